This is an optimization exercise on Yosys and OpenROAD, whose aim is small area, a short achievable clock period and few clock cycles per item, not a production implementation.
The RTL was checked by simulation tests, not by an equivalence proof against the original design.
The runs stand in the order in which they began. Some may have run side by side, so a run need not build on the results above it, and the first need not be the original design.
Not every run is shown, and edits may drop behaviour that the tests do not exercise.

$ cat flow/design.v
module bram 
#(parameter BRAM_ADDR_WIDTH = 10,
  parameter BRAM_DATA_WIDTH = 8) 
 (input  logic clock,
  input  logic [BRAM_ADDR_WIDTH-1:0] rd_addr,
  input  logic [BRAM_ADDR_WIDTH-1:0] wr_addr,
  input  logic wr_en,
  input  logic [BRAM_DATA_WIDTH-1:0] din, 
  output logic [BRAM_DATA_WIDTH-1:0] dout);
  logic [BRAM_DATA_WIDTH-1:0] mem [0:2**BRAM_ADDR_WIDTH-1];
  logic [BRAM_ADDR_WIDTH-1:0] read_addr;
  assign dout = mem[read_addr];
  always_ff @(posedge clock) begin
    read_addr <= rd_addr;
    if (wr_en) mem[wr_addr] <= din; 
  end
endmodule
module matmul
#(
    parameter DATA_WIDTH = 32,
    parameter ADDR_WIDTH = 6,
    parameter VECTOR_SIZE = 8,
    parameter IDX_SIZE = 3
)
(
    input   logic                   clock,
    input   logic                   reset,
    input   logic                   start,
    output  logic                   done,
    input   logic [DATA_WIDTH-1:0]  x_dout,
    output  logic [ADDR_WIDTH-1:0]  x_addr,
    input   logic [DATA_WIDTH-1:0]  y_dout,
    output  logic [ADDR_WIDTH-1:0]  y_addr,
    output  logic [DATA_WIDTH-1:0]  z_din,
    output  logic [ADDR_WIDTH-1:0]  z_addr,
    output  logic                   z_wr_en
);
typedef enum logic [1:0] { s0, s1, s2, s3 } state_t;
state_t state, state_c;
logic [IDX_SIZE:0] j, k, j_c, k_c;
logic [IDX_SIZE:0] i, i_c;
logic done_c;
logic [DATA_WIDTH-1:0] sum, sum_c;
always_ff @(posedge clock or posedge reset) begin
    if (reset) begin
        state <= s0;
        i <= '0;
        j <= '0;
        k <= '0;
        done <= 1'b0;
        sum <= '0;
    end else begin
        state <= state_c;
        i <= i_c;
        j <= j_c;
        k <= k_c;
        done <= done_c;
        sum <= sum_c;
    end
end
always_comb begin
    x_addr = 'b0;
    y_addr = 'b0;
    z_addr = 'b0;
    z_din = 'b0;
    z_wr_en = 'b0;
    done_c = done;
    i_c = i;
    j_c = j;
    k_c = k;
    state_c = state;
    sum_c = sum;
    case (state)
        s0: begin
            i_c = '0;
            j_c = '0;
            k_c = '0;
            sum_c = '0;
            if (start == 1'b1) begin
                state_c = s1;
                done_c = 1'b0;
            end
        end
        s1: begin
            x_addr = ($unsigned(i_c) * $unsigned(VECTOR_SIZE)) + $unsigned(k_c);
            y_addr = ($unsigned(k_c) * $unsigned(VECTOR_SIZE)) + $unsigned(j_c);
            state_c = s2; 
        end
        s2: begin
            sum_c = (sum + ($unsigned(x_dout) * $unsigned(y_dout)));
            k_c = k + 1;
            if ($unsigned(k) == $unsigned(VECTOR_SIZE) - 1) begin
                k_c = '0;
                state_c = s3;
            end else begin
                state_c = s2;
            end
            x_addr = ($unsigned(i_c) * $unsigned(VECTOR_SIZE)) + $unsigned(k_c);
            y_addr = ($unsigned(k_c) * $unsigned(VECTOR_SIZE)) + $unsigned(j_c);
        end
        s3: begin
            z_din = sum;
            z_addr = ($unsigned(i) * $unsigned(VECTOR_SIZE)) + $unsigned(j);
            z_wr_en = 1'b1;
            sum_c = '0;
            state_c = s1;
            if ($unsigned(j) == $unsigned(VECTOR_SIZE) - 1 && $unsigned(i) == $unsigned(VECTOR_SIZE) - 1) begin
                done_c = 1'b1;
                state_c = s0;
            end else if ($unsigned(j) == $unsigned(VECTOR_SIZE) - 1) begin
                j_c = '0;
                i_c = i + 1;
            end else begin
                j_c = j + 1;
                i_c = i;
            end   
        end
        default: begin
            x_addr = 'x;
            y_addr = 'x;
            z_addr = 'x;
            z_din = 'x;
            z_wr_en = 'x;
            done_c = 'x;
            i_c = 'x;
            j_c = 'x;
            k_c = 'x;
            state_c = s0;
            sum_c = 'x;
        end
    endcase
end
endmodule
module matmul_top
#(
    parameter DATA_WIDTH = 32,
    parameter ADDR_WIDTH = 6,
    parameter VECTOR_SIZE = 8
)
(
    input logic                     clock,
    input logic                     reset,
    input logic                     start,
    output logic                    done,
    input logic [DATA_WIDTH-1:0]    x_din,
    input logic [ADDR_WIDTH-1:0]    x_wr_addr,
    input logic                     x_wr_en,
    input logic [DATA_WIDTH-1:0]    y_din,
    input logic [ADDR_WIDTH-1:0]    y_wr_addr,
    input logic                     y_wr_en,
    output logic [DATA_WIDTH-1:0]   z_dout,
    input logic [ADDR_WIDTH-1:0]    z_addr
);
logic [DATA_WIDTH-1:0]  x_dout;
logic [ADDR_WIDTH-1:0]  x_addr;
logic [DATA_WIDTH-1:0]  y_dout;
logic [ADDR_WIDTH-1:0]  y_addr;
logic [DATA_WIDTH-1:0]  z_din;
logic [ADDR_WIDTH-1:0]  z_wr_addr;
logic                   z_wr_en;
matmul #(
    .DATA_WIDTH(DATA_WIDTH),
    .ADDR_WIDTH(ADDR_WIDTH),
    .VECTOR_SIZE(VECTOR_SIZE)
) matmul_inst (
    .clock(clock),
    .reset(reset),
    .start(start),
    .done(done),
    .x_dout(x_dout),
    .x_addr(x_addr),
    .y_dout(y_dout),
    .y_addr(y_addr),
    .z_din(z_din),
    .z_addr(z_wr_addr),
    .z_wr_en(z_wr_en)
);
bram #(
    .BRAM_DATA_WIDTH(DATA_WIDTH),
    .BRAM_ADDR_WIDTH(ADDR_WIDTH)
) x_inst (
    .clock(clock),
    .rd_addr(x_addr),
    .wr_addr(x_wr_addr),
    .wr_en(x_wr_en),
    .dout(x_dout),
    .din(x_din)
);
bram #(
    .BRAM_DATA_WIDTH(DATA_WIDTH),
    .BRAM_ADDR_WIDTH(ADDR_WIDTH)
) y_inst (
    .clock(clock),
    .rd_addr(y_addr),
    .wr_addr(y_wr_addr),
    .wr_en(y_wr_en),
    .dout(y_dout),
    .din(y_din)
);
bram #(
    .BRAM_DATA_WIDTH(DATA_WIDTH),
    .BRAM_ADDR_WIDTH(ADDR_WIDTH)
) z_inst (
    .clock(clock),
    .rd_addr(z_addr),
    .wr_addr(z_wr_addr),
    .wr_en(z_wr_en),
    .dout(z_dout),
    .din(z_din)
);
endmodule
$ cat flow/run.sh
#!/bin/bash
# synth_recipe.tcl (not shown) runs the flow's synth.tcl, then flattens the netlist and writes it again
# the make line also repeats each setting of config.mk as NAME=value (left out here)
make -C /OpenROAD-flow-scripts/flow DESIGN_CONFIG=/design/flow/config.mk WORK_HOME=/design/flow/orfs CLKGATE_MAP_FILE= SYNTH_SCRIPT=/design/flow/synth_recipe.tcl finish
$ cat flow/config.mk
export PLATFORM = sky130hd
export DESIGN_NAME = matmul_top
export DESIGN_NICKNAME = matmul_top
export VERILOG_FILES = /design/flow/design.v
export SDC_FILE = /design/flow/constraint.sdc
export NUM_CORES = 4
export LEC_CHECK = 0
export CAP_MARGIN = 20
export CORE_MARGIN = 2
export CORE_UTILIZATION = 45
export SLEW_MARGIN = 20
$ cat flow/constraint.sdc
create_clock -name core_clock -period 10.5 [get_ports {clock}]
set_input_delay 2.1000 -clock core_clock [delete_from_list [all_inputs] [get_ports {clock}]]
set_output_delay 2.1000 -clock core_clock [all_outputs]
set_load 0.01 [all_outputs]
==> summary.txt, run 1 <==
First-pass GRT wire length = 991100 um
Tmin final = 10.18 ns
Final Skew = 0.08655 ns
Final Wtd Congestion = 0.8538
Final Hold Violating Endpoints = 0
Req. time, crit path = 11.42 ns
Htree depth = 6
Crit path buffers/inverters = 12
Final worst-path cycle share = 0.9695
Post-Route WL = 706400 um
Critical path's top delay family = adder cells
Number of synthesized flops with an enable pin = 6144
Layout cells sized above 1 = 0.2801
Netlist cell types = 86
Synthesized cell area = 0.2538 mm2
Fmax = 98.24 MHz
Worst skew pair latency = 1.09 ns
Number of filler cells placed in the layout = 43.38k
Placeable Area = 0.5612 mm2
Row Count = 275
Fin worst setup slack = 0.3205 ns
Max-slew violation count = 0
Vias in the first global route = 129.4k
Ys flop type = edfxtp_1
Actual slew at the worst max-slew pin = 1.210 ns
Number of I/O port buffers = 119
I/O pin count = 120
Slowest CP cell = mux4_2
Nets = 13.30k
Post-place setup slack = 0.2302 ns
Worst Hold Class = reg -> reg
Max transition margin = 0.1932
Synth Area per Inst = 21.45 um2
Total congestion overflow = 0
Antenna viol nets, final = 0
Die height = 755.0 um
DR pass1 iterations = 6
Drt initial violations = 18.12k
CTS root buffer = clkbuf_16
Routed vias/inst = 6.131
Cells after Synth = 11.83k
Largest cells by area after synthesis = edfxtp_1, mux4_2, fa_1, mux2i_1, inv_1
Vias = 126.6k
Final setup vio count = 0
Clock Tree Buf Depth = 4
Yosys top cell area share = 0.7270
Slowest stage delay, CP = 0.55 ns
WL/cell = 34.21 um
Startpoint type of the worst setup path = flop
Number of synthesized register bits = 6209
Clock-pin slew of the registers on the worst-case setup and hold paths = 0.06 ns
TNS Setup = 0 ns
Layout area overhead = 14.05%
Status = finished clean
Worst endpoint data arrival time = 11.10 ns
Pin count of the biggest net entering global routing = 141
CP Capture Type = flop
CTS Buf Count = 638
Max-Cap Viols = 0
Crit path top cell by count = fa_1
Global Route Usage Sum = 0.2451
Initial antenna violation count = 43
Ys async rst share = 0.007570
Initial Utilization = 0.4522
Synthesis Warnings = 2
Crit path max fanout = 24
Critical path class = reg -> reg
DRC = 0
Post-Syn Nets = 12.49k
# clock sinks = 6209
Die W = 755.0 um
Sequential-to-total area share from yosys stat = 0.7331
Cts hold-fix bufs = 0
Die area = 0.5700 mm2
Hold path startpoint = matmul_inst.done
Dominant cell type by area after synthesis = edfxtp_1
Post-DP HPWL = 408000 um
TritonCTS clock tree = done
==> cell usage after synthesis, drive strengths merged (15+ instances only) <==
library cell,instances
buf,331
a221oi,53
edfxtp,6144
dfrtp,47
fa,438
nand4,25
o211ai,15
nor2,520
nor2b,106
a22o,53
nand2,238
clkbuf,270
mux2i,236
dfxtp,18
inv,540
a211oi,31
a21oi,77
nand2b,91
o21ai,80
a22oi,111
mux4,1693
ha,138
mux2,46
o22ai,63
nor3,24
nand3,70
xnor2,63
or2,58
and2,61
xor2,15
==> sequential cells by signal, indices dropped and copies added, names as in the netlist, 2 cells and up, named ones only <==
name               cells
x_inst.mem          2048
y_inst.mem          2048
z_inst.mem          2048
matmul_inst.sum       32
matmul_inst.i          4
matmul_inst.j          4
matmul_inst.k          4
matmul_inst.state      2
==> worst paths after layout <==
| check | end | slack (ns) | depth (start not counted) |
|---|---|---|---|
| worst max-delay path | matmul_inst.sum[28] | 0.32 | 37 |
| worst min-delay path | matmul_inst.done | 0.52 | 1 |
| worst max register to register | matmul_inst.sum[28] | 0.32 | 37 |
| worst min register to register | matmul_inst.done | 0.52 | 1 |
| max in group asynchronous | matmul_inst.sum[6] | 8.03 | 2 |
| min in group asynchronous | matmul_inst.i[3] | 1.89 | 2 |
==> kinds of logic after synthesis <==
family | count (synthesis) | share of synthesized area
DFF | 6209 | 0.7331
muxes | 1975 | 0.1617
and+or+nand+nor | 1265 | 0.02364
buffers and inverters | 1142 | 0.02061
AOI/OAI and AO/OA | 579 | 0.01645
adders and majority gates | 576 | 0.04136
xor gates and xnor gates | 84 | 0.003224
==> metal layers <==
| metal | wire length, um | global-route usage | share of wire |
|---|---|---|---|
| met1 | 285000 | 0.3518 | 0.40 |
| met2 | 337800 | 0.3917 | 0.48 |
| met3 | 64190 | 0.04622 | 0.091 |
| met4 | 19280 | 0.06111 | 0.027 |
| met5 | 149 | 0 | 0.00021 |
==> timing repair <==
item                       in CTS  in global routing
setup endpoints to repair       0                  5
resized for setup               0                 10
setup buffers                   0                 21
==> layout by cell type, fill, tap and decap left out, types with 136 or more instances in the layout <==
master and n:
clkinv_1 150, nor2_1 326, ha_1 136, nand2_1 238, fa_1 438, clkbuf_16 645, edfxtp_1 6144, inv_1 535
buf_4 579, mux4_2 1688, mux2i_1 234, nor2_4 192, clkbuf_1 139
==> through the flow <==
stage | std cells | util | cell area (um2) | hold WS (ns)
final | 20650 | 0.5157 | 289400 | 0.5153
after global routing | 20640 | 0.5157 | 289400 | 0.5470
after CTS | 20610 | 0.5148 | 288900 | 0.5144
after detailed placement | 19450 | 0.4781 | 268300 | 0.5133
after global placement | 19450 | 0.4781 | 268300 | 0.5034
after floorplan | 11830 | - | 253800 | 0.4598
==> area by class of cell <==
cell class | count | area, um2 | share of cell area
sequential | 6209 | 186100 | 0.6430
multi-input combinational | 4479 | 64300 | 0.2222
clock buffer | 788 | 16710 | 0.05772
tap | 7479 | 9358 | 0.03233
timing repair buffer | 766 | 7028 | 0.02428
clock inverter | 378 | 3889 | 0.01344
inverter | 541 | 2032 | 0.007021
antenna | 10 | 25.02 | 0.00008646
Testbench counts, summed over its fixed seeds: cycles 23,064, jobs 32.
Power of run 1 is not shown: the default activity estimate is doubtful for this run.
==> inputs of run 2 (changes only) <==
==> flow/design.v (replaced) <==
module bram
#(parameter BRAM_ADDR_WIDTH = 6,
  parameter BRAM_DATA_WIDTH = 32)
 (input  logic clock,
  input  logic [BRAM_ADDR_WIDTH-1:0] wr_addr,
  input  logic wr_en,
  input  logic [BRAM_DATA_WIDTH-1:0] din,
  output logic [2**BRAM_ADDR_WIDTH-1:0][BRAM_DATA_WIDTH-1:0] q);
  for (genvar w = 0; w < 2**BRAM_ADDR_WIDTH; w++) begin : g_word
    always_ff @(posedge clock)
      if (wr_en && wr_addr == w) q[w] <= din;
  end
endmodule
module mul_csa (
  input  logic [15:0] one,
  input  logic [15:0] two,
  input  logic [15:0] neg,
  input  logic [31:0] b,
  output logic [31:0] s,
  output logic [31:0] c
);
  logic pp1;
  logic pp2;
  logic pp3;
  logic pp4;
  logic pp5;
  logic pp6;
  logic pp7;
  logic pp8;
  logic pp9;
  logic pp10;
  logic pp11;
  logic pp12;
  logic pp13;
  logic pp14;
  logic pp15;
  logic pp16;
  logic pp17;
  logic pp18;
  logic pp19;
  logic pp20;
  logic pp21;
  logic pp22;
  logic pp23;
  logic pp24;
  logic pp25;
  logic pp26;
  logic pp27;
  logic pp28;
  logic pp29;
  logic pp30;
  logic pp31;
  logic pp32;
  logic pp33;
  logic pp34;
  logic pp35;
  logic pp36;
  logic pp37;
  logic pp38;
  logic pp39;
  logic pp40;
  logic pp41;
  logic pp42;
  logic pp43;
  logic pp44;
  logic pp45;
  logic pp46;
  logic pp47;
  logic pp48;
  logic pp49;
  logic pp50;
  logic pp51;
  logic pp52;
  logic pp53;
  logic pp54;
  logic pp55;
  logic pp56;
  logic pp57;
  logic pp58;
  logic pp59;
  logic pp60;
  logic pp61;
  logic pp62;
  logic pp63;
  logic pp64;
  logic pp65;
  logic pp66;
  logic pp67;
  logic pp68;
  logic pp69;
  logic pp70;
  logic pp71;
  logic pp72;
  logic pp73;
  logic pp74;
  logic pp75;
  logic pp76;
  logic pp77;
  logic pp78;
  logic pp79;
  logic pp80;
  logic pp81;
  logic pp82;
  logic pp83;
  logic pp84;
  logic pp85;
  logic pp86;
  logic pp87;
  logic pp88;
  logic pp89;
  logic pp90;
  logic pp91;
  logic pp92;
  logic pp93;
  logic pp94;
  logic pp95;
  logic pp96;
  logic pp97;
  logic pp98;
  logic pp99;
  logic pp100;
  logic pp101;
  logic pp102;
  logic pp103;
  logic pp104;
  logic pp105;
  logic pp106;
  logic pp107;
  logic pp108;
  logic pp109;
  logic pp110;
  logic pp111;
  logic pp112;
  logic pp113;
  logic pp114;
  logic pp115;
  logic pp116;
  logic pp117;
  logic pp118;
  logic pp119;
  logic pp120;
  logic pp121;
  logic pp122;
  logic pp123;
  logic pp124;
  logic pp125;
  logic pp126;
  logic pp127;
  logic pp128;
  logic pp129;
  logic pp130;
  logic pp131;
  logic pp132;
  logic pp133;
  logic pp134;
  logic pp135;
  logic pp136;
  logic pp137;
  logic pp138;
  logic pp139;
  logic pp140;
  logic pp141;
  logic pp142;
  logic pp143;
  logic pp144;
  logic pp145;
  logic pp146;
  logic pp147;
  logic pp148;
  logic pp149;
  logic pp150;
  logic pp151;
  logic pp152;
  logic pp153;
  logic pp154;
  logic pp155;
  logic pp156;
  logic pp157;
  logic pp158;
  logic pp159;
  logic pp160;
  logic pp161;
  logic pp162;
  logic pp163;
  logic pp164;
  logic pp165;
  logic pp166;
  logic pp167;
  logic pp168;
  logic pp169;
  logic pp170;
  logic pp171;
  logic pp172;
  logic pp173;
  logic pp174;
  logic pp175;
  logic pp176;
  logic pp177;
  logic pp178;
  logic pp179;
  logic pp180;
  logic pp181;
  logic pp182;
  logic pp183;
  logic pp184;
  logic pp185;
  logic pp186;
  logic pp187;
  logic pp188;
  logic pp189;
  logic pp190;
  logic pp191;
  logic pp192;
  logic pp193;
  logic pp194;
  logic pp195;
  logic pp196;
  logic pp197;
  logic pp198;
  logic pp199;
  logic pp200;
  logic pp201;
  logic pp202;
  logic pp203;
  logic pp204;
  logic pp205;
  logic pp206;
  logic pp207;
  logic pp208;
  logic pp209;
  logic pp210;
  logic pp211;
  logic pp212;
  logic pp213;
  logic pp214;
  logic pp215;
  logic pp216;
  logic pp217;
  logic pp218;
  logic pp219;
  logic pp220;
  logic pp221;
  logic pp222;
  logic pp223;
  logic pp224;
  logic pp225;
  logic pp226;
  logic pp227;
  logic pp228;
  logic pp229;
  logic pp230;
  logic pp231;
  logic pp232;
  logic pp233;
  logic pp234;
  logic pp235;
  logic pp236;
  logic pp237;
  logic pp238;
  logic pp239;
  logic pp240;
  logic pp241;
  logic pp242;
  logic pp243;
  logic pp244;
  logic pp245;
  logic pp246;
  logic pp247;
  logic pp248;
  logic pp249;
  logic pp250;
  logic pp251;
  logic pp252;
  logic pp253;
  logic pp254;
  logic pp255;
  logic pp256;
  logic pp257;
  logic pp258;
  logic pp259;
  logic pp260;
  logic pp261;
  logic pp262;
  logic pp263;
  logic pp264;
  logic pp265;
  logic pp266;
  logic pp267;
  logic pp268;
  logic pp269;
  logic pp270;
  logic pp271;
  logic pp272;
  logic hs273;
  logic hc274;
  logic hs275;
  logic hc276;
  logic fs277;
  logic fc278;
  logic hs279;
  logic hc280;
  logic fs281;
  logic fc282;
  logic hs283;
  logic hc284;
  logic fs285;
  logic fc286;
  logic fs287;
  logic fc288;
  logic hs289;
  logic hc290;
  logic fs291;
  logic fc292;
  logic fs293;
  logic fc294;
  logic hs295;
  logic hc296;
  logic fs297;
  logic fc298;
  logic fs299;
  logic fc300;
  logic fs301;
  logic fc302;
  logic hs303;
  logic hc304;
  logic fs305;
  logic fc306;
  logic fs307;
  logic fc308;
  logic fs309;
  logic fc310;
  logic hs311;
  logic hc312;
  logic hs313;
  logic hc314;
  logic hs315;
  logic hc316;
  logic fs317;
  logic fc318;
  logic hs319;
  logic hc320;
  logic fs321;
  logic fc322;
  logic hs323;
  logic hc324;
  logic fs325;
  logic fc326;
  logic fs327;
  logic fc328;
  logic hs329;
  logic hc330;
  logic fs331;
  logic fc332;
  logic fs333;
  logic fc334;
  logic hs335;
  logic hc336;
  logic fs337;
  logic fc338;
  logic fs339;
  logic fc340;
  logic fs341;
  logic fc342;
  logic hs343;
  logic hc344;
  logic fs345;
  logic fc346;
  logic fs347;
  logic fc348;
  logic fs349;
  logic fc350;
  logic hs351;
  logic hc352;
  logic fs353;
  logic fc354;
  logic fs355;
  logic fc356;
  logic fs357;
  logic fc358;
  logic fs359;
  logic fc360;
  logic fs361;
  logic fc362;
  logic fs363;
  logic fc364;
  logic fs365;
  logic fc366;
  logic fs367;
  logic fc368;
  logic fs369;
  logic fc370;
  logic fs371;
  logic fc372;
  logic fs373;
  logic fc374;
  logic fs375;
  logic fc376;
  logic fs377;
  logic fc378;
  logic fs379;
  logic fc380;
  logic fs381;
  logic fc382;
  logic fs383;
  logic fc384;
  logic fs385;
  logic fc386;
  logic fs387;
  logic fc388;
  logic fs389;
  logic fc390;
  logic fs391;
  logic fc392;
  logic fs393;
  logic fc394;
  logic fs395;
  logic fc396;
  logic fs397;
  logic fc398;
  logic fs399;
  logic fc400;
  logic fs401;
  logic fc402;
  logic fs403;
  logic fc404;
  logic fs405;
  logic fc406;
  logic fs407;
  logic fc408;
  logic fs409;
  logic fc410;
  logic fs411;
  logic fc412;
  logic fs413;
  logic fc414;
  logic fs415;
  logic fc416;
  logic hs417;
  logic hc418;
  logic hs419;
  logic hc420;
  logic fs421;
  logic fc422;
  logic hs423;
  logic hc424;
  logic fs425;
  logic fc426;
  logic hs427;
  logic hc428;
  logic fs429;
  logic fc430;
  logic fs431;
  logic fc432;
  logic hs433;
  logic hc434;
  logic fs435;
  logic fc436;
  logic fs437;
  logic fc438;
  logic hs439;
  logic hc440;
  logic fs441;
  logic fc442;
  logic fs443;
  logic fc444;
  logic fs445;
  logic fc446;
  logic fs447;
  logic fc448;
  logic fs449;
  logic fc450;
  logic fs451;
  logic fc452;
  logic fs453;
  logic fc454;
  logic fs455;
  logic fc456;
  logic fs457;
  logic fc458;
  logic fs459;
  logic fc460;
  logic fs461;
  logic fc462;
  logic fs463;
  logic fc464;
  logic fs465;
  logic fc466;
  logic fs467;
  logic fc468;
  logic fs469;
  logic fc470;
  logic fs471;
  logic fc472;
  logic fs473;
  logic fc474;
  logic fs475;
  logic fc476;
  logic fs477;
  logic fc478;
  logic fs479;
  logic fc480;
  logic fs481;
  logic fc482;
  logic fs483;
  logic fc484;
  logic fs485;
  logic fc486;
  logic fs487;
  logic fc488;
  logic fs489;
  logic fc490;
  logic fs491;
  logic fc492;
  logic fs493;
  logic fc494;
  logic fs495;
  logic fc496;
  logic fs497;
  logic fc498;
  logic fs499;
  logic fc500;
  logic fs501;
  logic fc502;
  logic fs503;
  logic fc504;
  logic fs505;
  logic fc506;
  logic fs507;
  logic fc508;
  logic fs509;
  logic fc510;
  logic fs511;
  logic fc512;
  logic fs513;
  logic fc514;
  logic fs515;
  logic fc516;
  logic fs517;
  logic fc518;
  logic fs519;
  logic fc520;
  logic fs521;
  logic fc522;
  logic fs523;
  logic fc524;
  logic fs525;
  logic fc526;
  logic fs527;
  logic fc528;
  logic fs529;
  logic fc530;
  logic fs531;
  logic fc532;
  logic fs533;
  logic fc534;
  logic fs535;
  logic fc536;
  logic hs537;
  logic hc538;
  logic hs539;
  logic hc540;
  logic fs541;
  logic fc542;
  logic hs543;
  logic hc544;
  logic fs545;
  logic fc546;
  logic hs547;
  logic hc548;
  logic fs549;
  logic fc550;
  logic fs551;
  logic fc552;
  logic fs553;
  logic fc554;
  logic fs555;
  logic fc556;
  logic fs557;
  logic fc558;
  logic fs559;
  logic fc560;
  logic fs561;
  logic fc562;
  logic fs563;
  logic fc564;
  logic fs565;
  logic fc566;
  logic fs567;
  logic fc568;
  logic fs569;
  logic fc570;
  logic fs571;
  logic fc572;
  logic fs573;
  logic fc574;
  logic fs575;
  logic fc576;
  logic fs577;
  logic fc578;
  logic fs579;
  logic fc580;
  logic fs581;
  logic fc582;
  logic fs583;
  logic fc584;
  logic fs585;
  logic fc586;
  logic fs587;
  logic fc588;
  logic fs589;
  logic fc590;
  logic fs591;
  logic fc592;
  logic fs593;
  logic fc594;
  logic fs595;
  logic fc596;
  logic fs597;
  logic fc598;
  logic fs599;
  logic fc600;
  logic fs601;
  logic fc602;
  logic fs603;
  logic fc604;
  logic fs605;
  logic fc606;
  logic fs607;
  logic fc608;
  logic fs609;
  logic fc610;
  logic fs611;
  logic fc612;
  logic fs613;
  logic fc614;
  logic fs615;
  logic fc616;
  logic fs617;
  logic fc618;
  logic fs619;
  logic fc620;
  logic fs621;
  logic fc622;
  logic fs623;
  logic fc624;
  logic fs625;
  logic fc626;
  logic fs627;
  logic fc628;
  logic fs629;
  logic fc630;
  logic fs631;
  logic fc632;
  logic fs633;
  logic fc634;
  logic fs635;
  logic fc636;
  logic hs637;
  logic hc638;
  logic hs639;
  logic hc640;
  logic fs641;
  logic fc642;
  logic fs643;
  logic fc644;
  logic fs645;
  logic fc646;
  logic fs647;
  logic fc648;
  logic fs649;
  logic fc650;
  logic fs651;
  logic fc652;
  logic fs653;
  logic fc654;
  logic fs655;
  logic fc656;
  logic fs657;
  logic fc658;
  logic fs659;
  logic fc660;
  logic fs661;
  logic fc662;
  logic fs663;
  logic fc664;
  logic fs665;
  logic fc666;
  logic fs667;
  logic fc668;
  logic fs669;
  logic fc670;
  logic fs671;
  logic fc672;
  logic fs673;
  logic fc674;
  logic fs675;
  logic fc676;
  logic fs677;
  logic fc678;
  logic fs679;
  logic fc680;
  logic fs681;
  logic fc682;
  logic fs683;
  logic fc684;
  logic fs685;
  logic fc686;
  logic fs687;
  logic fc688;
  logic fs689;
  logic fc690;
  logic fs691;
  logic fc692;
  logic hs693;
  logic hc694;
  logic hs695;
  logic hc696;
  logic fs697;
  logic fc698;
  logic fs699;
  logic fc700;
  logic fs701;
  logic fc702;
  logic fs703;
  logic fc704;
  logic fs705;
  logic fc706;
  logic fs707;
  logic fc708;
  logic fs709;
  logic fc710;
  logic fs711;
  logic fc712;
  logic fs713;
  logic fc714;
  logic fs715;
  logic fc716;
  logic fs717;
  logic fc718;
  logic fs719;
  logic fc720;
  logic fs721;
  logic fc722;
  logic fs723;
  logic fc724;
  logic fs725;
  logic fc726;
  logic fs727;
  logic fc728;
  logic fs729;
  logic fc730;
  logic fs731;
  logic fc732;
  logic fs733;
  logic fc734;
  logic fs735;
  logic fc736;
  logic fs737;
  logic fc738;
  logic fs739;
  logic fc740;
  logic fs741;
  logic fc742;
  logic fs743;
  logic fc744;
  logic fs745;
  logic fc746;
  logic fs747;
  logic fc748;
  logic fs749;
  logic fc750;
  logic fs751;
  logic fc752;
  assign pp1 = (one[0] & b[0]) ^ neg[0];
  assign pp2 = ((one[0] & b[1]) | (two[0] & b[0])) ^ neg[0];
  assign pp3 = ((one[0] & b[2]) | (two[0] & b[1])) ^ neg[0];
  assign pp4 = ((one[0] & b[3]) | (two[0] & b[2])) ^ neg[0];
  assign pp5 = ((one[0] & b[4]) | (two[0] & b[3])) ^ neg[0];
  assign pp6 = ((one[0] & b[5]) | (two[0] & b[4])) ^ neg[0];
  assign pp7 = ((one[0] & b[6]) | (two[0] & b[5])) ^ neg[0];
  assign pp8 = ((one[0] & b[7]) | (two[0] & b[6])) ^ neg[0];
  assign pp9 = ((one[0] & b[8]) | (two[0] & b[7])) ^ neg[0];
  assign pp10 = ((one[0] & b[9]) | (two[0] & b[8])) ^ neg[0];
  assign pp11 = ((one[0] & b[10]) | (two[0] & b[9])) ^ neg[0];
  assign pp12 = ((one[0] & b[11]) | (two[0] & b[10])) ^ neg[0];
  assign pp13 = ((one[0] & b[12]) | (two[0] & b[11])) ^ neg[0];
  assign pp14 = ((one[0] & b[13]) | (two[0] & b[12])) ^ neg[0];
  assign pp15 = ((one[0] & b[14]) | (two[0] & b[13])) ^ neg[0];
  assign pp16 = ((one[0] & b[15]) | (two[0] & b[14])) ^ neg[0];
  assign pp17 = ((one[0] & b[16]) | (two[0] & b[15])) ^ neg[0];
  assign pp18 = ((one[0] & b[17]) | (two[0] & b[16])) ^ neg[0];
  assign pp19 = ((one[0] & b[18]) | (two[0] & b[17])) ^ neg[0];
  assign pp20 = ((one[0] & b[19]) | (two[0] & b[18])) ^ neg[0];
  assign pp21 = ((one[0] & b[20]) | (two[0] & b[19])) ^ neg[0];
  assign pp22 = ((one[0] & b[21]) | (two[0] & b[20])) ^ neg[0];
  assign pp23 = ((one[0] & b[22]) | (two[0] & b[21])) ^ neg[0];
  assign pp24 = ((one[0] & b[23]) | (two[0] & b[22])) ^ neg[0];
  assign pp25 = ((one[0] & b[24]) | (two[0] & b[23])) ^ neg[0];
  assign pp26 = ((one[0] & b[25]) | (two[0] & b[24])) ^ neg[0];
  assign pp27 = ((one[0] & b[26]) | (two[0] & b[25])) ^ neg[0];
  assign pp28 = ((one[0] & b[27]) | (two[0] & b[26])) ^ neg[0];
  assign pp29 = ((one[0] & b[28]) | (two[0] & b[27])) ^ neg[0];
  assign pp30 = ((one[0] & b[29]) | (two[0] & b[28])) ^ neg[0];
  assign pp31 = ((one[0] & b[30]) | (two[0] & b[29])) ^ neg[0];
  assign pp32 = ((one[0] & b[31]) | (two[0] & b[30])) ^ neg[0];
  assign pp33 = (one[1] & b[0]) ^ neg[1];
  assign pp34 = ((one[1] & b[1]) | (two[1] & b[0])) ^ neg[1];
  assign pp35 = ((one[1] & b[2]) | (two[1] & b[1])) ^ neg[1];
  assign pp36 = ((one[1] & b[3]) | (two[1] & b[2])) ^ neg[1];
  assign pp37 = ((one[1] & b[4]) | (two[1] & b[3])) ^ neg[1];
  assign pp38 = ((one[1] & b[5]) | (two[1] & b[4])) ^ neg[1];
  assign pp39 = ((one[1] & b[6]) | (two[1] & b[5])) ^ neg[1];
  assign pp40 = ((one[1] & b[7]) | (two[1] & b[6])) ^ neg[1];
  assign pp41 = ((one[1] & b[8]) | (two[1] & b[7])) ^ neg[1];
  assign pp42 = ((one[1] & b[9]) | (two[1] & b[8])) ^ neg[1];
  assign pp43 = ((one[1] & b[10]) | (two[1] & b[9])) ^ neg[1];
  assign pp44 = ((one[1] & b[11]) | (two[1] & b[10])) ^ neg[1];
  assign pp45 = ((one[1] & b[12]) | (two[1] & b[11])) ^ neg[1];
  assign pp46 = ((one[1] & b[13]) | (two[1] & b[12])) ^ neg[1];
  assign pp47 = ((one[1] & b[14]) | (two[1] & b[13])) ^ neg[1];
  assign pp48 = ((one[1] & b[15]) | (two[1] & b[14])) ^ neg[1];
  assign pp49 = ((one[1] & b[16]) | (two[1] & b[15])) ^ neg[1];
  assign pp50 = ((one[1] & b[17]) | (two[1] & b[16])) ^ neg[1];
  assign pp51 = ((one[1] & b[18]) | (two[1] & b[17])) ^ neg[1];
  assign pp52 = ((one[1] & b[19]) | (two[1] & b[18])) ^ neg[1];
  assign pp53 = ((one[1] & b[20]) | (two[1] & b[19])) ^ neg[1];
  assign pp54 = ((one[1] & b[21]) | (two[1] & b[20])) ^ neg[1];
  assign pp55 = ((one[1] & b[22]) | (two[1] & b[21])) ^ neg[1];
  assign pp56 = ((one[1] & b[23]) | (two[1] & b[22])) ^ neg[1];
  assign pp57 = ((one[1] & b[24]) | (two[1] & b[23])) ^ neg[1];
  assign pp58 = ((one[1] & b[25]) | (two[1] & b[24])) ^ neg[1];
  assign pp59 = ((one[1] & b[26]) | (two[1] & b[25])) ^ neg[1];
  assign pp60 = ((one[1] & b[27]) | (two[1] & b[26])) ^ neg[1];
  assign pp61 = ((one[1] & b[28]) | (two[1] & b[27])) ^ neg[1];
  assign pp62 = ((one[1] & b[29]) | (two[1] & b[28])) ^ neg[1];
  assign pp63 = (one[2] & b[0]) ^ neg[2];
  assign pp64 = ((one[2] & b[1]) | (two[2] & b[0])) ^ neg[2];
  assign pp65 = ((one[2] & b[2]) | (two[2] & b[1])) ^ neg[2];
  assign pp66 = ((one[2] & b[3]) | (two[2] & b[2])) ^ neg[2];
  assign pp67 = ((one[2] & b[4]) | (two[2] & b[3])) ^ neg[2];
  assign pp68 = ((one[2] & b[5]) | (two[2] & b[4])) ^ neg[2];
  assign pp69 = ((one[2] & b[6]) | (two[2] & b[5])) ^ neg[2];
  assign pp70 = ((one[2] & b[7]) | (two[2] & b[6])) ^ neg[2];
  assign pp71 = ((one[2] & b[8]) | (two[2] & b[7])) ^ neg[2];
  assign pp72 = ((one[2] & b[9]) | (two[2] & b[8])) ^ neg[2];
  assign pp73 = ((one[2] & b[10]) | (two[2] & b[9])) ^ neg[2];
  assign pp74 = ((one[2] & b[11]) | (two[2] & b[10])) ^ neg[2];
  assign pp75 = ((one[2] & b[12]) | (two[2] & b[11])) ^ neg[2];
  assign pp76 = ((one[2] & b[13]) | (two[2] & b[12])) ^ neg[2];
  assign pp77 = ((one[2] & b[14]) | (two[2] & b[13])) ^ neg[2];
  assign pp78 = ((one[2] & b[15]) | (two[2] & b[14])) ^ neg[2];
  assign pp79 = ((one[2] & b[16]) | (two[2] & b[15])) ^ neg[2];
  assign pp80 = ((one[2] & b[17]) | (two[2] & b[16])) ^ neg[2];
  assign pp81 = ((one[2] & b[18]) | (two[2] & b[17])) ^ neg[2];
  assign pp82 = ((one[2] & b[19]) | (two[2] & b[18])) ^ neg[2];
  assign pp83 = ((one[2] & b[20]) | (two[2] & b[19])) ^ neg[2];
  assign pp84 = ((one[2] & b[21]) | (two[2] & b[20])) ^ neg[2];
  assign pp85 = ((one[2] & b[22]) | (two[2] & b[21])) ^ neg[2];
  assign pp86 = ((one[2] & b[23]) | (two[2] & b[22])) ^ neg[2];
  assign pp87 = ((one[2] & b[24]) | (two[2] & b[23])) ^ neg[2];
  assign pp88 = ((one[2] & b[25]) | (two[2] & b[24])) ^ neg[2];
  assign pp89 = ((one[2] & b[26]) | (two[2] & b[25])) ^ neg[2];
  assign pp90 = ((one[2] & b[27]) | (two[2] & b[26])) ^ neg[2];
  assign pp91 = (one[3] & b[0]) ^ neg[3];
  assign pp92 = ((one[3] & b[1]) | (two[3] & b[0])) ^ neg[3];
  assign pp93 = ((one[3] & b[2]) | (two[3] & b[1])) ^ neg[3];
  assign pp94 = ((one[3] & b[3]) | (two[3] & b[2])) ^ neg[3];
  assign pp95 = ((one[3] & b[4]) | (two[3] & b[3])) ^ neg[3];
  assign pp96 = ((one[3] & b[5]) | (two[3] & b[4])) ^ neg[3];
  assign pp97 = ((one[3] & b[6]) | (two[3] & b[5])) ^ neg[3];
  assign pp98 = ((one[3] & b[7]) | (two[3] & b[6])) ^ neg[3];
  assign pp99 = ((one[3] & b[8]) | (two[3] & b[7])) ^ neg[3];
  assign pp100 = ((one[3] & b[9]) | (two[3] & b[8])) ^ neg[3];
  assign pp101 = ((one[3] & b[10]) | (two[3] & b[9])) ^ neg[3];
  assign pp102 = ((one[3] & b[11]) | (two[3] & b[10])) ^ neg[3];
  assign pp103 = ((one[3] & b[12]) | (two[3] & b[11])) ^ neg[3];
  assign pp104 = ((one[3] & b[13]) | (two[3] & b[12])) ^ neg[3];
  assign pp105 = ((one[3] & b[14]) | (two[3] & b[13])) ^ neg[3];
  assign pp106 = ((one[3] & b[15]) | (two[3] & b[14])) ^ neg[3];
  assign pp107 = ((one[3] & b[16]) | (two[3] & b[15])) ^ neg[3];
  assign pp108 = ((one[3] & b[17]) | (two[3] & b[16])) ^ neg[3];
  assign pp109 = ((one[3] & b[18]) | (two[3] & b[17])) ^ neg[3];
  assign pp110 = ((one[3] & b[19]) | (two[3] & b[18])) ^ neg[3];
  assign pp111 = ((one[3] & b[20]) | (two[3] & b[19])) ^ neg[3];
  assign pp112 = ((one[3] & b[21]) | (two[3] & b[20])) ^ neg[3];
  assign pp113 = ((one[3] & b[22]) | (two[3] & b[21])) ^ neg[3];
  assign pp114 = ((one[3] & b[23]) | (two[3] & b[22])) ^ neg[3];
  assign pp115 = ((one[3] & b[24]) | (two[3] & b[23])) ^ neg[3];
  assign pp116 = ((one[3] & b[25]) | (two[3] & b[24])) ^ neg[3];
  assign pp117 = (one[4] & b[0]) ^ neg[4];
  assign pp118 = ((one[4] & b[1]) | (two[4] & b[0])) ^ neg[4];
  assign pp119 = ((one[4] & b[2]) | (two[4] & b[1])) ^ neg[4];
  assign pp120 = ((one[4] & b[3]) | (two[4] & b[2])) ^ neg[4];
  assign pp121 = ((one[4] & b[4]) | (two[4] & b[3])) ^ neg[4];
  assign pp122 = ((one[4] & b[5]) | (two[4] & b[4])) ^ neg[4];
  assign pp123 = ((one[4] & b[6]) | (two[4] & b[5])) ^ neg[4];
  assign pp124 = ((one[4] & b[7]) | (two[4] & b[6])) ^ neg[4];
  assign pp125 = ((one[4] & b[8]) | (two[4] & b[7])) ^ neg[4];
  assign pp126 = ((one[4] & b[9]) | (two[4] & b[8])) ^ neg[4];
  assign pp127 = ((one[4] & b[10]) | (two[4] & b[9])) ^ neg[4];
  assign pp128 = ((one[4] & b[11]) | (two[4] & b[10])) ^ neg[4];
  assign pp129 = ((one[4] & b[12]) | (two[4] & b[11])) ^ neg[4];
  assign pp130 = ((one[4] & b[13]) | (two[4] & b[12])) ^ neg[4];
  assign pp131 = ((one[4] & b[14]) | (two[4] & b[13])) ^ neg[4];
  assign pp132 = ((one[4] & b[15]) | (two[4] & b[14])) ^ neg[4];
  assign pp133 = ((one[4] & b[16]) | (two[4] & b[15])) ^ neg[4];
  assign pp134 = ((one[4] & b[17]) | (two[4] & b[16])) ^ neg[4];
  assign pp135 = ((one[4] & b[18]) | (two[4] & b[17])) ^ neg[4];
  assign pp136 = ((one[4] & b[19]) | (two[4] & b[18])) ^ neg[4];
  assign pp137 = ((one[4] & b[20]) | (two[4] & b[19])) ^ neg[4];
  assign pp138 = ((one[4] & b[21]) | (two[4] & b[20])) ^ neg[4];
  assign pp139 = ((one[4] & b[22]) | (two[4] & b[21])) ^ neg[4];
  assign pp140 = ((one[4] & b[23]) | (two[4] & b[22])) ^ neg[4];
  assign pp141 = (one[5] & b[0]) ^ neg[5];
  assign pp142 = ((one[5] & b[1]) | (two[5] & b[0])) ^ neg[5];
  assign pp143 = ((one[5] & b[2]) | (two[5] & b[1])) ^ neg[5];
  assign pp144 = ((one[5] & b[3]) | (two[5] & b[2])) ^ neg[5];
  assign pp145 = ((one[5] & b[4]) | (two[5] & b[3])) ^ neg[5];
  assign pp146 = ((one[5] & b[5]) | (two[5] & b[4])) ^ neg[5];
  assign pp147 = ((one[5] & b[6]) | (two[5] & b[5])) ^ neg[5];
  assign pp148 = ((one[5] & b[7]) | (two[5] & b[6])) ^ neg[5];
  assign pp149 = ((one[5] & b[8]) | (two[5] & b[7])) ^ neg[5];
  assign pp150 = ((one[5] & b[9]) | (two[5] & b[8])) ^ neg[5];
  assign pp151 = ((one[5] & b[10]) | (two[5] & b[9])) ^ neg[5];
  assign pp152 = ((one[5] & b[11]) | (two[5] & b[10])) ^ neg[5];
  assign pp153 = ((one[5] & b[12]) | (two[5] & b[11])) ^ neg[5];
  assign pp154 = ((one[5] & b[13]) | (two[5] & b[12])) ^ neg[5];
  assign pp155 = ((one[5] & b[14]) | (two[5] & b[13])) ^ neg[5];
  assign pp156 = ((one[5] & b[15]) | (two[5] & b[14])) ^ neg[5];
  assign pp157 = ((one[5] & b[16]) | (two[5] & b[15])) ^ neg[5];
  assign pp158 = ((one[5] & b[17]) | (two[5] & b[16])) ^ neg[5];
  assign pp159 = ((one[5] & b[18]) | (two[5] & b[17])) ^ neg[5];
  assign pp160 = ((one[5] & b[19]) | (two[5] & b[18])) ^ neg[5];
  assign pp161 = ((one[5] & b[20]) | (two[5] & b[19])) ^ neg[5];
  assign pp162 = ((one[5] & b[21]) | (two[5] & b[20])) ^ neg[5];
  assign pp163 = (one[6] & b[0]) ^ neg[6];
  assign pp164 = ((one[6] & b[1]) | (two[6] & b[0])) ^ neg[6];
  assign pp165 = ((one[6] & b[2]) | (two[6] & b[1])) ^ neg[6];
  assign pp166 = ((one[6] & b[3]) | (two[6] & b[2])) ^ neg[6];
  assign pp167 = ((one[6] & b[4]) | (two[6] & b[3])) ^ neg[6];
  assign pp168 = ((one[6] & b[5]) | (two[6] & b[4])) ^ neg[6];
  assign pp169 = ((one[6] & b[6]) | (two[6] & b[5])) ^ neg[6];
  assign pp170 = ((one[6] & b[7]) | (two[6] & b[6])) ^ neg[6];
  assign pp171 = ((one[6] & b[8]) | (two[6] & b[7])) ^ neg[6];
  assign pp172 = ((one[6] & b[9]) | (two[6] & b[8])) ^ neg[6];
  assign pp173 = ((one[6] & b[10]) | (two[6] & b[9])) ^ neg[6];
  assign pp174 = ((one[6] & b[11]) | (two[6] & b[10])) ^ neg[6];
  assign pp175 = ((one[6] & b[12]) | (two[6] & b[11])) ^ neg[6];
  assign pp176 = ((one[6] & b[13]) | (two[6] & b[12])) ^ neg[6];
  assign pp177 = ((one[6] & b[14]) | (two[6] & b[13])) ^ neg[6];
  assign pp178 = ((one[6] & b[15]) | (two[6] & b[14])) ^ neg[6];
  assign pp179 = ((one[6] & b[16]) | (two[6] & b[15])) ^ neg[6];
  assign pp180 = ((one[6] & b[17]) | (two[6] & b[16])) ^ neg[6];
  assign pp181 = ((one[6] & b[18]) | (two[6] & b[17])) ^ neg[6];
  assign pp182 = ((one[6] & b[19]) | (two[6] & b[18])) ^ neg[6];
  assign pp183 = (one[7] & b[0]) ^ neg[7];
  assign pp184 = ((one[7] & b[1]) | (two[7] & b[0])) ^ neg[7];
  assign pp185 = ((one[7] & b[2]) | (two[7] & b[1])) ^ neg[7];
  assign pp186 = ((one[7] & b[3]) | (two[7] & b[2])) ^ neg[7];
  assign pp187 = ((one[7] & b[4]) | (two[7] & b[3])) ^ neg[7];
  assign pp188 = ((one[7] & b[5]) | (two[7] & b[4])) ^ neg[7];
  assign pp189 = ((one[7] & b[6]) | (two[7] & b[5])) ^ neg[7];
  assign pp190 = ((one[7] & b[7]) | (two[7] & b[6])) ^ neg[7];
  assign pp191 = ((one[7] & b[8]) | (two[7] & b[7])) ^ neg[7];
  assign pp192 = ((one[7] & b[9]) | (two[7] & b[8])) ^ neg[7];
  assign pp193 = ((one[7] & b[10]) | (two[7] & b[9])) ^ neg[7];
  assign pp194 = ((one[7] & b[11]) | (two[7] & b[10])) ^ neg[7];
  assign pp195 = ((one[7] & b[12]) | (two[7] & b[11])) ^ neg[7];
  assign pp196 = ((one[7] & b[13]) | (two[7] & b[12])) ^ neg[7];
  assign pp197 = ((one[7] & b[14]) | (two[7] & b[13])) ^ neg[7];
  assign pp198 = ((one[7] & b[15]) | (two[7] & b[14])) ^ neg[7];
  assign pp199 = ((one[7] & b[16]) | (two[7] & b[15])) ^ neg[7];
  assign pp200 = ((one[7] & b[17]) | (two[7] & b[16])) ^ neg[7];
  assign pp201 = (one[8] & b[0]) ^ neg[8];
  assign pp202 = ((one[8] & b[1]) | (two[8] & b[0])) ^ neg[8];
  assign pp203 = ((one[8] & b[2]) | (two[8] & b[1])) ^ neg[8];
  assign pp204 = ((one[8] & b[3]) | (two[8] & b[2])) ^ neg[8];
  assign pp205 = ((one[8] & b[4]) | (two[8] & b[3])) ^ neg[8];
  assign pp206 = ((one[8] & b[5]) | (two[8] & b[4])) ^ neg[8];
  assign pp207 = ((one[8] & b[6]) | (two[8] & b[5])) ^ neg[8];
  assign pp208 = ((one[8] & b[7]) | (two[8] & b[6])) ^ neg[8];
  assign pp209 = ((one[8] & b[8]) | (two[8] & b[7])) ^ neg[8];
  assign pp210 = ((one[8] & b[9]) | (two[8] & b[8])) ^ neg[8];
  assign pp211 = ((one[8] & b[10]) | (two[8] & b[9])) ^ neg[8];
  assign pp212 = ((one[8] & b[11]) | (two[8] & b[10])) ^ neg[8];
  assign pp213 = ((one[8] & b[12]) | (two[8] & b[11])) ^ neg[8];
  assign pp214 = ((one[8] & b[13]) | (two[8] & b[12])) ^ neg[8];
  assign pp215 = ((one[8] & b[14]) | (two[8] & b[13])) ^ neg[8];
  assign pp216 = ((one[8] & b[15]) | (two[8] & b[14])) ^ neg[8];
  assign pp217 = (one[9] & b[0]) ^ neg[9];
  assign pp218 = ((one[9] & b[1]) | (two[9] & b[0])) ^ neg[9];
  assign pp219 = ((one[9] & b[2]) | (two[9] & b[1])) ^ neg[9];
  assign pp220 = ((one[9] & b[3]) | (two[9] & b[2])) ^ neg[9];
  assign pp221 = ((one[9] & b[4]) | (two[9] & b[3])) ^ neg[9];
  assign pp222 = ((one[9] & b[5]) | (two[9] & b[4])) ^ neg[9];
  assign pp223 = ((one[9] & b[6]) | (two[9] & b[5])) ^ neg[9];
  assign pp224 = ((one[9] & b[7]) | (two[9] & b[6])) ^ neg[9];
  assign pp225 = ((one[9] & b[8]) | (two[9] & b[7])) ^ neg[9];
  assign pp226 = ((one[9] & b[9]) | (two[9] & b[8])) ^ neg[9];
  assign pp227 = ((one[9] & b[10]) | (two[9] & b[9])) ^ neg[9];
  assign pp228 = ((one[9] & b[11]) | (two[9] & b[10])) ^ neg[9];
  assign pp229 = ((one[9] & b[12]) | (two[9] & b[11])) ^ neg[9];
  assign pp230 = ((one[9] & b[13]) | (two[9] & b[12])) ^ neg[9];
  assign pp231 = (one[10] & b[0]) ^ neg[10];
  assign pp232 = ((one[10] & b[1]) | (two[10] & b[0])) ^ neg[10];
  assign pp233 = ((one[10] & b[2]) | (two[10] & b[1])) ^ neg[10];
  assign pp234 = ((one[10] & b[3]) | (two[10] & b[2])) ^ neg[10];
  assign pp235 = ((one[10] & b[4]) | (two[10] & b[3])) ^ neg[10];
  assign pp236 = ((one[10] & b[5]) | (two[10] & b[4])) ^ neg[10];
  assign pp237 = ((one[10] & b[6]) | (two[10] & b[5])) ^ neg[10];
  assign pp238 = ((one[10] & b[7]) | (two[10] & b[6])) ^ neg[10];
  assign pp239 = ((one[10] & b[8]) | (two[10] & b[7])) ^ neg[10];
  assign pp240 = ((one[10] & b[9]) | (two[10] & b[8])) ^ neg[10];
  assign pp241 = ((one[10] & b[10]) | (two[10] & b[9])) ^ neg[10];
  assign pp242 = ((one[10] & b[11]) | (two[10] & b[10])) ^ neg[10];
  assign pp243 = (one[11] & b[0]) ^ neg[11];
  assign pp244 = ((one[11] & b[1]) | (two[11] & b[0])) ^ neg[11];
  assign pp245 = ((one[11] & b[2]) | (two[11] & b[1])) ^ neg[11];
  assign pp246 = ((one[11] & b[3]) | (two[11] & b[2])) ^ neg[11];
  assign pp247 = ((one[11] & b[4]) | (two[11] & b[3])) ^ neg[11];
  assign pp248 = ((one[11] & b[5]) | (two[11] & b[4])) ^ neg[11];
  assign pp249 = ((one[11] & b[6]) | (two[11] & b[5])) ^ neg[11];
  assign pp250 = ((one[11] & b[7]) | (two[11] & b[6])) ^ neg[11];
  assign pp251 = ((one[11] & b[8]) | (two[11] & b[7])) ^ neg[11];
  assign pp252 = ((one[11] & b[9]) | (two[11] & b[8])) ^ neg[11];
  assign pp253 = (one[12] & b[0]) ^ neg[12];
  assign pp254 = ((one[12] & b[1]) | (two[12] & b[0])) ^ neg[12];
  assign pp255 = ((one[12] & b[2]) | (two[12] & b[1])) ^ neg[12];
  assign pp256 = ((one[12] & b[3]) | (two[12] & b[2])) ^ neg[12];
  assign pp257 = ((one[12] & b[4]) | (two[12] & b[3])) ^ neg[12];
  assign pp258 = ((one[12] & b[5]) | (two[12] & b[4])) ^ neg[12];
  assign pp259 = ((one[12] & b[6]) | (two[12] & b[5])) ^ neg[12];
  assign pp260 = ((one[12] & b[7]) | (two[12] & b[6])) ^ neg[12];
  assign pp261 = (one[13] & b[0]) ^ neg[13];
  assign pp262 = ((one[13] & b[1]) | (two[13] & b[0])) ^ neg[13];
  assign pp263 = ((one[13] & b[2]) | (two[13] & b[1])) ^ neg[13];
  assign pp264 = ((one[13] & b[3]) | (two[13] & b[2])) ^ neg[13];
  assign pp265 = ((one[13] & b[4]) | (two[13] & b[3])) ^ neg[13];
  assign pp266 = ((one[13] & b[5]) | (two[13] & b[4])) ^ neg[13];
  assign pp267 = (one[14] & b[0]) ^ neg[14];
  assign pp268 = ((one[14] & b[1]) | (two[14] & b[0])) ^ neg[14];
  assign pp269 = ((one[14] & b[2]) | (two[14] & b[1])) ^ neg[14];
  assign pp270 = ((one[14] & b[3]) | (two[14] & b[2])) ^ neg[14];
  assign pp271 = (one[15] & b[0]) ^ neg[15];
  assign pp272 = ((one[15] & b[1]) | (two[15] & b[0])) ^ neg[15];
  assign hs273 = pp25 ^ pp55;
  assign hc274 = pp25 & pp55;
  assign hs275 = pp26 ^ pp56;
  assign hc276 = pp26 & pp56;
  assign fs277 = pp27 ^ pp57 ^ pp85;
  assign fc278 = (pp27 & pp57) | (pp27 & pp85) | (pp57 & pp85);
  assign hs279 = pp111 ^ pp135;
  assign hc280 = pp111 & pp135;
  assign fs281 = pp28 ^ pp58 ^ pp86;
  assign fc282 = (pp28 & pp58) | (pp28 & pp86) | (pp58 & pp86);
  assign hs283 = pp112 ^ pp136;
  assign hc284 = pp112 & pp136;
  assign fs285 = pp29 ^ pp59 ^ pp87;
  assign fc286 = (pp29 & pp59) | (pp29 & pp87) | (pp59 & pp87);
  assign fs287 = pp113 ^ pp137 ^ pp159;
  assign fc288 = (pp113 & pp137) | (pp113 & pp159) | (pp137 & pp159);
  assign hs289 = pp179 ^ pp197;
  assign hc290 = pp179 & pp197;
  assign fs291 = pp30 ^ pp60 ^ pp88;
  assign fc292 = (pp30 & pp60) | (pp30 & pp88) | (pp60 & pp88);
  assign fs293 = pp114 ^ pp138 ^ pp160;
  assign fc294 = (pp114 & pp138) | (pp114 & pp160) | (pp138 & pp160);
  assign hs295 = pp180 ^ pp198;
  assign hc296 = pp180 & pp198;
  assign fs297 = pp31 ^ pp61 ^ pp89;
  assign fc298 = (pp31 & pp61) | (pp31 & pp89) | (pp61 & pp89);
  assign fs299 = pp115 ^ pp139 ^ pp161;
  assign fc300 = (pp115 & pp139) | (pp115 & pp161) | (pp139 & pp161);
  assign fs301 = pp181 ^ pp199 ^ pp215;
  assign fc302 = (pp181 & pp199) | (pp181 & pp215) | (pp199 & pp215);
  assign hs303 = pp229 ^ pp241;
  assign hc304 = pp229 & pp241;
  assign fs305 = pp32 ^ pp62 ^ pp90;
  assign fc306 = (pp32 & pp62) | (pp32 & pp90) | (pp62 & pp90);
  assign fs307 = pp116 ^ pp140 ^ pp162;
  assign fc308 = (pp116 & pp140) | (pp116 & pp162) | (pp140 & pp162);
  assign fs309 = pp182 ^ pp200 ^ pp216;
  assign fc310 = (pp182 & pp200) | (pp182 & pp216) | (pp200 & pp216);
  assign hs311 = pp230 ^ pp242;
  assign hc312 = pp230 & pp242;
  assign hs313 = pp17 ^ pp47;
  assign hc314 = pp17 & pp47;
  assign hs315 = pp18 ^ pp48;
  assign hc316 = pp18 & pp48;
  assign fs317 = pp19 ^ pp49 ^ pp77;
  assign fc318 = (pp19 & pp49) | (pp19 & pp77) | (pp49 & pp77);
  assign hs319 = pp103 ^ pp127;
  assign hc320 = pp103 & pp127;
  assign fs321 = pp20 ^ pp50 ^ pp78;
  assign fc322 = (pp20 & pp50) | (pp20 & pp78) | (pp50 & pp78);
  assign hs323 = pp104 ^ pp128;
  assign hc324 = pp104 & pp128;
  assign fs325 = pp21 ^ pp51 ^ pp79;
  assign fc326 = (pp21 & pp51) | (pp21 & pp79) | (pp51 & pp79);
  assign fs327 = pp105 ^ pp129 ^ pp151;
  assign fc328 = (pp105 & pp129) | (pp105 & pp151) | (pp129 & pp151);
  assign hs329 = pp171 ^ pp189;
  assign hc330 = pp171 & pp189;
  assign fs331 = pp22 ^ pp52 ^ pp80;
  assign fc332 = (pp22 & pp52) | (pp22 & pp80) | (pp52 & pp80);
  assign fs333 = pp106 ^ pp130 ^ pp152;
  assign fc334 = (pp106 & pp130) | (pp106 & pp152) | (pp130 & pp152);
  assign hs335 = pp172 ^ pp190;
  assign hc336 = pp172 & pp190;
  assign fs337 = pp23 ^ pp53 ^ pp81;
  assign fc338 = (pp23 & pp53) | (pp23 & pp81) | (pp53 & pp81);
  assign fs339 = pp107 ^ pp131 ^ pp153;
  assign fc340 = (pp107 & pp131) | (pp107 & pp153) | (pp131 & pp153);
  assign fs341 = pp173 ^ pp191 ^ pp207;
  assign fc342 = (pp173 & pp191) | (pp173 & pp207) | (pp191 & pp207);
  assign hs343 = pp221 ^ pp233;
  assign hc344 = pp221 & pp233;
  assign fs345 = pp24 ^ pp54 ^ pp82;
  assign fc346 = (pp24 & pp54) | (pp24 & pp82) | (pp54 & pp82);
  assign fs347 = pp108 ^ pp132 ^ pp154;
  assign fc348 = (pp108 & pp132) | (pp108 & pp154) | (pp132 & pp154);
  assign fs349 = pp174 ^ pp192 ^ pp208;
  assign fc350 = (pp174 & pp192) | (pp174 & pp208) | (pp192 & pp208);
  assign hs351 = pp222 ^ pp234;
  assign hc352 = pp222 & pp234;
  assign fs353 = hs273 ^ pp83 ^ pp109;
  assign fc354 = (hs273 & pp83) | (hs273 & pp109) | (pp83 & pp109);
  assign fs355 = pp133 ^ pp155 ^ pp175;
  assign fc356 = (pp133 & pp155) | (pp133 & pp175) | (pp155 & pp175);
  assign fs357 = pp193 ^ pp209 ^ pp223;
  assign fc358 = (pp193 & pp209) | (pp193 & pp223) | (pp209 & pp223);
  assign fs359 = pp235 ^ pp245 ^ pp253;
  assign fc360 = (pp235 & pp245) | (pp235 & pp253) | (pp245 & pp253);
  assign fs361 = hc274 ^ hs275 ^ pp84;
  assign fc362 = (hc274 & hs275) | (hc274 & pp84) | (hs275 & pp84);
  assign fs363 = pp110 ^ pp134 ^ pp156;
  assign fc364 = (pp110 & pp134) | (pp110 & pp156) | (pp134 & pp156);
  assign fs365 = pp176 ^ pp194 ^ pp210;
  assign fc366 = (pp176 & pp194) | (pp176 & pp210) | (pp194 & pp210);
  assign fs367 = pp224 ^ pp236 ^ pp246;
  assign fc368 = (pp224 & pp236) | (pp224 & pp246) | (pp236 & pp246);
  assign fs369 = hc276 ^ fs277 ^ hs279;
  assign fc370 = (hc276 & fs277) | (hc276 & hs279) | (fs277 & hs279);
  assign fs371 = pp157 ^ pp177 ^ pp195;
  assign fc372 = (pp157 & pp177) | (pp157 & pp195) | (pp177 & pp195);
  assign fs373 = pp211 ^ pp225 ^ pp237;
  assign fc374 = (pp211 & pp225) | (pp211 & pp237) | (pp225 & pp237);
  assign fs375 = pp247 ^ pp255 ^ pp261;
  assign fc376 = (pp247 & pp255) | (pp247 & pp261) | (pp255 & pp261);
  assign fs377 = fc278 ^ hc280 ^ fs281;
  assign fc378 = (fc278 & hc280) | (fc278 & fs281) | (hc280 & fs281);
  assign fs379 = hs283 ^ pp158 ^ pp178;
  assign fc380 = (hs283 & pp158) | (hs283 & pp178) | (pp158 & pp178);
  assign fs381 = pp196 ^ pp212 ^ pp226;
  assign fc382 = (pp196 & pp212) | (pp196 & pp226) | (pp212 & pp226);
  assign fs383 = pp238 ^ pp248 ^ pp256;
  assign fc384 = (pp238 & pp248) | (pp238 & pp256) | (pp248 & pp256);
  assign fs385 = fc282 ^ hc284 ^ fs285;
  assign fc386 = (fc282 & hc284) | (fc282 & fs285) | (hc284 & fs285);
  assign fs387 = fs287 ^ hs289 ^ pp213;
  assign fc388 = (fs287 & hs289) | (fs287 & pp213) | (hs289 & pp213);
  assign fs389 = pp227 ^ pp239 ^ pp249;
  assign fc390 = (pp227 & pp239) | (pp227 & pp249) | (pp239 & pp249);
  assign fs391 = pp257 ^ pp263 ^ pp267;
  assign fc392 = (pp257 & pp263) | (pp257 & pp267) | (pp263 & pp267);
  assign fs393 = fc286 ^ fc288 ^ hc290;
  assign fc394 = (fc286 & fc288) | (fc286 & hc290) | (fc288 & hc290);
  assign fs395 = fs291 ^ fs293 ^ hs295;
  assign fc396 = (fs291 & fs293) | (fs291 & hs295) | (fs293 & hs295);
  assign fs397 = pp214 ^ pp228 ^ pp240;
  assign fc398 = (pp214 & pp228) | (pp214 & pp240) | (pp228 & pp240);
  assign fs399 = pp250 ^ pp258 ^ pp264;
  assign fc400 = (pp250 & pp258) | (pp250 & pp264) | (pp258 & pp264);
  assign fs401 = fc292 ^ fc294 ^ hc296;
  assign fc402 = (fc292 & fc294) | (fc292 & hc296) | (fc294 & hc296);
  assign fs403 = fs297 ^ fs299 ^ fs301;
  assign fc404 = (fs297 & fs299) | (fs297 & fs301) | (fs299 & fs301);
  assign fs405 = hs303 ^ pp251 ^ pp259;
  assign fc406 = (hs303 & pp251) | (hs303 & pp259) | (pp251 & pp259);
  assign fs407 = pp265 ^ pp269 ^ pp271;
  assign fc408 = (pp265 & pp269) | (pp265 & pp271) | (pp269 & pp271);
  assign fs409 = fc298 ^ fc300 ^ fc302;
  assign fc410 = (fc298 & fc300) | (fc298 & fc302) | (fc300 & fc302);
  assign fs411 = hc304 ^ fs305 ^ fs307;
  assign fc412 = (hc304 & fs305) | (hc304 & fs307) | (fs305 & fs307);
  assign fs413 = fs309 ^ hs311 ^ pp252;
  assign fc414 = (fs309 & hs311) | (fs309 & pp252) | (hs311 & pp252);
  assign fs415 = pp260 ^ pp266 ^ pp270;
  assign fc416 = (pp260 & pp266) | (pp260 & pp270) | (pp266 & pp270);
  assign hs417 = pp11 ^ pp41;
  assign hc418 = pp11 & pp41;
  assign hs419 = pp12 ^ pp42;
  assign hc420 = pp12 & pp42;
  assign fs421 = pp13 ^ pp43 ^ pp71;
  assign fc422 = (pp13 & pp43) | (pp13 & pp71) | (pp43 & pp71);
  assign hs423 = pp97 ^ pp121;
  assign hc424 = pp97 & pp121;
  assign fs425 = pp14 ^ pp44 ^ pp72;
  assign fc426 = (pp14 & pp44) | (pp14 & pp72) | (pp44 & pp72);
  assign hs427 = pp98 ^ pp122;
  assign hc428 = pp98 & pp122;
  assign fs429 = pp15 ^ pp45 ^ pp73;
  assign fc430 = (pp15 & pp45) | (pp15 & pp73) | (pp45 & pp73);
  assign fs431 = pp99 ^ pp123 ^ pp145;
  assign fc432 = (pp99 & pp123) | (pp99 & pp145) | (pp123 & pp145);
  assign hs433 = pp165 ^ pp183;
  assign hc434 = pp165 & pp183;
  assign fs435 = pp16 ^ pp46 ^ pp74;
  assign fc436 = (pp16 & pp46) | (pp16 & pp74) | (pp46 & pp74);
  assign fs437 = pp100 ^ pp124 ^ pp146;
  assign fc438 = (pp100 & pp124) | (pp100 & pp146) | (pp124 & pp146);
  assign hs439 = pp166 ^ pp184;
  assign hc440 = pp166 & pp184;
  assign fs441 = hs313 ^ pp75 ^ pp101;
  assign fc442 = (hs313 & pp75) | (hs313 & pp101) | (pp75 & pp101);
  assign fs443 = pp125 ^ pp147 ^ pp167;
  assign fc444 = (pp125 & pp147) | (pp125 & pp167) | (pp147 & pp167);
  assign fs445 = pp185 ^ pp201 ^ neg[8];
  assign fc446 = (pp185 & pp201) | (pp185 & neg[8]) | (pp201 & neg[8]);
  assign fs447 = hc314 ^ hs315 ^ pp76;
  assign fc448 = (hc314 & hs315) | (hc314 & pp76) | (hs315 & pp76);
  assign fs449 = pp102 ^ pp126 ^ pp148;
  assign fc450 = (pp102 & pp126) | (pp102 & pp148) | (pp126 & pp148);
  assign fs451 = pp168 ^ pp186 ^ pp202;
  assign fc452 = (pp168 & pp186) | (pp168 & pp202) | (pp186 & pp202);
  assign fs453 = hc316 ^ fs317 ^ hs319;
  assign fc454 = (hc316 & fs317) | (hc316 & hs319) | (fs317 & hs319);
  assign fs455 = pp149 ^ pp169 ^ pp187;
  assign fc456 = (pp149 & pp169) | (pp149 & pp187) | (pp169 & pp187);
  assign fs457 = pp203 ^ pp217 ^ neg[9];
  assign fc458 = (pp203 & pp217) | (pp203 & neg[9]) | (pp217 & neg[9]);
  assign fs459 = fc318 ^ hc320 ^ fs321;
  assign fc460 = (fc318 & hc320) | (fc318 & fs321) | (hc320 & fs321);
  assign fs461 = hs323 ^ pp150 ^ pp170;
  assign fc462 = (hs323 & pp150) | (hs323 & pp170) | (pp150 & pp170);
  assign fs463 = pp188 ^ pp204 ^ pp218;
  assign fc464 = (pp188 & pp204) | (pp188 & pp218) | (pp204 & pp218);
  assign fs465 = fc322 ^ hc324 ^ fs325;
  assign fc466 = (fc322 & hc324) | (fc322 & fs325) | (hc324 & fs325);
  assign fs467 = fs327 ^ hs329 ^ pp205;
  assign fc468 = (fs327 & hs329) | (fs327 & pp205) | (hs329 & pp205);
  assign fs469 = pp219 ^ pp231 ^ neg[10];
  assign fc470 = (pp219 & pp231) | (pp219 & neg[10]) | (pp231 & neg[10]);
  assign fs471 = fc326 ^ fc328 ^ hc330;
  assign fc472 = (fc326 & fc328) | (fc326 & hc330) | (fc328 & hc330);
  assign fs473 = fs331 ^ fs333 ^ hs335;
  assign fc474 = (fs331 & fs333) | (fs331 & hs335) | (fs333 & hs335);
  assign fs475 = pp206 ^ pp220 ^ pp232;
  assign fc476 = (pp206 & pp220) | (pp206 & pp232) | (pp220 & pp232);
  assign fs477 = fc332 ^ fc334 ^ hc336;
  assign fc478 = (fc332 & fc334) | (fc332 & hc336) | (fc334 & hc336);
  assign fs479 = fs337 ^ fs339 ^ fs341;
  assign fc480 = (fs337 & fs339) | (fs337 & fs341) | (fs339 & fs341);
  assign fs481 = hs343 ^ pp243 ^ neg[11];
  assign fc482 = (hs343 & pp243) | (hs343 & neg[11]) | (pp243 & neg[11]);
  assign fs483 = fc338 ^ fc340 ^ fc342;
  assign fc484 = (fc338 & fc340) | (fc338 & fc342) | (fc340 & fc342);
  assign fs485 = hc344 ^ fs345 ^ fs347;
  assign fc486 = (hc344 & fs345) | (hc344 & fs347) | (fs345 & fs347);
  assign fs487 = fs349 ^ hs351 ^ pp244;
  assign fc488 = (fs349 & hs351) | (fs349 & pp244) | (hs351 & pp244);
  assign fs489 = fc346 ^ fc348 ^ fc350;
  assign fc490 = (fc346 & fc348) | (fc346 & fc350) | (fc348 & fc350);
  assign fs491 = hc352 ^ fs353 ^ fs355;
  assign fc492 = (hc352 & fs353) | (hc352 & fs355) | (fs353 & fs355);
  assign fs493 = fs357 ^ fs359 ^ neg[12];
  assign fc494 = (fs357 & fs359) | (fs357 & neg[12]) | (fs359 & neg[12]);
  assign fs495 = fc354 ^ fc356 ^ fc358;
  assign fc496 = (fc354 & fc356) | (fc354 & fc358) | (fc356 & fc358);
  assign fs497 = fc360 ^ fs361 ^ fs363;
  assign fc498 = (fc360 & fs361) | (fc360 & fs363) | (fs361 & fs363);
  assign fs499 = fs365 ^ fs367 ^ pp254;
  assign fc500 = (fs365 & fs367) | (fs365 & pp254) | (fs367 & pp254);
  assign fs501 = fc362 ^ fc364 ^ fc366;
  assign fc502 = (fc362 & fc364) | (fc362 & fc366) | (fc364 & fc366);
  assign fs503 = fc368 ^ fs369 ^ fs371;
  assign fc504 = (fc368 & fs369) | (fc368 & fs371) | (fs369 & fs371);
  assign fs505 = fs373 ^ fs375 ^ neg[13];
  assign fc506 = (fs373 & fs375) | (fs373 & neg[13]) | (fs375 & neg[13]);
  assign fs507 = fc370 ^ fc372 ^ fc374;
  assign fc508 = (fc370 & fc372) | (fc370 & fc374) | (fc372 & fc374);
  assign fs509 = fc376 ^ fs377 ^ fs379;
  assign fc510 = (fc376 & fs377) | (fc376 & fs379) | (fs377 & fs379);
  assign fs511 = fs381 ^ fs383 ^ pp262;
  assign fc512 = (fs381 & fs383) | (fs381 & pp262) | (fs383 & pp262);
  assign fs513 = fc378 ^ fc380 ^ fc382;
  assign fc514 = (fc378 & fc380) | (fc378 & fc382) | (fc380 & fc382);
  assign fs515 = fc384 ^ fs385 ^ fs387;
  assign fc516 = (fc384 & fs385) | (fc384 & fs387) | (fs385 & fs387);
  assign fs517 = fs389 ^ fs391 ^ neg[14];
  assign fc518 = (fs389 & fs391) | (fs389 & neg[14]) | (fs391 & neg[14]);
  assign fs519 = fc386 ^ fc388 ^ fc390;
  assign fc520 = (fc386 & fc388) | (fc386 & fc390) | (fc388 & fc390);
  assign fs521 = fc392 ^ fs393 ^ fs395;
  assign fc522 = (fc392 & fs393) | (fc392 & fs395) | (fs393 & fs395);
  assign fs523 = fs397 ^ fs399 ^ pp268;
  assign fc524 = (fs397 & fs399) | (fs397 & pp268) | (fs399 & pp268);
  assign fs525 = fc394 ^ fc396 ^ fc398;
  assign fc526 = (fc394 & fc396) | (fc394 & fc398) | (fc396 & fc398);
  assign fs527 = fc400 ^ fs401 ^ fs403;
  assign fc528 = (fc400 & fs401) | (fc400 & fs403) | (fs401 & fs403);
  assign fs529 = fs405 ^ fs407 ^ neg[15];
  assign fc530 = (fs405 & fs407) | (fs405 & neg[15]) | (fs407 & neg[15]);
  assign fs531 = fc402 ^ fc404 ^ fc406;
  assign fc532 = (fc402 & fc404) | (fc402 & fc406) | (fc404 & fc406);
  assign fs533 = fc408 ^ fs409 ^ fs411;
  assign fc534 = (fc408 & fs409) | (fc408 & fs411) | (fs409 & fs411);
  assign fs535 = fs413 ^ fs415 ^ pp272;
  assign fc536 = (fs413 & fs415) | (fs413 & pp272) | (fs415 & pp272);
  assign hs537 = pp7 ^ pp37;
  assign hc538 = pp7 & pp37;
  assign hs539 = pp8 ^ pp38;
  assign hc540 = pp8 & pp38;
  assign fs541 = pp9 ^ pp39 ^ pp67;
  assign fc542 = (pp9 & pp39) | (pp9 & pp67) | (pp39 & pp67);
  assign hs543 = pp93 ^ pp117;
  assign hc544 = pp93 & pp117;
  assign fs545 = pp10 ^ pp40 ^ pp68;
  assign fc546 = (pp10 & pp40) | (pp10 & pp68) | (pp40 & pp68);
  assign hs547 = pp94 ^ pp118;
  assign hc548 = pp94 & pp118;
  assign fs549 = hs417 ^ pp69 ^ pp95;
  assign fc550 = (hs417 & pp69) | (hs417 & pp95) | (pp69 & pp95);
  assign fs551 = pp119 ^ pp141 ^ neg[5];
  assign fc552 = (pp119 & pp141) | (pp119 & neg[5]) | (pp141 & neg[5]);
  assign fs553 = hc418 ^ hs419 ^ pp70;
  assign fc554 = (hc418 & hs419) | (hc418 & pp70) | (hs419 & pp70);
  assign fs555 = pp96 ^ pp120 ^ pp142;
  assign fc556 = (pp96 & pp120) | (pp96 & pp142) | (pp120 & pp142);
  assign fs557 = hc420 ^ fs421 ^ hs423;
  assign fc558 = (hc420 & fs421) | (hc420 & hs423) | (fs421 & hs423);
  assign fs559 = pp143 ^ pp163 ^ neg[6];
  assign fc560 = (pp143 & pp163) | (pp143 & neg[6]) | (pp163 & neg[6]);
  assign fs561 = fc422 ^ hc424 ^ fs425;
  assign fc562 = (fc422 & hc424) | (fc422 & fs425) | (hc424 & fs425);
  assign fs563 = hs427 ^ pp144 ^ pp164;
  assign fc564 = (hs427 & pp144) | (hs427 & pp164) | (pp144 & pp164);
  assign fs565 = fc426 ^ hc428 ^ fs429;
  assign fc566 = (fc426 & hc428) | (fc426 & fs429) | (hc428 & fs429);
  assign fs567 = fs431 ^ hs433 ^ neg[7];
  assign fc568 = (fs431 & hs433) | (fs431 & neg[7]) | (hs433 & neg[7]);
  assign fs569 = fc430 ^ fc432 ^ hc434;
  assign fc570 = (fc430 & fc432) | (fc430 & hc434) | (fc432 & hc434);
  assign fs571 = fs435 ^ fs437 ^ hs439;
  assign fc572 = (fs435 & fs437) | (fs435 & hs439) | (fs437 & hs439);
  assign fs573 = fc436 ^ fc438 ^ hc440;
  assign fc574 = (fc436 & fc438) | (fc436 & hc440) | (fc438 & hc440);
  assign fs575 = fs441 ^ fs443 ^ fs445;
  assign fc576 = (fs441 & fs443) | (fs441 & fs445) | (fs443 & fs445);
  assign fs577 = fc442 ^ fc444 ^ fc446;
  assign fc578 = (fc442 & fc444) | (fc442 & fc446) | (fc444 & fc446);
  assign fs579 = fs447 ^ fs449 ^ fs451;
  assign fc580 = (fs447 & fs449) | (fs447 & fs451) | (fs449 & fs451);
  assign fs581 = fc448 ^ fc450 ^ fc452;
  assign fc582 = (fc448 & fc450) | (fc448 & fc452) | (fc450 & fc452);
  assign fs583 = fs453 ^ fs455 ^ fs457;
  assign fc584 = (fs453 & fs455) | (fs453 & fs457) | (fs455 & fs457);
  assign fs585 = fc454 ^ fc456 ^ fc458;
  assign fc586 = (fc454 & fc456) | (fc454 & fc458) | (fc456 & fc458);
  assign fs587 = fs459 ^ fs461 ^ fs463;
  assign fc588 = (fs459 & fs461) | (fs459 & fs463) | (fs461 & fs463);
  assign fs589 = fc460 ^ fc462 ^ fc464;
  assign fc590 = (fc460 & fc462) | (fc460 & fc464) | (fc462 & fc464);
  assign fs591 = fs465 ^ fs467 ^ fs469;
  assign fc592 = (fs465 & fs467) | (fs465 & fs469) | (fs467 & fs469);
  assign fs593 = fc466 ^ fc468 ^ fc470;
  assign fc594 = (fc466 & fc468) | (fc466 & fc470) | (fc468 & fc470);
  assign fs595 = fs471 ^ fs473 ^ fs475;
  assign fc596 = (fs471 & fs473) | (fs471 & fs475) | (fs473 & fs475);
  assign fs597 = fc472 ^ fc474 ^ fc476;
  assign fc598 = (fc472 & fc474) | (fc472 & fc476) | (fc474 & fc476);
  assign fs599 = fs477 ^ fs479 ^ fs481;
  assign fc600 = (fs477 & fs479) | (fs477 & fs481) | (fs479 & fs481);
  assign fs601 = fc478 ^ fc480 ^ fc482;
  assign fc602 = (fc478 & fc480) | (fc478 & fc482) | (fc480 & fc482);
  assign fs603 = fs483 ^ fs485 ^ fs487;
  assign fc604 = (fs483 & fs485) | (fs483 & fs487) | (fs485 & fs487);
  assign fs605 = fc484 ^ fc486 ^ fc488;
  assign fc606 = (fc484 & fc486) | (fc484 & fc488) | (fc486 & fc488);
  assign fs607 = fs489 ^ fs491 ^ fs493;
  assign fc608 = (fs489 & fs491) | (fs489 & fs493) | (fs491 & fs493);
  assign fs609 = fc490 ^ fc492 ^ fc494;
  assign fc610 = (fc490 & fc492) | (fc490 & fc494) | (fc492 & fc494);
  assign fs611 = fs495 ^ fs497 ^ fs499;
  assign fc612 = (fs495 & fs497) | (fs495 & fs499) | (fs497 & fs499);
  assign fs613 = fc496 ^ fc498 ^ fc500;
  assign fc614 = (fc496 & fc498) | (fc496 & fc500) | (fc498 & fc500);
  assign fs615 = fs501 ^ fs503 ^ fs505;
  assign fc616 = (fs501 & fs503) | (fs501 & fs505) | (fs503 & fs505);
  assign fs617 = fc502 ^ fc504 ^ fc506;
  assign fc618 = (fc502 & fc504) | (fc502 & fc506) | (fc504 & fc506);
  assign fs619 = fs507 ^ fs509 ^ fs511;
  assign fc620 = (fs507 & fs509) | (fs507 & fs511) | (fs509 & fs511);
  assign fs621 = fc508 ^ fc510 ^ fc512;
  assign fc622 = (fc508 & fc510) | (fc508 & fc512) | (fc510 & fc512);
  assign fs623 = fs513 ^ fs515 ^ fs517;
  assign fc624 = (fs513 & fs515) | (fs513 & fs517) | (fs515 & fs517);
  assign fs625 = fc514 ^ fc516 ^ fc518;
  assign fc626 = (fc514 & fc516) | (fc514 & fc518) | (fc516 & fc518);
  assign fs627 = fs519 ^ fs521 ^ fs523;
  assign fc628 = (fs519 & fs521) | (fs519 & fs523) | (fs521 & fs523);
  assign fs629 = fc520 ^ fc522 ^ fc524;
  assign fc630 = (fc520 & fc522) | (fc520 & fc524) | (fc522 & fc524);
  assign fs631 = fs525 ^ fs527 ^ fs529;
  assign fc632 = (fs525 & fs527) | (fs525 & fs529) | (fs527 & fs529);
  assign fs633 = fc526 ^ fc528 ^ fc530;
  assign fc634 = (fc526 & fc528) | (fc526 & fc530) | (fc528 & fc530);
  assign fs635 = fs531 ^ fs533 ^ fs535;
  assign fc636 = (fs531 & fs533) | (fs531 & fs535) | (fs533 & fs535);
  assign hs637 = pp5 ^ pp35;
  assign hc638 = pp5 & pp35;
  assign hs639 = pp6 ^ pp36;
  assign hc640 = pp6 & pp36;
  assign fs641 = hs537 ^ pp65 ^ pp91;
  assign fc642 = (hs537 & pp65) | (hs537 & pp91) | (pp65 & pp91);
  assign fs643 = hc538 ^ hs539 ^ pp66;
  assign fc644 = (hc538 & hs539) | (hc538 & pp66) | (hs539 & pp66);
  assign fs645 = hc540 ^ fs541 ^ hs543;
  assign fc646 = (hc540 & fs541) | (hc540 & hs543) | (fs541 & hs543);
  assign fs647 = fc542 ^ hc544 ^ fs545;
  assign fc648 = (fc542 & hc544) | (fc542 & fs545) | (hc544 & fs545);
  assign fs649 = fc546 ^ hc548 ^ fs549;
  assign fc650 = (fc546 & hc548) | (fc546 & fs549) | (hc548 & fs549);
  assign fs651 = fc550 ^ fc552 ^ fs553;
  assign fc652 = (fc550 & fc552) | (fc550 & fs553) | (fc552 & fs553);
  assign fs653 = fc554 ^ fc556 ^ fs557;
  assign fc654 = (fc554 & fc556) | (fc554 & fs557) | (fc556 & fs557);
  assign fs655 = fc558 ^ fc560 ^ fs561;
  assign fc656 = (fc558 & fc560) | (fc558 & fs561) | (fc560 & fs561);
  assign fs657 = fc562 ^ fc564 ^ fs565;
  assign fc658 = (fc562 & fc564) | (fc562 & fs565) | (fc564 & fs565);
  assign fs659 = fc566 ^ fc568 ^ fs569;
  assign fc660 = (fc566 & fc568) | (fc566 & fs569) | (fc568 & fs569);
  assign fs661 = fc570 ^ fc572 ^ fs573;
  assign fc662 = (fc570 & fc572) | (fc570 & fs573) | (fc572 & fs573);
  assign fs663 = fc574 ^ fc576 ^ fs577;
  assign fc664 = (fc574 & fc576) | (fc574 & fs577) | (fc576 & fs577);
  assign fs665 = fc578 ^ fc580 ^ fs581;
  assign fc666 = (fc578 & fc580) | (fc578 & fs581) | (fc580 & fs581);
  assign fs667 = fc582 ^ fc584 ^ fs585;
  assign fc668 = (fc582 & fc584) | (fc582 & fs585) | (fc584 & fs585);
  assign fs669 = fc586 ^ fc588 ^ fs589;
  assign fc670 = (fc586 & fc588) | (fc586 & fs589) | (fc588 & fs589);
  assign fs671 = fc590 ^ fc592 ^ fs593;
  assign fc672 = (fc590 & fc592) | (fc590 & fs593) | (fc592 & fs593);
  assign fs673 = fc594 ^ fc596 ^ fs597;
  assign fc674 = (fc594 & fc596) | (fc594 & fs597) | (fc596 & fs597);
  assign fs675 = fc598 ^ fc600 ^ fs601;
  assign fc676 = (fc598 & fc600) | (fc598 & fs601) | (fc600 & fs601);
  assign fs677 = fc602 ^ fc604 ^ fs605;
  assign fc678 = (fc602 & fc604) | (fc602 & fs605) | (fc604 & fs605);
  assign fs679 = fc606 ^ fc608 ^ fs609;
  assign fc680 = (fc606 & fc608) | (fc606 & fs609) | (fc608 & fs609);
  assign fs681 = fc610 ^ fc612 ^ fs613;
  assign fc682 = (fc610 & fc612) | (fc610 & fs613) | (fc612 & fs613);
  assign fs683 = fc614 ^ fc616 ^ fs617;
  assign fc684 = (fc614 & fc616) | (fc614 & fs617) | (fc616 & fs617);
  assign fs685 = fc618 ^ fc620 ^ fs621;
  assign fc686 = (fc618 & fc620) | (fc618 & fs621) | (fc620 & fs621);
  assign fs687 = fc622 ^ fc624 ^ fs625;
  assign fc688 = (fc622 & fc624) | (fc622 & fs625) | (fc624 & fs625);
  assign fs689 = fc626 ^ fc628 ^ fs629;
  assign fc690 = (fc626 & fc628) | (fc626 & fs629) | (fc628 & fs629);
  assign fs691 = fc630 ^ fc632 ^ fs633;
  assign fc692 = (fc630 & fc632) | (fc630 & fs633) | (fc632 & fs633);
  assign hs693 = pp3 ^ pp33;
  assign hc694 = pp3 & pp33;
  assign hs695 = pp4 ^ pp34;
  assign hc696 = pp4 & pp34;
  assign fs697 = hs637 ^ pp63 ^ neg[2];
  assign fc698 = (hs637 & pp63) | (hs637 & neg[2]) | (pp63 & neg[2]);
  assign fs699 = hc638 ^ hs639 ^ pp64;
  assign fc700 = (hc638 & hs639) | (hc638 & pp64) | (hs639 & pp64);
  assign fs701 = hc640 ^ fs641 ^ neg[3];
  assign fc702 = (hc640 & fs641) | (hc640 & neg[3]) | (fs641 & neg[3]);
  assign fs703 = fc642 ^ fs643 ^ pp92;
  assign fc704 = (fc642 & fs643) | (fc642 & pp92) | (fs643 & pp92);
  assign fs705 = fc644 ^ fs645 ^ neg[4];
  assign fc706 = (fc644 & fs645) | (fc644 & neg[4]) | (fs645 & neg[4]);
  assign fs707 = fc646 ^ fs647 ^ hs547;
  assign fc708 = (fc646 & fs647) | (fc646 & hs547) | (fs647 & hs547);
  assign fs709 = fc648 ^ fs649 ^ fs551;
  assign fc710 = (fc648 & fs649) | (fc648 & fs551) | (fs649 & fs551);
  assign fs711 = fc650 ^ fs651 ^ fs555;
  assign fc712 = (fc650 & fs651) | (fc650 & fs555) | (fs651 & fs555);
  assign fs713 = fc652 ^ fs653 ^ fs559;
  assign fc714 = (fc652 & fs653) | (fc652 & fs559) | (fs653 & fs559);
  assign fs715 = fc654 ^ fs655 ^ fs563;
  assign fc716 = (fc654 & fs655) | (fc654 & fs563) | (fs655 & fs563);
  assign fs717 = fc656 ^ fs657 ^ fs567;
  assign fc718 = (fc656 & fs657) | (fc656 & fs567) | (fs657 & fs567);
  assign fs719 = fc658 ^ fs659 ^ fs571;
  assign fc720 = (fc658 & fs659) | (fc658 & fs571) | (fs659 & fs571);
  assign fs721 = fc660 ^ fs661 ^ fs575;
  assign fc722 = (fc660 & fs661) | (fc660 & fs575) | (fs661 & fs575);
  assign fs723 = fc662 ^ fs663 ^ fs579;
  assign fc724 = (fc662 & fs663) | (fc662 & fs579) | (fs663 & fs579);
  assign fs725 = fc664 ^ fs665 ^ fs583;
  assign fc726 = (fc664 & fs665) | (fc664 & fs583) | (fs665 & fs583);
  assign fs727 = fc666 ^ fs667 ^ fs587;
  assign fc728 = (fc666 & fs667) | (fc666 & fs587) | (fs667 & fs587);
  assign fs729 = fc668 ^ fs669 ^ fs591;
  assign fc730 = (fc668 & fs669) | (fc668 & fs591) | (fs669 & fs591);
  assign fs731 = fc670 ^ fs671 ^ fs595;
  assign fc732 = (fc670 & fs671) | (fc670 & fs595) | (fs671 & fs595);
  assign fs733 = fc672 ^ fs673 ^ fs599;
  assign fc734 = (fc672 & fs673) | (fc672 & fs599) | (fs673 & fs599);
  assign fs735 = fc674 ^ fs675 ^ fs603;
  assign fc736 = (fc674 & fs675) | (fc674 & fs603) | (fs675 & fs603);
  assign fs737 = fc676 ^ fs677 ^ fs607;
  assign fc738 = (fc676 & fs677) | (fc676 & fs607) | (fs677 & fs607);
  assign fs739 = fc678 ^ fs679 ^ fs611;
  assign fc740 = (fc678 & fs679) | (fc678 & fs611) | (fs679 & fs611);
  assign fs741 = fc680 ^ fs681 ^ fs615;
  assign fc742 = (fc680 & fs681) | (fc680 & fs615) | (fs681 & fs615);
  assign fs743 = fc682 ^ fs683 ^ fs619;
  assign fc744 = (fc682 & fs683) | (fc682 & fs619) | (fs683 & fs619);
  assign fs745 = fc684 ^ fs685 ^ fs623;
  assign fc746 = (fc684 & fs685) | (fc684 & fs623) | (fs685 & fs623);
  assign fs747 = fc686 ^ fs687 ^ fs627;
  assign fc748 = (fc686 & fs687) | (fc686 & fs627) | (fs687 & fs627);
  assign fs749 = fc688 ^ fs689 ^ fs631;
  assign fc750 = (fc688 & fs689) | (fc688 & fs631) | (fs689 & fs631);
  assign fs751 = fc690 ^ fs691 ^ fs635;
  assign fc752 = (fc690 & fs691) | (fc690 & fs635) | (fs691 & fs635);
  assign s[0] = pp1;
  assign c[0] = neg[0];
  assign s[1] = pp2;
  assign c[1] = 1'b0;
  assign s[2] = hs693;
  assign c[2] = neg[1];
  assign s[3] = hc694;
  assign c[3] = hs695;
  assign s[4] = hc696;
  assign c[4] = fs697;
  assign s[5] = fc698;
  assign c[5] = fs699;
  assign s[6] = fc700;
  assign c[6] = fs701;
  assign s[7] = fc702;
  assign c[7] = fs703;
  assign s[8] = fc704;
  assign c[8] = fs705;
  assign s[9] = fc706;
  assign c[9] = fs707;
  assign s[10] = fc708;
  assign c[10] = fs709;
  assign s[11] = fc710;
  assign c[11] = fs711;
  assign s[12] = fc712;
  assign c[12] = fs713;
  assign s[13] = fc714;
  assign c[13] = fs715;
  assign s[14] = fc716;
  assign c[14] = fs717;
  assign s[15] = fc718;
  assign c[15] = fs719;
  assign s[16] = fc720;
  assign c[16] = fs721;
  assign s[17] = fc722;
  assign c[17] = fs723;
  assign s[18] = fc724;
  assign c[18] = fs725;
  assign s[19] = fc726;
  assign c[19] = fs727;
  assign s[20] = fc728;
  assign c[20] = fs729;
  assign s[21] = fc730;
  assign c[21] = fs731;
  assign s[22] = fc732;
  assign c[22] = fs733;
  assign s[23] = fc734;
  assign c[23] = fs735;
  assign s[24] = fc736;
  assign c[24] = fs737;
  assign s[25] = fc738;
  assign c[25] = fs739;
  assign s[26] = fc740;
  assign c[26] = fs741;
  assign s[27] = fc742;
  assign c[27] = fs743;
  assign s[28] = fc744;
  assign c[28] = fs745;
  assign s[29] = fc746;
  assign c[29] = fs747;
  assign s[30] = fc748;
  assign c[30] = fs749;
  assign s[31] = fc750;
  assign c[31] = fs751;
endmodule
module matmul_top
#(
    parameter DATA_WIDTH = 32,
    parameter ADDR_WIDTH = 6,
    parameter VECTOR_SIZE = 8
)
(
    input logic                     clock,
    input logic                     reset,
    input logic                     start,
    output logic                    done,
    input logic [DATA_WIDTH-1:0]    x_din,
    input logic [ADDR_WIDTH-1:0]    x_wr_addr,
    input logic                     x_wr_en,
    input logic [DATA_WIDTH-1:0]    y_din,
    input logic [ADDR_WIDTH-1:0]    y_wr_addr,
    input logic                     y_wr_en,
    output logic [DATA_WIDTH-1:0]   z_dout,
    input logic [ADDR_WIDTH-1:0]    z_addr
);
logic        xw_en, yw_en, start_r;
logic [5:0]  xw_addr, yw_addr, z_rd;
logic [31:0] xw_din, yw_din;
always_ff @(posedge clock or posedge reset) begin
    if (reset) begin
        xw_en   <= 1'b0;
        yw_en   <= 1'b0;
        start_r <= 1'b0;
    end else begin
        xw_en   <= x_wr_en;
        yw_en   <= y_wr_en;
        start_r <= start;
    end
end
always_ff @(posedge clock) begin
    xw_addr <= x_wr_addr;
    xw_din  <= x_din;
    yw_addr <= y_wr_addr;
    yw_din  <= y_din;
    z_rd    <= z_addr;
end
logic [63:0][31:0] xq, yq;
bram #(.BRAM_ADDR_WIDTH(6), .BRAM_DATA_WIDTH(32)) x_inst (
    .clock(clock), .wr_addr(xw_addr), .wr_en(xw_en), .din(xw_din), .q(xq));
bram #(.BRAM_ADDR_WIDTH(6), .BRAM_DATA_WIDTH(32)) y_inst (
    .clock(clock), .wr_addr(yw_addr), .wr_en(yw_en), .din(yw_din), .q(yq));
typedef enum logic [1:0] { IDLE, FLUSH, BUSY } state_t;
state_t state;
logic [63:0] issued;     
logic [63:0] wx, wy;     
logic        spec_ok;    
logic [7:0]  rowv;       
logic        v1, v2, v3;
logic [5:0]  p1;
logic [2:0]  i2, i3;
logic [7:0]  yfull, icol;
logic [63:0] elig;
logic        go, pipe_empty, finish;
always_comb begin
    for (int k = 0; k < 8; k++) begin
        yfull[k] = &wy[k*8 +: 8];
        icol[k]  = 1'b0;
        for (int i = 0; i < 8; i++) icol[k] = icol[k] | issued[i*8+k];
    end
    go = (state == BUSY);
    for (int p = 0; p < 64; p++)
        elig[p] = ~issued[p] & (go | (spec_ok & wx[p] & yfull[p % 8]));
end
logic [7:0]  gany;
logic [2:0]  gsel [0:7];
logic [2:0]  gfirst;
logic        sel_v;
logic [5:0]  sel_p;
always_comb begin
    for (int g = 0; g < 8; g++) begin
        gany[g] = |elig[g*8 +: 8];
        gsel[g] = 3'd0;
        for (int b = 7; b >= 0; b--) if (elig[g*8+b]) gsel[g] = b[2:0];
    end
    gfirst = 3'd0;
    for (int g = 7; g >= 0; g--) if (gany[g]) gfirst = g[2:0];
    sel_v = |gany;
    sel_p = {gfirst, gsel[gfirst]};
end
assign pipe_empty = ~v1 & ~v2 & ~v3;
assign finish = (state == BUSY) & (&issued) & pipe_empty;
always_ff @(posedge clock or posedge reset) begin
    if (reset) begin
        state   <= IDLE;
        issued  <= '0;
        wx      <= '0;
        wy      <= '0;
        spec_ok <= 1'b1;
        rowv    <= '0;
        v1      <= 1'b0;
        v2      <= 1'b0;
        v3      <= 1'b0;
        done    <= 1'b0;
    end else begin
        v1 <= sel_v;
        v2 <= v1;
        v3 <= v2;
        if (sel_v) issued[sel_p] <= 1'b1;
        if (xw_en) begin
            wx[xw_addr] <= 1'b1;
            if (issued[xw_addr]) spec_ok <= 1'b0;
        end
        if (yw_en) begin
            wy[yw_addr] <= 1'b1;
            if (icol[yw_addr[5:3]]) spec_ok <= 1'b0;
        end
        if (v3) rowv[i3] <= 1'b1;
        if (start) done <= 1'b0;
        case (state)
            IDLE: if (start_r) state <= spec_ok ? BUSY : FLUSH;
            FLUSH: if (pipe_empty) begin
                issued <= '0;
                rowv   <= '0;
                state  <= BUSY;
            end
            BUSY: if (finish) begin
                done    <= 1'b1;
                issued  <= '0;
                wx      <= '0;
                wy      <= '0;
                rowv    <= '0;
                spec_ok <= 1'b1;
                state   <= IDLE;
            end
            default: state <= IDLE;
        endcase
    end
end
logic [31:0] xop;
logic [32:0] xext;
logic [15:0] one2, two2, neg2, one_c, two_c, neg_c;
logic [7:0][31:0] yop2;
always_ff @(posedge clock) p1 <= sel_p;
always_comb begin
    xop  = xq[p1];
    xext = {xop, 1'b0};
    for (int m = 0; m < 16; m++) begin
        one_c[m] = xext[2*m+1] ^ xext[2*m];
        two_c[m] = (xext[2*m+2] & ~xext[2*m+1] & ~xext[2*m]) |
                   (~xext[2*m+2] & xext[2*m+1] & xext[2*m]);
        neg_c[m] = xext[2*m+2];
    end
end
always_ff @(posedge clock) begin
    one2 <= one_c;
    two2 <= two_c;
    neg2 <= neg_c;
    i2   <= p1[5:3];
    for (int j = 0; j < 8; j++) yop2[j] <= yq[{p1[2:0], j[2:0]}];
end
logic [7:0][31:0] ps, pc, ps3, pc3;
for (genvar j = 0; j < 8; j++) begin : g_lane
    mul_csa u_mul (.one(one2), .two(two2), .neg(neg2), .b(yop2[j]),
                   .s(ps[j]), .c(pc[j]));
end
always_ff @(posedge clock) begin
    ps3 <= ps;
    pc3 <= pc;
    i3  <= i2;
end
logic [7:0][7:0][31:0] za, zo;
logic [7:0][31:0] zsum;
always_comb
    for (int j = 0; j < 8; j++)
        zsum[j] = (rowv[i3] ? za[i3][j] : 32'd0) + ps3[j] + pc3[j];
for (genvar i = 0; i < 8; i++) begin : g_zrow
    always_ff @(posedge clock)
        if (v3 && i3 == i) za[i] <= zsum;
end
always_ff @(posedge clock)
    if (finish) zo <= za;
assign z_dout = zo[z_rd[5:3]][z_rd[2:0]];
endmodule
==> summary.txt, run 2 <==
Status = finished clean
WL/cell = 35.50 um
Critical-path cell list = buf_12, buf_4, mux4_2, nand2_1, a21oi_1, fa_1, ha_1, nand2_1, a2111oi_0, buf_4, o31ai_1, o21ai_0, o41ai_1, o21ai_0, o41ai_1, o21ai_0, buf_4, or3b_2, a31oi_1, xnor2_1
Setup Buffers After CTS = 0
Number of synthesized flops with an enable pin = 8192
Pin count of the biggest net entering global routing = 177
Critical path's top delay family = compound AO/OA/AOI/OAI gates
Most frequent cells in the layout = edfxtp_1, mux4_2, a22oi_1
TritonCTS clock tree = done
Number of I/O port buffers = 119
Die height = 986.7 um
Actual slew at the worst max-slew pin = 1.317 ns
Vias in the first global route = 247.7k
Global Route Usage Sum = 0.2802
Ys flop type = edfxtp_1
First-pass GRT wire length = 1944000 um
Crit path max fanout = 69
Top-count cell post-synth = edfxtp_1
TNS Setup = 0 ns
DRC = 0
Worst skew pair latency = 1.17 ns
CTS Buf Count = 951
Layout cells sized above 1 = 0.2005
Final Skew = 0.1502 ns
RSZ-0062 raised after global routing = false
Post-Route WL = 1389000 um
Cts hold-fix bufs = 0
M2 GR Usage = 0.4295
Post-Layout Inst Area = 0.4850 mm2
Vias = 244.1k
I/O pin count = 120
Dominant cell type by area after synthesis = edfxtp_1
Synthesis Warnings = 3
Final worst-path cycle share = 0.8929
Netlist cell types = 96
Req. time, crit path = 11.26 ns
Startpoint type of the worst setup path = flop
Crit path buffers/inverters = 4
Initial antenna violation count = 110
Max-slew violation count = 0
Post-Syn Nets = 27.80k
Number of synthesized register bits = 9290
# clock sinks = 9290
Final Wtd Congestion = 0.9211
Slowest stage delay, CP = 0.82 ns
Layout area overhead = 11.61%
GRT Max-Usage Layer = met2
RR Startpoint = i3[0]
Routed vias/inst = 6.238
Leading cell type in the layout, fill and taps excluded = edfxtp_1
Sequential-to-total area share from yosys stat = 0.6190
CP Capture Type = flop
Post-DP HPWL = 877600 um
Total congestion overflow = 0
Fmax = 106.7 MHz
Synthesized cell area = 0.4346 mm2
Post-place setup slack = 1.237 ns
Die area = 0.9736 mm2
GRT met1 Usage = 0.3980
Worst reg2reg setup slack = 1.13 ns
Htree depth = 6
Synth Area per Inst = 17.08 um2
Drt initial violations = 33.84k
Largest cells by area after synthesis = edfxtp_1, mux4_2, fa_1, dfxtp_1, a22oi_1
Hold path startpoint = za[925]
Crit path launch = i3[0]
Worst Hold Class = reg -> reg
Final Hold Violating Endpoints = 0
Die W = 986.7 um
Placed Area = 0.4529 mm2
Row Count = 361
Resize count post-CTS = 0
DR pass1 iterations = 7
Clock-pin slew of the registers on the worst-case setup and hold paths = 0.06 ns
Initial Utilization = 0.4507
Final setup vio count = 0
Yosys top cell area share = 0.5660
Placeable Area = 0.9643 mm2
Clock Tree Buf Depth = 5
Tmin final = 9.375 ns
Post-synth top cells = edfxtp_1, mux4_2, a22oi_1
Antenna viol nets, final = 0
Met3 Use GR = 0.06044
Fin worst setup slack = 1.125 ns
Worst endpoint data arrival time = 10.13 ns
Critical path class = reg -> reg
CTS root buffer = clkbuf_16
Max transition margin = 0.1220
Nets = 27.72k
Ys async rst share = 0.02260
Max-Cap Viols = 0
Slowest CP cell = a21oi_1
Cells after Synth = 25.45k
## run 2: kinds of logic (layout without fill, tap and decap cells)
kind of cell             Yosys count  count (layout)  share of synthesized area
AND/OR/NAND/NOR                 1736            1736                    0.01758
multiplexers                    2720            2720                     0.1321
other                              0              58                          0
AO/OA/AOI/OAI                   3204            3204                    0.05231
adder cells (fa/ha/maj)         2264            2264                    0.09558
XOR/XNOR                        2556            2556                    0.05151
buffers and inverters           3680            4413                    0.03188
flip-flops                      9290            9290                     0.6190
## run 2: worst register-to-register path: stages, from the launching register on
cell and delay (ns):
dfxtp_4 0.65, buf_12 0.51, buf_4 0.67, mux4_2 0.32, nand2_1 0.05, a21oi_1 0.82, fa_1 0.57, ha_1 0.39
nand2_1 0.12, a2111oi_0 0.13, buf_4 0.21, o31ai_1 0.81, o21ai_0 0.39, o41ai_1 0.73, o21ai_0 0.42, o41ai_1 0.68
o21ai_0 0.24, buf_4 0.21, or3b_2 0.51, a31oi_1 0.24, xnor2_1 0.36
## run 2: metrics by stage
stage / util / hold slack [ns] / std cells
6_report: 0.5030 / 0.3455 / 39130
5_1_grt: 0.5029 / 0.3846 / 39100
4_1_cts: 0.5027 / 0.3546 / 39070
3_5_place_dp: 0.4696 / 0.3700 / 37300
3_3_place_gp: 0.4695 / 0.3534 / 37300
2_1_floorplan: - / 0.3096 / 25450
## run 2: final cells by class
type | instances | area (um2)
diodes | 58 | 145.1
clock buffers | 1201 | 25630
clock inverters | 568 | 6248
fillers | 78150 | 479300
inverters | 1836 | 6914
multi-input cells | 12480 | 153000
flip-flops and latches | 9290 | 269400
well taps | 12890 | 16120
repair buffers | 808 | 7515
## run 2: per-layer routing
layer  vias to the layer above  share of wire
li1                      96350              -
met1                    130700           0.40
met2                     14330           0.45
met3                      2678           0.10
met4                        52          0.044
met5                         -        0.00027
## run 2: worst paths after layout
| kind | endpoint | depth (start not counted) |
|---|---|---|
| max | za[510] | 20 |
| min | zo[925] | 0 |
| max reg2reg | za[510] | 20 |
| min reg2reg | zo[925] | 0 |
| max in group asynchronous | wx[17] | 3 |
| min in group asynchronous | issued[16] | 2 |
Testbench counts for the RTL of run 2, summed over its fixed seeds: cycles 3,352, jobs 32.
Power of run 2 is not shown: default switching activity piles up to over one toggle a cycle in this logic, so the estimate is an artifact.
==> inputs of run 3 (changes only) <==
--- a/flow/design.v
+++ b/flow/design.v
@@ -12,11 +12,13 @@
   end
 endmodule
-module mul_csa (
+module mul_pp4 (
   input  logic [15:0] one,
   input  logic [15:0] two,
   input  logic [15:0] neg,
   input  logic [31:0] b,
-  output logic [31:0] s,
-  output logic [31:0] c
+  output logic [31:0] r0,
+  output logic [31:0] r1,
+  output logic [31:0] r2,
+  output logic [31:0] r3
 );
   logic pp1;
@@ -656,120 +658,4 @@
   logic fs635;
   logic fc636;
-  logic hs637;
-  logic hc638;
-  logic hs639;
-  logic hc640;
-  logic fs641;
-  logic fc642;
-  logic fs643;
-  logic fc644;
-  logic fs645;
-  logic fc646;
-  logic fs647;
-  logic fc648;
-  logic fs649;
-  logic fc650;
-  logic fs651;
-  logic fc652;
-  logic fs653;
-  logic fc654;
-  logic fs655;
-  logic fc656;
-  logic fs657;
-  logic fc658;
-  logic fs659;
-  logic fc660;
-  logic fs661;
-  logic fc662;
-  logic fs663;
-  logic fc664;
-  logic fs665;
-  logic fc666;
-  logic fs667;
-  logic fc668;
-  logic fs669;
-  logic fc670;
-  logic fs671;
-  logic fc672;
-  logic fs673;
-  logic fc674;
-  logic fs675;
-  logic fc676;
-  logic fs677;
-  logic fc678;
-  logic fs679;
-  logic fc680;
-  logic fs681;
-  logic fc682;
-  logic fs683;
-  logic fc684;
-  logic fs685;
-  logic fc686;
-  logic fs687;
-  logic fc688;
-  logic fs689;
-  logic fc690;
-  logic fs691;
-  logic fc692;
-  logic hs693;
-  logic hc694;
-  logic hs695;
-  logic hc696;
-  logic fs697;
-  logic fc698;
-  logic fs699;
-  logic fc700;
-  logic fs701;
-  logic fc702;
-  logic fs703;
-  logic fc704;
-  logic fs705;
-  logic fc706;
-  logic fs707;
-  logic fc708;
-  logic fs709;
-  logic fc710;
-  logic fs711;
-  logic fc712;
-  logic fs713;
-  logic fc714;
-  logic fs715;
-  logic fc716;
-  logic fs717;
-  logic fc718;
-  logic fs719;
-  logic fc720;
-  logic fs721;
-  logic fc722;
-  logic fs723;
-  logic fc724;
-  logic fs725;
-  logic fc726;
-  logic fs727;
-  logic fc728;
-  logic fs729;
-  logic fc730;
-  logic fs731;
-  logic fc732;
-  logic fs733;
-  logic fc734;
-  logic fs735;
-  logic fc736;
-  logic fs737;
-  logic fc738;
-  logic fs739;
-  logic fc740;
-  logic fs741;
-  logic fc742;
-  logic fs743;
-  logic fc744;
-  logic fs745;
-  logic fc746;
-  logic fs747;
-  logic fc748;
-  logic fs749;
-  logic fc750;
-  logic fs751;
-  logic fc752;
   assign pp1 = (one[0] & b[0]) ^ neg[0];
   assign pp2 = ((one[0] & b[1]) | (two[0] & b[0])) ^ neg[0];
@@ -1408,184 +1294,461 @@
   assign fs635 = fs531 ^ fs533 ^ fs535;
   assign fc636 = (fs531 & fs533) | (fs531 & fs535) | (fs533 & fs535);
-  assign hs637 = pp5 ^ pp35;
-  assign hc638 = pp5 & pp35;
-  assign hs639 = pp6 ^ pp36;
-  assign hc640 = pp6 & pp36;
-  assign fs641 = hs537 ^ pp65 ^ pp91;
-  assign fc642 = (hs537 & pp65) | (hs537 & pp91) | (pp65 & pp91);
-  assign fs643 = hc538 ^ hs539 ^ pp66;
-  assign fc644 = (hc538 & hs539) | (hc538 & pp66) | (hs539 & pp66);
-  assign fs645 = hc540 ^ fs541 ^ hs543;
-  assign fc646 = (hc540 & fs541) | (hc540 & hs543) | (fs541 & hs543);
-  assign fs647 = fc542 ^ hc544 ^ fs545;
-  assign fc648 = (fc542 & hc544) | (fc542 & fs545) | (hc544 & fs545);
-  assign fs649 = fc546 ^ hc548 ^ fs549;
-  assign fc650 = (fc546 & hc548) | (fc546 & fs549) | (hc548 & fs549);
-  assign fs651 = fc550 ^ fc552 ^ fs553;
-  assign fc652 = (fc550 & fc552) | (fc550 & fs553) | (fc552 & fs553);
-  assign fs653 = fc554 ^ fc556 ^ fs557;
-  assign fc654 = (fc554 & fc556) | (fc554 & fs557) | (fc556 & fs557);
-  assign fs655 = fc558 ^ fc560 ^ fs561;
-  assign fc656 = (fc558 & fc560) | (fc558 & fs561) | (fc560 & fs561);
-  assign fs657 = fc562 ^ fc564 ^ fs565;
-  assign fc658 = (fc562 & fc564) | (fc562 & fs565) | (fc564 & fs565);
-  assign fs659 = fc566 ^ fc568 ^ fs569;
-  assign fc660 = (fc566 & fc568) | (fc566 & fs569) | (fc568 & fs569);
-  assign fs661 = fc570 ^ fc572 ^ fs573;
-  assign fc662 = (fc570 & fc572) | (fc570 & fs573) | (fc572 & fs573);
-  assign fs663 = fc574 ^ fc576 ^ fs577;
-  assign fc664 = (fc574 & fc576) | (fc574 & fs577) | (fc576 & fs577);
-  assign fs665 = fc578 ^ fc580 ^ fs581;
-  assign fc666 = (fc578 & fc580) | (fc578 & fs581) | (fc580 & fs581);
-  assign fs667 = fc582 ^ fc584 ^ fs585;
-  assign fc668 = (fc582 & fc584) | (fc582 & fs585) | (fc584 & fs585);
-  assign fs669 = fc586 ^ fc588 ^ fs589;
-  assign fc670 = (fc586 & fc588) | (fc586 & fs589) | (fc588 & fs589);
-  assign fs671 = fc590 ^ fc592 ^ fs593;
-  assign fc672 = (fc590 & fc592) | (fc590 & fs593) | (fc592 & fs593);
-  assign fs673 = fc594 ^ fc596 ^ fs597;
-  assign fc674 = (fc594 & fc596) | (fc594 & fs597) | (fc596 & fs597);
-  assign fs675 = fc598 ^ fc600 ^ fs601;
-  assign fc676 = (fc598 & fc600) | (fc598 & fs601) | (fc600 & fs601);
-  assign fs677 = fc602 ^ fc604 ^ fs605;
-  assign fc678 = (fc602 & fc604) | (fc602 & fs605) | (fc604 & fs605);
-  assign fs679 = fc606 ^ fc608 ^ fs609;
-  assign fc680 = (fc606 & fc608) | (fc606 & fs609) | (fc608 & fs609);
-  assign fs681 = fc610 ^ fc612 ^ fs613;
-  assign fc682 = (fc610 & fc612) | (fc610 & fs613) | (fc612 & fs613);
-  assign fs683 = fc614 ^ fc616 ^ fs617;
-  assign fc684 = (fc614 & fc616) | (fc614 & fs617) | (fc616 & fs617);
-  assign fs685 = fc618 ^ fc620 ^ fs621;
-  assign fc686 = (fc618 & fc620) | (fc618 & fs621) | (fc620 & fs621);
-  assign fs687 = fc622 ^ fc624 ^ fs625;
-  assign fc688 = (fc622 & fc624) | (fc622 & fs625) | (fc624 & fs625);
-  assign fs689 = fc626 ^ fc628 ^ fs629;
-  assign fc690 = (fc626 & fc628) | (fc626 & fs629) | (fc628 & fs629);
-  assign fs691 = fc630 ^ fc632 ^ fs633;
-  assign fc692 = (fc630 & fc632) | (fc630 & fs633) | (fc632 & fs633);
-  assign hs693 = pp3 ^ pp33;
-  assign hc694 = pp3 & pp33;
-  assign hs695 = pp4 ^ pp34;
-  assign hc696 = pp4 & pp34;
-  assign fs697 = hs637 ^ pp63 ^ neg[2];
-  assign fc698 = (hs637 & pp63) | (hs637 & neg[2]) | (pp63 & neg[2]);
-  assign fs699 = hc638 ^ hs639 ^ pp64;
-  assign fc700 = (hc638 & hs639) | (hc638 & pp64) | (hs639 & pp64);
-  assign fs701 = hc640 ^ fs641 ^ neg[3];
-  assign fc702 = (hc640 & fs641) | (hc640 & neg[3]) | (fs641 & neg[3]);
-  assign fs703 = fc642 ^ fs643 ^ pp92;
-  assign fc704 = (fc642 & fs643) | (fc642 & pp92) | (fs643 & pp92);
-  assign fs705 = fc644 ^ fs645 ^ neg[4];
-  assign fc706 = (fc644 & fs645) | (fc644 & neg[4]) | (fs645 & neg[4]);
-  assign fs707 = fc646 ^ fs647 ^ hs547;
-  assign fc708 = (fc646 & fs647) | (fc646 & hs547) | (fs647 & hs547);
-  assign fs709 = fc648 ^ fs649 ^ fs551;
-  assign fc710 = (fc648 & fs649) | (fc648 & fs551) | (fs649 & fs551);
-  assign fs711 = fc650 ^ fs651 ^ fs555;
-  assign fc712 = (fc650 & fs651) | (fc650 & fs555) | (fs651 & fs555);
-  assign fs713 = fc652 ^ fs653 ^ fs559;
-  assign fc714 = (fc652 & fs653) | (fc652 & fs559) | (fs653 & fs559);
-  assign fs715 = fc654 ^ fs655 ^ fs563;
-  assign fc716 = (fc654 & fs655) | (fc654 & fs563) | (fs655 & fs563);
-  assign fs717 = fc656 ^ fs657 ^ fs567;
-  assign fc718 = (fc656 & fs657) | (fc656 & fs567) | (fs657 & fs567);
-  assign fs719 = fc658 ^ fs659 ^ fs571;
-  assign fc720 = (fc658 & fs659) | (fc658 & fs571) | (fs659 & fs571);
-  assign fs721 = fc660 ^ fs661 ^ fs575;
-  assign fc722 = (fc660 & fs661) | (fc660 & fs575) | (fs661 & fs575);
-  assign fs723 = fc662 ^ fs663 ^ fs579;
-  assign fc724 = (fc662 & fs663) | (fc662 & fs579) | (fs663 & fs579);
-  assign fs725 = fc664 ^ fs665 ^ fs583;
-  assign fc726 = (fc664 & fs665) | (fc664 & fs583) | (fs665 & fs583);
-  assign fs727 = fc666 ^ fs667 ^ fs587;
-  assign fc728 = (fc666 & fs667) | (fc666 & fs587) | (fs667 & fs587);
-  assign fs729 = fc668 ^ fs669 ^ fs591;
-  assign fc730 = (fc668 & fs669) | (fc668 & fs591) | (fs669 & fs591);
-  assign fs731 = fc670 ^ fs671 ^ fs595;
-  assign fc732 = (fc670 & fs671) | (fc670 & fs595) | (fs671 & fs595);
-  assign fs733 = fc672 ^ fs673 ^ fs599;
-  assign fc734 = (fc672 & fs673) | (fc672 & fs599) | (fs673 & fs599);
-  assign fs735 = fc674 ^ fs675 ^ fs603;
-  assign fc736 = (fc674 & fs675) | (fc674 & fs603) | (fs675 & fs603);
-  assign fs737 = fc676 ^ fs677 ^ fs607;
-  assign fc738 = (fc676 & fs677) | (fc676 & fs607) | (fs677 & fs607);
-  assign fs739 = fc678 ^ fs679 ^ fs611;
-  assign fc740 = (fc678 & fs679) | (fc678 & fs611) | (fs679 & fs611);
-  assign fs741 = fc680 ^ fs681 ^ fs615;
-  assign fc742 = (fc680 & fs681) | (fc680 & fs615) | (fs681 & fs615);
-  assign fs743 = fc682 ^ fs683 ^ fs619;
-  assign fc744 = (fc682 & fs683) | (fc682 & fs619) | (fs683 & fs619);
-  assign fs745 = fc684 ^ fs685 ^ fs623;
-  assign fc746 = (fc684 & fs685) | (fc684 & fs623) | (fs685 & fs623);
-  assign fs747 = fc686 ^ fs687 ^ fs627;
-  assign fc748 = (fc686 & fs687) | (fc686 & fs627) | (fs687 & fs627);
-  assign fs749 = fc688 ^ fs689 ^ fs631;
-  assign fc750 = (fc688 & fs689) | (fc688 & fs631) | (fs689 & fs631);
-  assign fs751 = fc690 ^ fs691 ^ fs635;
-  assign fc752 = (fc690 & fs691) | (fc690 & fs635) | (fs691 & fs635);
-  assign s[0] = pp1;
-  assign c[0] = neg[0];
-  assign s[1] = pp2;
-  assign c[1] = 1'b0;
-  assign s[2] = hs693;
-  assign c[2] = neg[1];
-  assign s[3] = hc694;
-  assign c[3] = hs695;
-  assign s[4] = hc696;
-  assign c[4] = fs697;
-  assign s[5] = fc698;
-  assign c[5] = fs699;
-  assign s[6] = fc700;
-  assign c[6] = fs701;
-  assign s[7] = fc702;
-  assign c[7] = fs703;
-  assign s[8] = fc704;
-  assign c[8] = fs705;
-  assign s[9] = fc706;
-  assign c[9] = fs707;
-  assign s[10] = fc708;
-  assign c[10] = fs709;
-  assign s[11] = fc710;
-  assign c[11] = fs711;
-  assign s[12] = fc712;
-  assign c[12] = fs713;
-  assign s[13] = fc714;
-  assign c[13] = fs715;
-  assign s[14] = fc716;
-  assign c[14] = fs717;
-  assign s[15] = fc718;
-  assign c[15] = fs719;
-  assign s[16] = fc720;
-  assign c[16] = fs721;
-  assign s[17] = fc722;
-  assign c[17] = fs723;
-  assign s[18] = fc724;
-  assign c[18] = fs725;
-  assign s[19] = fc726;
-  assign c[19] = fs727;
-  assign s[20] = fc728;
-  assign c[20] = fs729;
-  assign s[21] = fc730;
-  assign c[21] = fs731;
-  assign s[22] = fc732;
-  assign c[22] = fs733;
-  assign s[23] = fc734;
-  assign c[23] = fs735;
-  assign s[24] = fc736;
-  assign c[24] = fs737;
-  assign s[25] = fc738;
-  assign c[25] = fs739;
-  assign s[26] = fc740;
-  assign c[26] = fs741;
-  assign s[27] = fc742;
-  assign c[27] = fs743;
-  assign s[28] = fc744;
-  assign c[28] = fs745;
-  assign s[29] = fc746;
-  assign c[29] = fs747;
-  assign s[30] = fc748;
-  assign c[30] = fs749;
-  assign s[31] = fc750;
-  assign c[31] = fs751;
+  assign r0[0] = pp1;
+  assign r1[0] = neg[0];
+  assign r2[0] = 1'b0;
+  assign r3[0] = 1'b0;
+  assign r0[1] = pp2;
+  assign r1[1] = 1'b0;
+  assign r2[1] = 1'b0;
+  assign r3[1] = 1'b0;
+  assign r0[2] = pp3;
+  assign r1[2] = pp33;
+  assign r2[2] = neg[1];
+  assign r3[2] = 1'b0;
+  assign r0[3] = pp4;
+  assign r1[3] = pp34;
+  assign r2[3] = 1'b0;
+  assign r3[3] = 1'b0;
+  assign r0[4] = pp5;
+  assign r1[4] = pp35;
+  assign r2[4] = pp63;
+  assign r3[4] = neg[2];
+  assign r0[5] = pp6;
+  assign r1[5] = pp36;
+  assign r2[5] = pp64;
+  assign r3[5] = 1'b0;
+  assign r0[6] = hs537;
+  assign r1[6] = pp65;
+  assign r2[6] = pp91;
+  assign r3[6] = neg[3];
+  assign r0[7] = hc538;
+  assign r1[7] = hs539;
+  assign r2[7] = pp66;
+  assign r3[7] = pp92;
+  assign r0[8] = hc540;
+  assign r1[8] = fs541;
+  assign r2[8] = hs543;
+  assign r3[8] = neg[4];
+  assign r0[9] = fc542;
+  assign r1[9] = hc544;
+  assign r2[9] = fs545;
+  assign r3[9] = hs547;
+  assign r0[10] = fc546;
+  assign r1[10] = hc548;
+  assign r2[10] = fs549;
+  assign r3[10] = fs551;
+  assign r0[11] = fc550;
+  assign r1[11] = fc552;
+  assign r2[11] = fs553;
+  assign r3[11] = fs555;
+  assign r0[12] = fc554;
+  assign r1[12] = fc556;
+  assign r2[12] = fs557;
+  assign r3[12] = fs559;
+  assign r0[13] = fc558;
+  assign r1[13] = fc560;
+  assign r2[13] = fs561;
+  assign r3[13] = fs563;
+  assign r0[14] = fc562;
+  assign r1[14] = fc564;
+  assign r2[14] = fs565;
+  assign r3[14] = fs567;
+  assign r0[15] = fc566;
+  assign r1[15] = fc568;
+  assign r2[15] = fs569;
+  assign r3[15] = fs571;
+  assign r0[16] = fc570;
+  assign r1[16] = fc572;
+  assign r2[16] = fs573;
+  assign r3[16] = fs575;
+  assign r0[17] = fc574;
+  assign r1[17] = fc576;
+  assign r2[17] = fs577;
+  assign r3[17] = fs579;
+  assign r0[18] = fc578;
+  assign r1[18] = fc580;
+  assign r2[18] = fs581;
+  assign r3[18] = fs583;
+  assign r0[19] = fc582;
+  assign r1[19] = fc584;
+  assign r2[19] = fs585;
+  assign r3[19] = fs587;
+  assign r0[20] = fc586;
+  assign r1[20] = fc588;
+  assign r2[20] = fs589;
+  assign r3[20] = fs591;
+  assign r0[21] = fc590;
+  assign r1[21] = fc592;
+  assign r2[21] = fs593;
+  assign r3[21] = fs595;
+  assign r0[22] = fc594;
+  assign r1[22] = fc596;
+  assign r2[22] = fs597;
+  assign r3[22] = fs599;
+  assign r0[23] = fc598;
+  assign r1[23] = fc600;
+  assign r2[23] = fs601;
+  assign r3[23] = fs603;
+  assign r0[24] = fc602;
+  assign r1[24] = fc604;
+  assign r2[24] = fs605;
+  assign r3[24] = fs607;
+  assign r0[25] = fc606;
+  assign r1[25] = fc608;
+  assign r2[25] = fs609;
+  assign r3[25] = fs611;
+  assign r0[26] = fc610;
+  assign r1[26] = fc612;
+  assign r2[26] = fs613;
+  assign r3[26] = fs615;
+  assign r0[27] = fc614;
+  assign r1[27] = fc616;
+  assign r2[27] = fs617;
+  assign r3[27] = fs619;
+  assign r0[28] = fc618;
+  assign r1[28] = fc620;
+  assign r2[28] = fs621;
+  assign r3[28] = fs623;
+  assign r0[29] = fc622;
+  assign r1[29] = fc624;
+  assign r2[29] = fs625;
+  assign r3[29] = fs627;
+  assign r0[30] = fc626;
+  assign r1[30] = fc628;
+  assign r2[30] = fs629;
+  assign r3[30] = fs631;
+  assign r0[31] = fc630;
+  assign r1[31] = fc632;
+  assign r2[31] = fs633;
+  assign r3[31] = fs635;
+endmodule
+module csa4to2 (
+  input  logic [31:0] r0,
+  input  logic [31:0] r1,
+  input  logic [31:0] r2,
+  input  logic [31:0] r3,
+  output logic [31:0] s,
+  output logic [31:0] c
+);
+  logic hs1;
+  logic hc2;
+  logic fs3;
+  logic fc4;
+  logic fs5;
+  logic fc6;
+  logic fs7;
+  logic fc8;
+  logic fs9;
+  logic fc10;
+  logic fs11;
+  logic fc12;
+  logic fs13;
+  logic fc14;
+  logic fs15;
+  logic fc16;
+  logic fs17;
+  logic fc18;
+  logic fs19;
+  logic fc20;
+  logic fs21;
+  logic fc22;
+  logic fs23;
+  logic fc24;
+  logic fs25;
+  logic fc26;
+  logic fs27;
+  logic fc28;
+  logic fs29;
+  logic fc30;
+  logic fs31;
+  logic fc32;
+  logic fs33;
+  logic fc34;
+  logic fs35;
+  logic fc36;
+  logic fs37;
+  logic fc38;
+  logic fs39;
+  logic fc40;
+  logic fs41;
+  logic fc42;
+  logic fs43;
+  logic fc44;
+  logic fs45;
+  logic fc46;
+  logic fs47;
+  logic fc48;
+  logic fs49;
+  logic fc50;
+  logic fs51;
+  logic fc52;
+  logic fs53;
+  logic fc54;
+  logic fs55;
+  logic fc56;
+  logic fs57;
+  logic fc58;
+  logic fs59;
+  logic fc60;
+  logic fs61;
+  logic fc62;
+  logic fs63;
+  logic fc64;
+  logic hs65;
+  logic hc66;
+  logic fs67;
+  logic fc68;
+  logic fs69;
+  logic fc70;
+  logic fs71;
+  logic fc72;
+  logic fs73;
+  logic fc74;
+  logic fs75;
+  logic fc76;
+  logic fs77;
+  logic fc78;
+  logic fs79;
+  logic fc80;
+  logic fs81;
+  logic fc82;
+  logic fs83;
+  logic fc84;
+  logic fs85;
+  logic fc86;
+  logic fs87;
+  logic fc88;
+  logic fs89;
+  logic fc90;
+  logic fs91;
+  logic fc92;
+  logic fs93;
+  logic fc94;
+  logic fs95;
+  logic fc96;
+  logic fs97;
+  logic fc98;
+  logic fs99;
+  logic fc100;
+  logic fs101;
+  logic fc102;
+  logic fs103;
+  logic fc104;
+  logic fs105;
+  logic fc106;
+  logic fs107;
+  logic fc108;
+  logic fs109;
+  logic fc110;
+  logic fs111;
+  logic fc112;
+  logic fs113;
+  logic fc114;
+  logic fs115;
+  logic fc116;
+  logic fs117;
+  logic fc118;
+  logic fs119;
+  logic fc120;
+  logic fs121;
+  logic fc122;
+  logic fs123;
+  logic fc124;
+  logic fs125;
+  logic fc126;
+  logic fs127;
+  logic fc128;
+  assign hs1 = r0[0] ^ r1[0];
+  assign hc2 = r0[0] & r1[0];
+  assign fs3 = r0[1] ^ r1[1] ^ r2[1];
+  assign fc4 = (r0[1] & r1[1]) | (r0[1] & r2[1]) | (r1[1] & r2[1]);
+  assign fs5 = r0[2] ^ r1[2] ^ r2[2];
+  assign fc6 = (r0[2] & r1[2]) | (r0[2] & r2[2]) | (r1[2] & r2[2]);
+  assign fs7 = r0[3] ^ r1[3] ^ r2[3];
+  assign fc8 = (r0[3] & r1[3]) | (r0[3] & r2[3]) | (r1[3] & r2[3]);
+  assign fs9 = r0[4] ^ r1[4] ^ r2[4];
+  assign fc10 = (r0[4] & r1[4]) | (r0[4] & r2[4]) | (r1[4] & r2[4]);
+  assign fs11 = r0[5] ^ r1[5] ^ r2[5];
+  assign fc12 = (r0[5] & r1[5]) | (r0[5] & r2[5]) | (r1[5] & r2[5]);
+  assign fs13 = r0[6] ^ r1[6] ^ r2[6];
+  assign fc14 = (r0[6] & r1[6]) | (r0[6] & r2[6]) | (r1[6] & r2[6]);
+  assign fs15 = r0[7] ^ r1[7] ^ r2[7];
+  assign fc16 = (r0[7] & r1[7]) | (r0[7] & r2[7]) | (r1[7] & r2[7]);
+  assign fs17 = r0[8] ^ r1[8] ^ r2[8];
+  assign fc18 = (r0[8] & r1[8]) | (r0[8] & r2[8]) | (r1[8] & r2[8]);
+  assign fs19 = r0[9] ^ r1[9] ^ r2[9];
+  assign fc20 = (r0[9] & r1[9]) | (r0[9] & r2[9]) | (r1[9] & r2[9]);
+  assign fs21 = r0[10] ^ r1[10] ^ r2[10];
+  assign fc22 = (r0[10] & r1[10]) | (r0[10] & r2[10]) | (r1[10] & r2[10]);
+  assign fs23 = r0[11] ^ r1[11] ^ r2[11];
+  assign fc24 = (r0[11] & r1[11]) | (r0[11] & r2[11]) | (r1[11] & r2[11]);
+  assign fs25 = r0[12] ^ r1[12] ^ r2[12];
+  assign fc26 = (r0[12] & r1[12]) | (r0[12] & r2[12]) | (r1[12] & r2[12]);
+  assign fs27 = r0[13] ^ r1[13] ^ r2[13];
+  assign fc28 = (r0[13] & r1[13]) | (r0[13] & r2[13]) | (r1[13] & r2[13]);
+  assign fs29 = r0[14] ^ r1[14] ^ r2[14];
+  assign fc30 = (r0[14] & r1[14]) | (r0[14] & r2[14]) | (r1[14] & r2[14]);
+  assign fs31 = r0[15] ^ r1[15] ^ r2[15];
+  assign fc32 = (r0[15] & r1[15]) | (r0[15] & r2[15]) | (r1[15] & r2[15]);
+  assign fs33 = r0[16] ^ r1[16] ^ r2[16];
+  assign fc34 = (r0[16] & r1[16]) | (r0[16] & r2[16]) | (r1[16] & r2[16]);
+  assign fs35 = r0[17] ^ r1[17] ^ r2[17];
+  assign fc36 = (r0[17] & r1[17]) | (r0[17] & r2[17]) | (r1[17] & r2[17]);
+  assign fs37 = r0[18] ^ r1[18] ^ r2[18];
+  assign fc38 = (r0[18] & r1[18]) | (r0[18] & r2[18]) | (r1[18] & r2[18]);
+  assign fs39 = r0[19] ^ r1[19] ^ r2[19];
+  assign fc40 = (r0[19] & r1[19]) | (r0[19] & r2[19]) | (r1[19] & r2[19]);
+  assign fs41 = r0[20] ^ r1[20] ^ r2[20];
+  assign fc42 = (r0[20] & r1[20]) | (r0[20] & r2[20]) | (r1[20] & r2[20]);
+  assign fs43 = r0[21] ^ r1[21] ^ r2[21];
+  assign fc44 = (r0[21] & r1[21]) | (r0[21] & r2[21]) | (r1[21] & r2[21]);
+  assign fs45 = r0[22] ^ r1[22] ^ r2[22];
+  assign fc46 = (r0[22] & r1[22]) | (r0[22] & r2[22]) | (r1[22] & r2[22]);
+  assign fs47 = r0[23] ^ r1[23] ^ r2[23];
+  assign fc48 = (r0[23] & r1[23]) | (r0[23] & r2[23]) | (r1[23] & r2[23]);
+  assign fs49 = r0[24] ^ r1[24] ^ r2[24];
+  assign fc50 = (r0[24] & r1[24]) | (r0[24] & r2[24]) | (r1[24] & r2[24]);
+  assign fs51 = r0[25] ^ r1[25] ^ r2[25];
+  assign fc52 = (r0[25] & r1[25]) | (r0[25] & r2[25]) | (r1[25] & r2[25]);
+  assign fs53 = r0[26] ^ r1[26] ^ r2[26];
+  assign fc54 = (r0[26] & r1[26]) | (r0[26] & r2[26]) | (r1[26] & r2[26]);
+  assign fs55 = r0[27] ^ r1[27] ^ r2[27];
+  assign fc56 = (r0[27] & r1[27]) | (r0[27] & r2[27]) | (r1[27] & r2[27]);
+  assign fs57 = r0[28] ^ r1[28] ^ r2[28];
+  assign fc58 = (r0[28] & r1[28]) | (r0[28] & r2[28]) | (r1[28] & r2[28]);
+  assign fs59 = r0[29] ^ r1[29] ^ r2[29];
+  assign fc60 = (r0[29] & r1[29]) | (r0[29] & r2[29]) | (r1[29] & r2[29]);
+  assign fs61 = r0[30] ^ r1[30] ^ r2[30];
+  assign fc62 = (r0[30] & r1[30]) | (r0[30] & r2[30]) | (r1[30] & r2[30]);
+  assign fs63 = r0[31] ^ r1[31] ^ r2[31];
+  assign fc64 = (r0[31] & r1[31]) | (r0[31] & r2[31]) | (r1[31] & r2[31]);
+  assign hs65 = hs1 ^ r2[0];
+  assign hc66 = hs1 & r2[0];
+  assign fs67 = hc2 ^ fs3 ^ r3[1];
+  assign fc68 = (hc2 & fs3) | (hc2 & r3[1]) | (fs3 & r3[1]);
+  assign fs69 = fc4 ^ fs5 ^ r3[2];
+  assign fc70 = (fc4 & fs5) | (fc4 & r3[2]) | (fs5 & r3[2]);
+  assign fs71 = fc6 ^ fs7 ^ r3[3];
+  assign fc72 = (fc6 & fs7) | (fc6 & r3[3]) | (fs7 & r3[3]);
+  assign fs73 = fc8 ^ fs9 ^ r3[4];
+  assign fc74 = (fc8 & fs9) | (fc8 & r3[4]) | (fs9 & r3[4]);
+  assign fs75 = fc10 ^ fs11 ^ r3[5];
+  assign fc76 = (fc10 & fs11) | (fc10 & r3[5]) | (fs11 & r3[5]);
+  assign fs77 = fc12 ^ fs13 ^ r3[6];
+  assign fc78 = (fc12 & fs13) | (fc12 & r3[6]) | (fs13 & r3[6]);
+  assign fs79 = fc14 ^ fs15 ^ r3[7];
+  assign fc80 = (fc14 & fs15) | (fc14 & r3[7]) | (fs15 & r3[7]);
+  assign fs81 = fc16 ^ fs17 ^ r3[8];
+  assign fc82 = (fc16 & fs17) | (fc16 & r3[8]) | (fs17 & r3[8]);
+  assign fs83 = fc18 ^ fs19 ^ r3[9];
+  assign fc84 = (fc18 & fs19) | (fc18 & r3[9]) | (fs19 & r3[9]);
+  assign fs85 = fc20 ^ fs21 ^ r3[10];
+  assign fc86 = (fc20 & fs21) | (fc20 & r3[10]) | (fs21 & r3[10]);
+  assign fs87 = fc22 ^ fs23 ^ r3[11];
+  assign fc88 = (fc22 & fs23) | (fc22 & r3[11]) | (fs23 & r3[11]);
+  assign fs89 = fc24 ^ fs25 ^ r3[12];
+  assign fc90 = (fc24 & fs25) | (fc24 & r3[12]) | (fs25 & r3[12]);
+  assign fs91 = fc26 ^ fs27 ^ r3[13];
+  assign fc92 = (fc26 & fs27) | (fc26 & r3[13]) | (fs27 & r3[13]);
+  assign fs93 = fc28 ^ fs29 ^ r3[14];
+  assign fc94 = (fc28 & fs29) | (fc28 & r3[14]) | (fs29 & r3[14]);
+  assign fs95 = fc30 ^ fs31 ^ r3[15];
+  assign fc96 = (fc30 & fs31) | (fc30 & r3[15]) | (fs31 & r3[15]);
+  assign fs97 = fc32 ^ fs33 ^ r3[16];
+  assign fc98 = (fc32 & fs33) | (fc32 & r3[16]) | (fs33 & r3[16]);
+  assign fs99 = fc34 ^ fs35 ^ r3[17];
+  assign fc100 = (fc34 & fs35) | (fc34 & r3[17]) | (fs35 & r3[17]);
+  assign fs101 = fc36 ^ fs37 ^ r3[18];
+  assign fc102 = (fc36 & fs37) | (fc36 & r3[18]) | (fs37 & r3[18]);
+  assign fs103 = fc38 ^ fs39 ^ r3[19];
+  assign fc104 = (fc38 & fs39) | (fc38 & r3[19]) | (fs39 & r3[19]);
+  assign fs105 = fc40 ^ fs41 ^ r3[20];
+  assign fc106 = (fc40 & fs41) | (fc40 & r3[20]) | (fs41 & r3[20]);
+  assign fs107 = fc42 ^ fs43 ^ r3[21];
+  assign fc108 = (fc42 & fs43) | (fc42 & r3[21]) | (fs43 & r3[21]);
+  assign fs109 = fc44 ^ fs45 ^ r3[22];
+  assign fc110 = (fc44 & fs45) | (fc44 & r3[22]) | (fs45 & r3[22]);
+  assign fs111 = fc46 ^ fs47 ^ r3[23];
+  assign fc112 = (fc46 & fs47) | (fc46 & r3[23]) | (fs47 & r3[23]);
+  assign fs113 = fc48 ^ fs49 ^ r3[24];
+  assign fc114 = (fc48 & fs49) | (fc48 & r3[24]) | (fs49 & r3[24]);
+  assign fs115 = fc50 ^ fs51 ^ r3[25];
+  assign fc116 = (fc50 & fs51) | (fc50 & r3[25]) | (fs51 & r3[25]);
+  assign fs117 = fc52 ^ fs53 ^ r3[26];
+  assign fc118 = (fc52 & fs53) | (fc52 & r3[26]) | (fs53 & r3[26]);
+  assign fs119 = fc54 ^ fs55 ^ r3[27];
+  assign fc120 = (fc54 & fs55) | (fc54 & r3[27]) | (fs55 & r3[27]);
+  assign fs121 = fc56 ^ fs57 ^ r3[28];
+  assign fc122 = (fc56 & fs57) | (fc56 & r3[28]) | (fs57 & r3[28]);
+  assign fs123 = fc58 ^ fs59 ^ r3[29];
+  assign fc124 = (fc58 & fs59) | (fc58 & r3[29]) | (fs59 & r3[29]);
+  assign fs125 = fc60 ^ fs61 ^ r3[30];
+  assign fc126 = (fc60 & fs61) | (fc60 & r3[30]) | (fs61 & r3[30]);
+  assign fs127 = fc62 ^ fs63 ^ r3[31];
+  assign fc128 = (fc62 & fs63) | (fc62 & r3[31]) | (fs63 & r3[31]);
+  assign s[0] = hs65;
+  assign c[0] = r3[0];
+  assign s[1] = hc66;
+  assign c[1] = fs67;
+  assign s[2] = fc68;
+  assign c[2] = fs69;
+  assign s[3] = fc70;
+  assign c[3] = fs71;
+  assign s[4] = fc72;
+  assign c[4] = fs73;
+  assign s[5] = fc74;
+  assign c[5] = fs75;
+  assign s[6] = fc76;
+  assign c[6] = fs77;
+  assign s[7] = fc78;
+  assign c[7] = fs79;
+  assign s[8] = fc80;
+  assign c[8] = fs81;
+  assign s[9] = fc82;
+  assign c[9] = fs83;
+  assign s[10] = fc84;
+  assign c[10] = fs85;
+  assign s[11] = fc86;
+  assign c[11] = fs87;
+  assign s[12] = fc88;
+  assign c[12] = fs89;
+  assign s[13] = fc90;
+  assign c[13] = fs91;
+  assign s[14] = fc92;
+  assign c[14] = fs93;
+  assign s[15] = fc94;
+  assign c[15] = fs95;
+  assign s[16] = fc96;
+  assign c[16] = fs97;
+  assign s[17] = fc98;
+  assign c[17] = fs99;
+  assign s[18] = fc100;
+  assign c[18] = fs101;
+  assign s[19] = fc102;
+  assign c[19] = fs103;
+  assign s[20] = fc104;
+  assign c[20] = fs105;
+  assign s[21] = fc106;
+  assign c[21] = fs107;
+  assign s[22] = fc108;
+  assign c[22] = fs109;
+  assign s[23] = fc110;
+  assign c[23] = fs111;
+  assign s[24] = fc112;
+  assign c[24] = fs113;
+  assign s[25] = fc114;
+  assign c[25] = fs115;
+  assign s[26] = fc116;
+  assign c[26] = fs117;
+  assign s[27] = fc118;
+  assign c[27] = fs119;
+  assign s[28] = fc120;
+  assign c[28] = fs121;
+  assign s[29] = fc122;
+  assign c[29] = fs123;
+  assign s[30] = fc124;
+  assign c[30] = fs125;
+  assign s[31] = fc126;
+  assign c[31] = fs127;
 endmodule
 module matmul_top
@@ -1609,30 +1772,9 @@
     input logic [ADDR_WIDTH-1:0]    z_addr
 );
-logic        xw_en, yw_en, start_r;
-logic [5:0]  xw_addr, yw_addr, z_rd;
-logic [31:0] xw_din, yw_din;
-always_ff @(posedge clock or posedge reset) begin
-    if (reset) begin
-        xw_en   <= 1'b0;
-        yw_en   <= 1'b0;
-        start_r <= 1'b0;
-    end else begin
-        xw_en   <= x_wr_en;
-        yw_en   <= y_wr_en;
-        start_r <= start;
-    end
-end
-always_ff @(posedge clock) begin
-    xw_addr <= x_wr_addr;
-    xw_din  <= x_din;
-    yw_addr <= y_wr_addr;
-    yw_din  <= y_din;
-    z_rd    <= z_addr;
-end
 logic [63:0][31:0] xq, yq;
 bram #(.BRAM_ADDR_WIDTH(6), .BRAM_DATA_WIDTH(32)) x_inst (
-    .clock(clock), .wr_addr(xw_addr), .wr_en(xw_en), .din(xw_din), .q(xq));
+    .clock(clock), .wr_addr(x_wr_addr), .wr_en(x_wr_en), .din(x_din), .q(xq));
 bram #(.BRAM_ADDR_WIDTH(6), .BRAM_DATA_WIDTH(32)) y_inst (
-    .clock(clock), .wr_addr(yw_addr), .wr_en(yw_en), .din(yw_din), .q(yq));
+    .clock(clock), .wr_addr(y_wr_addr), .wr_en(y_wr_en), .din(y_din), .q(yq));
 typedef enum logic [1:0] { IDLE, FLUSH, BUSY } state_t;
 state_t state;
@@ -1641,10 +1783,14 @@
 logic        spec_ok;    
 logic [7:0]  rowv;       
-logic        v1, v2, v3;
-logic [5:0]  p1;
-logic [2:0]  i2, i3;
+logic        v1, v2, v3, v4, v5;
+logic        finish;     
+logic        zdone;      
+logic [63:0] p1;         
+logic [7:0]  k1;         
+logic [7:0]  i1, i2, i3, i4, i5;   
+logic [7:0]  rd3, rd4, rd5;   
 logic [7:0]  yfull, icol;
 logic [63:0] elig;
-logic        go, pipe_empty, finish;
+logic        go, pipe_empty;
 always_comb begin
     for (int k = 0; k < 8; k++) begin
@@ -1657,22 +1803,30 @@
         elig[p] = ~issued[p] & (go | (spec_ok & wx[p] & yfull[p % 8]));
 end
-logic [7:0]  gany;
-logic [2:0]  gsel [0:7];
-logic [2:0]  gfirst;
+logic [7:0]  gany, gfirst;
+logic [7:0]  lfirst [0:7];
+logic [63:0] sel_oh;
+logic [7:0]  sel_k;
 logic        sel_v;
-logic [5:0]  sel_p;
 always_comb begin
     for (int g = 0; g < 8; g++) begin
         gany[g] = |elig[g*8 +: 8];
-        gsel[g] = 3'd0;
-        for (int b = 7; b >= 0; b--) if (elig[g*8+b]) gsel[g] = b[2:0];
+        for (int b = 0; b < 8; b++) begin
+            lfirst[g][b] = elig[g*8+b];
+            for (int c = 0; c < b; c++) lfirst[g][b] = lfirst[g][b] & ~elig[g*8+c];
+        end
+    end
+    for (int g = 0; g < 8; g++) begin
+        gfirst[g] = gany[g];
+        for (int h = 0; h < g; h++) gfirst[g] = gfirst[g] & ~gany[h];
     end
-    gfirst = 3'd0;
-    for (int g = 7; g >= 0; g--) if (gany[g]) gfirst = g[2:0];
     sel_v = |gany;
-    sel_p = {gfirst, gsel[gfirst]};
+    sel_k = '0;
+    for (int g = 0; g < 8; g++)
+        for (int b = 0; b < 8; b++) begin
+            sel_oh[g*8+b] = gfirst[g] & lfirst[g][b];
+            sel_k[b] = sel_k[b] | sel_oh[g*8+b];
+        end
 end
-assign pipe_empty = ~v1 & ~v2 & ~v3;
-assign finish = (state == BUSY) & (&issued) & pipe_empty;
+assign pipe_empty = ~v1 & ~v2 & ~v3 & ~v4 & ~v5;
 always_ff @(posedge clock or posedge reset) begin
     if (reset) begin
@@ -1686,4 +1840,8 @@
         v2      <= 1'b0;
         v3      <= 1'b0;
+        v4      <= 1'b0;
+        v5      <= 1'b0;
+        finish  <= 1'b0;
+        zdone   <= 1'b0;
         done    <= 1'b0;
     end else begin
@@ -1691,17 +1849,22 @@
         v2 <= v1;
         v3 <= v2;
-        if (sel_v) issued[sel_p] <= 1'b1;
-        if (xw_en) begin
-            wx[xw_addr] <= 1'b1;
-            if (issued[xw_addr]) spec_ok <= 1'b0;
+        v4 <= v3;
+        v5 <= v4;
+        issued <= issued | sel_oh;
+        if (x_wr_en) begin
+            wx[x_wr_addr] <= 1'b1;
+            if (issued[x_wr_addr]) spec_ok <= 1'b0;
         end
-        if (yw_en) begin
-            wy[yw_addr] <= 1'b1;
-            if (icol[yw_addr[5:3]]) spec_ok <= 1'b0;
+        if (y_wr_en) begin
+            wy[y_wr_addr] <= 1'b1;
+            if (icol[y_wr_addr[5:3]]) spec_ok <= 1'b0;
         end
-        if (v3) rowv[i3] <= 1'b1;
+        if (v3) rowv <= rowv | i3;
+        finish <= (state == BUSY) & (&issued) & ~v1 & ~v2 & ~v3 & ~v4 & ~finish;
+        zdone <= finish;
         if (start) done <= 1'b0;
+        else if (zdone) done <= 1'b1;
         case (state)
-            IDLE: if (start_r) state <= spec_ok ? BUSY : FLUSH;
+            IDLE: if (start) state <= spec_ok ? BUSY : FLUSH;
             FLUSH: if (pipe_empty) begin
                 issued <= '0;
@@ -1710,5 +1873,4 @@
             end
             BUSY: if (finish) begin
-                done    <= 1'b1;
                 issued  <= '0;
                 wx      <= '0;
@@ -1725,8 +1887,17 @@
 logic [32:0] xext;
 logic [15:0] one2, two2, neg2, one_c, two_c, neg_c;
-logic [7:0][31:0] yop2;
-always_ff @(posedge clock) p1 <= sel_p;
+logic [7:0][31:0] yop2, yrow;
+always_ff @(posedge clock) begin
+    p1 <= sel_oh;
+    k1 <= sel_k;
+    i1 <= gfirst;
+end
 always_comb begin
-    xop  = xq[p1];
+    xop = '0;
+    for (int p = 0; p < 64; p++) xop = xop | ({32{p1[p]}} & xq[p]);
+    for (int j = 0; j < 8; j++) begin
+        yrow[j] = '0;
+        for (int k = 0; k < 8; k++) yrow[j] = yrow[j] | ({32{k1[k]}} & yq[k*8+j]);
+    end
     xext = {xop, 1'b0};
     for (int m = 0; m < 16; m++) begin
@@ -1741,28 +1912,97 @@
     two2 <= two_c;
     neg2 <= neg_c;
-    i2   <= p1[5:3];
-    for (int j = 0; j < 8; j++) yop2[j] <= yq[{p1[2:0], j[2:0]}];
+    i2   <= i1;
+    yop2 <= yrow;
 end
-logic [7:0][31:0] ps, pc, ps3, pc3;
+logic [7:0][31:0] r0, r1, r2, r3, q0, q1, q2, q3;
 for (genvar j = 0; j < 8; j++) begin : g_lane
-    mul_csa u_mul (.one(one2), .two(two2), .neg(neg2), .b(yop2[j]),
-                   .s(ps[j]), .c(pc[j]));
+    mul_pp4 u_mul (.one(one2), .two(two2), .neg(neg2), .b(yop2[j]),
+                   .r0(r0[j]), .r1(r1[j]), .r2(r2[j]), .r3(r3[j]));
 end
 always_ff @(posedge clock) begin
-    ps3 <= ps;
-    pc3 <= pc;
+    q0  <= r0;
+    q1  <= r1;
+    q2  <= r2;
+    q3  <= r3;
     i3  <= i2;
+    rd3 <= i2 & (rowv | ({8{v3}} & i3));
 end
 logic [7:0][7:0][31:0] za, zo;
-logic [7:0][31:0] zsum;
-always_comb
-    for (int j = 0; j < 8; j++)
-        zsum[j] = (rowv[i3] ? za[i3][j] : 32'd0) + ps3[j] + pc3[j];
+logic [7:0][31:0] ts, tc;
+logic [7:0][10:0] zold_a, fs_a, fc_a, zsum_a;
+logic [7:0][10:0] zold_b, fs_b, fc_b, zsum_b, ts4b, tc4b;
+logic [7:0][9:0]  zold_c, fs_c, fc_c, zsum_c, ts4c, tc4c, ts5c, tc5c;
+logic [7:0]       ca_a, cb_a, ca_a4, cb_a4, ca_b, cb_b, ca_b5, cb_b5;
+for (genvar j = 0; j < 8; j++) begin : g_acc
+    csa4to2 u_csa (.r0(q0[j]), .r1(q1[j]), .r2(q2[j]), .r3(q3[j]),
+                   .s(ts[j]), .c(tc[j]));
+    always_comb begin
+        zold_a[j] = '0;
+        zold_b[j] = '0;
+        zold_c[j] = '0;
+        for (int i = 0; i < 8; i++) begin
+            zold_a[j] = zold_a[j] | ({11{rd3[i]}} & za[i][j][10:0]);
+            zold_b[j] = zold_b[j] | ({11{rd4[i]}} & za[i][j][21:11]);
+            zold_c[j] = zold_c[j] | ({10{rd5[i]}} & za[i][j][31:22]);
+        end
+    end
+    assign fs_a[j] = zold_a[j] ^ ts[j][10:0] ^ tc[j][10:0];
+    assign fc_a[j] = {(zold_a[j][9:0] & ts[j][9:0]) | (zold_a[j][9:0] & tc[j][9:0]) |
+                      (ts[j][9:0] & tc[j][9:0]), 1'b0};
+    assign ca_a[j] = (zold_a[j][10] & ts[j][10]) | (zold_a[j][10] & tc[j][10]) |
+                     (ts[j][10] & tc[j][10]);
+    assign {cb_a[j], zsum_a[j]} = {1'b0, fs_a[j]} + {1'b0, fc_a[j]};
+    assign fs_b[j] = zold_b[j] ^ ts4b[j] ^ tc4b[j];
+    assign fc_b[j] = {(zold_b[j][9:0] & ts4b[j][9:0]) | (zold_b[j][9:0] & tc4b[j][9:0]) |
+                      (ts4b[j][9:0] & tc4b[j][9:0]), ca_a4[j]};
+    assign ca_b[j] = (zold_b[j][10] & ts4b[j][10]) | (zold_b[j][10] & tc4b[j][10]) |
+                     (ts4b[j][10] & tc4b[j][10]);
+    logic [12:0] bsum;
+    assign bsum = {1'b0, fs_b[j], cb_a4[j]} + {1'b0, fc_b[j], cb_a4[j]};
+    assign zsum_b[j] = bsum[11:1];
+    assign cb_b[j]   = bsum[12];
+    assign fs_c[j] = zold_c[j] ^ ts5c[j] ^ tc5c[j];
+    assign fc_c[j] = {(zold_c[j][8:0] & ts5c[j][8:0]) | (zold_c[j][8:0] & tc5c[j][8:0]) |
+                      (ts5c[j][8:0] & tc5c[j][8:0]), ca_b5[j]};
+    logic [10:0] csum;
+    assign csum = {fs_c[j], cb_b5[j]} + {fc_c[j], cb_b5[j]};
+    assign zsum_c[j] = csum[10:1];
+end
+always_ff @(posedge clock) begin
+    for (int j = 0; j < 8; j++) begin
+        ts4b[j] <= ts[j][21:11];
+        tc4b[j] <= tc[j][21:11];
+        ts4c[j] <= ts[j][31:22];
+        tc4c[j] <= tc[j][31:22];
+    end
+    ts5c  <= ts4c;
+    tc5c  <= tc4c;
+    ca_a4 <= ca_a;
+    cb_a4 <= cb_a;
+    ca_b5 <= ca_b;
+    cb_b5 <= cb_b;
+    i4    <= i3;
+    i5    <= i4;
+    rd4   <= rd3;
+    rd5   <= rd4;
+end
 for (genvar i = 0; i < 8; i++) begin : g_zrow
-    always_ff @(posedge clock)
-        if (v3 && i3 == i) za[i] <= zsum;
+    always_ff @(posedge clock) begin
+        if (v3 && i3[i])
+            for (int j = 0; j < 8; j++) za[i][j][10:0] <= zsum_a[j];
+        if (v4 && i4[i])
+            for (int j = 0; j < 8; j++) za[i][j][21:11] <= zsum_b[j];
+        if (v5 && i5[i])
+            for (int j = 0; j < 8; j++) za[i][j][31:22] <= zsum_c[j];
+    end
 end
 always_ff @(posedge clock)
     if (finish) zo <= za;
-assign z_dout = zo[z_rd[5:3]][z_rd[2:0]];
+logic [31:0] zrd;
+always_comb begin
+    zrd = '0;
+    for (int a = 0; a < 64; a++) zrd = zrd | ({32{z_addr == a}} & zo[a / 8][a % 8]);
+end
+always_ff @(posedge clock)
+    z_dout <= zrd;
 endmodule
==> flow/flow/run.sh (new file) <==
#!/bin/bash
# The standard layout, with timing repair aiming for a setup slack of
# SETUP_SLACK_MARGIN ns at the design's clock period, and buf_4 cells as
# the port buffers.
set -o pipefail
bash standard.sh "BUFFER_PORTS_ARGS=-buffer_cell sky130_fd_sc_hd__buf_4" \
    SETUP_SLACK_MARGIN=6.5 finish > orfs_make.log 2>&1
==> flow/standard.sh (new file) <==
#!/bin/bash
# synth_recipe.tcl (not shown) runs the flow's synth.tcl, then flattens the netlist and writes it again
# the make line also repeats each setting of config.mk as NAME=value (left out here)
make -C /OpenROAD-flow-scripts/flow DESIGN_CONFIG=/design/flow/config.mk WORK_HOME=/design/flow/orfs CLKGATE_MAP_FILE= SYNTH_SCRIPT=/design/flow/synth_recipe.tcl "${@:-finish}"
--- a/flow/config.mk
+++ b/flow/config.mk
@@ -8,4 +8,4 @@
 export CAP_MARGIN = 20
 export CORE_MARGIN = 2
-export CORE_UTILIZATION = 45
+export CORE_UTILIZATION = 55
 export SLEW_MARGIN = 20
removed: flow/run.sh
==> summary.txt, run 3 <==
Status = finished clean
CTS Buf Count = 1136
Slowest stage delay, CP = 0.79 ns
Most frequent cells in the layout = edfxtp_1, a22oi_1, fa_1
Ys async rst share = 0.02045
Vias = 286.6k
I/O pin count = 120
Final Core Density = 0.6272
Total congestion overflow = 0
Synth Area per Inst = 15.53 um2
Htree depth = 7
RSZ-0062 raised after global routing = true
Layout area overhead = 13.85%
Placed Area = 0.4485 mm2
Synthesis Warnings = 3
Placeable Area = 0.7864 mm2
Yosys top cell area share = 0.5678
Largest cells by area after synthesis = edfxtp_1, dfxtp_1, fa_1, a22oi_1, xnor2_1
Cells after Synth = 27.90k
Routed vias/inst = 7.218
Final Hold Violating Endpoints = 0
Max-slew violation count = 0
Top-count cell post-synth = edfxtp_1
Post-DP HPWL = 1030000 um
Dominant cell type by area after synthesis = edfxtp_1
Die area = 0.7948 mm2
Ys flop type = edfxtp_1
Tmin final = 4.459 ns
Worst Hold Class = reg -> reg
Critical path's top delay family = compound AO/OA/AOI/OAI gates
Synthesized cell area = 0.4332 mm2
Row Count = 326
Die W = 891.5 um
Post-Syn Nets = 30.29k
Leading cell type in the layout, fill and taps excluded = edfxtp_1
Final Wtd Congestion = 0.9639
Initial antenna violation count = 184
Clock-pin slew of the registers on the worst-case setup and hold paths = 0.06 ns
Final worst-path cycle share = 0.4247
Worst endpoint data arrival time = 5.45 ns
Dpl cells = 37.25k
Final Skew = 0.1091 ns
CP Capture Type = flop
Slowest CP cell = fa_1
Global Route Usage Sum = 0.4262
DR pass1 iterations = 10
Max-Cap Viols = 0
Number of synthesized flops with an enable pin = 8192
Critical-path cell list = buf_16, buf_12, buf_6, a22oi_2, nand4_1, fa_1, buf_6, ha_4, a21o_1, a21oi_4, o21bai_1, a21oi_2, o21ai_2, a21o_1, a21oi_4, xnor2_4
Nets = 30.68k
Actual slew at the worst max-slew pin = 1.319 ns
Startpoint type of the worst setup path = flop
Vias in the first global route = 271.3k
Worst skew pair latency = 1.32 ns
Post-Layout Inst Area = 0.4932 mm2
# clock sinks = 10.32k
Cts hold-fix bufs = 0
Final setup vio count = 0
WL/cell = 43.80 um
Number of synthesized register bits = 10.32k
DRC = 0
Initial Utilization = 0.5509
Fmax = 224.3 MHz
CTS root buffer = clkbuf_16
Netlist cell types = 70
Crit path buffers/inverters = 4
Antenna viol nets, final = 0
Die height = 891.5 um
Drt initial violations = 55.30k
Post-Route WL = 1739000 um
Crit path max fanout = 8
First-pass GRT wire length = 2316000 um
TNS Setup = 0 ns
Pin count of the biggest net entering global routing = 187
Req. time, crit path = 11.50 ns
Layout cells sized above 1 = 0.1320
Sequential-to-total area share from yosys stat = 0.6686
Critical path class = reg -> reg
Clock Tree Buf Depth = 5
Post-synth top cells = edfxtp_1, a22oi_1, dfxtp_1
Max transition margin = 0.1142
TritonCTS clock tree = done
Final non-filler cell total = 39.70k
Number of I/O port buffers = 119
run 3: cell count changes after synthesis, moves of 139 or more:
| cell | change |
|---|---|
| a21oi_1 | -197 |
| clkbuf_1 | +319 |
| mux2_2 | -259 |
| nand4_1 | +614 |
| a22oi_1 | +2444 |
| a22o_1 | +804 |
| xor2_1 | +139 |
| mux4_2 | -2360 |
| inv_1 | -181 |
| a221oi_1 | +822 |
| nand2_1 | -504 |
| and4_1 | +165 |
| dfxtp_1 | +1029 |
run 3: cell families (layout without fill, tap and decap cells):
logic type	count (synthesis)	in the layout	share of synthesized area
AO/OA/AOI/OAI	6806	6806	0.1207
XOR/XNOR	2567	2567	0.05189
adder cells (fa/ha/maj)	2301	2301	0.09737
buffers and inverters	3686	4884	0.03205
flip-flops	10320	10320	0.6686
multiplexers	70	70	0.002362
other	0	108	0
AND/OR/NAND/NOR	2147	2148	0.02708
run 3: routing by layer:
layer	routed length, um	GRT usage	vias to the layer above
li1	-	-	107400
met1	617600	0.5747	146000
met4	110600	0.2181	112
met2	727900	0.6011	27240
met5	1088	0.003101	-
met3	281900	0.1692	5811
run 3: metrics by stage:
step                      hold WS (ns)  setup slack, ns
final                           0.2885            6.041
after global placement          0.3104            4.820
after detailed placement        0.3121            4.773
after global routing            0.2926            6.081
after CTS                       0.2946            6.258
after floorplan                 0.3096           -14.68
run 3: worst paths after layout:
check / from / to / slack, ns / cells after the start
max: rd3[3] / za[362] / 6.04 / 16
min: ts4c[2] / ts5c[2] / 0.29 / 0
max reg2reg: rd3[3] / za[362] / 6.04 / 16
min reg2reg: ts4c[2] / ts5c[2] / 0.29 / 0
max in group asynchronous: reset / finish / 8.20 / 3
min in group asynchronous: reset / issued[57] / 1.02 / 2
run 3: final cells by class:
| class | instances | area [um2] |
|---|---|---|
| fillers | 57410 | 293200 |
| multi-input cells | 13890 | 134500 |
| clock buffers | 1523 | 31110 |
| repair buffers | 1292 | 14070 |
| clock inverters | 418 | 3810 |
| inverters | 1651 | 6208 |
| well taps | 10500 | 13130 |
| flip-flops and latches | 10320 | 290200 |
| diodes | 108 | 270.3 |
run 3: timing repair:
action	4_1_cts	5_1_grt
gates resized for setup	571	345
hold endpoints to repair	0	0
cloned	33	16
endpoints found under the setup margin	2815	1675
pin swaps	105	195
setup buffers	193	159
run 3: worst register-to-register path: stages (launching register included):
cell      delay [ns]
dfxtp_4         0.36
buf_16          0.15
buf_12          0.14
buf_6           0.12
a22oi_2         0.14
nand4_1         0.58
fa_1            0.80
buf_6           0.12
ha_4            0.19
a21o_1          0.17
a21oi_4         0.21
o21bai_1        0.13
a21oi_2         0.31
o21ai_2         0.18
a21o_1          0.24
a21oi_4         0.19
xnor2_4         0.15
Testbench counts for the RTL of run 3, summed over its fixed seeds: cycles 3,416, jobs 32.
Power of run 3 is not shown: the default activity estimate is doubtful for this run.
==> inputs of run 4 (changes only) <==
==> flow/run.sh (new file) <==
#!/bin/bash
# synth_recipe.tcl (not shown) runs the flow's synth.tcl, then flattens the netlist and writes it again
# the make line also repeats each setting of config.mk as NAME=value (left out here)
make -C /OpenROAD-flow-scripts/flow DESIGN_CONFIG=/design/flow/config.mk WORK_HOME=/design/flow/orfs CLKGATE_MAP_FILE= SYNTH_SCRIPT=/design/flow/synth_recipe.tcl finish
--- a/flow/config.mk
+++ b/flow/config.mk
@@ -8,4 +8,5 @@
 export CAP_MARGIN = 20
 export CORE_MARGIN = 2
-export CORE_UTILIZATION = 55
+export CORE_UTILIZATION = 45
+export SETUP_SLACK_MARGIN = 5
 export SLEW_MARGIN = 20
removed: flow/flow/run.sh
removed: flow/standard.sh
==> summary.txt, run 4 <==
Slowest CP cell = buf_4
Final setup vio count = 0
TritonCTS clock tree = done
Row Count = 360
Startpoint type of the worst setup path = flop
Hold path startpoint = ts4c[12]
Worst Hold Class = reg -> reg
Post-Syn Nets = 30.29k
Max transition margin = 0.1068
Clock-pin slew of the registers on the worst-case setup and hold paths = 0.06 ns
Max-Cap Viols = 0
Final Core Density = 0.5083
Placeable Area = 0.9603 mm2
Die height = 985.2 um
Number of synthesized flops with an enable pin = 8192
Cells after Synth = 27.90k
Layout cells sized above 1 = 0.1069
Adder-cell share of the synthesized area = 0.09737
DRC = 0
Critical path's top delay family = compound AO/OA/AOI/OAI gates
Ys flop type = edfxtp_1
Antenna viol nets, final = 0
Total congestion overflow = 0
Critical-path cell list = buf_4, a22oi_1, and4_1, fa_1, inv_1, ha_1, a21o_1, a21oi_1, o21bai_1, a21oi_1, o21ai_0, a21o_1, a21oi_1, xnor2_1
Drt initial violations = 51.69k
Req. time, crit path = 11.26 ns
Worst skew pair latency = 1.17 ns
Status = finished clean
TNS Setup = 0 ns
Post-Route WL = 1711000 um
Largest cells by area after synthesis = edfxtp_1, dfxtp_1, fa_1, a22oi_1, xnor2_1
Netlist cell types = 70
Die area = 0.9706 mm2
Worst reg2reg setup slack = 4.95 ns
Htree depth = 7
Mux contribution to synthesized area = 0.002362
WHS Path Cells = 0
Yosys top cell area share = 0.5678
Critical path class = reg -> reg
Vias = 281.5k
I/O pin count = 120
Final worst-path cycle share = 0.5283
Max-slew violation count = 0
Leading cell type in the layout, fill and taps excluded = edfxtp_1
Final Skew = 0.1202 ns
Nets = 30.28k
Synthesis Warnings = 3
Vias in the first global route = 269.8k
Cts hold-fix bufs = 0
Crit path buffers/inverters = 2
Ys async rst share = 0.02045
Global Route Usage Sum = 0.3425
Die W = 985.2 um
Slowest stage delay, CP = 0.68 ns
CTS root buffer = clkbuf_16
Post-synthesis simple-gate area fraction = 0.02708
Main combinational cell family by area after synthesis = compound AO/OA/AOI/OAI gates
Post-DP HPWL = 1063000 um
Post-synth top cells = edfxtp_1, a22oi_1, dfxtp_1
Layout area overhead = 12.67%
Clock Tree Buf Depth = 5
First-pass GRT wire length = 2299000 um
Fmax = 180.3 MHz
Initial Utilization = 0.4511
Initial antenna violation count = 170
Final Hold Violating Endpoints = 0
Pin count of the biggest net entering global routing = 182
Hold Path Sink = ts5c[12]
Worst endpoint data arrival time = 6.31 ns
# clock sinks = 10.32k
Synthesized cell area = 0.4332 mm2
Tmin final = 5.548 ns
CP Capture Type = flop
Number of synthesized register bits = 10.32k
Synth Area per Inst = 15.53 um2
Number of I/O port buffers = 119
RSZ-0062 raised after global routing = false
Crit path top cell by count = a21oi_1
Crit path launch = rd5[2]
Final Wtd Congestion = 0.9642
Actual slew at the worst max-slew pin = 1.335 ns
Reg-to-Reg End = za[1567]
Top-count cell post-synth = edfxtp_1
Number of filler cells placed in the layout = 78.90k
Dominant cell type by area after synthesis = edfxtp_1
Most frequent cells in the layout = edfxtp_1, a22oi_1, fa_1
Sequential-to-total area share from yosys stat = 0.6686
Depth of the most critical reg-to-reg path = 14
Routed vias/inst = 6.752
Complex-gate fraction of the synthesized area = 0.1207
CTS Buf Count = 1104
DR pass1 iterations = 9
Xor/xnor share of the synthesized area = 0.05189
RR Startpoint = rd5[2]
Crit path max fanout = 37
WL/cell = 41.02 um
==> run 4: metrics by stage <==
stage | setup WS (ns) | instances | hold slack (ns) | cell area, um2
global route | 5.007 | 41630 | 0.3209 | 488000
floorplan | -14.68 | 27900 | 0.3096 | 433500
detailed placement | 4.285 | 39620 | 0.3121 | 451800
finish | 4.952 | 41700 | 0.3079 | 488100
CTS | 5.022 | 41600 | 0.3101 | 487300
global placement | 4.322 | 39600 | 0.3113 | 451200
==> run 4: cell type report <==
type,count,area (um2),area share
Antenna cell,81,202.7,0.0004152
Clock buffer,1415,29900,0.06125
Clock inverter,563,5579,0.01143
Inverter,1651,6205,0.01271
Multi-Input combinational cell,13890,131900,0.2703
Sequential cell,10320,290100,0.5943
Tap cell,12850,16080,0.03294
Timing Repair Buffer,927,8149,0.01669
==> run 4: repair_timing <==
action	CTS	global route
buffers inserted	1	2
endpoints found under the setup margin	48	64
gates resized for setup	5	14
==> run 4: how the worst max path moves through the flow <==
stage                     cells after the start              to  slack, ns
final                                        14        za[1567]       4.95
after global routing                         14         za[799]       5.01
after CTS                                    14        za[1620]       5.02
after detailed placement                      6   y_inst.q[838]       4.28
after global placement                        6  y_inst.q[1858]       4.32
after floorplan                               0           zdone     -14.68
==> run 4: cell families after synthesis <==
family / count (synthesis)
simple gates: 2147
xor+xnor: 2567
buf+inv: 3686
compound gates: 6806
fa+ha+maj: 2301
flops: 10320
mux: 70
==> run 4: metal layers <==
metal / track usage / vias up / wire length (um)
li1: - / 106600 / -
met1: 0.4639 / 144600 / 628400
met2: 0.4889 / 25210 / 717300
met3: 0.1323 / 4969 / 267800
met4: 0.1566 / 116 / 96040
met5: 0.001894 / - / 1093
Power of run 4 is not shown: the default activity estimate is doubtful for this run.

## re-timing with driven ports
No port has a modelled driver above. Below, the same layouts with a new extraction and two added sets of constraints. Step 1 (the two cells are an assumption about what drives the block):
set clk [get_ports {clock}]
set_driving_cell -lib_cell sky130_fd_sc_hd__clkbuf_16 $clk
set_driving_cell -lib_cell sky130_fd_sc_hd__buf_2 [delete_from_list [all_inputs] $clk]
Step 2 times the ports against the registers' clock, not the clock port: input delays grow and output delays shrink by t, the midpoint of the rising clock arrivals with the driver on. Three values: no drivers, after step 1, after step 2; two values: the first two.
run	t, ns	slack for setup (ns)	worst hold slack (ns)
run 1	1.182	0.320 / 0.320 / 0.320	0.515 / 0.515 / 0.515
run 2	1.255	1.125 / 1.125 / 1.125	0.346 / 0.346 / 0.346
run 3	1.407	6.041 / 6.041 / 4.896	0.288 / 0.288 / 0.288
run 4	1.294	4.952 / 4.952 / 4.316	0.308 / 0.308 / 0.308
After both steps every run listed still meets setup and hold. The setup slack of run 3, which loses most, moves by 0.000 ns with the drivers and by -1.145 ns with both steps.
